What follows belongs to an exercise in optimizing a design on an open flow for small area; a production flow would make more cautious choices.
RTL that was checked went through simulation tests only; none was proved equivalent to the original.
Runs are listed by start time; runs that overlapped did not see each other's results, and the first one shown may already differ from the original design.
Not every run is shown, and edits may drop behaviour that the tests do not exercise.
Only the layout flow was run in run 11; the RTL was not checked for function there.
No activity file was given, so power comes from the tool's default toggle rates.

<file path="run.sh">
#!/bin/bash
# synth_recipe.tcl (not shown) runs the flow's synth.tcl, then flattens the netlist and writes it again
# the make line also repeats each setting of config.mk as NAME=value (left out here)
make -C /OpenROAD-flow-scripts/flow DESIGN_CONFIG=/design/flow/config.mk WORK_HOME=/design/flow/orfs CLKGATE_MAP_FILE= SYNTH_SCRIPT=/design/flow/synth_recipe.tcl finish
</file>
<file path="config.mk">
export PLATFORM = sky130hd
export DESIGN_NAME = tiny_cache_vlog
export DESIGN_NICKNAME = tiny_cache_vlog
export VERILOG_FILES = /design/flow/design.v
export SDC_FILE = /design/flow/constraint.sdc
export NUM_CORES = 4
export LEC_CHECK = 0
export CAP_MARGIN = 20
export CORE_MARGIN = 2
export CORE_UTILIZATION = 40
export PLACE_DENSITY = 0.6
export SLEW_MARGIN = 20
</file>
<file path="constraint.sdc">
create_clock -name core_clock -period 6.0 [get_ports {clk}]
set_input_delay 1.2000 -clock core_clock [delete_from_list [all_inputs] [get_ports {clk}]]
set_output_delay 1.2000 -clock core_clock [all_outputs]
set_load 0.01 [all_outputs]
</file>
<file path="design.v">
module tiny_cache_vlog( 
   clk, 
   cpu_address, 
   cpu_rd, 
   cpu_wr, 
   reset, 
   cpuwait, 
   memory_address, 
   memory_rd, 
   memory_wr, 
   cpu_data_in, 
   cpu_data_out, 
   memory_data_in, 
   memory_data_out
);
parameter CACHE_DEPTH = 16;
parameter DATA_WIDTH = 8;
parameter ADDRESS_WIDTH = 8;
parameter HIT = 2'd0;
parameter WRITE = 2'd1;
parameter MISS = 2'd2;
parameter RESET = 2'd3;
input        clk;
input  [7:0] cpu_address;
input        cpu_rd;
input        cpu_wr;
input        reset;
output       cpuwait;
output [7:0] memory_address;
output       memory_rd;
output       memory_wr;
input  [7:0] cpu_data_in;
output [7:0] cpu_data_out;
input  [7:0] memory_data_in;
output [7:0] memory_data_out;
wire clk;
wire [7:0] cpu_address;
wire cpu_rd;
wire cpu_wr;
wire reset;
wire cpuwait;
wire [7:0] memory_address;
reg memory_rd;
reg memory_wr;
wire [7:0] cpu_data_in;
wire [7:0] cpu_data_out;
wire [7:0] memory_data_in;
wire [7:0] memory_data_out;
reg [1:0] cache_control_current_state, cache_control_next_state;
wire [3:0] cache_address;
reg [DATA_WIDTH-1 : 0] cache_ram [0 : CACHE_DEPTH - 1];
reg [ADDRESS_WIDTH-1:0]  key_ram [0 : CACHE_DEPTH - 1];
reg [CACHE_DEPTH-1 : 0] invalid ;
assign cpu_data_out    = cache_ram[cache_address];
assign memory_data_out = cpu_data_in;
assign cache_address = cpu_address[3:0];
assign memory_address = cpu_address;   
assign cpuwait =  ((key_ram[cache_address] != cpu_address) ||
                           (invalid [cache_address]) )&& cpu_rd; 
always @(
   cache_control_current_state or 
   cpu_wr or 
   cpuwait
)
begin : cache_control_next_state_block_proc
   case (cache_control_current_state) 
      HIT: begin
         if (cpuwait)
            cache_control_next_state = MISS;
         else if (cpu_wr)
            cache_control_next_state = WRITE;
         else
            cache_control_next_state = HIT;
      end
      WRITE: begin
         cache_control_next_state = HIT;
      end
      MISS: begin
         cache_control_next_state = HIT;
      end
      RESET: begin
         cache_control_next_state = HIT;
      end
      default: 
         cache_control_next_state = RESET;
   endcase
end  
always @(
   cache_control_current_state
)
begin : cache_control_output_block_proc
   memory_rd = 0;
   memory_wr = 0;
   case (cache_control_current_state) 
      HIT: begin
         memory_wr = 0;
      end
      WRITE: begin
         memory_wr = 1;
      end
      MISS: begin
         memory_rd = 1;
      end
      default: begin
      end
   endcase
end  
always @(
   posedge clk
) 
begin : cache_control_clocked_block_proc
   if (reset) begin
      cache_control_current_state <= RESET;
   end
   else 
   begin
      case (cache_control_current_state) 
            WRITE: begin
               key_ram[cache_address] <= cpu_address;
               invalid[cache_address] <= 1'b0;
               cache_ram[cache_address] <= cpu_data_in;
            end
            MISS: begin
               cache_ram[cache_address] <= memory_data_in;
               key_ram[cache_address] <= cpu_address;
               invalid[cache_address] <= 1'b0;
            end
            RESET : begin
               invalid <= 16'hFFFF;
            end
      endcase
      cache_control_current_state <= cache_control_next_state;
   end
end  
endmodule  
</file>
==> PnR_summary.wiki, run 1 <==
{| class="wikitable"
! Metric !! Value
|-
| Share of the cycle needed by the critical path after routing || 0.9138
|-
| Mean instance size in the synthesized netlist || 19.47 µm²
|-
| Crit Path Class || in -> out
|-
| Die width || ~170 µm
|-
| Area Overhead vs Synth || 16.97%
|-
| Reg2reg path depth || 5
|-
| Maximum number of pins on one net before global-route repair || 70
|-
| Antenna-violating nets left || 0
|-
| Post-Place Cell Area || 0.01210 mm²
|-
| Clock latency on the worst-skew pair || 0.55 ns
|-
| Slew headroom || 0.4910
|-
| Post CTS Setup Buffer Count || 0
|-
| Post-synthesis net count || 604
|-
| Number of buffers inserted by hold repair at cts || 0
|-
| Final Hold Fails || 0
|-
| Max-Cap Viols || 0
|-
| Synth unique cells || 49
|-
| Status || no timing/DRC/antenna violations
|-
| Flops & latches, synth || about 270
|-
| Area of the die || 0.02909 mm²
|-
| Worst min-delay path startpoint || invalid[5]
|-
| Reg-to-reg critical path endpoint || cache_ram[13][5]
|-
| Maximum number of buffers from clock root to sink || 3
|-
| DR DRC count || 0
|-
| Final core occ || 0.4790
|-
| Number of cells on the worst hold path || 2
|-
| Flip-flop and latch area || 0.008208 mm²
|-
| I/O Buffers || 54
|-
| Clock buffer count from CTS || 27
|-
| Avg Vias per Cell || 5.477
|-
| Final-report setup violation count || 0
|-
| Setup TNS || 0 ns
|-
| Clock transition time at the flip-flop clock pins of the worst setup and hold paths || 0.06 ns
|-
| Actual slew at the worst max-slew pin || approximately 0.76 ns
|-
| Proportion of synthesized chip area in sequential cells || 0.7396
|-
| Highest net fanout along the worst path || 15
|-
| Pwr dens || 313.4 mW/mm²
|-
| First-pass detailed-route iteration total || 5
|-
| Maximum achievable frequency || 182.4 MHz
|-
| Post-DP HPWL || 14570 µm
|-
| Vias || 5669
|-
| Proportion of synthesized flip-flops having asynchronous set or reset || 0
|-
| Starting density of the core || 0.4095
|-
| Setup skew after layout || between 0.02 and 0.025 ns
|-
| Via count of the first global-routing pass || 5789
|-
| Reg-to-reg startpoint || cache_control_current_state[0]
|-
| Endpoint of the worst hold-timing path || invalid[5]
|-
| # nets final || 677
|-
| Maximum ir drop on the vdd rail || between 150 and 200 µV
|-
| Number of inserted diodes || 0
|-
| Total Power Consumption || around 4.1 mW
|-
| Root Buffer Master || sky130_fd_sc_hd__clkbuf_16
|-
| CP arrival || 4.28 ns
|-
| Fraction of final layout cells with drive strength greater than 1 || 0.2368
|-
| Deepest level of the CTS H-tree || 1
|-
| Number of DRC violations after detailed-routing iteration 0 || 612
|-
| Class of the tightest hold or removal check || reg -> reg
|-
| Setup repair after global routing missed its margin || false
|-
| Multi-input logic area || 0.002613 mm²
|-
| Worst reg-to-reg setup slack || 3.43 ns
|-
| Post-synthesis instance total || 570
|-
| Warnings from Yosys || 1
|-
| First-pass GRT wire length || 36290 µm
|-
| Count of pins over their slew limit || 0
|-
| Total wirelength of the detailed-routed design || 24250 µm
|-
| Overall global routing resource usage || 0.1704
|-
| Die Span Y || between 150 and 200 µm
|-
| Time the final worst path needs with I/O delays and setup || 5.483 ns
|-
| Critical path capture point type || output pin
|-
| Primary FF master, synth || sky130_fd_sc_hd__edfxtp_1
|-
| GRT overflow || 0
|-
| Non-Filler Cell Area, Final || 0.01298 mm²
|-
| CTS tree || done
|-
| Number of gates resized after CTS || 0
|-
| CP required || 4.80 ns
|-
| Top-Level Pins || 55
|-
| Summed instance area of the synthesized netlist || 0.01110 mm²
|-
| Initial antenna violation count || 0
|-
| Number of sinks driven by the clock tree || approximately 270
|-
| Number of filler cells placed in the layout || 2218
|-
| Number of flops mapped to enable cells by yosys || 272
|-
| Placeable core region || 0.02710 mm²
|-
| Weighted congestion reported at the end of routability-driven placement || 0.7971
|-
| Leakage Power || 4.201 nW
|-
| Post-DR wirelength/cell || 23.43 µm
|-
| Num rows || 60
|-
| Nature of the critical path startpoint || input port
|}
-- worst max-delay path: stages --
cell and delay (ns):
sky130_fd_sc_hd__clkdlybuf4s50_1 0.86, sky130_fd_sc_hd__nand2_1 0.50, sky130_fd_sc_hd__o221ai_1 0.34, sky130_fd_sc_hd__xor2_1 0.20, sky130_fd_sc_hd__nand4_1 0.29, sky130_fd_sc_hd__o31a_1 0.39
sky130_fd_sc_hd__clkdlybuf4s50_1 0.48
-- sequential cells by signal (all words and copies together) (netlist names) --
signal,cells
key_ram,128
cache_ram,128
cache_control_current_state,2
invalid,16
-- Yosys cell counts (all sizes together), types with 2 or more instances --
cell / number / share of area
xor2: 4 / 0.0032
a221o: 2 / 0.0018
o21ai: 6 / 0.0027
a21oi: 4 / 0.0018
ha: 6 / 0.0068
inv: 7 / 0.0024
edfxtp: 272 / 0.74
nor2: 32 / 0.011
a211oi: 3 / 0.0020
o22a: 4 / 0.0032
a22oi: 5 / 0.0034
buf: 37 / 0.024
mux2i: 16 / 0.014
o41ai: 2 / 0.0016
a311oi: 3 / 0.0024
nand2b: 2 / 0.0011
nor3: 5 / 0.0027
and2b: 2 / 0.0014
mux4: 61 / 0.13
o221ai: 5 / 0.0045
nand3: 6 / 0.0027
nor2b: 7 / 0.0039
xnor2: 2 / 0.0016
nand2: 43 / 0.015
dfxtp: 2 / 0.0036
clkbuf: 7 / 0.0024
mux2: 8 / 0.0081
a221oi: 2 / 0.0016
-- report_power, final --
group	total, mW	switching [mW]	internal (mW)
registers	2.15	0.00746	2.14
clock network	1.65	0.696	0.955
logic	0.271	0.151	0.121
total	4.07	0.854	3.21
-- through the flow --
step,hold WS (ns),instances,setup slack [ns]
final,0.5414,1035,0.5172
after detailed placement,0.5301,985,0.4945
after global placement,0.5318,984,0.5671
after global routing,0.5671,1035,0.3951
after floorplan,0.5076,570,1.928
after CTS,0.5463,1034,0.4580
-- cell usage in the layout, fill, tap and decap left out, types with 3 or more instances in the layout --
cell / n
sky130_fd_sc_hd__a211oi_1: 3
sky130_fd_sc_hd__a21oi_1: 4
sky130_fd_sc_hd__a22oi_1: 5
sky130_fd_sc_hd__a311oi_1: 3
sky130_fd_sc_hd__buf_4: 34
sky130_fd_sc_hd__bufinv_16: 3
sky130_fd_sc_hd__clkbuf_1: 4
sky130_fd_sc_hd__clkbuf_16: 27
sky130_fd_sc_hd__clkdlybuf4s50_1: 51
sky130_fd_sc_hd__clkinv_1: 9
sky130_fd_sc_hd__clkinv_2: 4
sky130_fd_sc_hd__edfxtp_1: 272
sky130_fd_sc_hd__ha_1: 6
sky130_fd_sc_hd__inv_1: 7
sky130_fd_sc_hd__mux2_2: 8
sky130_fd_sc_hd__mux2i_1: 16
sky130_fd_sc_hd__mux4_1: 4
sky130_fd_sc_hd__mux4_2: 57
sky130_fd_sc_hd__nand2_1: 43
sky130_fd_sc_hd__nand3_1: 6
sky130_fd_sc_hd__nor2_1: 16
sky130_fd_sc_hd__nor2_2: 16
sky130_fd_sc_hd__nor2b_1: 7
sky130_fd_sc_hd__nor3_1: 4
sky130_fd_sc_hd__o21ai_0: 6
sky130_fd_sc_hd__o221ai_1: 4
sky130_fd_sc_hd__o22a_1: 4
sky130_fd_sc_hd__xor2_1: 4
-- worst max-delay path by stage --
| stage | to | slack, ns | depth (start not counted) | start |
|---|---|---|---|---|
| after floorplan | cpu_data_out[0] | 1.93 | 5 | cpu_address[0] |
| after global placement | cpuwait | 0.57 | 8 | cpu_address[0] |
| after detailed placement | cpuwait | 0.49 | 8 | cpu_address[0] |
| after CTS | cpuwait | 0.46 | 8 | cpu_address[0] |
| after global routing | cpuwait | 0.40 | 7 | cpu_address[3] |
| final | cpuwait | 0.52 | 7 | cpu_address[3] |
-- cell type report --
cell class	instances	area share
Sequential cell	274	0.6323
Multi-Input combinational cell	245	0.2013
Timing Repair Buffer	88	0.06207
Clock buffer	31	0.05320
Tap cell	372	0.03586
Clock inverter	18	0.01330
Inverter	7	0.002024
-- routing by layer --
| layer | global-route usage | up-vias | part of all wire |
|---|---|---|---|
| li1 | - | 2454 | - |
| met1 | 0.2399 | 2978 | 0.42 |
| met5 | 0 | - | 0 |
| met2 | 0.2751 | 202 | 0.49 |
| met4 | 0.04794 | 0 | 0.022 |
| met3 | 0.02984 | 35 | 0.065 |
-- kinds of logic (layout without fill, tap and decap cells) --
logic type / after synthesis / in the layout / synth area share
muxes: 85 / 85 / 0.1477
buffers and inverters: 51 / 144 / 0.02864
and+or+nand+nor: 105 / 105 / 0.04228
DFF: 274 / 274 / 0.7396
AOI/OAI and AO/OA: 43 / 43 / 0.03033
xor gates and xnor gates: 6 / 6 / 0.004735
adders and majority gates: 6 / 6 / 0.006764
==> inputs of run 2 (changes only) <==
==> design.v (replaced) <==
module tiny_cache_vlog (
   input        clk,
   input  [7:0] cpu_address,
   input        cpu_rd,
   input        cpu_wr,
   input        reset,
   output       cpuwait,
   output [7:0] memory_address,
   output       memory_rd,
   output       memory_wr,
   input  [7:0] cpu_data_in,
   output [7:0] cpu_data_out,
   input  [7:0] memory_data_in,
   output [7:0] memory_data_out
);
reg st_write, st_miss, st_reset;
reg [7:0]  data_q [0:15];
reg [3:0]  tag_q  [0:15];
reg [15:0] valid;
wire [3:0] idx = cpu_address[3:0];
wire [15:0] sel;
assign memory_address  = cpu_address;
assign memory_data_out = cpu_data_in;
assign memory_rd       = st_miss;
assign memory_wr       = st_write;
wire st_hit = ~(st_write | st_miss | st_reset);
wire fill   = ~reset & (st_write | st_miss);
wire clear  = ~reset & st_reset;
wire [7:0] fill_data = st_miss ? memory_data_in : cpu_data_in;
reg [7:0] rd_data;
reg [3:0] rd_tag;
reg       rd_valid;
integer k;
always @(*) begin
   rd_data  = 8'd0;
   rd_tag   = 4'd0;
   rd_valid = 1'b0;
   for (k = 0; k < 16; k = k + 1) begin
      rd_data  = rd_data  | ({8{sel[k]}} & data_q[k]);
      rd_tag   = rd_tag   | ({4{sel[k]}} & tag_q[k]);
      rd_valid = rd_valid | (sel[k] & valid[k]);
   end
end
assign cpu_data_out = rd_data;
assign cpuwait = cpu_rd & (~rd_valid | (rd_tag != cpu_address[7:4]));
always @(posedge clk) begin
   st_reset <= reset;
   st_miss  <= ~reset & st_hit & cpuwait;
   st_write <= ~reset & st_hit & ~cpuwait & cpu_wr;
end
genvar i;
generate
   for (i = 0; i < 16; i = i + 1) begin : g_line
      assign sel[i] = (idx == i);
      always @(posedge clk) begin
         if (fill & sel[i]) begin
            data_q[i] <= fill_data;
            tag_q[i]  <= cpu_address[7:4];
         end
         valid[i] <= ~clear & (valid[i] | (fill & sel[i]));
      end
   end
endgenerate
endmodule
--- a/config.mk
+++ b/config.mk
@@ -5,6 +5,7 @@
 export SDC_FILE = /design/flow/constraint.sdc
 export NUM_CORES = 4
 export LEC_CHECK = 0
+export ABC_AREA = 1
 export CAP_MARGIN = 20
 export CORE_MARGIN = 2
 export CORE_UTILIZATION = 40
==> PnR_summary.wiki, run 2 <==
{| class="wikitable"
! Metric !! Value
|-
| CTS tree || done
|-
| Flip-flop count of the largest register, all copies and words added || 128
|-
| Post-DP HPWL || 13400 µm
|-
| Setup repair after global routing missed its margin || false
|-
| Xor and xnor area share after synthesis || 0
|-
| Antenna-violating nets left || 0
|-
| I/O Buffers || between 50 and 60
|-
| CP required || 4.80 ns
|-
| Leakage Power || 3.628 nW
|-
| Total wirelength of the detailed-routed design || 20570 µm
|-
| Crit Path Class || in -> out
|-
| CP arrival || approximately 4.2 ns
|-
| Top cells by area, synth || sky130_fd_sc_hd__edfxtp_1, sky130_fd_sc_hd__nand2_1, sky130_fd_sc_hd__dfxtp_1, sky130_fd_sc_hd__nor2_1, sky130_fd_sc_hd__nand3_1
|-
| Dominant cell by count in the synthesized netlist || sky130_fd_sc_hd__edfxtp_1
|-
| Top-Level Pins || between 50 and 60
|-
| Class of the tightest hold or removal check || reg -> reg
|-
| Share of the cycle needed by the critical path after routing || 0.8988
|-
| Final Hold Fails || 0
|-
| Maximum number of pins on one net before global-route repair || 20
|-
| Non-Filler Cell Area, Final || 0.009965 mm²
|-
| Clock buffer count from CTS || 22
|-
| Actual slew at the worst max-slew pin || 0.9058 ns
|-
| Mean instance size in the synthesized netlist || about 12 µm²
|-
| Combinational family with the most area after synthesis || simple AND/OR/NAND/NOR gates
|-
| Flops & latches, synth || 211
|-
| Overall global routing resource usage || 0.1901
|-
| Compound-gate portion of the synthesized area || 0.04961
|-
| Final-report setup violation count || 0
|-
| Root Buffer Master || sky130_fd_sc_hd__clkbuf_16
|-
| Number of filler cells placed in the layout || 1793
|-
| Register with the most flip-flops || data_q
|-
| Max-Cap Viols || 0
|-
| Leading cell types in the layout, fill and taps excluded || sky130_fd_sc_hd__edfxtp_1, sky130_fd_sc_hd__nand2_1, sky130_fd_sc_hd__nor2_1
|-
| Fraction of the mapped netlist area in adder cells || 0
|-
| Setup skew after layout || 0.01224 ns
|-
| Num rows || 52
|-
| Post-DR wirelength/cell || around 20 µm
|-
| GRT overflow || 0
|-
| Post-synthesis instance total || 668
|-
| Starting density of the core || 0.4100
|-
| First-pass GRT wire length || 31360 µm
|-
| Number of inserted diodes || 0
|-
| Avg Vias per Cell || 5.271
|-
| Time the final worst path needs with I/O delays and setup || 5.393 ns
|-
| Number of buffers inserted by hold repair at cts || 0
|-
| Pwr dens || 322.1 mW/mm²
|-
| Critical path capture point type || output pin
|-
| Number of DRC violations after detailed-routing iteration 0 || around 430
|-
| Proportion of synthesized chip area in sequential cells || 0.7384
|-
| Proportion of synthesized flip-flops having asynchronous set or reset || 0
|-
| Via count of the first global-routing pass || 5389
|-
| Met3 routed wirelength || 1380 µm
|-
| Primary FF master, synth || sky130_fd_sc_hd__edfxtp_1
|-
| Post-synthesis net count || 696
|-
| Deepest level of the CTS H-tree || 1
|-
| Count of pins over their slew limit || 0
|-
| DR DRC count || 0
|-
| Summed instance area of the synthesized netlist || 0.008323 mm²
|-
| Area Overhead vs Synth || 19.72%
|-
| Top cell type by total area after synthesis || sky130_fd_sc_hd__edfxtp_1
|-
| Highest Signal Layer || met4
|-
| Fraction of final layout cells with drive strength greater than 1 || 0.1207
|-
| Detailed-route wire length on metal 1 || 8998 µm
|-
| Number of gates resized after CTS || 0
|-
| Clock latency on the worst-skew pair || 0.51 ns
|-
| Die Span Y || 148.2 µm
|-
| Maximum achievable frequency || around 190 MHz
|-
| Status || no timing/DRC/antenna violations
|-
| Setup TNS || 0 ns
|-
| Post CTS Setup Buffer Count || 0
|-
| Commonest cells in the netlist || sky130_fd_sc_hd__edfxtp_1, sky130_fd_sc_hd__nand2_1, sky130_fd_sc_hd__nor2_1, sky130_fd_sc_hd__nand3_1, sky130_fd_sc_hd__inv_1
|-
| Registers with the most flip-flops || data_q: 128 flops, tag_q: 64 flops, valid: 16 flops
|-
| First-pass detailed-route iteration total || 5
|-
| Multiplexer area fraction after synthesis || 0
|-
| Weighted congestion reported at the end of routability-driven placement || 0.8161
|-
| Nature of the critical path startpoint || input port
|-
| Slew headroom || 0.3955
|-
| Clock transition time at the flip-flop clock pins of the worst setup and hold paths || 0.06 ns
|-
| Warnings from Yosys || 3
|-
| Number of flops mapped to enable cells by yosys || 192
|-
| Synth unique cells || 28
|-
| Highest net fanout along the worst path || 13
|-
| Top-area cell type share of the netlist area || 0.6927
|-
| Initial antenna violation count || 0
|-
| Placeable core region || 0.02030 mm²
|-
| Die width || about 150 µm
|-
| Area share of and/or/nand/nor cells after synthesis || 0.1720
|-
| Worst reg-to-reg setup slack || 3.32 ns
|-
| Maximum number of buffers from clock root to sink || 3
|-
| Met2 wirelength from detailed routing || 9460 µm
|-
| Number of sinks driven by the clock tree || 211
|-
| Maximum ir drop on the vdd rail || 245.8 µV
|-
| Post-Place Cell Area || 0.009196 mm²
|-
| Most common cell after layout, fill and taps aside || sky130_fd_sc_hd__edfxtp_1
|-
| Vias || 5397
|-
| # nets final || around 770
|-
| Area of the die || 0.02198 mm²
|}
## run 2: cell count changes after synthesis, moves of 11 or more
cell / change
sky130_fd_sc_hd__a221oi_1: +17
sky130_fd_sc_hd__a22o_1: +12
sky130_fd_sc_hd__dfxtp_1: +17
sky130_fd_sc_hd__edfxtp_1: -80
sky130_fd_sc_hd__inv_1: +21
sky130_fd_sc_hd__mux2i_1: -16
sky130_fd_sc_hd__mux4_2: -57
sky130_fd_sc_hd__nand2_1: +138
sky130_fd_sc_hd__nand3_1: +37
sky130_fd_sc_hd__nor2_1: +46
sky130_fd_sc_hd__nor2_2: +11
## run 2: final timing paths
path	startpoint	endpoint	cells after the start
setup / recovery	cpu_address[3]	cpuwait	16
hold / removal	valid[7]	valid[7]	2
setup reg to reg	st_miss	tag_q[10][2]	5
hold reg to reg	valid[7]	valid[7]	2
## run 2: report_power, final
group	internal [mW]	switching (mW)	leakage, nW
clock network	0.863	0.546	0.379
logic	0.0666	0.114	1.37
registers	1.62	0.00310	1.88
total	2.55	0.664	3.63
## run 2: cell families after synthesis
kind of cell	Yosys count
simple gates	340
flops	211
buf+inv	63
compound gates	54
## run 2: per-stage QoR
stage          power [mW]  hold WS (ns)  utilization  cells  setup WS [ns]
3_5_place_dp        1.831        0.4585       0.4530    984         0.5987
6_report            3.209        0.4734       0.4909   1024         0.6071
4_1_cts             3.232        0.4735       0.4908   1024         0.5974
2_1_floorplan       1.739        0.4407            -    668          2.475
3_3_place_gp        1.828        0.4531       0.4528    984         0.6524
5_1_grt             3.310        0.5060       0.4909   1024         0.2625
## run 2: final cells by class
| class | count | area [µm²] | share of cell area |
|---|---|---|---|
| Sequential cell | 211 | 6146 | 0.6168 |
| Tap cell | 270 | 337.8 | 0.03390 |
| Timing Repair Buffer | 77 | 713.2 | 0.07157 |
| Clock buffer | 26 | 616.8 | 0.06190 |
| Inverter | 32 | 120.1 | 0.01205 |
| Multi-Input combinational cell | 394 | 1882 | 0.1888 |
| Clock inverter | 14 | 148.9 | 0.01494 |
## run 2: metal layers
layer  global-route usage  vias up
li1                     -     2493
met1               0.2659     2635
met4              0.06952        0
met5                    0        -
met2               0.3019      220
met3              0.03190       49
## run 2: worst max-delay path, cell delays in order
cell and delay, ns:
sky130_fd_sc_hd__clkdlybuf4s50_1 0.58, sky130_fd_sc_hd__inv_2 0.18, sky130_fd_sc_hd__nand2_4 0.09, sky130_fd_sc_hd__nor2_2 0.66
sky130_fd_sc_hd__nand2_1 0.10, sky130_fd_sc_hd__nand2_1 0.10, sky130_fd_sc_hd__nor2_1 0.05, sky130_fd_sc_hd__nand2_1 0.07
sky130_fd_sc_hd__nor2_1 0.04, sky130_fd_sc_hd__nand2_1 0.05, sky130_fd_sc_hd__nand2_1 0.05, sky130_fd_sc_hd__nor2_1 0.22
sky130_fd_sc_hd__nand3_2 0.17, sky130_fd_sc_hd__nand2_1 0.12, sky130_fd_sc_hd__inv_1 0.04, sky130_fd_sc_hd__clkdlybuf4s50_1 0.46
==> inputs of run 3 (changes only) <==
==> flow/run.sh (new file) <==
#!/bin/bash
# Own layout flow: the standard flow (standard.sh) with
#  - an area-oriented ABC script for the combinational logic,
#  - buf_1 cells as the port buffers,
#  - clock tree synthesis without dummy loads and with small clock buffers.
# Each tool's full output stays in orfs/logs; make's own output goes to
# flow_make.log in the work folder.
set -euo pipefail
W=$(pwd)
export OWN_WORK=$W
export OWN_ABC_SCRIPT=$W/flow/abc_area.script
bash standard.sh \
  SYNTH_SCRIPT=$W/flow/synth.tcl \
  "BUFFER_PORTS_ARGS=-buffer_cell sky130_fd_sc_hd__buf_1" \
  "CTS_ARGS=-sink_clustering_enable -repair_clock_nets -dont_use_dummy_load -buf_list {sky130_fd_sc_hd__clkbuf_2 sky130_fd_sc_hd__clkbuf_4 sky130_fd_sc_hd__clkbuf_8}" \
  finish > $W/flow_make.log 2>&1
==> flow/abc_area.script (new file) <==
&get -n
&st
&dch
&nf -R 1000
&put
==> flow/synth.tcl (new file) <==
# The standard synthesis (synth_recipe.tcl in the work folder), with one
# change: the combinational mapping uses an area-recovering ABC script.
# Registers are mapped before this step, so their names and cells are the
# standard synthesis's.
proc abc {args} {
  set i [lsearch -exact $args -script]
  if {$i >= 0} { lset args [expr {$i + 1}] $::env(OWN_ABC_SCRIPT) }
  yosys abc {*}$args
}
source $::env(OWN_WORK)/synth_recipe.tcl
==> standard.sh (new file) <==
#!/bin/bash
# synth_recipe.tcl (not shown) runs the flow's synth.tcl, then flattens the netlist and writes it again
# the make line also repeats each setting of config.mk as NAME=value (left out here)
make -C /OpenROAD-flow-scripts/flow DESIGN_CONFIG=/design/flow/config.mk WORK_HOME=/design/flow/orfs CLKGATE_MAP_FILE= SYNTH_SCRIPT=/design/flow/synth_recipe.tcl "${@:-finish}"
--- a/config.mk
+++ b/config.mk
@@ -5,7 +5,6 @@
 export SDC_FILE = /design/flow/constraint.sdc
 export NUM_CORES = 4
 export LEC_CHECK = 0
-export ABC_AREA = 1
 export CAP_MARGIN = 20
 export CORE_MARGIN = 2
 export CORE_UTILIZATION = 40
removed: run.sh
==> PnR_summary.wiki, run 3 <==
{| class="wikitable"
! Metric !! Value
|-
| Area share of and/or/nand/nor cells after synthesis || 0.05760
|-
| Count of pins over their slew limit || 0
|-
| Final non-filler cell total || 798
|-
| Maximum number of buffers from clock root to sink || 3
|-
| Top cell type by total area after synthesis || sky130_fd_sc_hd__edfxtp_1
|-
| Post-synthesis instance total || 434
|-
| Root Buffer Master || sky130_fd_sc_hd__clkbuf_8
|-
| Area of the die || 0.02046 mm²
|-
| Top cells by area, synth || sky130_fd_sc_hd__edfxtp_1, sky130_fd_sc_hd__a221o_1, sky130_fd_sc_hd__dfxtp_1, sky130_fd_sc_hd__a222oi_1, sky130_fd_sc_hd__nand2_1
|-
| Fraction of the mapped netlist area in adder cells || 0
|-
| Number of gates resized after CTS || 0
|-
| Maximum number of pins on one net before global-route repair || 20
|-
| Number of DRC violations after detailed-routing iteration 0 || 381
|-
| Non-Filler Cell Area, Final || 0.008985 mm²
|-
| Setup skew after layout || 0.04628 ns
|-
| Vias || 4492
|-
| Weighted congestion reported at the end of routability-driven placement || 0.8200
|-
| Setup repair after global routing missed its margin || false
|-
| First-pass GRT wire length || 25410 µm
|-
| CP arrival || 4.28 ns
|-
| Met3 routed wirelength || 1081 µm
|-
| Final-report setup violation count || 0
|-
| Leakage Power || around 2.8 nW
|-
| Num rows || 50
|-
| Synth unique cells || 26
|-
| Total wirelength of the detailed-routed design || 16790 µm
|-
| Die width || about 140 µm
|-
| Via count of the first global-routing pass || 4416
|-
| Slew headroom || 0.3022
|-
| GRT overflow || 0
|-
| Top-Level Pins || 55
|-
| Overall global routing resource usage || 0.1660
|-
| Dominant cell by count in the synthesized netlist || sky130_fd_sc_hd__edfxtp_1
|-
| Final WS setup || 0.5208 ns
|-
| Post-DR wirelength/cell || 21.05 µm
|-
| Clock buffer count from CTS || 34
|-
| Most common cell after layout, fill and taps aside || sky130_fd_sc_hd__edfxtp_1
|-
| Post CTS Setup Buffer Count || 0
|-
| CTS tree || done
|-
| Time the final worst path needs with I/O delays and setup || 5.479 ns
|-
| Proportion of synthesized flip-flops having asynchronous set or reset || 0
|-
| Combinational family with the most area after synthesis || compound AO/OA/AOI/OAI gates
|-
| DR DRC count || 0
|-
| Number of buffers inserted by hold repair at cts || 0
|-
| Actual slew at the worst max-slew pin || 1.041 ns
|-
| Placed cell count || 762
|-
| Starting density of the core || 0.4107
|-
| Xor and xnor area share after synthesis || 0.001133
|-
| Warnings from Yosys || 3
|-
| Mean instance size in the synthesized netlist || 17.82 µm²
|-
| Combined buffer and inverter count along the critical path || 2
|-
| Flops & latches, synth || 211
|-
| Proportion of synthesized chip area in sequential cells || 0.7947
|-
| Number of sinks driven by the clock tree || 211
|-
| Setup TNS || 0 ns
|-
| Fraction of final layout cells with drive strength greater than 1 || 0.1561
|-
| Maximum ir drop on the vdd rail || 224.1 µV
|-
| Detailed-route wire length on metal 1 || 7568 µm
|-
| Pwr dens || 306.5 mW/mm²
|-
| Primary FF master, synth || sky130_fd_sc_hd__edfxtp_1
|-
| # nets final || between 500 and 600
|-
| Class of the tightest hold or removal check || reg -> reg
|-
| Post-Place Cell Area || around 0.0085 mm²
|-
| I/O Buffers || 54
|-
| Area Overhead vs Synth || 16.18%
|-
| Registers with the most flip-flops || data_q: 128 flops, tag_q: 64 flops, valid: 16 flops
|-
| Status || no timing/DRC/antenna violations
|-
| Met2 wirelength from detailed routing || slightly below 8000 µm
|-
| Total Power Consumption || roughly 2.8 mW
|-
| Number of filler cells placed in the layout || around 1600
|-
| Avg Vias per Cell || roughly 5.6
|-
| Number of inserted diodes || 0
|-
| Critical path capture point type || output pin
|-
| Register with the most flip-flops || data_q
|-
| First-pass detailed-route iteration total || 8
|-
| Compound-gate portion of the synthesized area || 0.1189
|-
| Maximum achievable frequency || 182.5 MHz
|-
| Multiplexer area fraction after synthesis || 0.01165
|-
| Final Hold Fails || 0
|-
| CP required || 4.80 ns
|-
| Delay of the slowest cell on the worst path || between 0.4 and 0.5 ns
|-
| Summed instance area of the synthesized netlist || about 0.0077 mm²
|-
| Crit Path Class || in -> out
|-
| Cell family contributing the most delay on the critical path || compound AO/OA/AOI/OAI gates
|-
| Number of flops mapped to enable cells by yosys || around 190
|-
| Post-DP HPWL || 11130 µm
|-
| Placeable core region || 0.01883 mm²
|-
| Max-Cap Viols || 0
|-
| Initial antenna violation count || 0
|-
| Clock latency on the worst-skew pair || roughly 0.52 ns
|-
| Commonest cells in the netlist || sky130_fd_sc_hd__edfxtp_1, sky130_fd_sc_hd__a221o_1, sky130_fd_sc_hd__nand2_1, sky130_fd_sc_hd__a222oi_1, sky130_fd_sc_hd__dfxtp_1
|-
| Top-area cell type share of the netlist area || 0.7455
|-
| Clock transition time at the flip-flop clock pins of the worst setup and hold paths || 0.05 ns
|-
| Highest net fanout along the worst path || 8
|-
| Worst Setup Slack post-DPL || 0.5055 ns
|-
| Die Span Y || 143.0 µm
|-
| Share of the cycle needed by the critical path after routing || 0.9132
|-
| Antenna-violating nets left || 0
|-
| Leading cell types in the layout, fill and taps excluded || sky130_fd_sc_hd__edfxtp_1, sky130_fd_sc_hd__buf_1, sky130_fd_sc_hd__a221o_1
|-
| Nature of the critical path startpoint || input port
|-
| Post-synthesis net count || 462
|-
| Deepest level of the CTS H-tree || 2
|-
| Most numerous cell on the critical path || sky130_fd_sc_hd__a221o_1
|-
| Critical-path top delay cell || sky130_fd_sc_hd__a222oi_1
|-
| Highest Signal Layer || met4
|-
| Critical Path, Cell by Cell || buf_1 -> nor3_1 -> a222oi_1 -> nand4_1 -> a221o_1 -> a221o_1 -> a221o_1 -> a221o_1 -> a221oi_1 -> nor2_1 -> a21oi_1 -> o21ai_0 -> o21a_1 -> buf_1
|-
| Flip-flop count of the largest register, all copies and words added || around 130
|}
-- run 3: metal layers --
layer / vias up / GRT usage
li1: 2035 / -
met1: 2246 / 0.2375
met2: 180 / 0.2536
met3: 31 / 0.03387
met4: 0 / 0.05836
met5: - / 0
-- run 3: layout make-up --
type	instances	area [µm²]	area share
Tap cell	260	325.3	0.03621
Timing Repair Buffer	86	450.4	0.05013
Inverter	1	3.754	0.0004178
Sequential cell	211	6146	0.6840
Multi-Input combinational cell	206	1592	0.1771
Clock buffer	34	467.9	0.05208
-- run 3: final timing paths --
kind / start / end / slack, ns / cells after the start
min: valid[9] / valid[9] / 0.46 / 1
max reg2reg: tag_q[1][3] / st_miss / 2.97 / 12
max: cpu_address[2] / cpuwait / 0.52 / 14
min reg2reg: valid[9] / valid[9] / 0.46 / 1
-- run 3: per-stage QoR --
step | hold WS (ns) | util
CTS | 0.4665 | 0.4746
floorplan | 0.4396 | -
finish | 0.4638 | 0.4771
global route | 0.4812 | 0.4771
detailed placement | 0.4547 | 0.4497
global placement | 0.4445 | 0.4492
-- run 3: logic make-up (layout without fill, tap and decap cells) --
kind of cell              after synthesis  count (layout)
AOI/OAI and AO/OA                     102             102
xor gates and xnor gates                1               1
buffers and inverters                  17             121
DFF                                   211             211
muxes                                   8               8
and+or+nand+nor                        95              95
-- run 3: worst register-to-register path, stage by stage (launching register included) --
cell and delay (ns):
sky130_fd_sc_hd__edfxtp_1 0.37, sky130_fd_sc_hd__a222oi_1 0.36, sky130_fd_sc_hd__nand4_1 0.16, sky130_fd_sc_hd__a221o_1 0.29, sky130_fd_sc_hd__a221o_1 0.27, sky130_fd_sc_hd__a221o_1 0.27, sky130_fd_sc_hd__a221o_1 0.26, sky130_fd_sc_hd__a221oi_1 0.28
sky130_fd_sc_hd__nor2_1 0.07, sky130_fd_sc_hd__a21oi_1 0.12, sky130_fd_sc_hd__nand4_1 0.11, sky130_fd_sc_hd__o21a_1 0.21, sky130_fd_sc_hd__and2_0 0.13
-- run 3: power breakdown --
group | total (mW) | internal (mW) | switching [mW] | leakage [nW]
logic | 0.155 | 0.0552 | 0.0999 | 0.723
clock network | 0.979 | 0.501 | 0.478 | 0.244
registers | 1.62 | 1.62 | 0.00341 | 1.88
total | 2.75 | 2.17 | 0.581 | 2.85
==> inputs of run 4 (changes only) <==
==> flow/run.sh (replaced) <==
#!/bin/bash
# Own layout flow: the standard flow (standard.sh) with
#  - an area-oriented ABC script for the combinational logic,
#  - buf_1 cells as the port buffers,
#  - clock tree synthesis without dummy loads, with clkbuf_8 buffers only.
# Each tool's full output stays in orfs/logs; make's own output goes to
# flow_make.log in the work folder.
set -euo pipefail
W=$(pwd)
export OWN_WORK=$W
export OWN_ABC_SCRIPT=$W/flow/abc_area.script
bash standard.sh \
  SYNTH_SCRIPT=$W/flow/synth.tcl \
  "BUFFER_PORTS_ARGS=-buffer_cell sky130_fd_sc_hd__buf_1" \
  "CTS_ARGS=-repair_clock_nets -dont_use_dummy_load -buf_list {sky130_fd_sc_hd__clkbuf_8}" \
  finish > $W/flow_make.log 2>&1
--- a/config.mk
+++ b/config.mk
@@ -7,6 +7,6 @@
 export LEC_CHECK = 0
 export CAP_MARGIN = 20
 export CORE_MARGIN = 2
-export CORE_UTILIZATION = 40
-export PLACE_DENSITY = 0.6
+export CORE_UTILIZATION = 65
+export PLACE_DENSITY = 0.75
 export SLEW_MARGIN = 20
==> PnR_summary.wiki, run 4 <==
{| class="wikitable"
! Metric !! Value
|-
| Status || no timing/DRC/antenna violations
|-
| Fraction of final layout cells with drive strength greater than 1 || 0.1269
|-
| GRT overflow || 0
|-
| Met2 wirelength from detailed routing || 7571 µm
|-
| # nets final || 550
|-
| Count of pins over their slew limit || 0
|-
| Xor and xnor area share after synthesis || 0.001133
|-
| Fraction of the mapped netlist area in adder cells || 0
|-
| Critical path capture point type || output pin
|-
| Setup TNS || 0 ns
|-
| Met3 routed wirelength || 1248 µm
|-
| Root Buffer Master || sky130_fd_sc_hd__clkbuf_8
|-
| Primary FF master, synth || sky130_fd_sc_hd__edfxtp_1
|-
| Post-DR wirelength/cell || 23.24 µm
|-
| Class of the tightest hold or removal check || reg -> reg
|-
| Most common cell after layout, fill and taps aside || sky130_fd_sc_hd__edfxtp_1
|-
| Clock latency on the worst-skew pair || 0.48 ns
|-
| Overall global routing resource usage || 0.2508
|-
| Leakage Power || 2.744 nW
|-
| Post-DP HPWL || 10400 µm
|-
| Antenna-violating nets left || 0
|-
| Number of gates resized after CTS || 0
|-
| Via count of the first global-routing pass || roughly 4300
|-
| Top cells by area, synth || sky130_fd_sc_hd__edfxtp_1, sky130_fd_sc_hd__a221o_1, sky130_fd_sc_hd__dfxtp_1, sky130_fd_sc_hd__a222oi_1, sky130_fd_sc_hd__nand2_1
|-
| Leading cell types in the layout, fill and taps excluded || sky130_fd_sc_hd__edfxtp_1, sky130_fd_sc_hd__buf_1, sky130_fd_sc_hd__a221o_1
|-
| Maximum achievable frequency || roughly 180 MHz
|-
| Multiplexer area fraction after synthesis || 0.01165
|-
| First-pass GRT wire length || 23420 µm
|-
| Proportion of synthesized chip area in sequential cells || 0.7947
|-
| Weighted congestion reported at the end of routability-driven placement || 0.8344
|-
| Highest Signal Layer || met4
|-
| Time the final worst path needs with I/O delays and setup || 5.681 ns
|-
| Top-area cell type share of the netlist area || 0.7455
|-
| Combinational family with the most area after synthesis || compound AO/OA/AOI/OAI gates
|-
| Number of buffers inserted by hold repair at cts || 0
|-
| Vias || 4468
|-
| Proportion of synthesized flip-flops having asynchronous set or reset || 0
|-
| Num rows || 39
|-
| Summed instance area of the synthesized netlist || 0.007734 mm²
|-
| Warnings from Yosys || 3
|-
| Area share of and/or/nand/nor cells after synthesis || 0.05760
|-
| Number of DRC violations after detailed-routing iteration 0 || 564
|-
| Top cell type by total area after synthesis || sky130_fd_sc_hd__edfxtp_1
|-
| First-pass detailed-route iteration total || 17
|-
| Maximum number of buffers from clock root to sink || 2
|-
| Register with the most flip-flops || data_q
|-
| Clock transition time at the flip-flop clock pins of the worst setup and hold paths || 0.09 ns
|-
| Setup skew after layout || between 0.015 and 0.02 ns
|-
| CP required || 4.80 ns
|-
| Actual slew at the worst max-slew pin || ~1.1 ns
|-
| Flops & latches, synth || 211
|-
| Area of the die || 0.01279 mm²
|-
| Detailed-route wire length on metal 1 || 6277 µm
|-
| Deepest level of the CTS H-tree || 4
|-
| I/O Buffers || between 50 and 60
|-
| Top-Level Pins || 55
|-
| Placed cell count || 646
|-
| Pwr dens || ~280 mW/mm²
|-
| Mean instance size in the synthesized netlist || 17.82 µm²
|-
| Highest net fanout along the worst path || 13
|-
| Final Hold Fails || 0
|-
| Crit Path Class || in -> out
|-
| Final-report setup violation count || 0
|-
| Number of sinks driven by the clock tree || approximately 210
|-
| Clock buffer count from CTS || 17
|-
| Post CTS Setup Buffer Count || 0
|-
| Initial antenna violation count || 0
|-
| Number of flops mapped to enable cells by yosys || 192
|-
| Final non-filler cell total || 663
|-
| Die Span Y || 113.1 µm
|-
| Worst reg-to-reg setup slack || 2.99 ns
|-
| Commonest cells in the netlist || sky130_fd_sc_hd__edfxtp_1, sky130_fd_sc_hd__a221o_1, sky130_fd_sc_hd__nand2_1, sky130_fd_sc_hd__a222oi_1, sky130_fd_sc_hd__dfxtp_1
|-
| Dominant cell by count in the synthesized netlist || sky130_fd_sc_hd__edfxtp_1
|-
| Maximum number of pins on one net before global-route repair || 20
|-
| Placeable core region || 0.01152 mm²
|-
| Starting density of the core || 0.6716
|-
| Registers with the most flip-flops || data_q: 128 flops, tag_q: 64 flops, valid: 16 flops
|-
| DR DRC count || 0
|-
| Slew headroom || 0.2866
|-
| Nature of the critical path startpoint || input port
|-
| Total wirelength of the detailed-routed design || 15410 µm
|-
| Avg Vias per Cell || 6.739
|-
| Compound-gate portion of the synthesized area || 0.1189
|-
| Setup repair after global routing missed its margin || false
|-
| Synth unique cells || 26
|-
| Flip-flop count of the largest register, all copies and words added || 128
|-
| Max-Cap Viols || 0
|-
| Area Overhead vs Synth || 11.31%
|-
| Number of inserted diodes || 0
|-
| Post-synthesis instance total || between 400 and 500
|-
| CTS tree || done
|-
| Share of the cycle needed by the critical path after routing || 0.9468
|-
| Post-synthesis net count || 462
|-
| CP arrival || 4.48 ns
|-
| Maximum ir drop on the vdd rail || 397.2 µV
|-
| Die width || about 110 µm
|}
[run 4: worst paths after layout]
check | startpoint | endpoint | cells past startpoint
hold reg to reg | valid[4] | valid[4] | 1
setup / recovery | cpu_address[3] | cpuwait | 14
setup reg to reg | tag_q[2][1] | st_miss | 12
hold / removal | valid[4] | valid[4] | 1
[run 4: cell type report]
class,count,area [µm²]
Inverter,1,3.754
Fill cell,681,2908
Tap cell,143,178.9
Clock buffer,17,234.0
Sequential cell,211,6146
Timing Repair Buffer,85,435.4
Multi-Input combinational cell,206,1610
[run 4: through the flow]
stage / power, mW / util / hold WS (ns) / instance area, µm² / setup slack [ns]
6_report: 2.409 / 0.7475 / 0.4722 / 8608 / 0.3189
5_1_grt: 2.487 / 0.7475 / 0.4844 / 8608 / 0.1266
4_1_cts: 2.418 / 0.7430 / 0.4752 / 8557 / 0.3934
3_5_place_dp: 1.799 / 0.7227 / 0.4538 / 8323 / 0.3999
3_3_place_gp: 1.794 / 0.7225 / 0.4460 / 8320 / 0.4837
2_1_floorplan: 1.736 / - / 0.4396 / 7734 / 1.005
[run 4: cells by family after synthesis]
| kind of cell | Yosys count |
|---|---|
| flip-flops | 211 |
| AO/OA/AOI/OAI | 102 |
| AND/OR/NAND/NOR | 95 |
| buffers and inverters | 17 |
| multiplexers | 8 |
| XOR/XNOR | 1 |
[run 4: power breakdown]
part | internal [mW] | switching [mW]
sequential | 1.61 | 0.00377
clock | 0.251 | 0.389
combinational | 0.0555 | 0.0973
total | 1.92 | 0.490
[run 4: per-layer routing]
| metal | global-route usage | vias up |
|---|---|---|
| met5 | 0 | - |
| met4 | 0.06992 | 0 |
| met3 | 0.07124 | 25 |
| met2 | 0.3940 | 226 |
| met1 | 0.3526 | 2216 |
| li1 | - | 2001 |
[run 4: worst max-delay path, stage by stage]
cell	delay, ns
sky130_fd_sc_hd__buf_1	0.43
sky130_fd_sc_hd__nand2b_1	0.21
sky130_fd_sc_hd__buf_4	0.20
sky130_fd_sc_hd__nor2_1	0.24
sky130_fd_sc_hd__a221o_1	0.42
sky130_fd_sc_hd__a221o_1	0.28
sky130_fd_sc_hd__a221o_1	0.26
sky130_fd_sc_hd__a221o_1	0.26
sky130_fd_sc_hd__a221oi_1	0.29
sky130_fd_sc_hd__nor2_1	0.08
sky130_fd_sc_hd__a21oi_1	0.14
sky130_fd_sc_hd__nand4_1	0.12
sky130_fd_sc_hd__o21a_1	0.21
sky130_fd_sc_hd__buf_1	0.13
==> inputs of run 5 (changes only) <==
--- a/config.mk
+++ b/config.mk
@@ -7,6 +7,7 @@
 export LEC_CHECK = 0
 export CAP_MARGIN = 20
 export CORE_MARGIN = 2
-export CORE_UTILIZATION = 65
-export PLACE_DENSITY = 0.75
+export CORE_UTILIZATION = 40
+export GPL_TIMING_DRIVEN = 0
+export PLACE_DENSITY = 0.6
 export SLEW_MARGIN = 20
==> PnR_summary.wiki, run 5 <==
{| class="wikitable"
! Metric !! Value
|-
| Area of the die || 0.02046 mm²
|-
| Critical-path top delay cell || sky130_fd_sc_hd__a222oi_1
|-
| # nets final || 566
|-
| Critical Path, Cell by Cell || clkbuf_4 -> nand2b_4 -> nor3_2 -> buf_4 -> a222oi_1 -> nand4_1 -> a221o_1 -> a221o_1 -> a221o_1 -> a221o_1 -> a221oi_2 -> nor2_1 -> a21oi_1 -> o21ai_0 -> o21a_1 -> buf_1
|-
| Pwr dens || 271.4 mW/mm²
|-
| Primary FF master, synth || sky130_fd_sc_hd__edfxtp_1
|-
| Actual slew at the worst max-slew pin || 1.114 ns
|-
| Post-synthesis net count || about 460
|-
| Area Overhead vs Synth || 15.35%
|-
| GRT overflow || 0
|-
| Nature of the critical path startpoint || input port
|-
| Multiplexer area fraction after synthesis || 0.01165
|-
| Delay of the slowest cell on the worst path || 0.39 ns
|-
| Setup skew after layout || 0.01165 ns
|-
| Proportion of synthesized chip area in sequential cells || 0.7947
|-
| Number of flops mapped to enable cells by yosys || 192
|-
| CP arrival || between 4 and 5 ns
|-
| Top cell type by total area after synthesis || sky130_fd_sc_hd__edfxtp_1
|-
| Commonest cells in the netlist || sky130_fd_sc_hd__edfxtp_1, sky130_fd_sc_hd__a221o_1, sky130_fd_sc_hd__nand2_1, sky130_fd_sc_hd__a222oi_1, sky130_fd_sc_hd__dfxtp_1
|-
| Number of buffers inserted by hold repair at cts || 0
|-
| Area share of and/or/nand/nor cells after synthesis || 0.05760
|-
| Compound-gate portion of the synthesized area || 0.1189
|-
| Summed instance area of the synthesized netlist || 0.007734 mm²
|-
| Fraction of the mapped netlist area in adder cells || 0
|-
| Most common cell after layout, fill and taps aside || sky130_fd_sc_hd__edfxtp_1
|-
| Overall global routing resource usage || 0.1662
|-
| First-pass GRT wire length || 25580 µm
|-
| Top cells by area, synth || sky130_fd_sc_hd__edfxtp_1, sky130_fd_sc_hd__a221o_1, sky130_fd_sc_hd__dfxtp_1, sky130_fd_sc_hd__a222oi_1, sky130_fd_sc_hd__nand2_1
|-
| Number of DRC violations after detailed-routing iteration 0 || 492
|-
| Clock transition time at the flip-flop clock pins of the worst setup and hold paths || 0.08 ns
|-
| Count of pins over their slew limit || 0
|-
| Register with the most flip-flops || data_q
|-
| Number of inserted diodes || 0
|-
| Crit Path Class || in -> out
|-
| Highest net fanout along the worst path || 11
|-
| Flip-flop count of the largest register, all copies and words added || 128
|-
| Num rows || 50
|-
| Maximum achievable frequency || between 150 and 200 MHz
|-
| Critical path capture point type || output pin
|-
| Mean instance size in the synthesized netlist || ~18 µm²
|-
| Most numerous cell on the critical path || sky130_fd_sc_hd__a221o_1
|-
| Root Buffer Master || sky130_fd_sc_hd__clkbuf_8
|-
| Flops & latches, synth || ~210
|-
| Placed cell count || 775
|-
| Clock buffer count from CTS || 17
|-
| Starting density of the core || 0.4107
|-
| Final core occ || 0.4738
|-
| Maximum number of pins on one net before global-route repair || 20
|-
| Post-synthesis instance total || 434
|-
| Leakage Power || 2.807 nW
|-
| I/O Buffers || 54
|-
| Combined buffer and inverter count along the critical path || 3
|-
| Die Span Y || 143.0 µm
|-
| Deepest level of the CTS H-tree || 4
|-
| Clock latency on the worst-skew pair || 0.45 ns
|-
| Maximum ir drop on the vdd rail || 115.6 µV
|-
| Xor and xnor area share after synthesis || 0.001133
|-
| Max-Cap Viols || 0
|-
| Setup TNS || 0 ns
|-
| Vias || around 4400
|-
| Status || no timing/DRC/antenna violations
|-
| DR DRC count || 0
|-
| Avg Vias per Cell || 5.562
|-
| Placeable core region || 0.01883 mm²
|-
| Final non-filler cell total || 796
|-
| CTS tree || done
|-
| Synth unique cells || 26
|-
| Combinational family with the most area after synthesis || compound AO/OA/AOI/OAI gates
|-
| Dominant cell by count in the synthesized netlist || sky130_fd_sc_hd__edfxtp_1
|-
| Final WS setup || 0.2232 ns
|-
| Fraction of final layout cells with drive strength greater than 1 || 0.1810
|-
| Class of the tightest hold or removal check || reg -> reg
|-
| Setup repair after global routing missed its margin || false
|-
| CP required || 4.80 ns
|-
| Number of sinks driven by the clock tree || 211
|-
| Total wirelength of the detailed-routed design || ~16000 µm
|-
| Registers with the most flip-flops || data_q: 128 flops, tag_q: 64 flops, valid: 16 flops
|-
| First-pass detailed-route iteration total || 8
|-
| Proportion of synthesized flip-flops having asynchronous set or reset || 0
|-
| Initial antenna violation count || 0
|-
| Final Hold Fails || 0
|-
| Cell family contributing the most delay on the critical path || compound AO/OA/AOI/OAI gates
|-
| Antenna-violating nets left || 0
|-
| Leading cell types in the layout, fill and taps excluded || sky130_fd_sc_hd__edfxtp_1, sky130_fd_sc_hd__buf_1, sky130_fd_sc_hd__a221o_1
|-
| Worst Setup Slack post-DPL || -0.6782 ns
|-
| Share of the cycle needed by the critical path after routing || 0.9628
|-
| Top-Level Pins || 55
|-
| Maximum number of buffers from clock root to sink || 2
|-
| Slew headroom || 0.2569
|-
| Warnings from Yosys || 3
|-
| Die width || 143.0 µm
|-
| Via count of the first global-routing pass || between 4000 and 5000
|-
| Top-area cell type share of the netlist area || 0.7455
|-
| Post-DP HPWL || 11400 µm
|-
| Weighted congestion reported at the end of routability-driven placement || 0.7472
|-
| Post-DR wirelength/cell || just over 20 µm
|-
| Time the final worst path needs with I/O delays and setup || 5.777 ns
|-
| Final-report setup violation count || 0
|-
| Post-route worst hold slack || 0.4752 ns
|}
[run 5: layout make-up]
class | instances | area (µm²)
fill | 1605 | 9910
inverter | 1 | 3.754
tap | 260 | 325.3
sequential | 211 | 6146
timing repair buffer | 85 | 476.7
buffer | 16 | 120.1
clock buffer | 17 | 234.0
multi-input combinational | 206 | 1615
[run 5: per-stage QoR]
stage               power (mW)  instance area (µm²)
floorplan                1.736                 7734
global placement         1.792                 8262
detailed placement       1.805                 8620
CTS                      2.435                 8871
global route             2.517                 8921
finish                   2.422                 8921
[run 5: logic make-up (layout without fill, tap and decap cells)]
kind of cell | after synthesis | in the layout
mux | 8 | 8
buf+inv | 17 | 119
compound gates | 102 | 102
xor+xnor | 1 | 1
flops | 211 | 211
simple gates | 95 | 95
[run 5: power by group]
group	total (mW)	internal, mW	switching [mW]
sequential	1.62	1.61	0.00334
combinational	0.160	0.0600	0.0999
clock	0.646	0.251	0.394
[run 5: final timing paths]
kind,cells after the start,start,slack (ns),end
max reg2reg,12,tag_q[2][1],2.87,st_miss
min reg2reg,1,valid[11],0.48,valid[11]
max,16,cpu_address[1],0.22,cpuwait
min,1,valid[11],0.48,valid[11]
[run 5: metal layers]
layer | global-route usage | vias up | share of wire | wire [µm]
met2 | 0.2682 | 129 | 0.49 | 7990
met4 | 0.04690 | 0 | 0.0091 | 149
li1 | - | 2024 | - | -
met5 | 0 | - | 0 | 0
met1 | 0.2328 | 2258 | 0.45 | 7405
met3 | 0.02951 | 16 | 0.047 | 769
[run 5: timing repair]
action,4_1_cts,5_1_grt
pin swaps,0,1
endpoints found under the setup margin,1,1
buffers inserted,0,4
gates resized for setup,8,4
==> inputs of run 6 (changes only) <==
--- a/config.mk
+++ b/config.mk
@@ -7,7 +7,6 @@
 export LEC_CHECK = 0
 export CAP_MARGIN = 20
 export CORE_MARGIN = 2
-export CORE_UTILIZATION = 40
-export GPL_TIMING_DRIVEN = 0
-export PLACE_DENSITY = 0.6
+export CORE_UTILIZATION = 80
+export PLACE_DENSITY = 0.88
 export SLEW_MARGIN = 20
==> PnR_summary.wiki, run 6 <==
{| class="wikitable"
! Metric !! Value
|-
| Leading cell types in the layout, fill and taps excluded || sky130_fd_sc_hd__edfxtp_1, sky130_fd_sc_hd__buf_1, sky130_fd_sc_hd__a221o_1
|-
| Num rows || 35
|-
| Setup repair after global routing missed its margin || false
|-
| Number of sinks driven by the clock tree || 211
|-
| Maximum ir drop on the vdd rail || 228.4 µV
|-
| Summed instance area of the synthesized netlist || ~0.0077 mm²
|-
| Maximum number of pins on one net before global-route repair || 20
|-
| I/O Buffers || 54
|-
| Flip-flop count of the largest register, all copies and words added || roughly 130
|-
| Vias || 4898
|-
| Delay of the slowest cell on the worst path || 0.45 ns
|-
| Reg-to-reg critical path endpoint || st_miss
|-
| Critical-path top delay cell || sky130_fd_sc_hd__nand2_1
|-
| Most numerous cell on the critical path || sky130_fd_sc_hd__a221o_1
|-
| Die Span Y || a little over 100 µm
|-
| Total wirelength of the detailed-routed design || 17850 µm
|-
| Die width || around 100 µm
|-
| Critical path capture point type || output pin
|-
| Area of the die || 0.01047 mm²
|-
| Root Buffer Master || sky130_fd_sc_hd__clkbuf_8
|-
| Area Overhead vs Synth || 10.71%
|-
| Number of flops mapped to enable cells by yosys || ~190
|-
| Critical Path, Cell by Cell || buf_1 -> nand2_1 -> nor3_1 -> nand2_1 -> nand4_1 -> a221o_1 -> a221o_1 -> a221o_1 -> a221o_1 -> a221oi_1 -> nor2_1 -> a21oi_1 -> nand4_1 -> o21a_1 -> buf_1
|-
| Maximum achievable frequency || roughly 180 MHz
|-
| Warnings from Yosys || 3
|-
| Synth unique cells || 26
|-
| Final-report setup violation count || 0
|-
| Multiplexer area fraction after synthesis || 0.01165
|-
| Class of the tightest hold or removal check || reg -> reg
|-
| Proportion of synthesized chip area in sequential cells || 0.7947
|-
| Weighted congestion reported at the end of routability-driven placement || slightly below 0.9
|-
| Fraction of the mapped netlist area in adder cells || 0
|-
| Top cells by area, synth || sky130_fd_sc_hd__edfxtp_1, sky130_fd_sc_hd__a221o_1, sky130_fd_sc_hd__dfxtp_1, sky130_fd_sc_hd__a222oi_1, sky130_fd_sc_hd__nand2_1
|-
| Number of buffers inserted by hold repair at cts || 0
|-
| Via count of the first global-routing pass || 4571
|-
| Worst reg-to-reg setup slack || 2.84 ns
|-
| Count of pins over their slew limit || 0
|-
| Register with the most flip-flops || data_q
|-
| Reg2reg path depth || 12
|-
| First-pass detailed-route iteration total || 9
|-
| Overall global routing resource usage || 0.3507
|-
| Reg-to-reg startpoint || tag_q[2][1]
|-
| Starting density of the core || 0.8291
|-
| Fraction of final layout cells with drive strength greater than 1 || 0.1248
|-
| Actual slew at the worst max-slew pin || 1.124 ns
|-
| # nets final || 551
|-
| Multi-input logic area || 0.001572 mm²
|-
| Worst min-delay path startpoint || valid[8]
|-
| Share of the cycle needed by the critical path after routing || 0.9422
|-
| Post-synthesis net count || around 460
|-
| Setup TNS || 0 ns
|-
| Primary FF master, synth || sky130_fd_sc_hd__edfxtp_1
|-
| Proportion of synthesized flip-flops having asynchronous set or reset || 0
|-
| Area share of and/or/nand/nor cells after synthesis || 0.05760
|-
| Post CTS Setup Buffer Count || 0
|-
| Pwr dens || 283.7 mW/mm²
|-
| Final WS setup || 0.3468 ns
|-
| Worst Setup Slack post-DPL || 0.3160 ns
|-
| Top-area cell type share of the netlist area || 0.7455
|-
| Avg Vias per Cell || between 7 and 8
|-
| Maximum number of buffers from clock root to sink || 2
|-
| Deepest level of the CTS H-tree || 4
|-
| Clock buffer count from CTS || 17
|-
| Dominant cell by count in the synthesized netlist || sky130_fd_sc_hd__edfxtp_1
|-
| Leakage Power || 2.740 nW
|-
| Commonest cells in the netlist || sky130_fd_sc_hd__edfxtp_1, sky130_fd_sc_hd__a221o_1, sky130_fd_sc_hd__nand2_1, sky130_fd_sc_hd__a222oi_1, sky130_fd_sc_hd__dfxtp_1
|-
| GRT overflow || 0
|-
| Placeable core region || 0.009328 mm²
|-
| Max-Cap Viols || 0
|-
| Flops & latches, synth || 211
|-
| Post-DR wirelength/cell || 27.45 µm
|-
| Registers with the most flip-flops || data_q: 128 flops, tag_q: 64 flops, valid: 16 flops
|-
| Status || no timing/DRC/antenna violations
|-
| First-pass GRT wire length || approximately 26000 µm
|-
| CP arrival || approximately 4.5 ns
|-
| Most common cell after layout, fill and taps aside || sky130_fd_sc_hd__edfxtp_1
|-
| Final Hold Fails || 0
|-
| Clock latency on the worst-skew pair || approximately 0.47 ns
|-
| Top cell type by total area after synthesis || sky130_fd_sc_hd__edfxtp_1
|-
| CP required || ~4.8 ns
|-
| Crit Path Class || in -> out
|-
| End of the critical path || cpuwait
|-
| Compound-gate portion of the synthesized area || 0.1189
|-
| DR DRC count || 0
|-
| Clock transition time at the flip-flop clock pins of the worst setup and hold paths || 0.08 ns
|-
| Post-synthesis instance total || 434
|-
| Top-Level Pins || 55
|-
| Mean instance size in the synthesized netlist || 17.82 µm²
|-
| Time the final worst path needs with I/O delays and setup || 5.653 ns
|-
| Flip-flop and latch area || 0.006146 mm²
|-
| Highest net fanout along the worst path || 8
|-
| Setup skew after layout || 0.03430 ns
|-
| Combinational family with the most area after synthesis || compound AO/OA/AOI/OAI gates
|-
| Initial antenna violation count || 0
|-
| Xor and xnor area share after synthesis || 0.001133
|-
| Nature of the critical path startpoint || input port
|-
| Number of inserted diodes || 0
|-
| Number of filler cells placed in the layout || 306
|-
| Number of DRC violations after detailed-routing iteration 0 || between 800 and 900
|-
| CTS tree || done
|-
| Post-DP HPWL || 10890 µm
|-
| Slew headroom || 0.2468
|-
| Antenna-violating nets left || 0
|-
| Worst setup startpoint || cpu_address[0]
|}
[run 6: cell counts after synthesis]
Identical to the previous run, type by type.
[run 6: logic make-up (layout without fill, tap and decap cells)]
logic type,Yosys count,in the layout
mux,8,8
compound gates,102,102
simple gates,95,95
xor+xnor,1,1
buf+inv,17,104
flops,211,211
[run 6: worst min path at each step]
stage	endpoint	slack [ns]	cells after the start
after floorplan	valid[13]	0.44	1
final	valid[8]	0.48	1
after global routing	valid[8]	0.48	1
after global placement	valid[2]	0.45	1
after CTS	valid[8]	0.48	1
after detailed placement	valid[12]	0.45	1
[run 6: power breakdown]
group / switching (mW) / internal [mW] / total [mW]
logic: 0.103 / 0.0544 / 0.157
clock network: 0.403 / 0.252 / 0.655
registers: 0.00392 / 1.61 / 1.62
total: 0.510 / 1.92 / 2.43
[run 6: metal layers]
layer,share of wire,global-route usage,routed length (µm)
met5,0,0,0
met4,0.053,0.1569,952
met3,0.12,0.07319,2163
met2,0.49,0.5729,8822
met1,0.33,0.4669,5907
[run 6: per-stage QoR]
| step | instance area [µm²] | power (mW) | hold slack (ns) | cells | utilization |
|---|---|---|---|---|---|
| final | 8562 | 2.429 | 0.4758 | 650 | 0.9179 |
| after global routing | 8562 | 2.475 | 0.4819 | 650 | 0.9179 |
| after CTS | 8526 | 2.414 | 0.4775 | 650 | 0.9140 |
| after detailed placement | 8292 | 1.798 | 0.4527 | 633 | 0.8889 |
| after global placement | 8292 | 1.790 | 0.4452 | 633 | 0.8889 |
| after floorplan | 7734 | 1.736 | 0.4396 | 434 | - |
[run 6: layout make-up]
class | instances | share of cell area
clock buffers | 17 | 0.02733
inverters | 1 | 0.0004384
multi-input cells | 206 | 0.1835
flip-flops and latches | 211 | 0.7178
well taps | 129 | 0.01885
repair buffers | 86 | 0.05202
[run 6: what timing repair did]
item	in CTS	in global routing
endpoints found under the hold margin	0	0
gates resized for setup	0	2
setup endpoints to repair	0	1
[run 6: critical path, delay by kind of cell]
family | cells | cell delay [ns]
AO/OA/AOI/OAI | 7 | 1.78
buffers and inverters | 2 | 0.28
AND/OR/NAND/NOR | 6 | 1.18
==> inputs of run 7 (changes only) <==
==> config.mk (replaced) <==
export PLATFORM = sky130hd
export DESIGN_NAME = tiny_cache_vlog
export DESIGN_NICKNAME = tiny_cache_vlog
export VERILOG_FILES = /design/flow/design.v
export SDC_FILE = /design/flow/constraint.sdc
export NUM_CORES = 4
export LEC_CHECK = 0
export CAP_MARGIN = 0
export CORE_MARGIN = 2
export CORE_UTILIZATION = 65
export PLACE_DENSITY = 0.75
export SLEW_MARGIN = 0
==> PnR_summary.wiki, run 7 <==
{| class="wikitable"
! Metric !! Value
|-
| Maximum number of buffers from clock root to sink || 2
|-
| Area of the die || ~0.013 mm²
|-
| Summed instance area of the synthesized netlist || a little under 0.008 mm²
|-
| Most common cell after layout, fill and taps aside || sky130_fd_sc_hd__edfxtp_1
|-
| Top cell type by total area after synthesis || sky130_fd_sc_hd__edfxtp_1
|-
| Top-Level Pins || 55
|-
| Max-Cap Viols || 0
|-
| Nature of the critical path startpoint || input port
|-
| Post-Place Cell Area || 0.008320 mm²
|-
| Initial antenna violation count || 0
|-
| # nets final || 550
|-
| Post-synthesis instance total || 434
|-
| Num rows || 39
|-
| Slew headroom || 0.1891
|-
| Die width || between 100 and 150 µm
|-
| Overall global routing resource usage || 0.2497
|-
| Placeable core region || 0.01152 mm²
|-
| Final-report setup violation count || 0
|-
| CP arrival || 4.44 ns
|-
| Post-DP HPWL || 10380 µm
|-
| Registers with the most flip-flops || data_q: 128 flops, tag_q: 64 flops, valid: 16 flops
|-
| Clock power share || 0.267
|-
| Root Buffer Master || sky130_fd_sc_hd__clkbuf_8
|-
| Post-route worst hold slack || 0.4772 ns
|-
| Weighted congestion reported at the end of routability-driven placement || 0.8344
|-
| Non-Filler Cell Area, Final || 0.008554 mm²
|-
| Proportion of synthesized chip area in sequential cells || 0.7947
|-
| Share of the cycle needed by the critical path after routing || 0.9402
|-
| Primary FF master, synth || sky130_fd_sc_hd__edfxtp_1
|-
| Class of the tightest hold or removal check || reg -> reg
|-
| Reg2reg path depth || 12
|-
| Commonest cells in the netlist || sky130_fd_sc_hd__edfxtp_1, sky130_fd_sc_hd__a221o_1, sky130_fd_sc_hd__nand2_1, sky130_fd_sc_hd__a222oi_1, sky130_fd_sc_hd__dfxtp_1
|-
| Switching Share || 0.2036
|-
| Final WS setup || 0.3587 ns
|-
| Number of sinks driven by the clock tree || 211
|-
| Total Power Consumption || 2.409 mW
|-
| Dominant cell by count in the synthesized netlist || sky130_fd_sc_hd__edfxtp_1
|-
| Fraction of final layout cells with drive strength greater than 1 || 0.1250
|-
| Status || no timing/DRC/antenna violations
|-
| Post-DR wirelength/cell || 22.97 µm
|-
| CTS tree || done
|-
| Internal Pwr Total || approximately 1.9 mW
|-
| Final core occ || 0.7428
|-
| Number of buffers inserted by hold repair at cts || 0
|-
| Number of cells on the worst hold path || 1
|-
| Count of pins over their slew limit || 0
|-
| Final non-filler cell total || 663
|-
| Maximum ir drop on the vdd rail || 396.5 µV
|-
| Post CTS Setup Buffer Count || 0
|-
| GRT overflow || 0
|-
| Deepest level of the CTS H-tree || 4
|-
| Warnings from Yosys || 3
|-
| I/O Buffers || 54
|-
| Final Hold Fails || 0
|-
| Setup TNS || 0 ns
|-
| Leakage Power || 2.683 nW
|-
| Top-area cell type share of the netlist area || 0.7455
|-
| Critical path capture point type || output pin
|-
| Starting density of the core || 0.6716
|-
| Total wirelength of the detailed-routed design || 15230 µm
|-
| Mean instance size in the synthesized netlist || 17.82 µm²
|-
| First-pass GRT wire length || approximately 23000 µm
|-
| Pwr dens || approximately 280 mW/mm²
|-
| Top cells by area, synth || sky130_fd_sc_hd__edfxtp_1, sky130_fd_sc_hd__a221o_1, sky130_fd_sc_hd__dfxtp_1, sky130_fd_sc_hd__a222oi_1, sky130_fd_sc_hd__nand2_1
|-
| Multi-input logic area || 0.001556 mm²
|-
| Flip-flop count of the largest register, all copies and words added || 128
|-
| Actual slew at the worst max-slew pin || 1.210 ns
|-
| CP required || 4.80 ns
|-
| DR DRC count || 0
|-
| Die Span Y || 113.1 µm
|-
| Highest net fanout along the worst path || 11
|-
| Maximum achievable frequency || 177.3 MHz
|-
| Number of flops mapped to enable cells by yosys || 192
|-
| Synth unique cells || 26
|-
| Flip-flop and latch area || 0.006146 mm²
|-
| Clock transition time at the flip-flop clock pins of the worst setup and hold paths || approximately 0.09 ns
|-
| Crit Path Class || in -> out
|-
| Number of filler cells placed in the layout || between 700 and 800
|-
| Number of DRC violations after detailed-routing iteration 0 || 506
|-
| Number of gates resized after CTS || 0
|-
| Avg Vias per Cell || between 6 and 7
|-
| Clock buffer count from CTS || 17
|-
| Post-synthesis net count || 462
|-
| Placed cell count || approximately 650
|-
| Sequential cell fraction of total power || 0.671
|-
| Time the final worst path needs with I/O delays and setup || 5.641 ns
|-
| Number of inserted diodes || 0
|-
| Combinational share of power || 0.062
|-
| Sw power || 0.4904 mW
|-
| Flops & latches, synth || ~210
|-
| Leading cell types in the layout, fill and taps excluded || sky130_fd_sc_hd__edfxtp_1, sky130_fd_sc_hd__buf_1, sky130_fd_sc_hd__a221o_1
|-
| Register with the most flip-flops || data_q
|-
| First-pass detailed-route iteration total || 19
|-
| Proportion of synthesized flip-flops having asynchronous set or reset || 0
|-
| Area Overhead vs Synth || 10.61%
|-
| Antenna-violating nets left || 0
|-
| Worst Setup Slack post-DPL || 0.3863 ns
|-
| Via count of the first global-routing pass || about 4400
|-
| Setup skew after layout || 0.02024 ns
|-
| Vias || 4405
|-
| Maximum number of pins on one net before global-route repair || 20
|-
| Clock latency on the worst-skew pair || between 0.4 and 0.5 ns
|-
| Setup repair after global routing missed its margin || false
|}
[run 7: cell counts after synthesis]
Identical to the previous run, type by type.
[run 7: final timing paths]
check / slack, ns / to / startpoint
setup reg to reg: 2.97 / st_miss / tag_q[2][3]
hold reg to reg: 0.48 / valid[9] / valid[9]
hold / removal: 0.48 / valid[9] / valid[9]
setup / recovery: 0.36 / cpuwait / cpu_address[3]
[run 7: critical path: stages]
cell	delay [ns]
sky130_fd_sc_hd__buf_1	0.42
sky130_fd_sc_hd__nor3_1	0.24
sky130_fd_sc_hd__a222oi_1	0.41
sky130_fd_sc_hd__nand4_1	0.13
sky130_fd_sc_hd__a221o_1	0.28
sky130_fd_sc_hd__a221o_1	0.28
sky130_fd_sc_hd__a221o_1	0.26
sky130_fd_sc_hd__a221o_1	0.26
sky130_fd_sc_hd__a221oi_1	0.28
sky130_fd_sc_hd__nor2_1	0.08
sky130_fd_sc_hd__a21oi_1	0.13
sky130_fd_sc_hd__nand4_1	0.13
sky130_fd_sc_hd__o21a_1	0.22
sky130_fd_sc_hd__buf_1	0.13
[run 7: layout make-up]
class	count	area share
sequential	211	0.7184
multi-input combinational	206	0.1820
timing repair buffer	85	0.05090
clock buffer	17	0.02735
tap	143	0.02092
inverter	1	0.0004388
[run 7: cell families after synthesis]
group	Yosys count	share of synthesized area
xor gates and xnor gates	1	0.001133
muxes	8	0.01165
DFF	211	0.7947
and+or+nand+nor	95	0.05760
buffers and inverters	17	0.01602
AOI/OAI and AO/OA	102	0.1189
[run 7: layer usage]
metal  wire length [µm]  GRT usage
met5                  0          0
met4                306    0.08049
met3               1218    0.07392
met2               7636     0.3960
met1               6065     0.3402
[run 7: power by group through the flow]
stage	logic, mW	clock network, mW	registers [mW]
2_1_floorplan	0.0879	0	1.65
3_3_place_gp	0.145	0	1.65
3_5_place_dp	0.149	0	1.65
4_1_cts	0.149	0.651	1.62
5_1_grt	0.161	0.709	1.62
6_report	0.149	0.644	1.62
==> inputs of run 8 (changes only) <==
==> flow/run.sh (replaced) <==
#!/bin/bash
# Own layout flow: the standard flow (standard.sh) with
#  - an area-oriented ABC script for the combinational logic,
#  - buf_1 cells as the port buffers,
#  - gate resizing not limited to same-footprint cells,
#  - clock tree synthesis without dummy loads, with clkbuf_8 buffers only.
# Each tool's full output stays in orfs/logs; make's own output goes to
# flow_make.log in the work folder.
set -euo pipefail
W=$(pwd)
export OWN_WORK=$W
export OWN_ABC_SCRIPT=$W/flow/abc_area.script
bash standard.sh \
  SYNTH_SCRIPT=$W/flow/synth.tcl \
  MATCH_CELL_FOOTPRINT=0 \
  "BUFFER_PORTS_ARGS=-buffer_cell sky130_fd_sc_hd__buf_1" \
  "CTS_ARGS=-repair_clock_nets -dont_use_dummy_load -buf_list {sky130_fd_sc_hd__clkbuf_8}" \
  finish > $W/flow_make.log 2>&1
==> PnR_summary.wiki, run 8 <==
{| class="wikitable"
! Metric !! Value
|-
| Status || no timing/DRC/antenna violations
|-
| I/O Buffers || 54
|-
| Setup repair after global routing missed its margin || false
|-
| Commonest cells in the netlist || sky130_fd_sc_hd__edfxtp_1, sky130_fd_sc_hd__a221o_1, sky130_fd_sc_hd__nand2_1, sky130_fd_sc_hd__a222oi_1, sky130_fd_sc_hd__dfxtp_1
|-
| Nature of the critical path startpoint || input port
|-
| Proportion of synthesized chip area in sequential cells || 0.7947
|-
| Final WS setup || 0.3587 ns
|-
| Setup TNS || 0 ns
|-
| Maximum number of pins on one net before global-route repair || 20
|-
| Number of flops mapped to enable cells by yosys || 192
|-
| Die Span Y || 113.1 µm
|-
| Area Overhead vs Synth || 10.61%
|-
| Register with the most flip-flops || data_q
|-
| Time the final worst path needs with I/O delays and setup || 5.641 ns
|-
| Top-area cell type share of the netlist area || 0.7455
|-
| Maximum ir drop on the vdd rail || 396.5 µV
|-
| Non-Filler Cell Area, Final || around 0.0086 mm²
|-
| Flops & latches, synth || around 210
|-
| Number of DRC violations after detailed-routing iteration 0 || 506
|-
| Slew headroom || 0.1891
|-
| Actual slew at the worst max-slew pin || roughly 1.2 ns
|-
| # nets final || 550
|-
| Overall global routing resource usage || 0.2497
|-
| Top-Level Pins || 55
|-
| Deepest level of the CTS H-tree || 4
|-
| Leading cell types in the layout, fill and taps excluded || sky130_fd_sc_hd__edfxtp_1, sky130_fd_sc_hd__buf_1, sky130_fd_sc_hd__a221o_1
|-
| Clock latency on the worst-skew pair || 0.47 ns
|-
| Most common cell after layout, fill and taps aside || sky130_fd_sc_hd__edfxtp_1
|-
| Die width || between 100 and 150 µm
|-
| Setup skew after layout || approximately 0.020 ns
|-
| Area of the die || 0.01279 mm²
|-
| Post-DR wirelength/cell || 22.97 µm
|-
| CP arrival || about 4.4 ns
|-
| Avg Vias per Cell || 6.644
|-
| Dominant cell by count in the synthesized netlist || sky130_fd_sc_hd__edfxtp_1
|-
| Via count of the first global-routing pass || 4351
|-
| Total wirelength of the detailed-routed design || ~15000 µm
|-
| Flip-flop and latch area || 0.006146 mm²
|-
| Post-Place Cell Area || about 0.0083 mm²
|-
| Number of gates resized after CTS || 0
|-
| Number of filler cells placed in the layout || 724
|-
| Leakage Power || 2.683 nW
|-
| Final Hold Fails || 0
|-
| Proportion of synthesized flip-flops having asynchronous set or reset || 0
|-
| Class of the tightest hold or removal check || reg -> reg
|-
| Summed instance area of the synthesized netlist || 0.007734 mm²
|-
| Max-Cap Viols || 0
|-
| Top cells by area, synth || sky130_fd_sc_hd__edfxtp_1, sky130_fd_sc_hd__a221o_1, sky130_fd_sc_hd__dfxtp_1, sky130_fd_sc_hd__a222oi_1, sky130_fd_sc_hd__nand2_1
|-
| Final-report setup violation count || 0
|-
| Warnings from Yosys || 3
|-
| Number of inserted diodes || 0
|-
| Root Buffer Master || sky130_fd_sc_hd__clkbuf_8
|-
| Worst Setup Slack post-DPL || 0.3863 ns
|-
| Top cell type by total area after synthesis || sky130_fd_sc_hd__edfxtp_1
|-
| Final core occ || 0.7428
|-
| Pwr dens || 281.6 mW/mm²
|-
| Critical path capture point type || output pin
|-
| Initial antenna violation count || 0
|-
| Post-synthesis net count || about 460
|-
| Weighted congestion reported at the end of routability-driven placement || between 0.8 and 0.9
|-
| Count of pins over their slew limit || 0
|-
| Primary FF master, synth || sky130_fd_sc_hd__edfxtp_1
|-
| Num rows || 39
|-
| Share of the cycle needed by the critical path after routing || 0.9402
|-
| Maximum number of buffers from clock root to sink || 2
|-
| Flip-flop count of the largest register, all copies and words added || 128
|-
| Number of buffers inserted by hold repair at cts || 0
|-
| Post-DP HPWL || 10380 µm
|-
| Post CTS Setup Buffer Count || 0
|-
| Post-route worst hold slack || 0.4772 ns
|-
| Mean instance size in the synthesized netlist || ~18 µm²
|-
| Registers with the most flip-flops || data_q: 128 flops, tag_q: 64 flops, valid: 16 flops
|-
| GRT overflow || 0
|-
| Post-synthesis instance total || 434
|-
| Maximum achievable frequency || 177.3 MHz
|-
| DR DRC count || 0
|-
| CP required || ~4.8 ns
|-
| Multi-input logic area || ~0.0016 mm²
|-
| Fraction of final layout cells with drive strength greater than 1 || 0.1250
|-
| Clock transition time at the flip-flop clock pins of the worst setup and hold paths || 0.09 ns
|-
| Vias || 4405
|-
| Clock buffer count from CTS || 17
|-
| CTS tree || done
|-
| Number of sinks driven by the clock tree || 211
|-
| Crit Path Class || in -> out
|-
| Starting density of the core || 0.6716
|-
| Antenna-violating nets left || 0
|-
| First-pass detailed-route iteration total || 19
|-
| Placeable core region || 0.01152 mm²
|-
| Synth unique cells || 26
|-
| Highest net fanout along the worst path || 11
|-
| First-pass GRT wire length || 23400 µm
|}
[run 8: final timing paths]
| kind | from | endpoint | slack (ns) | cells past startpoint |
|---|---|---|---|---|
| max | cpu_address[3] | cpuwait | 0.36 | 14 |
| min | valid[9] | valid[9] | 0.48 | 1 |
| max reg2reg | tag_q[2][3] | st_miss | 2.97 | 12 |
| min reg2reg | valid[9] | valid[9] | 0.48 | 1 |
[run 8: worst max-delay path, cell delays in order]
cell,delay [ns]
sky130_fd_sc_hd__buf_1,0.42
sky130_fd_sc_hd__nor3_1,0.24
sky130_fd_sc_hd__a222oi_1,0.41
sky130_fd_sc_hd__nand4_1,0.13
sky130_fd_sc_hd__a221o_1,0.28
sky130_fd_sc_hd__a221o_1,0.28
sky130_fd_sc_hd__a221o_1,0.26
sky130_fd_sc_hd__a221o_1,0.26
sky130_fd_sc_hd__a221oi_1,0.28
sky130_fd_sc_hd__nor2_1,0.08
sky130_fd_sc_hd__a21oi_1,0.13
sky130_fd_sc_hd__nand4_1,0.13
sky130_fd_sc_hd__o21a_1,0.22
sky130_fd_sc_hd__buf_1,0.13
[run 8: layer usage]
metal	up-vias	track usage	wire length (µm)
met2	203	0.3960	7636
met4	0	0.08049	306
li1	1993	-	-
met3	27	0.07392	1218
met5	-	0	0
met1	2182	0.3402	6065
[run 8: through the flow]
step,power [mW],instances
floorplan,1.736,434
global placement,1.794,646
detailed placement,1.798,646
CTS,2.416,663
global route,2.486,663
finish,2.409,663
[run 8: area by class of cell]
class,instances,area share
clock buffers,17,0.02735
inverters,1,0.0004388
multi-input cells,206,0.1820
flip-flops and latches,211,0.7184
well taps,143,0.02092
repair buffers,85,0.05090
[run 8: logic make-up after synthesis]
logic type,count (synthesis),share of synthesized area
mux,8,0.01165
simple gates,95,0.05760
xor+xnor,1,0.001133
flops,211,0.7947
compound gates,102,0.1189
buf+inv,17,0.01602
[run 8: report_power, final]
part | switching, mW | internal (mW)
Combinational | 0.0937 | 0.0550
Sequential | 0.00355 | 1.61
Clock | 0.393 | 0.251
==> inputs of run 9 (changes only) <==
==> flow/run.sh (replaced) <==
#!/bin/bash
# Own layout flow: the standard flow (standard.sh) with
#  - an area-oriented ABC script for the combinational logic,
#  - buf_1 cells as the port buffers,
#  - gate resizing not limited to same-footprint cells,
#  - clock tree synthesis without dummy loads, with clkbuf_4 buffers and clusters of at most 12 sinks.
# Each tool's full output stays in orfs/logs; make's own output goes to
# flow_make.log in the work folder.
set -euo pipefail
W=$(pwd)
export OWN_WORK=$W
export OWN_ABC_SCRIPT=$W/flow/abc_area.script
bash standard.sh \
  SYNTH_SCRIPT=$W/flow/synth.tcl \
  MATCH_CELL_FOOTPRINT=0 \
  "BUFFER_PORTS_ARGS=-buffer_cell sky130_fd_sc_hd__buf_1" \
  "CTS_ARGS=-sink_clustering_enable -repair_clock_nets -dont_use_dummy_load -sink_clustering_size 12 -sink_clustering_max_diameter 50 -sink_clustering_buffer sky130_fd_sc_hd__clkbuf_4 -buf_list {sky130_fd_sc_hd__clkbuf_4}" \
  finish > $W/flow_make.log 2>&1
==> PnR_summary.wiki, run 9 <==
{| class="wikitable"
! Metric !! Value
|-
| Top cell type by total area after synthesis || sky130_fd_sc_hd__edfxtp_1
|-
| Leakage Power || 2.657 nW
|-
| Weighted congestion reported at the end of routability-driven placement || about 0.83
|-
| Commonest cells in the netlist || sky130_fd_sc_hd__edfxtp_1, sky130_fd_sc_hd__a221o_1, sky130_fd_sc_hd__nand2_1, sky130_fd_sc_hd__a222oi_1, sky130_fd_sc_hd__dfxtp_1
|-
| Sequential cell fraction of total power || 0.696
|-
| Leading cell types in the layout, fill and taps excluded || sky130_fd_sc_hd__edfxtp_1, sky130_fd_sc_hd__buf_1, sky130_fd_sc_hd__a221o_1
|-
| Area Overhead vs Synth || 9.659%
|-
| Mean instance size in the synthesized netlist || 17.82 µm²
|-
| Summed instance area of the synthesized netlist || 0.007734 mm²
|-
| Dominant cell by count in the synthesized netlist || sky130_fd_sc_hd__edfxtp_1
|-
| Starting density of the core || 0.6716
|-
| Crit Path Class || in -> out
|-
| Warnings from Yosys || 3
|-
| Setup skew after layout || 0.03130 ns
|-
| Final core occ || 0.7364
|-
| Number of cells on the worst hold path || 1
|-
| CP required || 4.80 ns
|-
| Worst min-delay path startpoint || valid[12]
|-
| Clock transition time at the flip-flop clock pins of the worst setup and hold paths || between 0.1 and 0.15 ns
|-
| Top-area cell type share of the netlist area || 0.7455
|-
| Via count of the first global-routing pass || ~4400
|-
| Highest net fanout along the worst path || 11
|-
| Setup repair after global routing missed its margin || false
|-
| Final-report setup violation count || 0
|-
| Die width || 113.1 µm
|-
| Maximum number of pins on one net before global-route repair || 20
|-
| Most common cell after layout, fill and taps aside || sky130_fd_sc_hd__edfxtp_1
|-
| Switching Share || 0.2117
|-
| Clock latency on the worst-skew pair || 0.60 ns
|-
| Maximum ir drop on the vdd rail || 208.9 µV
|-
| Flops & latches, synth || 211
|-
| First-pass detailed-route iteration total || 16
|-
| Post CTS Setup Buffer Count || 0
|-
| Top-Level Pins || 55
|-
| Slew headroom || 0.1876
|-
| GRT overflow || 0
|-
| First-pass GRT wire length || 23520 µm
|-
| Root Buffer Master || sky130_fd_sc_hd__clkbuf_4
|-
| Reg-to-reg critical path endpoint || st_miss
|-
| Max-Cap Viols || 0
|-
| Reg2reg path depth || 12
|-
| Registers with the most flip-flops || data_q: 128 flops, tag_q: 64 flops, valid: 16 flops
|-
| Delay of the slowest cell on the worst path || ~0.43 ns
|-
| Final Hold Fails || 0
|-
| Critical path capture point type || output pin
|-
| Primary FF master, synth || sky130_fd_sc_hd__edfxtp_1
|-
| Total Power Consumption || around 2.3 mW
|-
| Proportion of synthesized chip area in sequential cells || 0.7947
|-
| Vias || around 4400
|-
| Critical-path top delay cell || sky130_fd_sc_hd__buf_1
|-
| Number of filler cells placed in the layout || 732
|-
| Area of the die || 0.01279 mm²
|-
| Num rows || 39
|-
| Post-DP HPWL || approximately 10000 µm
|-
| DR DRC count || 0
|-
| Register with the most flip-flops || data_q
|-
| Synth unique cells || 26
|-
| Reg-to-reg startpoint || tag_q[2][1]
|-
| Share of the cycle needed by the critical path after routing || 0.9437
|-
| CTS tree || done
|-
| Sw power || roughly 0.5 mW
|-
| Worst reg-to-reg setup slack || 2.99 ns
|-
| Status || no timing/DRC/antenna violations
|-
| Flip-flop count of the largest register, all copies and words added || 128
|-
| Combinational share of power || 0.064
|-
| Placed cell count || around 650
|-
| Class of the tightest hold or removal check || reg -> reg
|-
| Actual slew at the worst max-slew pin || 1.212 ns
|-
| Post-synthesis net count || ~460
|-
| Most numerous cell on the critical path || sky130_fd_sc_hd__a221o_1
|-
| Count of pins over their slew limit || 0
|-
| Avg Vias per Cell || ~6.7
|-
| Proportion of synthesized flip-flops having asynchronous set or reset || 0
|-
| Maximum achievable frequency || around 180 MHz
|-
| Time the final worst path needs with I/O delays and setup || 5.662 ns
|-
| Number of sinks driven by the clock tree || 211
|-
| Internal Pwr Total || approximately 1.8 mW
|-
| Overall global routing resource usage || 0.2413
|-
| Pwr dens || 273.7 mW/mm²
|-
| CP arrival || 4.46 ns
|-
| Die Span Y || 113.1 µm
|-
| Critical Path, Cell by Cell || buf_1 -> nor3_1 -> a222oi_1 -> nand4_1 -> a221o_1 -> a221o_1 -> a221o_1 -> a221o_1 -> a221oi_1 -> nor2_1 -> a21oi_1 -> o21ai_0 -> o21a_1 -> buf_1
|-
| Antenna-violating nets left || 0
|-
| # nets final || 554
|-
| Number of flops mapped to enable cells by yosys || 192
|-
| Deepest level of the CTS H-tree || 1
|-
| Number of gates resized after CTS || 0
|-
| Clock power share || 0.240
|-
| Total wirelength of the detailed-routed design || 15270 µm
|-
| Post-DR wirelength/cell || 22.86 µm
|-
| Setup TNS || 0 ns
|-
| Initial antenna violation count || 1
|-
| Fraction of final layout cells with drive strength greater than 1 || 0.1317
|-
| I/O Buffers || 54
|-
| Number of buffers inserted by hold repair at cts || 0
|-
| Post-synthesis instance total || around 430
|-
| Clock buffer count from CTS || 21
|-
| Final non-filler cell total || between 600 and 700
|-
| Number of DRC violations after detailed-routing iteration 0 || 568
|-
| Nature of the critical path startpoint || input port
|-
| Placeable core region || 0.01152 mm²
|-
| Top cells by area, synth || sky130_fd_sc_hd__edfxtp_1, sky130_fd_sc_hd__a221o_1, sky130_fd_sc_hd__dfxtp_1, sky130_fd_sc_hd__a222oi_1, sky130_fd_sc_hd__nand2_1
|-
| Maximum number of buffers from clock root to sink || 3
|-
| Endpoint of the worst hold-timing path || valid[12]
|}
[run 9: cell counts after synthesis]
No cell type changed its count.
[run 9: cell type report]
cell class              count  area (µm²)  area share
clock buffers              21       157.7     0.01859
repair buffers             85       435.4     0.05134
flip-flops and latches    211        6146      0.7247
diodes                      1       2.502   0.0002951
inverters                   1       3.754   0.0004426
well taps                 143       178.9     0.02110
multi-input cells         206        1556      0.1835
[run 9: cell families (layout without fill, tap and decap cells)]
kind of cell | after synthesis | count (layout) | share of synthesized area
AO/OA/AOI/OAI | 102 | 102 | 0.1189
XOR/XNOR | 1 | 1 | 0.001133
buffers and inverters | 17 | 107 | 0.01602
flip-flops | 211 | 211 | 0.7947
multiplexers | 8 | 8 | 0.01165
other | 0 | 1 | 0
AND/OR/NAND/NOR | 95 | 95 | 0.05760
[run 9: worst max-delay path by stage]
| stage | from | endpoint | slack (ns) | cells past startpoint |
|---|---|---|---|---|
| final | cpu_address[3] | cpuwait | 0.34 | 14 |
| after global routing | cpu_address[3] | cpuwait | 0.12 | 14 |
| after CTS | cpu_address[3] | cpuwait | 0.38 | 14 |
| after detailed placement | cpu_address[3] | cpuwait | 0.39 | 14 |
| after global placement | cpu_address[3] | cpuwait | 0.48 | 14 |
| after floorplan | cpu_address[0] | cpuwait | 1.00 | 13 |
[run 9: power groups by stage]
stage                     Combinational, mW  Clock [mW]  Sequential (mW)
final                                 0.149       0.556             1.62
after global routing                  0.161       0.619             1.62
after floorplan                      0.0879           0             1.65
after global placement                0.145           0             1.65
after CTS                             0.149       0.567             1.62
after detailed placement              0.149           0             1.65
[run 9: routing by layer]
| layer | vias up | track usage | wire [µm] |
|---|---|---|---|
| met4 | 0 | 0.07805 | 415 |
| met1 | 2187 | 0.3404 | 6060 |
| met3 | 28 | 0.04231 | 1230 |
| met2 | 212 | 0.3924 | 7562 |
| li1 | 2020 | - | - |
| met5 | - | 0 | 0 |
[run 9: critical path: cells and delay by family]
| kind | cells | cell delay [ns] |
|---|---|---|
| buffers and inverters | 2 | 0.56 |
| and+or+nand+nor | 3 | 0.48 |
| AOI/OAI and AO/OA | 9 | 2.20 |
[run 9: per-stage QoR]
step	setup WS, ns	hold slack (ns)	cell area, µm²
CTS	0.3821	0.4814	8478
global placement	0.4837	0.4460	8320
detailed placement	0.3863	0.4538	8320
floorplan	1.005	0.4396	7734
finish	0.3376	0.4825	8481
global route	0.1160	0.4893	8481
==> inputs of run 10 (changes only) <==
==> flow/run.sh (replaced) <==
#!/bin/bash
# Own layout flow: the standard flow (standard.sh) with
#  - an area-oriented ABC script for the combinational logic,
#  - buf_1 cells as the port buffers,
#  - gate resizing not limited to same-footprint cells,
#  - placement that is not timing-driven, with synthesis buffers removed first,
#  - clock tree synthesis without dummy loads, with clkbuf_8 buffers only.
# Each tool's full output stays in orfs/logs; make's own output goes to
# flow_make.log in the work folder.
set -euo pipefail
W=$(pwd)
export OWN_WORK=$W
export OWN_ABC_SCRIPT=$W/flow/abc_area.script
bash standard.sh \
  SYNTH_SCRIPT=$W/flow/synth.tcl \
  MATCH_CELL_FOOTPRINT=0 \
  PRE_GLOBAL_PLACE_TCL=$W/flow/pre_gpl.tcl \
  "BUFFER_PORTS_ARGS=-buffer_cell sky130_fd_sc_hd__buf_1" \
  "CTS_ARGS=-repair_clock_nets -dont_use_dummy_load -buf_list {sky130_fd_sc_hd__clkbuf_8}" \
  finish > $W/flow_make.log 2>&1
==> flow/pre_gpl.tcl (new file) <==
# Before global placement: take out the buffers synthesis put on the
# port-to-port feedthroughs (timing-driven placement, which would do this,
# is off); buffer_ports then buffers every port as usual.
remove_buffers
--- a/config.mk
+++ b/config.mk
@@ -8,5 +8,6 @@
 export CAP_MARGIN = 0
 export CORE_MARGIN = 2
 export CORE_UTILIZATION = 65
+export GPL_TIMING_DRIVEN = 0
 export PLACE_DENSITY = 0.75
 export SLEW_MARGIN = 0
==> PnR_summary.wiki, run 10 <==
{| class="wikitable"
! Metric !! Value
|-
| Status || no timing/DRC/antenna violations
|-
| Combined buffer and inverter count along the critical path || 2
|-
| Proportion of synthesized chip area in sequential cells || 0.7947
|-
| Xor and xnor area share after synthesis || 0.001133
|-
| CTS tree || done
|-
| Cell family contributing the most delay on the critical path || compound AO/OA/AOI/OAI gates
|-
| Total Power Consumption || 2.407 mW
|-
| # nets final || 535
|-
| Mean instance size in the synthesized netlist || 17.82 µm²
|-
| Number of buffers inserted by hold repair at cts || 0
|-
| Weighted congestion reported at the end of routability-driven placement || 0.7616
|-
| Final core occ || 0.7419
|-
| Post-DR wirelength/cell || between 20 and 25 µm
|-
| Area Overhead vs Synth || 10.47%
|-
| Num rows || 39
|-
| Met1 Use GR || 0.3474
|-
| Most crowded layer after global routing || met2
|-
| Clock transition time at the flip-flop clock pins of the worst setup and hold paths || 0.06 ns
|-
| Post-synthesis net count || 462
|-
| Placeable core region || 0.01152 mm²
|-
| Antenna-violating nets left || 0
|-
| Setup repair after global routing missed its margin || false
|-
| Leakage Power || 2.652 nW
|-
| Max-Cap Viols || 0
|-
| Initial antenna violation count || 0
|-
| Avg Vias per Cell || 6.752
|-
| I/O Buffers || 54
|-
| Area share of and/or/nand/nor cells after synthesis || 0.05760
|-
| Synth unique cells || 26
|-
| Commonest cells in the netlist || sky130_fd_sc_hd__edfxtp_1, sky130_fd_sc_hd__a221o_1, sky130_fd_sc_hd__nand2_1, sky130_fd_sc_hd__a222oi_1, sky130_fd_sc_hd__dfxtp_1
|-
| First-pass detailed-route iteration total || 18
|-
| Nature of the critical path startpoint || input port
|-
| Number of sinks driven by the clock tree || 211
|-
| Most common cell after layout, fill and taps aside || sky130_fd_sc_hd__edfxtp_1
|-
| Reg2reg path depth || 12
|-
| Deepest level of the CTS H-tree || 4
|-
| CP arrival || 4.51 ns
|-
| Die width || 113.1 µm
|-
| Maximum ir drop on the vdd rail || 198.5 µV
|-
| Number of inserted diodes || 0
|-
| Dominant cell by count in the synthesized netlist || sky130_fd_sc_hd__edfxtp_1
|-
| Placed cell count || 631
|-
| Compound-gate portion of the synthesized area || 0.1189
|-
| Critical-path top delay cell || sky130_fd_sc_hd__a222oi_1
|-
| Highest net fanout along the worst path || 11
|-
| Endpoint of the worst hold-timing path || valid[15]
|-
| GRT overflow || 0
|-
| Critical path capture point type || output pin
|-
| Top cells by area, synth || sky130_fd_sc_hd__edfxtp_1, sky130_fd_sc_hd__a221o_1, sky130_fd_sc_hd__dfxtp_1, sky130_fd_sc_hd__a222oi_1, sky130_fd_sc_hd__nand2_1
|-
| Root Buffer Master || sky130_fd_sc_hd__clkbuf_8
|-
| Time the final worst path needs with I/O delays and setup || approximately 5.7 ns
|-
| Number of flops mapped to enable cells by yosys || between 150 and 200
|-
| Met2 usage || 0.4000
|-
| Via count of the first global-routing pass || about 4400
|-
| Worst reg-to-reg setup slack || 2.89 ns
|-
| Critical Path, Cell by Cell || clkbuf_2 -> nand2b_4 -> nor3_2 -> a222oi_1 -> nand4_1 -> a221o_1 -> a221o_1 -> a221o_1 -> a221o_1 -> a221oi_2 -> nor2_1 -> a21oi_1 -> o21ai_0 -> o21a_1 -> buf_1
|-
| Final Hold Fails || 0
|-
| Post CTS Setup Buffer Count || 0
|-
| Crit Path Class || in -> out
|-
| Overall global routing resource usage || 0.2492
|-
| Area of the die || 0.01279 mm²
|-
| Clock latency on the worst-skew pair || 0.47 ns
|-
| Top cell type by total area after synthesis || sky130_fd_sc_hd__edfxtp_1
|-
| Warnings from Yosys || 3
|-
| Total wirelength of the detailed-routed design || around 15000 µm
|-
| Multiplexer area fraction after synthesis || 0.01165
|-
| Fraction of final layout cells with drive strength greater than 1 || 0.1287
|-
| Summed instance area of the synthesized netlist || ~0.0077 mm²
|-
| CP required || 4.80 ns
|-
| Actual slew at the worst max-slew pin || roughly 1.2 ns
|-
| Count of pins over their slew limit || 0
|-
| Proportion of synthesized flip-flops having asynchronous set or reset || 0
|-
| Combinational family with the most area after synthesis || compound AO/OA/AOI/OAI gates
|-
| Clock buffer count from CTS || 17
|-
| Final non-filler cell total || ~650
|-
| Maximum number of pins on one net before global-route repair || 20
|-
| Post-synthesis instance total || 434
|-
| Delay of the slowest cell on the worst path || ~0.36 ns
|-
| Maximum achievable frequency || 175.1 MHz
|-
| Vias || 4375
|-
| Met3 Resource Use GR || 0.05303
|-
| Setup skew after layout || 0.01518 ns
|-
| Primary FF master, synth || sky130_fd_sc_hd__edfxtp_1
|-
| Final-report setup violation count || 0
|-
| Leading cell types in the layout, fill and taps excluded || sky130_fd_sc_hd__edfxtp_1, sky130_fd_sc_hd__buf_1, sky130_fd_sc_hd__a221o_1
|-
| Flip-flop count of the largest register, all copies and words added || 128
|-
| Maximum number of buffers from clock root to sink || 2
|-
| Slew headroom || 0.2147
|-
| Top-area cell type share of the netlist area || 0.7455
|-
| Reg-to-reg startpoint || tag_q[2][1]
|-
| Starting density of the core || 0.6716
|-
| DR DRC count || 0
|-
| First-pass GRT wire length || 23380 µm
|-
| Post-DP HPWL || 10150 µm
|-
| Registers with the most flip-flops || data_q: 128 flops, tag_q: 64 flops, valid: 16 flops
|-
| Post-route worst hold slack || 0.4684 ns
|-
| Number of DRC violations after detailed-routing iteration 0 || 544
|-
| Number of cells on the worst hold path || 1
|-
| Flops & latches, synth || 211
|-
| Die Span Y || ~110 µm
|-
| Register with the most flip-flops || data_q
|-
| Worst min-delay path startpoint || valid[15]
|-
| Top-Level Pins || 55
|-
| Share of the cycle needed by the critical path after routing || 0.9519
|-
| Class of the tightest hold or removal check || reg -> reg
|-
| Fraction of the mapped netlist area in adder cells || 0
|-
| Most numerous cell on the critical path || sky130_fd_sc_hd__a221o_1
|-
| Pwr dens || 281.7 mW/mm²
|-
| Reg-to-reg critical path endpoint || st_miss
|}
==> run 10: changes by cell type in the layout (fill, tap and decap cells not counted), moves of 3 or more <==
| cell | change |
|---|---|
| sky130_fd_sc_hd__clkbuf_4 | -18 |
| sky130_fd_sc_hd__nor3_2 | +6 |
| sky130_fd_sc_hd__clkbuf_8 | +17 |
| sky130_fd_sc_hd__nor3_1 | -6 |
| sky130_fd_sc_hd__buf_6 | +9 |
| sky130_fd_sc_hd__clkbuf_2 | +3 |
| sky130_fd_sc_hd__nand2b_1 | -3 |
| sky130_fd_sc_hd__buf_4 | -26 |
| sky130_fd_sc_hd__buf_1 | -4 |
==> run 10: cells by family after synthesis <==
group | count (synthesis)
DFF | 211
buffers and inverters | 17
muxes | 8
AOI/OAI and AO/OA | 102
xor gates and xnor gates | 1
and+or+nand+nor | 95
==> run 10: where the power goes <==
group	switching [mW]	internal, mW	total (mW)
registers	0.00337	1.61	1.62
clock network	0.395	0.251	0.646
logic	0.0941	0.0508	0.145
total	0.493	1.91	2.41
==> run 10: metal layers <==
metal,wire (µm),vias to the layer above
met5,0,-
met2,7449,181
met4,281,0
met3,921,26
li1,-,1976
met1,6272,2192
==> run 10: cell type report <==
class	instances	area (µm²)
Clock buffer	17	234.0
Fill cell	684	2973
Inverter	1	3.754
Multi-Input combinational cell	206	1617
Tap cell	143	178.9
Sequential cell	211	6146
Timing Repair Buffer	70	364.1
==> run 10: worst max path at each step <==
stage	endpoint	cells past startpoint	from	slack [ns]
2_1_floorplan	cpuwait	13	cpu_address[0]	1.00
3_3_place_gp	cpuwait	13	cpu_address[1]	-0.59
3_5_place_dp	cpuwait	15	cpu_address[0]	-0.33
4_1_cts	cpuwait	14	cpu_address[2]	0.04
5_1_grt	cpuwait	15	cpu_address[0]	0.05
6_report	cpuwait	15	cpu_address[1]	0.29
==> run 10: metrics by stage <==
| step | setup TNS, ns | instance area, µm² | worst slack [ns] |
|---|---|---|---|
| after floorplan | 0 | 7734 | 1.005 |
| after global placement | -0.6786 | 7995 | -0.5942 |
| after detailed placement | -0.3263 | 8267 | -0.3263 |
| after CTS | 0 | 8507 | 0.04061 |
| after global routing | 0 | 8543 | 0.05309 |
| final | 0 | 8543 | 0.2886 |
==> run 10: what timing repair did <==
item,in CTS,in global routing
pin swaps,0,1
gates resized for setup,4,9
endpoints found under the setup margin,1,1
==> inputs of run 11 (changes only) <==
--- a/design.v
+++ b/design.v
@@ -19,6 +19,7 @@
 reg [15:0] valid;
 wire [3:0] idx = cpu_address[3:0];
 wire [15:0] sel;
+wire [3:0] lo, hi;    
 assign memory_address  = cpu_address;
 assign memory_data_out = cpu_data_in;
 assign memory_rd       = st_miss;
@@ -50,15 +51,29 @@
 end
 genvar i;
 generate
+   for (i = 0; i < 4; i = i + 1) begin : g_predec
+      assign lo[i] = (idx[1:0] == i);
+      assign hi[i] = (idx[3:2] == i);
+   end
    for (i = 0; i < 16; i = i + 1) begin : g_line
-      assign sel[i] = (idx == i);
+      wire we;
+      tiny_cache_and3 u_we (.a(fill), .b(lo[i % 4]), .c(hi[i / 4]), .y(we));
+      assign sel[i] = lo[i % 4] & hi[i / 4];
       always @(posedge clk) begin
-         if (fill & sel[i]) begin
+         if (we) begin
             data_q[i] <= fill_data;
             tag_q[i]  <= cpu_address[7:4];
          end
-         valid[i] <= ~clear & (valid[i] | (fill & sel[i]));
+         valid[i] <= ~clear & (valid[i] | we);
       end
    end
 endgenerate
 endmodule
+module tiny_cache_and3 (
+   input  a,
+   input  b,
+   input  c,
+   output y
+);
+assign y = a & b & c;
+endmodule
==> flow/run.sh (replaced) <==
#!/bin/bash
# Own layout flow: the standard flow (standard.sh) with
#  - an area-oriented ABC script for the combinational logic, with the
#    write-enable AND gates (module tiny_cache_and3) mapped on their own,
#  - buf_1 cells as the port buffers,
#  - gate resizing not limited to same-footprint cells,
#  - clock tree synthesis without dummy loads, with clkbuf_8 buffers only.
# Each tool's full output stays in orfs/logs; make's own output goes to
# flow_make.log in the work folder.
set -euo pipefail
W=$(pwd)
export OWN_WORK=$W
export OWN_ABC_SCRIPT=$W/flow/abc_area.script
bash standard.sh \
  SYNTH_SCRIPT=$W/flow/synth.tcl \
  MATCH_CELL_FOOTPRINT=0 \
  SYNTH_KEEP_MODULES=tiny_cache_and3 \
  "BUFFER_PORTS_ARGS=-buffer_cell sky130_fd_sc_hd__buf_1" \
  "CTS_ARGS=-repair_clock_nets -dont_use_dummy_load -buf_list {sky130_fd_sc_hd__clkbuf_8}" \
  finish > $W/flow_make.log 2>&1
--- a/config.mk
+++ b/config.mk
@@ -8,6 +8,5 @@
 export CAP_MARGIN = 0
 export CORE_MARGIN = 2
 export CORE_UTILIZATION = 65
-export GPL_TIMING_DRIVEN = 0
 export PLACE_DENSITY = 0.75
 export SLEW_MARGIN = 0
removed: flow/pre_gpl.tcl
==> PnR_summary.wiki, run 11 <==
{| class="wikitable"
! Metric !! Value
|-
| CP required || about 4.8 ns
|-
| Summed instance area of the synthesized netlist || around 0.008 mm²
|-
| Highest Signal Layer || met4
|-
| Top-area cell type share of the netlist area || 0.7423
|-
| Registers with the most flip-flops || data_q: 128 flops, tag_q: 64 flops, valid: 16 flops
|-
| Reg-to-reg critical path endpoint || st_write
|-
| Number of DRC violations after detailed-routing iteration 0 || roughly 570
|-
| Worst reg-to-reg setup slack || 2.71 ns
|-
| Final WS setup || 0.3085 ns
|-
| Most numerous cell on the critical path || sky130_fd_sc_hd__a221o_1
|-
| Register with the most flip-flops || data_q
|-
| First-pass detailed-route iteration total || 6
|-
| Top cells by area, synth || sky130_fd_sc_hd__edfxtp_1, sky130_fd_sc_hd__dfxtp_1, sky130_fd_sc_hd__a221o_1, sky130_fd_sc_hd__a222oi_1, sky130_fd_sc_hd__nor2_1
|-
| Cell family contributing the most delay on the critical path || compound AO/OA/AOI/OAI gates
|-
| Clock buffer count from CTS || 17
|-
| Final Hold Fails || 0
|-
| Count of pins over their slew limit || 0
|-
| CTS tree || done
|-
| Leading cell types in the layout, fill and taps excluded || sky130_fd_sc_hd__edfxtp_1, sky130_fd_sc_hd__buf_1, sky130_fd_sc_hd__nor2_1
|-
| Delay of the slowest cell on the worst path || 0.37 ns
|-
| Share of the cycle needed by the critical path after routing || 0.9486
|-
| Combinational family with the most area after synthesis || compound AO/OA/AOI/OAI gates
|-
| Area Overhead vs Synth || 9.311%
|-
| Crit Path Class || in -> out
|-
| Flops & latches, synth || 211
|-
| Setup skew after layout || 0.01769 ns
|-
| Total wirelength of the detailed-routed design || approximately 17000 µm
|-
| Num rows || 39
|-
| GRT overflow || 0
|-
| Reg2reg path depth || 13
|-
| Status || no timing/DRC/antenna violations
|-
| Post-synthesis instance total || between 400 and 500
|-
| Commonest cells in the netlist || sky130_fd_sc_hd__edfxtp_1, sky130_fd_sc_hd__nor2_1, sky130_fd_sc_hd__nand2_1, sky130_fd_sc_hd__a221o_1, sky130_fd_sc_hd__a222oi_1
|-
| Post-DP HPWL || between 10000 and 15000 µm
|-
| Total Power Consumption || 2.405 mW
|-
| Time the final worst path needs with I/O delays and setup || 5.691 ns
|-
| Xor and xnor area share after synthesis || 0.002255
|-
| Post-DR wirelength/cell || 24.71 µm
|-
| Maximum ir drop on the vdd rail || 199.8 µV
|-
| Met3 routed wirelength || 1767 µm
|-
| Vias || 4639
|-
| Critical path capture point type || output pin
|-
| Maximum number of buffers from clock root to sink || 2
|-
| Clock latency on the worst-skew pair || 0.46 ns
|-
| Primary FF master, synth || sky130_fd_sc_hd__edfxtp_1
|-
| Leakage Power || 2.790 nW
|-
| Placeable core region || approximately 0.012 mm²
|-
| Slew headroom || 0.4360
|-
| Multiplexer area fraction after synthesis || 0.01160
|-
| Max-Cap Viols || 0
|-
| Root Buffer Master || sky130_fd_sc_hd__clkbuf_8
|-
| Die Span Y || about 110 µm
|-
| Met2 wirelength from detailed routing || around 8400 µm
|-
| Overall global routing resource usage || 0.2801
|-
| Clock transition time at the flip-flop clock pins of the worst setup and hold paths || 0.09 ns
|-
| Fraction of the mapped netlist area in adder cells || 0
|-
| Number of sinks driven by the clock tree || 211
|-
| Proportion of synthesized flip-flops having asynchronous set or reset || 0
|-
| First-pass GRT wire length || 25650 µm
|-
| Detailed-route wire length on metal 1 || 6294 µm
|-
| Final-report setup violation count || 0
|-
| Dominant cell by count in the synthesized netlist || sky130_fd_sc_hd__edfxtp_1
|-
| Area share of and/or/nand/nor cells after synthesis || 0.07909
|-
| Initial antenna violation count || 0
|-
| Warnings from Yosys || 3
|-
| Number of flops mapped to enable cells by yosys || 192
|-
| Highest net fanout along the worst path || 10
|-
| Starting density of the core || 0.6745
|-
| Number of inserted diodes || 0
|-
| Worst min-delay path startpoint || valid[11]
|-
| Fraction of final layout cells with drive strength greater than 1 || 0.08487
|-
| Class of the tightest hold or removal check || reg -> reg
|-
| I/O Buffers || 54
|-
| DR DRC count || 0
|-
| Nature of the critical path startpoint || input port
|-
| Deepest level of the CTS H-tree || 4
|-
| Actual slew at the worst max-slew pin || 0.8460 ns
|-
| Top-Level Pins || 55
|-
| Die width || 113.3 µm
|-
| Reg-to-reg startpoint || tag_q[0][3]
|-
| Via count of the first global-routing pass || 4473
|-
| Compound-gate portion of the synthesized area || 0.09697
|-
| Number of cells on the critical path || 16
|-
| Area of the die || ~0.013 mm²
|-
| Critical Path, Cell by Cell || buf_1 -> buf_4 -> nand2b_1 -> nor3_1 -> buf_4 -> a222oi_1 -> nand4_1 -> a221o_1 -> a221o_1 -> a221o_1 -> a221o_1 -> a221oi_1 -> xnor2_1 -> o41ai_2 -> clkinv_1 -> buf_1
|-
| Maximum achievable frequency || 175.7 MHz
|-
| CP arrival || 4.49 ns
|-
| Avg Vias per Cell || 6.772
|-
| Top cell type by total area after synthesis || sky130_fd_sc_hd__edfxtp_1
|-
| Combined buffer and inverter count along the critical path || 5
|-
| Endpoint of the worst hold-timing path || valid[11]
|-
| Weighted congestion reported at the end of routability-driven placement || 0.9167
|-
| Number of cells on the worst hold path || 2
|-
| Synth unique cells || 25
|-
| Most common cell after layout, fill and taps aside || sky130_fd_sc_hd__edfxtp_1
|-
| Worst Setup Slack post-DPL || around 0.063 ns
|-
| Setup repair after global routing missed its margin || false
|-
| # nets final || 572
|-
| Maximum number of pins on one net before global-route repair || 19
|-
| Setup TNS || 0 ns
|-
| Post-synthesis net count || 489
|-
| Pwr dens || 283.2 mW/mm²
|-
| Flip-flop count of the largest register, all copies and words added || 128
|-
| Proportion of synthesized chip area in sequential cells || 0.7912
|-
| Mean instance size in the synthesized netlist || 16.85 µm²
|-
| Antenna-violating nets left || 0
|-
| Critical-path top delay cell || sky130_fd_sc_hd__o41ai_2
|}
-- run 11: cell type report --
| class | instances | area (µm²) |
|---|---|---|
| repair buffers | 80 | 410.4 |
| fillers | 703 | 3025 |
| multi-input cells | 227 | 1495 |
| flip-flops and latches | 211 | 6146 |
| clock buffers | 17 | 234.0 |
| well taps | 143 | 178.9 |
| inverters | 7 | 26.28 |
-- run 11: layer usage --
layer	track usage	vias up
li1	-	2033
met1	0.4009	2261
met2	0.4427	307
met4	0.09350	0
met3	0.05570	38
met5	0	-
-- run 11: worst max-delay path by stage --
| stage | startpoint | end |
|---|---|---|
| global placement | cpu_address[0] | cpuwait |
| global route | cpu_address[0] | cpuwait |
| detailed placement | cpu_address[0] | cpuwait |
| floorplan | cpu_address[0] | cpuwait |
| finish | cpu_address[0] | cpuwait |
| CTS | cpu_address[0] | cpuwait |
-- run 11: Yosys stat by module, one instance, submodules excluded --
module | times used | area, µm²
tiny_cache_and3 | 16 | 6.256
tiny_cache_vlog | 1 | 7667
-- run 11: kinds of logic after synthesis --
logic type	Yosys count
simple gates	136
compound gates	81
buf+inv	23
mux	8
flops	211
xor+xnor	2
-- run 11: worst min-delay path, cell delays in order, from the launching register on --
cell and delay [ns]:
sky130_fd_sc_hd__dfxtp_1 0.34, sky130_fd_sc_hd__nor2_1 0.05, sky130_fd_sc_hd__nor2_1 0.07
-- run 11: what timing repair did --
item	CTS	global route
setup endpoints to repair	0	1
hold endpoints to repair	0	0
resized for setup	0	2
hold buffers	0	0
setup buffers	0	1
-- run 11: where the power goes --
group | switching [mW] | internal [mW] | leakage, nW
combinational | 0.0929 | 0.0526 | 0.787
sequential | 0.00375 | 1.61 | 1.88
clock | 0.392 | 0.251 | 0.122
total | 0.489 | 1.92 | 2.79
-- run 11: through the flow --
stage,cell area [µm²],hold WS (ns),util,instances
after floorplan,7767,0.4392,-,461
after global placement,8235,0.4486,0.7151,667
after detailed placement,8235,0.4607,0.7151,667
after CTS,8469,0.4814,0.7354,684
after global routing,8491,0.5109,0.7373,685
final,8491,0.4799,0.7373,685
==> inputs of run 12 (changes only) <==
--- a/design.v
+++ b/design.v
@@ -19,7 +19,7 @@
 reg [15:0] valid;
 wire [3:0] idx = cpu_address[3:0];
 wire [15:0] sel;
-wire [3:0] lo, hi;    
+wire [3:0] lo_n, hi_n;    
 assign memory_address  = cpu_address;
 assign memory_data_out = cpu_data_in;
 assign memory_rd       = st_miss;
@@ -52,13 +52,13 @@
 genvar i;
 generate
    for (i = 0; i < 4; i = i + 1) begin : g_predec
-      assign lo[i] = (idx[1:0] == i);
-      assign hi[i] = (idx[3:2] == i);
+      assign lo_n[i] = (idx[1:0] != i);
+      assign hi_n[i] = (idx[3:2] != i);
    end
    for (i = 0; i < 16; i = i + 1) begin : g_line
       wire we;
-      tiny_cache_and3 u_we (.a(fill), .b(lo[i % 4]), .c(hi[i / 4]), .y(we));
-      assign sel[i] = lo[i % 4] & hi[i / 4];
+      tiny_cache_nor2 u_sel (.a(lo_n[i % 4]), .b(hi_n[i / 4]), .y(sel[i]));
+      tiny_cache_and2 u_we  (.a(sel[i]), .b(fill), .y(we));
       always @(posedge clk) begin
          if (we) begin
             data_q[i] <= fill_data;
@@ -69,11 +69,17 @@
    end
 endgenerate
 endmodule
-module tiny_cache_and3 (
+module tiny_cache_nor2 (
    input  a,
    input  b,
-   input  c,
    output y
 );
-assign y = a & b & c;
+assign y = ~(a | b);
 endmodule
+module tiny_cache_and2 (
+   input  a,
+   input  b,
+   output y
+);
+assign y = a & b;
+endmodule
==> flow/run.sh (replaced) <==
#!/bin/bash
# Own layout flow: the standard flow (standard.sh) with
#  - an area-oriented ABC script for the combinational logic, with the
#    line select and write-enable gates (modules tiny_cache_nor2 and
#    tiny_cache_and2) mapped on their own,
#  - buf_1 cells as the port buffers,
#  - gate resizing not limited to same-footprint cells,
#  - placement that is not timing-driven, with synthesis buffers removed first,
#  - clock tree synthesis without dummy loads, with clkbuf_4 buffers and clusters of at most 10 sinks.
# Each tool's full output stays in orfs/logs; make's own output goes to
# flow_make.log in the work folder.
set -euo pipefail
W=$(pwd)
export OWN_WORK=$W
export OWN_ABC_SCRIPT=$W/flow/abc_area.script
bash standard.sh \
  SYNTH_SCRIPT=$W/flow/synth.tcl \
  MATCH_CELL_FOOTPRINT=0 \
  "SYNTH_KEEP_MODULES=tiny_cache_nor2 tiny_cache_and2" \
  PRE_GLOBAL_PLACE_TCL=$W/flow/pre_gpl.tcl \
  "BUFFER_PORTS_ARGS=-buffer_cell sky130_fd_sc_hd__buf_1" \
  "CTS_ARGS=-sink_clustering_enable -repair_clock_nets -dont_use_dummy_load -sink_clustering_size 10 -sink_clustering_max_diameter 40 -sink_clustering_buffer sky130_fd_sc_hd__clkbuf_4 -buf_list {sky130_fd_sc_hd__clkbuf_4}" \
  finish > $W/flow_make.log 2>&1
==> flow/pre_gpl.tcl (new file) <==
# Before global placement: take out the buffers synthesis put on the
# port-to-port feedthroughs (timing-driven placement, which would do this,
# is off); buffer_ports then buffers every port as usual.
remove_buffers
--- a/config.mk
+++ b/config.mk
@@ -5,8 +5,9 @@
 export SDC_FILE = /design/flow/constraint.sdc
 export NUM_CORES = 4
 export LEC_CHECK = 0
-export CAP_MARGIN = 0
+export CAP_MARGIN = 15
 export CORE_MARGIN = 2
 export CORE_UTILIZATION = 65
+export GPL_TIMING_DRIVEN = 0
 export PLACE_DENSITY = 0.75
-export SLEW_MARGIN = 0
+export SLEW_MARGIN = 15
==> PnR_summary.wiki, run 12 <==
{| class="wikitable"
! Metric !! Value
|-
| Maximum achievable frequency || 175.6 MHz
|-
| Max-Cap Viols || 0
|-
| # nets final || 542
|-
| Post-DR wirelength/cell || 24.71 µm
|-
| Setup TNS || 0 ns
|-
| CP required || roughly 4.8 ns
|-
| Reg2reg path depth || 12
|-
| Pwr dens || between 200 and 300 mW/mm²
|-
| Most numerous cell on the critical path || sky130_fd_sc_hd__a221o_1
|-
| Reg-to-reg critical path endpoint || st_write
|-
| Fraction of final layout cells with drive strength greater than 1 || 0.08398
|-
| CTS tree || done
|-
| Via count of the first global-routing pass || 4516
|-
| Highest net fanout along the worst path || 14
|-
| Status || no timing/DRC/antenna violations
|-
| Top cell type by total area after synthesis || sky130_fd_sc_hd__edfxtp_1
|-
| Number of inserted diodes || 0
|-
| Summed instance area of the synthesized netlist || 0.007704 mm²
|-
| Most common cell after layout, fill and taps aside || sky130_fd_sc_hd__edfxtp_1
|-
| Root Buffer Master || sky130_fd_sc_hd__clkbuf_4
|-
| Top-area cell type share of the netlist area || 0.7484
|-
| Critical path capture point type || output pin
|-
| Starting density of the core || 0.6689
|-
| Clock buffer count from CTS || 26
|-
| Area of the die || roughly 0.013 mm²
|-
| GRT overflow || 0
|-
| Final Hold Fails || 0
|-
| Maximum number of buffers from clock root to sink || 3
|-
| First-pass detailed-route iteration total || 17
|-
| Mean instance size in the synthesized netlist || 17.27 µm²
|-
| Clock transition time at the flip-flop clock pins of the worst setup and hold paths || 0.09 ns
|-
| Endpoint of the worst hold-timing path || valid[5]
|-
| Reg-to-reg startpoint || tag_q[0][1]
|-
| First-pass GRT wire length || between 20000 and 25000 µm
|-
| Top cells by area, synth || sky130_fd_sc_hd__edfxtp_1, sky130_fd_sc_hd__a222oi_1, sky130_fd_sc_hd__dfxtp_1, sky130_fd_sc_hd__nor2_1, sky130_fd_sc_hd__a221o_1
|-
| Warnings from Yosys || 3
|-
| Weighted congestion reported at the end of routability-driven placement || 0.7652
|-
| Nature of the critical path startpoint || input port
|-
| Critical Path, Cell by Cell || buf_1 -> or2_4 -> nor2_2 -> a222oi_1 -> nand4_1 -> a221o_1 -> a221o_1 -> a221o_1 -> a221o_1 -> a221oi_1 -> xor2_1 -> o2111ai_1 -> o21ai_1 -> clkinv_1 -> buf_1
|-
| Initial antenna violation count || 0
|-
| Final-report setup violation count || 0
|-
| Die width || 112.9 µm
|-
| Critical-path top delay cell || sky130_fd_sc_hd__a222oi_1
|-
| Share of the cycle needed by the critical path after routing || 0.9493
|-
| Post-synthesis instance total || 446
|-
| Leakage Power || roughly 2.5 nW
|-
| Worst reg-to-reg setup slack || 2.74 ns
|-
| Deepest level of the CTS H-tree || 1
|-
| Actual slew at the worst max-slew pin || around 1.2 ns
|-
| Synth unique cells || 26
|-
| Time the final worst path needs with I/O delays and setup || roughly 5.7 ns
|-
| Delay of the slowest cell on the worst path || around 0.36 ns
|-
| Flops & latches, synth || 211
|-
| Number of DRC violations after detailed-routing iteration 0 || 663
|-
| Number of sinks driven by the clock tree || 211
|-
| Crit Path Class || in -> out
|-
| Registers with the most flip-flops || data_q: 128 flops, tag_q: 64 flops, valid: 16 flops
|-
| Post-route worst hold slack || 0.4850 ns
|-
| Clock latency on the worst-skew pair || 0.59 ns
|-
| Worst min-delay path startpoint || valid[5]
|-
| DR DRC count || 0
|-
| Total wirelength of the detailed-routed design || 16180 µm
|-
| Proportion of synthesized chip area in sequential cells || 0.7978
|-
| Avg Vias per Cell || about 6.8
|-
| Overall global routing resource usage || 0.2605
|-
| I/O Buffers || 54
|-
| Class of the tightest hold or removal check || reg -> reg
|-
| Placeable core region || 0.01152 mm²
|-
| Primary FF master, synth || sky130_fd_sc_hd__edfxtp_1
|-
| Count of pins over their slew limit || 0
|-
| Die Span Y || 112.9 µm
|-
| Proportion of synthesized flip-flops having asynchronous set or reset || 0
|-
| Vias || 4430
|-
| Maximum ir drop on the vdd rail || roughly 200 µV
|-
| Maximum number of pins on one net before global-route repair || 20
|-
| Setup skew after layout || between 0.02 and 0.03 ns
|-
| Area Overhead vs Synth || 6.675%
|-
| Number of cells on the worst hold path || 2
|-
| Number of flops mapped to enable cells by yosys || ~190
|-
| CP arrival || 4.50 ns
|-
| Commonest cells in the netlist || sky130_fd_sc_hd__edfxtp_1, sky130_fd_sc_hd__nor2_1, sky130_fd_sc_hd__a222oi_1, sky130_fd_sc_hd__nand2_1, sky130_fd_sc_hd__dfxtp_1
|-
| Register with the most flip-flops || data_q
|-
| Slew headroom || 0.1929
|-
| Top-Level Pins || 55
|-
| Post-synthesis net count || 474
|-
| Post-DP HPWL || 9732 µm
|-
| Dominant cell by count in the synthesized netlist || sky130_fd_sc_hd__edfxtp_1
|-
| Flip-flop count of the largest register, all copies and words added || approximately 130
|-
| Num rows || 39
|-
| Leading cell types in the layout, fill and taps excluded || sky130_fd_sc_hd__edfxtp_1, sky130_fd_sc_hd__buf_1, sky130_fd_sc_hd__nor2_1
|-
| Antenna-violating nets left || 0
|}
-- run 12: cell types whose count changed after synthesis, sizes merged, moves of 4 or more --
| cell | previous run | this run |
|---|---|---|
| a221o | 30 | 12 |
| nand2 | 42 | 25 |
| and2 | 0 | 16 |
| and3 | 18 | 3 |
| a22oi | 6 | 16 |
| a222oi | 29 | 38 |
| nand3 | 2 | 9 |
| nor3 | 6 | 0 |
| and4 | 0 | 4 |
| clkinv | 7 | 3 |
| nand4 | 10 | 6 |
| nor2 | 49 | 53 |
-- run 12: timing repair --
action                                  4_1_cts  5_1_grt
hold endpoints to repair                      0        0
hold buffers                                  0        0
setup buffers                                 0        0
endpoints found under the setup margin        1        1
resized for setup                             1        9
-- run 12: critical path, delay by kind of cell --
kind / cells / cell delay, ns
XOR/XNOR: 1 / 0.25
buffers and inverters: 3 / 0.44
AND/OR/NAND/NOR: 3 / 0.52
AO/OA/AOI/OAI: 8 / 2.07
-- run 12: logic make-up after synthesis --
logic type                Yosys count  synth area share
DFF                               211            0.7978
xor gates and xnor gates            2          0.002274
buffers and inverters              19           0.01705
AOI/OAI and AO/OA                  82           0.09583
and+or+nand+nor                   124           0.07536
muxes                               8           0.01169
-- run 12: how the worst max path moves through the flow --
| stage | startpoint | to | slack, ns | depth (start not counted) |
|---|---|---|---|---|
| after floorplan | cpu_address[2] | cpuwait | 0.94 | 13 |
| after global placement | cpu_address[1] | cpuwait | 0.07 | 15 |
| after detailed placement | cpu_address[1] | cpuwait | -0.007 | 15 |
| after CTS | cpu_address[2] | cpuwait | 0.02 | 15 |
| after global routing | cpu_address[3] | cpuwait | -0.006 | 15 |
| final | cpu_address[3] | cpuwait | 0.30 | 15 |
-- run 12: Yosys stat by module (local to each module, per instance) --
module | copies in the design | cells inside | flip-flops and latches
tiny_cache_nor2 | 16 | 1 | 0
tiny_cache_vlog | 1 | 414 | 211
tiny_cache_and2 | 16 | 1 | 0
-- run 12: routing by layer --
layer	up-vias	global-route usage	wire length [µm]
li1	1962	-	-
met1	2196	0.3659	6517
met2	237	0.4149	7934
met3	35	0.03910	1272
met4	0	0.1171	459
met5	-	0	0
-- run 12: layout make-up --
| cell class | instances | area, µm² |
|---|---|---|
| fill | 715 | 3298 |
| inverter | 3 | 11.26 |
| sequential | 211 | 6146 |
| clock buffer | 26 | 195.2 |
| timing repair buffer | 56 | 227.7 |
| multi-input combinational | 216 | 1459 |
| tap | 143 | 178.9 |
-- run 12: report_power, final --
group	leakage (nW)	total [mW]	switching, mW	internal, mW
combinational	0.529	0.125	0.0850	0.0398
sequential	1.88	1.62	0.00363	1.61
clock	0.120	0.599	0.399	0.200
-- run 12: stage by stage --
step	util	std cells	cell area [µm²]	setup slack, ns	total power [mW]
after detailed placement	0.6931	628	7981	-0.007086	1.771
after global routing	0.7136	655	8218	-0.006085	2.422
after CTS	0.7102	654	8179	0.01770	2.350
after global placement	0.6917	627	7965	0.07140	1.766
after floorplan	-	446	7704	0.9375	1.724
final	0.7136	655	8218	0.3043	2.340
==> inputs of run 13 (changes only) <==
--- a/config.mk
+++ b/config.mk
@@ -7,7 +7,7 @@
 export LEC_CHECK = 0
 export CAP_MARGIN = 15
 export CORE_MARGIN = 2
-export CORE_UTILIZATION = 65
+export CORE_UTILIZATION = 75
 export GPL_TIMING_DRIVEN = 0
-export PLACE_DENSITY = 0.75
+export PLACE_DENSITY = 0.85
 export SLEW_MARGIN = 15
==> PnR_summary.wiki, run 13 <==
{| class="wikitable"
! Metric !! Value
|-
| Delay of the slowest cell on the worst path || 0.41 ns
|-
| Initial antenna violation count || 0
|-
| Flops & latches, synth || ~210
|-
| Number of inserted diodes || 0
|-
| Count of pins over their slew limit || 0
|-
| Maximum ir drop on the vdd rail || about 190 µV
|-
| Top-area cell type share of the netlist area || 0.7484
|-
| Leakage Power || 2.540 nW
|-
| Critical Path, Cell by Cell || buf_1 -> nand2b_2 -> nor2_2 -> a222oi_1 -> nand4_1 -> a221o_1 -> a221o_1 -> a221o_1 -> a221o_1 -> a221oi_2 -> xor2_1 -> o2111ai_1 -> o21ai_1 -> clkinv_1 -> buf_1
|-
| Sw power || around 0.48 mW
|-
| Post-DR wirelength/cell || 25.36 µm
|-
| Area of the die || 0.01110 mm²
|-
| Setup skew after layout || roughly 0.026 ns
|-
| Share of the cycle needed by the critical path after routing || 0.9655
|-
| Critical path capture point type || output pin
|-
| CP required || 4.80 ns
|-
| First-pass detailed-route iteration total || 6
|-
| Root Buffer Master || sky130_fd_sc_hd__clkbuf_4
|-
| Post-DP HPWL || 9968 µm
|-
| Antenna-violating nets left || 0
|-
| Most common cell after layout, fill and taps aside || sky130_fd_sc_hd__edfxtp_1
|-
| Registers with the most flip-flops || data_q: 128 flops, tag_q: 64 flops, valid: 16 flops
|-
| Summed instance area of the synthesized netlist || 0.007704 mm²
|-
| Placeable core region || 0.009864 mm²
|-
| Post-synthesis instance total || 446
|-
| Avg Vias per Cell || 7.025
|-
| Nature of the critical path startpoint || input port
|-
| Top-Level Pins || 55
|-
| # nets final || 544
|-
| Clock transition time at the flip-flop clock pins of the worst setup and hold paths || 0.10 ns
|-
| Actual slew at the worst max-slew pin || 1.294 ns
|-
| Met2 wirelength from detailed routing || 8347 µm
|-
| Total wirelength of the detailed-routed design || between 15000 and 20000 µm
|-
| Multi-input logic area || roughly 0.0015 mm²
|-
| Post-synthesis net count || around 470
|-
| Die width || 105.4 µm
|-
| Internal Pwr Total || approximately 1.8 mW
|-
| Most numerous cell on the critical path || sky130_fd_sc_hd__a221o_1
|-
| Compound-gate portion of the synthesized area || 0.09583
|-
| Top cell type by total area after synthesis || sky130_fd_sc_hd__edfxtp_1
|-
| Synth unique cells || 26
|-
| Fraction of the mapped netlist area in adder cells || 0
|-
| Maximum number of pins on one net before global-route repair || 20
|-
| Max-Cap Viols || 0
|-
| Proportion of synthesized chip area in sequential cells || 0.7978
|-
| Class of the tightest hold or removal check || reg -> reg
|-
| Vias || around 4500
|-
| Critical-path top delay cell || sky130_fd_sc_hd__a222oi_1
|-
| Number of flops mapped to enable cells by yosys || 192
|-
| Maximum achievable frequency || 172.6 MHz
|-
| Top cells by area, synth || sky130_fd_sc_hd__edfxtp_1, sky130_fd_sc_hd__a222oi_1, sky130_fd_sc_hd__dfxtp_1, sky130_fd_sc_hd__nor2_1, sky130_fd_sc_hd__a221o_1
|-
| Mean instance size in the synthesized netlist || roughly 17 µm²
|-
| CP arrival || ~4.6 ns
|-
| Switching Share || 0.2057
|-
| Register with the most flip-flops || data_q
|-
| Die Span Y || ~110 µm
|-
| Status || no timing/DRC/antenna violations
|-
| Num rows || 36
|-
| Leading cell types in the layout, fill and taps excluded || sky130_fd_sc_hd__edfxtp_1, sky130_fd_sc_hd__buf_1, sky130_fd_sc_hd__nor2_1
|-
| Proportion of synthesized flip-flops having asynchronous set or reset || 0
|-
| I/O Buffers || 54
|-
| Highest net fanout along the worst path || 14
|-
| Worst reg-to-reg setup slack || 2.72 ns
|-
| Deepest level of the CTS H-tree || 1
|-
| Commonest cells in the netlist || sky130_fd_sc_hd__edfxtp_1, sky130_fd_sc_hd__nor2_1, sky130_fd_sc_hd__a222oi_1, sky130_fd_sc_hd__nand2_1, sky130_fd_sc_hd__dfxtp_1
|-
| Combined buffer and inverter count along the critical path || 3
|-
| Clock latency on the worst-skew pair || 0.59 ns
|-
| Number of filler cells placed in the layout || 478
|-
| Highest Signal Layer || met4
|-
| DR DRC count || 0
|-
| Clock power share || 0.249
|-
| Number of sinks driven by the clock tree || 211
|-
| Clock buffer count from CTS || 25
|-
| Multiplexer area fraction after synthesis || 0.01169
|-
| Maximum number of buffers from clock root to sink || 3
|-
| Final-report setup violation count || 0
|-
| Cell family contributing the most delay on the critical path || compound AO/OA/AOI/OAI gates
|-
| Crit Path Class || in -> out
|-
| Final Hold Fails || 0
|-
| Worst Setup Slack post-DPL || -0.1304 ns
|-
| Area Overhead vs Synth || 6.887%
|-
| Primary FF master, synth || sky130_fd_sc_hd__edfxtp_1
|-
| Fraction of final layout cells with drive strength greater than 1 || 0.08366
|-
| Time the final worst path needs with I/O delays and setup || 5.793 ns
|-
| Met3 routed wirelength || 1867 µm
|-
| Warnings from Yosys || 3
|-
| Dominant cell by count in the synthesized netlist || sky130_fd_sc_hd__edfxtp_1
|-
| Starting density of the core || 0.7809
|-
| Area share of and/or/nand/nor cells after synthesis || 0.07536
|-
| Sequential cell fraction of total power || 0.696
|-
| Weighted congestion reported at the end of routability-driven placement || 0.7626
|-
| Number of DRC violations after detailed-routing iteration 0 || 733
|-
| Via count of the first global-routing pass || 4535
|-
| Detailed-route wire length on metal 1 || 5792 µm
|-
| Pwr dens || 282.1 mW/mm²
|-
| Combinational share of power || 0.055
|-
| Overall global routing resource usage || 0.3031
|-
| Slew headroom || 0.1339
|-
| First-pass GRT wire length || 24760 µm
|-
| Final core occ || 0.8347
|-
| Flip-flop count of the largest register, all copies and words added || 128
|-
| GRT overflow || 0
|-
| Flip-flop and latch area || between 0.006 and 0.007 mm²
|-
| Final WS setup || 0.2068 ns
|-
| CTS tree || done
|-
| Combinational family with the most area after synthesis || compound AO/OA/AOI/OAI gates
|-
| Xor and xnor area share after synthesis || 0.002274
|}
run 13: worst reg2reg max path, delay by kind of cell, from the launching register on:
family | cells | cell delay (ns)
AOI/OAI and AO/OA | 9 | 2.26
and+or+nand+nor | 3 | 0.41
DFF | 1 | 0.38
buffers and inverters | 1 | 0.14
run 13: final cells by class:
| type | count | share of cell area |
|---|---|---|
| clock buffers | 25 | 0.02279 |
| inverters | 3 | 0.001368 |
| multi-input cells | 216 | 0.1787 |
| flip-flops and latches | 211 | 0.7464 |
| well taps | 133 | 0.02021 |
| repair buffers | 59 | 0.03054 |
run 13: kinds of logic (layout without fill, tap and decap cells):
logic type	Yosys count	count (layout)
muxes	8	8
xor gates and xnor gates	2	2
DFF	211	211
buffers and inverters	19	87
and+or+nand+nor	124	124
AOI/OAI and AO/OA	82	82
run 13: worst paths after layout:
kind / end / cells past startpoint / startpoint
setup / recovery: cpuwait / 15 / cpu_address[1]
setup reg to reg: st_write / 13 / tag_q[0][3]
hold reg to reg: valid[10] / 2 / valid[10]
hold / removal: valid[10] / 2 / valid[10]
run 13: per-module statistics from Yosys (local to each module, per instance):
module	flip-flops and latches	area, µm²
tiny_cache_vlog	211	7543
tiny_cache_and2	0	6.256
tiny_cache_nor2	0	3.754
run 13: power groups by stage:
stage / sequential, mW / combinational, mW / clock (mW)
after CTS: 1.62 / 0.122 / 0.590
after detailed placement: 1.65 / 0.121 / 0
after global routing: 1.62 / 0.138 / 0.639
after global placement: 1.65 / 0.115 / 0
after floorplan: 1.65 / 0.0763 / 0
final: 1.62 / 0.127 / 0.579
run 13: what timing repair did:
item / CTS / global route
setup buffers: 0 / 1
endpoints found under the setup margin: 1 / 1
hold buffers: 0 / 0
pin swaps: 0 / 3
gates resized for setup: 4 / 9
run 13: metrics by stage:
stage / std cells / TNS [ns] / total power, mW / instance area [µm²] / hold slack, ns
after floorplan: 446 / 0 / 1.724 / 7704 / 0.4399
after global placement: 617 / 0 / 1.764 / 7953 / 0.4485
after detailed placement: 617 / -0.1304 / 1.770 / 7955 / 0.4624
after CTS: 642 / 0 / 2.327 / 8150 / 0.4854
after global routing: 647 / -0.009287 / 2.393 / 8234 / 0.5166
final: 647 / 0 / 2.323 / 8234 / 0.4863
run 13: layer usage:
metal,track usage,vias up
met4,0.1114,0
met2,0.4908,326
li1,-,1971
met1,0.4203,2210
met5,0,-
met3,0.05751,38
==> inputs of run 14 (changes only) <==
==> config.mk (replaced) <==
export PLATFORM = sky130hd
export DESIGN_NAME = tiny_cache_vlog
export DESIGN_NICKNAME = tiny_cache_vlog
export VERILOG_FILES = /design/flow/design.v
export SDC_FILE = /design/flow/constraint.sdc
export NUM_CORES = 4
export LEC_CHECK = 0
export CAP_MARGIN = 0
export CORE_MARGIN = 2
export CORE_UTILIZATION = 65
export GPL_TIMING_DRIVEN = 0
export PLACE_DENSITY = 0.75
export SLEW_MARGIN = 0
==> PnR_summary.wiki, run 14 <==
{| class="wikitable"
! Metric !! Value
|-
| Total Power Consumption || 2.332 mW
|-
| Final core occ || 0.7096
|-
| Highest net fanout along the worst path || 14
|-
| Flops & latches, synth || 211
|-
| Reg-to-reg critical path endpoint || st_write
|-
| Worst min-delay path startpoint || valid[14]
|-
| Final-report setup violation count || 0
|-
| Vias || 4403
|-
| Total wirelength of the detailed-routed design || 16020 µm
|-
| First-pass GRT wire length || 24650 µm
|-
| Setup skew after layout || 0.03266 ns
|-
| Actual slew at the worst max-slew pin || 1.402 ns
|-
| Dominant cell by count in the synthesized netlist || sky130_fd_sc_hd__edfxtp_1
|-
| Num rows || 39
|-
| Overall global routing resource usage || 0.2587
|-
| Number of inserted diodes || 0
|-
| Number of sinks driven by the clock tree || 211
|-
| Die width || 112.9 µm
|-
| Registers with the most flip-flops || data_q: 128 flops, tag_q: 64 flops, valid: 16 flops
|-
| Post-route worst hold slack || 0.4867 ns
|-
| Commonest cells in the netlist || sky130_fd_sc_hd__edfxtp_1, sky130_fd_sc_hd__nor2_1, sky130_fd_sc_hd__a222oi_1, sky130_fd_sc_hd__nand2_1, sky130_fd_sc_hd__dfxtp_1
|-
| Register with the most flip-flops || data_q
|-
| Number of buffers inserted by hold repair at cts || 0
|-
| Slew headroom || 0.06194
|-
| Proportion of synthesized chip area in sequential cells || 0.7978
|-
| Crit Path Class || in -> out
|-
| Maximum ir drop on the vdd rail || 200.1 µV
|-
| Placeable core region || 0.01152 mm²
|-
| Via count of the first global-routing pass || 4445
|-
| I/O Buffers || 54
|-
| Maximum number of pins on one net before global-route repair || 20
|-
| Post CTS Setup Buffer Count || 0
|-
| First-pass detailed-route iteration total || 17
|-
| Fraction of final layout cells with drive strength greater than 1 || 0.05686
|-
| Non-Filler Cell Area, Final || about 0.0082 mm²
|-
| Post-Place Cell Area || 0.007965 mm²
|-
| Number of DRC violations after detailed-routing iteration 0 || 709
|-
| Clock buffer count from CTS || 25
|-
| Post-DR wirelength/cell || 24.53 µm
|-
| Critical Path, Cell by Cell || buf_1 -> or2_1 -> nor2_2 -> a222oi_1 -> nand4_1 -> a221o_1 -> a221o_1 -> a221o_1 -> a221o_1 -> a221oi_1 -> nor2_1 -> a21oi_1 -> o21ai_0 -> o21ai_1 -> clkinv_1 -> buf_1
|-
| Area Overhead vs Synth || 6.074%
|-
| Post-synthesis net count || between 400 and 500
|-
| Leakage Power || ~2.5 nW
|-
| CP required || 4.80 ns
|-
| Antenna-violating nets left || 0
|-
| Number of cells on the worst hold path || 2
|-
| Status || no timing/DRC/antenna violations
|-
| Area of the die || 0.01274 mm²
|-
| Die Span Y || between 100 and 150 µm
|-
| Final Hold Fails || 0
|-
| Share of the cycle needed by the critical path after routing || 0.9512
|-
| Placed cell count || 627
|-
| Starting density of the core || 0.6689
|-
| Number of flops mapped to enable cells by yosys || 192
|-
| Warnings from Yosys || 3
|-
| Setup TNS || 0 ns
|-
| Critical path capture point type || output pin
|-
| Endpoint of the worst hold-timing path || valid[14]
|-
| Class of the tightest hold or removal check || reg -> reg
|-
| Final non-filler cell total || about 650
|-
| Top cell type by total area after synthesis || sky130_fd_sc_hd__edfxtp_1
|-
| # nets final || 540
|-
| Worst Setup Slack post-DPL || 0.02602 ns
|-
| Avg Vias per Cell || 6.743
|-
| Primary FF master, synth || sky130_fd_sc_hd__edfxtp_1
|-
| Top-Level Pins || 55
|-
| Leading cell types in the layout, fill and taps excluded || sky130_fd_sc_hd__edfxtp_1, sky130_fd_sc_hd__buf_1, sky130_fd_sc_hd__nor2_1
|-
| Maximum achievable frequency || 175.2 MHz
|-
| Post-synthesis instance total || 446
|-
| Count of pins over their slew limit || 0
|-
| Delay of the slowest cell on the worst path || 0.36 ns
|-
| Nature of the critical path startpoint || input port
|-
| Top-area cell type share of the netlist area || 0.7484
|-
| Initial antenna violation count || 0
|-
| Worst reg-to-reg setup slack || 2.79 ns
|-
| Post-DP HPWL || 9625 µm
|-
| Pwr dens || ~290 mW/mm²
|-
| Clock transition time at the flip-flop clock pins of the worst setup and hold paths || 0.10 ns
|-
| Time the final worst path needs with I/O delays and setup || about 5.7 ns
|-
| Mean instance size in the synthesized netlist || between 15 and 20 µm²
|-
| Root Buffer Master || sky130_fd_sc_hd__clkbuf_4
|-
| Number of gates resized after CTS || 0
|-
| Max-Cap Viols || 0
|-
| Final WS setup || 0.2927 ns
|-
| Maximum number of buffers from clock root to sink || 3
|-
| Reg2reg path depth || 13
|-
| Most numerous cell on the critical path || sky130_fd_sc_hd__a221o_1
|-
| Reg-to-reg startpoint || tag_q[0][3]
|-
| Top cells by area, synth || sky130_fd_sc_hd__edfxtp_1, sky130_fd_sc_hd__a222oi_1, sky130_fd_sc_hd__dfxtp_1, sky130_fd_sc_hd__nor2_1, sky130_fd_sc_hd__a221o_1
|-
| DR DRC count || 0
|-
| Critical-path top delay cell || sky130_fd_sc_hd__a222oi_1
|-
| Proportion of synthesized flip-flops having asynchronous set or reset || 0
|-
| Setup repair after global routing missed its margin || false
|-
| Weighted congestion reported at the end of routability-driven placement || 0.7652
|-
| GRT overflow || 0
|-
| CTS tree || done
|-
| Clock latency on the worst-skew pair || 0.60 ns
|-
| Deepest level of the CTS H-tree || 1
|-
| Flip-flop count of the largest register, all copies and words added || 128
|-
| CP arrival || 4.51 ns
|-
| Most common cell after layout, fill and taps aside || sky130_fd_sc_hd__edfxtp_1
|-
| Synth unique cells || 26
|-
| Summed instance area of the synthesized netlist || between 0.007 and 0.008 mm²
|}
-- run 14: changes by cell type in the layout (fill, tap and decap cells not counted), sizes merged --
cell	before	now
buf	59	55
-- run 14: metal layers --
| metal | track usage | vias to the layer above | wire length [µm] |
|---|---|---|---|
| met2 | 0.4177 | 257 | 7736 |
| met4 | 0.1024 | 0 | 445 |
| met5 | 0 | - | 0 |
| met1 | 0.3688 | 2154 | 6287 |
| li1 | - | 1959 | - |
| met3 | 0.03267 | 33 | 1546 |
-- run 14: where the power goes --
group,internal (mW),leakage (nW),switching [mW]
sequential,1.61,1.88,0.00355
combinational,0.0383,0.513,0.0838
clock,0.192,0.115,0.402
total,1.84,2.51,0.489
-- run 14: worst max-delay path by stage --
stage	startpoint	end	cells after the start	slack [ns]
6_report	cpu_address[3]	cpuwait	16	0.29
5_1_grt	cpu_address[2]	cpuwait	15	0.01
4_1_cts	cpu_address[1]	cpuwait	16	0.01
3_5_place_dp	cpu_address[1]	cpuwait	16	0.03
3_3_place_gp	cpu_address[1]	cpuwait	15	0.07
2_1_floorplan	cpu_address[2]	cpuwait	13	0.94
-- run 14: logic make-up after synthesis --
family,count (synthesis),synth area share
XOR/XNOR,2,0.002274
AO/OA/AOI/OAI,82,0.09583
buffers and inverters,19,0.01705
flip-flops,211,0.7978
AND/OR/NAND/NOR,124,0.07536
multiplexers,8,0.01169
-- run 14: critical path, delay by kind of cell --
kind / cells / cell delay (ns)
buf+inv: 3 / 0.42
simple gates: 4 / 0.65
compound gates: 9 / 2.25
-- run 14: cell type report --
type / instances / area, µm²
well taps: 143 / 178.9
flip-flops and latches: 211 / 6146
inverters: 3 / 11.26
multi-input cells: 216 / 1434
clock buffers: 25 / 187.7
repair buffers: 55 / 214.0
fillers: 727 / 3344
-- run 14: modules after synthesis (local to each module, per instance) --
module	area (µm²)	cells
tiny_cache_nor2	3.754	1
tiny_cache_and2	6.256	1
tiny_cache_vlog	7543	414
==> inputs of run 15 (changes only) <==
==> flow/abc_area.script (replaced) <==
strash
dc2
&get -n
&dch -f
&nf -R 1000
&put
--- a/config.mk
+++ b/config.mk
@@ -5,9 +5,9 @@
 export SDC_FILE = /design/flow/constraint.sdc
 export NUM_CORES = 4
 export LEC_CHECK = 0
-export CAP_MARGIN = 0
+export CAP_MARGIN = 10
 export CORE_MARGIN = 2
 export CORE_UTILIZATION = 65
 export GPL_TIMING_DRIVEN = 0
 export PLACE_DENSITY = 0.75
-export SLEW_MARGIN = 0
+export SLEW_MARGIN = 10
==> PnR_summary.wiki, run 15 <==
{| class="wikitable"
! Metric !! Value
|-
| Critical-path top delay cell || sky130_fd_sc_hd__nor2_2
|-
| Switching Share || 0.2140
|-
| Top-Level Pins || 55
|-
| Die width || between 100 and 150 µm
|-
| Num rows || 39
|-
| Number of cells on the critical path || 13
|-
| Post-DR wirelength/cell || 28.27 µm
|-
| Sequential cell fraction of total power || 0.690
|-
| Highest net fanout along the worst path || 14
|-
| Maximum number of pins on one net before global-route repair || 20
|-
| Clock transition time at the flip-flop clock pins of the worst setup and hold paths || around 0.10 ns
|-
| Setup TNS || 0 ns
|-
| Fraction of final layout cells with drive strength greater than 1 || 0.09375
|-
| Number of inserted diodes || 0
|-
| Final-report setup violation count || 0
|-
| Total Power Consumption || 2.342 mW
|-
| Time the final worst path needs with I/O delays and setup || 5.659 ns
|-
| Number of gates resized after CTS || 0
|-
| Post CTS Setup Buffer Count || 0
|-
| Summed instance area of the synthesized netlist || 0.007675 mm²
|-
| Endpoint of the worst hold-timing path || valid[11]
|-
| Number of flops mapped to enable cells by yosys || 192
|-
| Clock power share || 0.258
|-
| Leakage Power || 2.541 nW
|-
| Worst reg-to-reg setup slack || 2.99 ns
|-
| Reg2reg path depth || 3
|-
| Antenna-violating nets left || 0
|-
| Max-Cap Viols || 0
|-
| Most common cell after layout, fill and taps aside || sky130_fd_sc_hd__edfxtp_1
|-
| Starting density of the core || 0.6693
|-
| Avg Vias per Cell || slightly above 7
|-
| Count of pins over their slew limit || 0
|-
| Number of filler cells placed in the layout || roughly 740
|-
| Combined buffer and inverter count along the critical path || 3
|-
| Overall global routing resource usage || 0.2935
|-
| Class of the tightest hold or removal check || reg -> reg
|-
| Proportion of synthesized flip-flops having asynchronous set or reset || 0
|-
| Warnings from Yosys || 3
|-
| Area of the die || ~0.013 mm²
|-
| Flops & latches, synth || 211
|-
| Via count of the first global-routing pass || 4485
|-
| Maximum achievable frequency || 176.7 MHz
|-
| Sw power || 0.5013 mW
|-
| Internal Pwr Total || 1.841 mW
|-
| Die Span Y || about 110 µm
|-
| Deepest level of the CTS H-tree || 1
|-
| Placeable core region || 0.01147 mm²
|-
| Top cell type by total area after synthesis || sky130_fd_sc_hd__edfxtp_1
|-
| Number of cells on the worst hold path || 2
|-
| Number of sinks driven by the clock tree || 211
|-
| Setup repair after global routing missed its margin || false
|-
| First-pass detailed-route iteration total || 8
|-
| CP arrival || 4.46 ns
|-
| Share of the cycle needed by the critical path after routing || 0.9431
|-
| Status || no timing/DRC/antenna violations
|-
| Nature of the critical path startpoint || input port
|-
| Delay of the slowest cell on the worst path || 0.82 ns
|-
| Flip-flop count of the largest register, all copies and words added || 128
|-
| Post-synthesis net count || 470
|-
| Setup skew after layout || roughly 0.027 ns
|-
| Root Buffer Master || sky130_fd_sc_hd__clkbuf_4
|-
| Final Hold Fails || 0
|-
| Primary FF master, synth || sky130_fd_sc_hd__edfxtp_1
|-
| Clock latency on the worst-skew pair || 0.59 ns
|-
| Initial antenna violation count || 0
|-
| Register with the most flip-flops || data_q
|-
| Top-area cell type share of the netlist area || 0.7512
|-
| Actual slew at the worst max-slew pin || 1.296 ns
|-
| Maximum ir drop on the vdd rail || 222.7 µV
|-
| Top cells by area, synth || sky130_fd_sc_hd__edfxtp_1, sky130_fd_sc_hd__a222oi_1, sky130_fd_sc_hd__dfxtp_1, sky130_fd_sc_hd__nor2_1, sky130_fd_sc_hd__a22oi_1
|-
| Weighted congestion reported at the end of routability-driven placement || 0.7771
|-
| Slew headroom || 0.1356
|-
| DR DRC count || 0
|-
| Number of DRC violations after detailed-routing iteration 0 || just under 1000
|-
| CTS tree || done
|-
| Maximum number of buffers from clock root to sink || 3
|-
| Reg-to-reg startpoint || st_miss
|-
| Area Overhead vs Synth || 7.597%
|-
| Cell family contributing the most delay on the critical path || simple AND/OR/NAND/NOR gates
|-
| CP required || 4.80 ns
|-
| Commonest cells in the netlist || sky130_fd_sc_hd__edfxtp_1, sky130_fd_sc_hd__nor2_1, sky130_fd_sc_hd__a222oi_1, sky130_fd_sc_hd__a22oi_1, sky130_fd_sc_hd__nand2_1
|-
| Clock buffer count from CTS || 25
|-
| Combinational share of power || 0.052
|-
| # nets final || between 500 and 600
|-
| Crit Path Class || in -> out
|-
| Total wirelength of the detailed-routed design || between 15000 and 20000 µm
|-
| Worst min-delay path startpoint || valid[11]
|-
| Mean instance size in the synthesized netlist || 17.36 µm²
|-
| Post-synthesis instance total || between 400 and 500
|-
| Proportion of synthesized chip area in sequential cells || 0.8008
|-
| Leading cell types in the layout, fill and taps excluded || sky130_fd_sc_hd__edfxtp_1, sky130_fd_sc_hd__buf_1, sky130_fd_sc_hd__a222oi_1
|-
| GRT overflow || 0
|-
| Synth unique cells || 25
|-
| Post-DP HPWL || 10520 µm
|-
| I/O Buffers || 54
|-
| Critical Path, Cell by Cell || buf_1 -> or2_0 -> nor2_2 -> a222oi_1 -> nand2_1 -> a221oi_1 -> nand3_1 -> a221oi_1 -> a21oi_1 -> nand2_1 -> o41ai_1 -> clkinv_1 -> buf_1
|-
| First-pass GRT wire length || 27100 µm
|-
| Registers with the most flip-flops || data_q: 128 flops, tag_q: 64 flops, valid: 16 flops
|-
| Reg-to-reg critical path endpoint || data_q[8][0]
|-
| Pwr dens || roughly 280 mW/mm²
|-
| Number of buffers inserted by hold repair at cts || 0
|-
| Vias || 4654
|-
| Dominant cell by count in the synthesized netlist || sky130_fd_sc_hd__edfxtp_1
|-
| Critical path capture point type || output pin
|}
run 15: changes by cell type after synthesis, moves of 2 or more:
cell / before / now
sky130_fd_sc_hd__a21oi_1: 4 / 2
sky130_fd_sc_hd__a221o_1: 12 / 0
sky130_fd_sc_hd__a221oi_1: 8 / 4
sky130_fd_sc_hd__a222oi_1: 38 / 47
sky130_fd_sc_hd__a22oi_1: 16 / 22
sky130_fd_sc_hd__clkinv_1: 3 / 1
sky130_fd_sc_hd__nand2_1: 25 / 21
sky130_fd_sc_hd__nand3_1: 9 / 11
sky130_fd_sc_hd__nor2_1: 53 / 57
sky130_fd_sc_hd__o21ai_0: 2 / 0
run 15: layer usage:
metal,GRT usage,vias to the layer above,part of all wire
met2,0.4487,350,0.47
met4,0.07886,0,0.022
li1,-,1966,-
met3,0.05616,38,0.14
met5,0,-,0
met1,0.4465,2300,0.37
run 15: cell type report:
| type | count | area [µm²] | area share |
|---|---|---|---|
| Clock buffer | 25 | 187.7 | 0.02273 |
| Inverter | 1 | 3.754 | 0.0004545 |
| Multi-Input combinational cell | 214 | 1445 | 0.1750 |
| Sequential cell | 211 | 6146 | 0.7442 |
| Tap cell | 143 | 178.9 | 0.02167 |
| Timing Repair Buffer | 61 | 296.5 | 0.03591 |
run 15: cells by family after synthesis:
family	count (synthesis)	share of synthesized area
compound gates	80	0.09390
xor+xnor	1	0.001141
buf+inv	17	0.01614
flops	211	0.8008
mux	8	0.01174
simple gates	125	0.07630
run 15: worst max-delay path by stage:
stage	start	to
2_1_floorplan	cpu_address[1]	cpuwait
3_3_place_gp	cpu_address[1]	cpuwait
3_5_place_dp	cpu_address[2]	cpuwait
4_1_cts	cpu_address[2]	cpuwait
5_1_grt	cpu_address[1]	cpuwait
6_report	cpu_address[1]	cpuwait
run 15: modules after synthesis, one instance, submodules excluded:
module	cells inside	times used	flops+latches
tiny_cache_vlog	410	1	211
tiny_cache_and2	1	16	0
tiny_cache_nor2	1	16	0
run 15: worst register-to-register path, cell delays in order, from the launching register on:
cell,delay (ns)
sky130_fd_sc_hd__dfxtp_1,0.84
sky130_fd_sc_hd__nor2_1,0.14
sky130_fd_sc_hd__nor2_1,0.53
sky130_fd_sc_hd__and2_0,1.08
run 15: metrics by stage:
stage	hold WS, ns	util	instances	cell area, µm²	worst slack, ns
finish	0.4834	0.7201	655	8258	0.3415
global route	0.5091	0.7201	655	8258	0.2110
CTS	0.4889	0.7187	654	8242	0.1947
detailed placement	0.4627	0.7023	629	8054	0.2620
global placement	0.4479	0.6921	623	7936	0.09449
floorplan	0.4399	-	442	7675	1.609
run 15: power groups by stage:
stage          Sequential [mW]  Combinational (mW)  Clock, mW
2_1_floorplan             1.65              0.0714          0
3_3_place_gp              1.65               0.109          0
3_5_place_dp              1.65               0.119          0
4_1_cts                   1.62               0.120      0.614
5_1_grt                   1.62               0.132      0.673
6_report                  1.62               0.121      0.605
==> inputs of run 16 (changes only) <==
--- a/config.mk
+++ b/config.mk
@@ -5,9 +5,9 @@
 export SDC_FILE = /design/flow/constraint.sdc
 export NUM_CORES = 4
 export LEC_CHECK = 0
-export CAP_MARGIN = 10
+export CAP_MARGIN = 0
 export CORE_MARGIN = 2
 export CORE_UTILIZATION = 65
 export GPL_TIMING_DRIVEN = 0
 export PLACE_DENSITY = 0.75
-export SLEW_MARGIN = 10
+export SLEW_MARGIN = 0
==> PnR_summary.wiki, run 16 <==
{| class="wikitable"
! Metric !! Value
|-
| Initial antenna violation count || 0
|-
| Flops & latches, synth || 211
|-
| Final Hold Fails || 0
|-
| End of the critical path || cpuwait
|-
| Top-area cell type share of the netlist area || 0.7512
|-
| Most common cell after layout, fill and taps aside || sky130_fd_sc_hd__edfxtp_1
|-
| DR DRC count || 0
|-
| Reg-to-reg critical path endpoint || data_q[13][1]
|-
| Maximum number of pins on one net before global-route repair || 20
|-
| CTS tree || done
|-
| GRT overflow || 0
|-
| Total wirelength of the detailed-routed design || approximately 19000 µm
|-
| Count of pins over their slew limit || 0
|-
| Placed cell count || roughly 630
|-
| Total Power Consumption || approximately 2.3 mW
|-
| I/O Buffers || 54
|-
| Max-Cap Viols || 0
|-
| Detailed-route wire length on metal 1 || 6807 µm
|-
| Setup skew after layout || 0.02389 ns
|-
| Switching Share || 0.2139
|-
| Crit Path Class || in -> out
|-
| Reg2reg path depth || 3
|-
| Clock power share || 0.258
|-
| Number of flops mapped to enable cells by yosys || 192
|-
| Top cells by area, synth || sky130_fd_sc_hd__edfxtp_1, sky130_fd_sc_hd__a222oi_1, sky130_fd_sc_hd__dfxtp_1, sky130_fd_sc_hd__nor2_1, sky130_fd_sc_hd__a22oi_1
|-
| Primary FF master, synth || sky130_fd_sc_hd__edfxtp_1
|-
| Met2 wirelength from detailed routing || 8666 µm
|-
| Share of the cycle needed by the critical path after routing || 0.9655
|-
| Setup TNS || 0 ns
|-
| Placeable core region || 0.01147 mm²
|-
| Post-route worst hold slack || 0.4809 ns
|-
| Post-DP HPWL || 10270 µm
|-
| Final core occ || 0.7143
|-
| Maximum ir drop on the vdd rail || 160.8 µV
|-
| Flip-flop count of the largest register, all copies and words added || 128
|-
| Leakage Power || 2.505 nW
|-
| Worst reg-to-reg setup slack || about 2.9 ns
|-
| Reg-to-reg startpoint || st_miss
|-
| Mean instance size in the synthesized netlist || 17.36 µm²
|-
| Proportion of synthesized chip area in sequential cells || 0.8008
|-
| Met3 routed wirelength || 2432 µm
|-
| Weighted congestion reported at the end of routability-driven placement || roughly 0.78
|-
| Slew headroom || 0.03202
|-
| Top cell type by total area after synthesis || sky130_fd_sc_hd__edfxtp_1
|-
| Clock buffer count from CTS || 25
|-
| Synth unique cells || 25
|-
| Time the final worst path needs with I/O delays and setup || 5.793 ns
|-
| Clock latency on the worst-skew pair || just over 0.6 ns
|-
| Final non-filler cell total || ~650
|-
| Worst Setup Slack post-DPL || around 0.14 ns
|-
| Area of the die || 0.01269 mm²
|-
| Non-Filler Cell Area, Final || 0.008192 mm²
|-
| Sequential cell fraction of total power || 0.691
|-
| Starting density of the core || 0.6693
|-
| Nature of the critical path startpoint || input port
|-
| Post-Place Cell Area || about 0.008 mm²
|-
| Overall global routing resource usage || 0.2942
|-
| Post-DR wirelength/cell || 28.49 µm
|-
| Die width || 112.7 µm
|-
| Warnings from Yosys || 3
|-
| First-pass detailed-route iteration total || 6
|-
| Critical path capture point type || output pin
|-
| Avg Vias per Cell || 7.149
|-
| First-pass GRT wire length || ~27000 µm
|-
| Final WS setup || just over 0.2 ns
|-
| Register with the most flip-flops || data_q
|-
| Setup repair after global routing missed its margin || false
|-
| Highest Signal Layer || met4
|-
| Maximum number of buffers from clock root to sink || 3
|-
| Root Buffer Master || sky130_fd_sc_hd__clkbuf_4
|-
| Number of inserted diodes || 0
|-
| Highest net fanout along the worst path || 14
|-
| Final-report setup violation count || 0
|-
| Dominant cell by count in the synthesized netlist || sky130_fd_sc_hd__edfxtp_1
|-
| Via count of the first global-routing pass || 4555
|-
| Area Overhead vs Synth || 6.733%
|-
| # nets final || around 540
|-
| Number of sinks driven by the clock tree || 211
|-
| Number of buffers inserted by hold repair at cts || 0
|-
| Post-synthesis net count || 470
|-
| Proportion of synthesized flip-flops having asynchronous set or reset || 0
|-
| Status || no timing/DRC/antenna violations
|-
| Worst setup startpoint || cpu_address[3]
|-
| Top-Level Pins || 55
|-
| Summed instance area of the synthesized netlist || 0.007675 mm²
|-
| CP arrival || between 4 and 5 ns
|-
| Class of the tightest hold or removal check || reg -> reg
|-
| Fraction of final layout cells with drive strength greater than 1 || 0.07874
|-
| Vias || 4654
|-
| Actual slew at the worst max-slew pin || between 1 and 1.5 ns
|-
| Commonest cells in the netlist || sky130_fd_sc_hd__edfxtp_1, sky130_fd_sc_hd__nor2_1, sky130_fd_sc_hd__a222oi_1, sky130_fd_sc_hd__a22oi_1, sky130_fd_sc_hd__nand2_1
|-
| Pwr dens || between 200 and 300 mW/mm²
|-
| Num rows || 39
|-
| Registers with the most flip-flops || data_q: 128 flops, tag_q: 64 flops, valid: 16 flops
|-
| Sw power || roughly 0.5 mW
|-
| Leading cell types in the layout, fill and taps excluded || sky130_fd_sc_hd__edfxtp_1, sky130_fd_sc_hd__buf_1, sky130_fd_sc_hd__a222oi_1
|-
| Number of filler cells placed in the layout || 729
|-
| Clock transition time at the flip-flop clock pins of the worst setup and hold paths || roughly 0.09 ns
|-
| Antenna-violating nets left || 0
|-
| Combinational share of power || 0.051
|-
| Maximum achievable frequency || 172.6 MHz
|-
| CP required || 4.80 ns
|-
| Internal Pwr Total || 1.839 mW
|-
| Post-synthesis instance total || 442
|-
| Number of DRC violations after detailed-routing iteration 0 || between 800 and 900
|-
| Die Span Y || between 100 and 150 µm
|-
| Deepest level of the CTS H-tree || 1
|}
-- run 16: cell counts after synthesis --
No cell type changed its count.
-- run 16: logic make-up (layout without fill, tap and decap cells) --
family | count (synthesis) | in the layout | synth area share
compound gates | 80 | 80 | 0.09390
xor+xnor | 1 | 1 | 0.001141
buf+inv | 17 | 83 | 0.01614
flops | 211 | 211 | 0.8008
mux | 8 | 8 | 0.01174
simple gates | 125 | 125 | 0.07630
-- run 16: final cells by class --
| cell class | instances | area (µm²) | share of cell area |
|---|---|---|---|
| Sequential cell | 211 | 6146 | 0.7503 |
| Multi-Input combinational cell | 214 | 1435 | 0.1752 |
| Timing Repair Buffer | 57 | 240.2 | 0.02933 |
| Clock buffer | 25 | 187.7 | 0.02291 |
| Tap cell | 143 | 178.9 | 0.02184 |
| Inverter | 1 | 3.754 | 0.0004582 |
-- run 16: worst min path at each step --
stage | start | to | slack, ns | cells after the start
2_1_floorplan | valid[12] | valid[12] | 0.44 | 2
3_3_place_gp | valid[2] | valid[2] | 0.45 | 2
3_5_place_dp | valid[3] | valid[3] | 0.46 | 2
4_1_cts | valid[3] | valid[3] | 0.49 | 2
5_1_grt | valid[15] | valid[15] | 0.52 | 2
6_report | valid[11] | valid[11] | 0.48 | 2
-- run 16: modules after synthesis (local to each module, per instance) --
module | cells inside | copies in the design | flops+latches
tiny_cache_nor2 | 1 | 16 | 0
tiny_cache_and2 | 1 | 16 | 0
tiny_cache_vlog | 410 | 1 | 211
-- run 16: timing repair --
action                                 CTS  global route
endpoints found under the hold margin    0             0
buffers inserted                         0             0
resized for setup                        0             3
setup endpoints to repair                0             1
-- run 16: worst max-delay path, cell delays in order --
cell and delay, ns:
sky130_fd_sc_hd__buf_1 0.13, sky130_fd_sc_hd__nand2b_1 0.26, sky130_fd_sc_hd__nor2_1 1.08, sky130_fd_sc_hd__a222oi_1 0.28, sky130_fd_sc_hd__nand4_1 0.19, sky130_fd_sc_hd__nor2_1 0.08
sky130_fd_sc_hd__a22oi_1 0.20, sky130_fd_sc_hd__nand2_1 0.08, sky130_fd_sc_hd__o41ai_1 0.78, sky130_fd_sc_hd__clkinv_1 0.15, sky130_fd_sc_hd__buf_1 0.16
-- run 16: power by group through the flow --
stage,sequential (mW),clock (mW),combinational (mW)
global placement,1.65,0,0.109
global route,1.62,0.667,0.130
floorplan,1.65,0,0.0714
finish,1.62,0.604,0.119
CTS,1.62,0.610,0.116
detailed placement,1.65,0,0.116
-- run 16: per-layer routing --
| metal | up-vias | track usage |
|---|---|---|
| met2 | 364 | 0.4375 |
| li1 | 1952 | - |
| met1 | 2278 | 0.4447 |
| met3 | 60 | 0.04968 |
| met5 | - | 0 |
| met4 | 0 | 0.1195 |
==> inputs of run 17 (changes only) <==
--- a/config.mk
+++ b/config.mk
@@ -7,7 +7,7 @@
 export LEC_CHECK = 0
 export CAP_MARGIN = 0
 export CORE_MARGIN = 2
-export CORE_UTILIZATION = 65
+export CORE_UTILIZATION = 70
 export GPL_TIMING_DRIVEN = 0
-export PLACE_DENSITY = 0.75
+export PLACE_DENSITY = 0.8
 export SLEW_MARGIN = 0
==> PnR_summary.wiki, run 17 <==
{| class="wikitable"
! Metric !! Value
|-
| # nets final || 542
|-
| Non-Filler Cell Area, Final || 0.008229 mm²
|-
| Post-route worst hold slack || 0.4834 ns
|-
| Post-DP HPWL || 10210 µm
|-
| CTS tree || done
|-
| CP arrival || 4.43 ns
|-
| Post CTS Setup Buffer Count || 0
|-
| Primary FF master, synth || sky130_fd_sc_hd__edfxtp_1
|-
| Fraction of final layout cells with drive strength greater than 1 || 0.08594
|-
| Warnings from Yosys || 3
|-
| Commonest cells in the netlist || sky130_fd_sc_hd__edfxtp_1, sky130_fd_sc_hd__nor2_1, sky130_fd_sc_hd__a222oi_1, sky130_fd_sc_hd__a22oi_1, sky130_fd_sc_hd__nand2_1
|-
| Nature of the critical path startpoint || input port
|-
| DR DRC count || 0
|-
| Top-Level Pins || 55
|-
| I/O Buffers || 54
|-
| Setup TNS || 0 ns
|-
| Proportion of synthesized chip area in sequential cells || 0.8008
|-
| Share of the cycle needed by the critical path after routing || 0.9390
|-
| Pwr dens || 282.1 mW/mm²
|-
| Post-Place Cell Area || ~0.0080 mm²
|-
| Clock buffer count from CTS || 25
|-
| Starting density of the core || 0.7143
|-
| Maximum ir drop on the vdd rail || 175.8 µV
|-
| Mean instance size in the synthesized netlist || between 15 and 20 µm²
|-
| Actual slew at the worst max-slew pin || roughly 1.5 ns
|-
| Top-area cell type share of the netlist area || 0.7512
|-
| Final Hold Fails || 0
|-
| Leading cell types in the layout, fill and taps excluded || sky130_fd_sc_hd__edfxtp_1, sky130_fd_sc_hd__buf_1, sky130_fd_sc_hd__a222oi_1
|-
| Combined buffer and inverter count along the critical path || 3
|-
| Leakage Power || 2.530 nW
|-
| Delay of the slowest cell on the worst path || 0.90 ns
|-
| Total wirelength of the detailed-routed design || 17980 µm
|-
| Post-synthesis net count || 470
|-
| Time the final worst path needs with I/O delays and setup || 5.634 ns
|-
| Class of the tightest hold or removal check || reg -> reg
|-
| Placeable core region || roughly 0.011 mm²
|-
| GRT overflow || 0
|-
| Critical-path top delay cell || sky130_fd_sc_hd__nor2_1
|-
| Critical Path, Cell by Cell || buf_1 -> or2_0 -> nor2_1 -> a22oi_1 -> nand4_1 -> nor2_1 -> xnor2_1 -> o41ai_1 -> clkinv_1 -> buf_1
|-
| Flops & latches, synth || 211
|-
| Post-synthesis instance total || between 400 and 500
|-
| Maximum number of pins on one net before global-route repair || 20
|-
| Setup skew after layout || about 0.048 ns
|-
| Clock latency on the worst-skew pair || 0.61 ns
|-
| Worst Setup Slack post-DPL || -0.03476 ns
|-
| Root Buffer Master || sky130_fd_sc_hd__clkbuf_4
|-
| Antenna-violating nets left || 0
|-
| Most common cell after layout, fill and taps aside || sky130_fd_sc_hd__edfxtp_1
|-
| Number of sinks driven by the clock tree || 211
|-
| Top cell type by total area after synthesis || sky130_fd_sc_hd__edfxtp_1
|-
| Initial antenna violation count || 0
|-
| Area of the die || 0.01182 mm²
|-
| Die width || 108.7 µm
|-
| Flip-flop count of the largest register, all copies and words added || 128
|-
| Proportion of synthesized flip-flops having asynchronous set or reset || 0
|-
| Area Overhead vs Synth || 7.222%
|-
| Number of inserted diodes || 0
|-
| Critical path capture point type || output pin
|-
| Dominant cell by count in the synthesized netlist || sky130_fd_sc_hd__edfxtp_1
|-
| Avg Vias per Cell || 7.141
|-
| Count of pins over their slew limit || 0
|-
| Crit Path Class || in -> out
|-
| Cell family contributing the most delay on the critical path || simple AND/OR/NAND/NOR gates
|-
| Registers with the most flip-flops || data_q: 128 flops, tag_q: 64 flops, valid: 16 flops
|-
| Weighted congestion reported at the end of routability-driven placement || 0.7926
|-
| Maximum number of buffers from clock root to sink || 3
|-
| Clock transition time at the flip-flop clock pins of the worst setup and hold paths || 0.10 ns
|-
| CP required || 4.80 ns
|-
| Die Span Y || 108.7 µm
|-
| First-pass GRT wire length || 26390 µm
|-
| First-pass detailed-route iteration total || 6
|-
| Overall global routing resource usage || 0.3191
|-
| Highest net fanout along the worst path || 10
|-
| Register with the most flip-flops || data_q
|-
| Post-DR wirelength/cell || 27.57 µm
|-
| Setup repair after global routing missed its margin || false
|-
| Top cells by area, synth || sky130_fd_sc_hd__edfxtp_1, sky130_fd_sc_hd__a222oi_1, sky130_fd_sc_hd__dfxtp_1, sky130_fd_sc_hd__nor2_1, sky130_fd_sc_hd__a22oi_1
|-
| Final WS setup || 0.3657 ns
|-
| Synth unique cells || 25
|-
| Number of DRC violations after detailed-routing iteration 0 || between 700 and 800
|-
| Number of flops mapped to enable cells by yosys || 192
|-
| Summed instance area of the synthesized netlist || 0.007675 mm²
|-
| Max-Cap Viols || 0
|-
| Num rows || 38
|-
| Vias || 4656
|-
| Deepest level of the CTS H-tree || 1
|-
| Via count of the first global-routing pass || 4548
|-
| Status || no timing/DRC/antenna violations
|-
| Final-report setup violation count || 0
|-
| Slew headroom || 0.02115
|-
| Maximum achievable frequency || approximately 180 MHz
|}
## run 17: cell counts after synthesis
No cell type changed its count.
## run 17: repair_timing
action                     in CTS  in global routing
hold endpoints to repair        0                  0
gates resized for setup         1                  5
hold buffers                    0                  0
pin swaps                       0                  0
setup endpoints to repair       1                  1
## run 17: cell families (layout without fill, tap and decap cells)
group           Yosys count  in the layout  share of synthesized area
flops                   211            211                     0.8008
simple gates            125            125                    0.07630
compound gates           80             80                    0.09390
buf+inv                  17             87                    0.01614
mux                       8              8                    0.01174
xor+xnor                  1              1                   0.001141
## run 17: worst paths after layout
check	from	to	slack (ns)	cells after the start
hold / removal	valid[7]	valid[7]	0.48	2
setup reg to reg	st_miss	tag_q[8][3]	2.97	3
setup / recovery	cpu_address[2]	cpuwait	0.37	10
hold reg to reg	valid[7]	valid[7]	0.48	2
## run 17: metrics by stage
stage / power [mW] / std cells / utilization
finish: 2.321 / 652 / 0.7658
global route: 2.400 / 652 / 0.7658
CTS: 2.327 / 649 / 0.7607
detailed placement: 1.766 / 624 / 0.7430
global placement: 1.757 / 620 / 0.7382
floorplan: 1.720 / 442 / -
## run 17: worst register-to-register path: cells and delay by family, from the launching register on
kind | cells | cell delay [ns]
AND/OR/NAND/NOR | 3 | 1.91
flip-flops | 1 | 0.74
## run 17: where the power goes
part | switching (mW) | internal (mW)
logic | 0.0841 | 0.0360
clock network | 0.394 | 0.192
registers | 0.00365 | 1.61
## run 17: cell type report
type	count	area [µm²]
inverter	1	3.754
sequential	211	6146
fill	640	2516
clock buffer	25	187.7
multi-input combinational	214	1435
timing repair buffer	61	281.5
tap	140	175.2
## run 17: modules after synthesis, one instance, submodules excluded
module | cell area [µm²] | flip-flops and latches | times used
tiny_cache_vlog | 7515 | 211 | 1
tiny_cache_nor2 | 3.754 | 0 | 16
tiny_cache_and2 | 6.256 | 0 | 16
## run 17: metal layers
| metal | GRT usage | wire length, µm | up-vias |
|---|---|---|---|
| li1 | - | - | 1962 |
| met1 | 0.4543 | 6191 | 2248 |
| met2 | 0.4839 | 8428 | 388 |
| met3 | 0.08010 | 2813 | 58 |
| met4 | 0.1291 | 543 | 0 |
| met5 | 0 | 0 | - |

==> separate check: timing with driven ports <==
The results above use ideal ports. As a check the final layouts listed here were re-extracted and re-timed, cells and wires unchanged.
Step 1 (the two cells are an assumption about what drives the block):
set clk [get_ports {clk}]
set_driving_cell -lib_cell sky130_fd_sc_hd__clkbuf_16 $clk
set_driving_cell -lib_cell sky130_fd_sc_hd__buf_2 [delete_from_list [all_inputs] $clk]
Step 2 adds t to the input delays and takes it off the output delays; t is the mean of the earliest and latest rising clock arrival at the registers after step 1. Input paths then give back, and output paths get back, about the clock's delay inside the block.
Three values: ideal ports, drivers, drivers and shift; two values: the first two.
run | t, ns | setup slack, ns | worst setup path at the end | slew at the worst register clock pin (ns) | pins driven straight from the clock port
run 1 | 0.583 | 0.517 / 0.490 / 0.490 | input to output | 0.06 / 0.06 | 1
run 2 | 0.545 | 0.607 / 0.584 / 0.584 | input to output | 0.06 / 0.06 | 1
run 3 | 0.535 | 0.521 / 0.499 / 0.499 | input to output | 0.06 / 0.06 | 1
run 4 | 0.496 | 0.319 / 0.294 / 0.294 | input to output | 0.10 / 0.10 | 1
run 5 | 0.481 | 0.223 / 0.202 / 0.202 | input to output | 0.09 / 0.09 | 1
run 6 | 0.478 | 0.347 / 0.324 / 0.324 | input to output | 0.11 / 0.11 | 1
run 7 | 0.492 | 0.359 / 0.336 / 0.336 | input to output | 0.09 / 0.09 | 1
run 8 | 0.492 | 0.359 / 0.336 / 0.336 | input to output | 0.09 / 0.09 | 1
run 9 | 0.623 | 0.338 / 0.314 / 0.314 | input to output | 0.12 / 0.12 | 1
run 10 | 0.491 | 0.289 / 0.252 / 0.252 | input to output | 0.09 / 0.09 | 1
run 11 | 0.484 | 0.309 / 0.289 / 0.289 | input to output | 0.09 / 0.09 | 1
run 12 | 0.599 | 0.304 / 0.281 / 0.281 | input to output | 0.11 / 0.11 | 1
run 13 | 0.603 | 0.207 / 0.182 / 0.182 | input to output | 0.10 / 0.10 | 1
run 14 | 0.613 | 0.293 / 0.271 / 0.271 | input to output | 0.11 / 0.11 | 1
run 15 | 0.614 | 0.341 / 0.318 / 0.318 | input to output | 0.11 / 0.11 | 1
run 16 | 0.637 | 0.207 / 0.186 / 0.186 | input to output | 0.11 / 0.11 | 1
run 17 | 0.611 | 0.366 / 0.343 / 0.343 | input to output | 0.11 / 0.11 | 1
After both steps every run listed still meets setup and hold. The setup slack of run 10, which loses most, moves by -0.037 ns with the drivers and by -0.037 ns with both steps.
